Background: an optimization exercise with open tools, aiming at small area and a short achievable clock period. Do not read the settings as production practice.
Where RTL was checked, it was by simulation tests only, not by an equivalence proof against the original.
Order is by start time. A run may have started before the one above it ended, and the first run may already hold edits.
Some runs may be left out. An edit can pass the tests and still lose a function that they never use.
The RTL of run 1 was laid out without a check of its function.
Power is estimated from default activity; no workload was simulated.

--- design/flow/config.mk ---
export PLATFORM = sky130hd
export DESIGN_NAME = TopLevel
export DESIGN_NICKNAME = TopLevel
export VERILOG_FILES = /design/flow/design.v
export SDC_FILE = /design/flow/constraint.sdc
export NUM_CORES = 4
export LEC_CHECK = 0
export CAP_MARGIN = 20
export CORE_MARGIN = 2
export CORE_UTILIZATION = 40
export SLEW_MARGIN = 20
--- design/flow/constraint.sdc ---
create_clock -name core_clock -period 15.0 [get_ports {clk}]
set_input_delay 3.0000 -clock core_clock [delete_from_list [all_inputs] [get_ports {clk}]]
set_output_delay 3.0000 -clock core_clock [all_outputs]
set_load 0.01 [all_outputs]
--- design/flow/design.v ---
module Instruction_Fetch (
    input logic [31:0] Inst,
    output logic [4:0] raddr1,raddr2,waddr
);
always_comb begin
        raddr1 = Inst[19:15];
        raddr2 = Inst[24:20];
        waddr  = Inst[11:7];  
end
endmodule
module program_counter (
	input  logic clk,rst,
	input  logic [31:0] PC,
	output logic [31:0] Addr
);
	always_ff @(posedge clk) begin
	 if (rst) 
	   		Addr <= 32'd0;
	 else 
			Addr <= PC;
	end	
endmodule
module PCPlus4 (
  input  logic [31:0] Addr,
  output logic [31:0] PCF
);
  assign PCF = Addr + 4;
endmodule
module Mux_PC (
    input logic         PCsrc,               
    input logic  [31:0] PCF,ALUResult,
    output logic [31:0] PC
);
 always_comb 
 begin 
    case (PCsrc)
        1'b0 :   PC = PCF;
        1'b1 :   PC = {ALUResult[31:1], 1'b0};
        default: PC = PCF;
    endcase
 end 
endmodule
module Register_file (
     input logic         clk,rst,reg_wr,
     input logic  [4:0]  raddr1,raddr2,waddr,
     input logic  [31:0] wdata,
     output logic [31:0] rdata1,rdata2
);
    logic [31:0] register_file[31:1];
    always_comb begin
        rdata1 = (|raddr1) ? register_file[raddr1] : '0 ;
        rdata2 = (|raddr2) ? register_file[raddr2] : '0 ;
    end
  integer i;
  always_ff @(posedge clk) begin
    if (rst) begin
      for(i = 1; i <= 31; i = i + 1)
        register_file[i] <= 32'd0;
    end
    else if (reg_wr && (|waddr)) begin
        register_file[waddr] <= wdata;
    end
  end
endmodule
module ALU (
    input logic  [4:0]  alu_op,
    input logic  [31:0] SrcA,SrcB,
    output logic [31:0] ALUResult
);
 always_comb begin
    case(alu_op)
    5'b00000: ALUResult = SrcA + SrcB ;                              
    5'b00001: ALUResult = SrcA - SrcB ;                              
    5'b00010: ALUResult = SrcA << SrcB[4:0];                         
    5'b00011: ALUResult = ($signed(SrcA) < $signed(SrcB)) ? 1 : 0;   
    5'b00100: ALUResult = (SrcA < SrcB) ? 1 : 0;                     
    5'b00101: ALUResult = SrcA ^ SrcB;                               
    5'b00110: ALUResult = SrcA >> SrcB[4:0];                              
    5'b00111: ALUResult = $signed(SrcA) >>> SrcB[4:0];                        
    5'b01000: ALUResult = SrcA | SrcB;                               
    5'b01001: ALUResult = SrcA & SrcB;                               
    5'b01010: ALUResult = SrcB;                                       
    default:  ALUResult = SrcA + SrcB;
    endcase
  end
endmodule
module controller (
    input  logic        br_taken,
    input  logic [31:0] Inst,
    output logic        PCsrc,reg_wr,sel_A,sel_B,
    output logic [1:0]  wb_sel,
    output logic [2:0]  ImmSrcD,funct3,
    output logic [4:0]  alu_op,
    output logic [6:0]  instr_opcode
);
logic       Btype;
logic [6:0] funct7;
parameter [4:0] ADD  = 5'b00000;
parameter [4:0] SUB  = 5'b00001;
parameter [4:0] SLL  = 5'b00010;
parameter [4:0] SLT  = 5'b00011;
parameter [4:0] SLTU = 5'b00100;
parameter [4:0] XOR  = 5'b00101;
parameter [4:0] SRL  = 5'b00110;
parameter [4:0] SRA  = 5'b00111;
parameter [4:0] OR   = 5'b01000;
parameter [4:0] AND  = 5'b01001;
parameter [4:0] LUI  = 5'b01010;
assign instr_opcode = Inst[6:0];
assign funct7       = Inst[31:25];
assign funct3       = Inst[14:12];
always_comb
begin
    reg_wr   = 1'b0;
    sel_A    = 1'b1;
    sel_B    = 1'b0;
    wb_sel   = 2'b01;
    Btype    = 1'b0;
    ImmSrcD  = 3'b000;
    alu_op   = ADD;
    case(instr_opcode)
        7'b0110011:  
        begin 
            reg_wr   = 1'b1;
            sel_A    = 1'b1;
            sel_B    = 1'b0;
            wb_sel   = 2'b01;
            Btype    = 1'b0;
            ImmSrcD  = 3'b000;
            case (funct3)
                3'b000: begin
                    case (funct7) 
                        7'b0000000 : alu_op = ADD; 
                        7'b0100000 : alu_op = SUB; 
                    endcase
                    end
                3'b001: alu_op = SLL;
                3'b010: alu_op = SLT;
                3'b011: alu_op = SLTU;
                3'b100: alu_op = XOR;
                3'b101: begin
                    case (funct7)
                        7'b0000000 : alu_op = SRL;
                        7'b0100000 : alu_op = SRA; 
                    endcase          
                    end
                3'b110: alu_op = OR;
                3'b111: alu_op = AND;   
            endcase
            end
        7'b0010011: begin  
        reg_wr   = 1'b1;
        sel_A    = 1'b1;
        sel_B    = 1'b1;
        wb_sel   = 2'b01;
        Btype    = 1'b0;
        ImmSrcD  = 3'b000;
        case (funct3)
            3'b000: alu_op = ADD;
            3'b001: alu_op = SLL;
            3'b010: alu_op = SLT;
            3'b011: alu_op = SLTU;
            3'b100: alu_op = XOR;
            3'b101: begin
                    case (funct7)
                        7'b0000000: alu_op = SRL;
                        7'b0100000: alu_op = SRA; 
                    endcase
                    end
            3'b110: alu_op = OR;
            3'b111: alu_op = AND; 
        endcase
        end
        7'b0000011: begin  
            reg_wr  = 1'b1;
            sel_A   = 1'b1;
            sel_B   = 1'b1;
            wb_sel  = 2'b10;
            Btype    = 1'b0;
            ImmSrcD = 3'b000;
            alu_op  = ADD;
            end
        7'b0100011: begin  
            reg_wr  = 1'b0;
            sel_A   = 1'b1;
            sel_B   = 1'b1;
            wb_sel  = 2'b01;
            Btype   = 1'b0;
            ImmSrcD = 3'b001;
            alu_op  = ADD;
        end
        7'b0110111: begin  
            reg_wr  = 1'b1;
            sel_B   = 1'b1;
            sel_A   = 1'b1;
            wb_sel  = 2'b01;
            Btype    = 1'b0;
            ImmSrcD = 3'b100;
            alu_op  = LUI;
        end
        7'b0010111: begin  
            reg_wr  = 1'b1;
            sel_B   = 1'b1;
            sel_A   = 1'b0; 
            wb_sel  = 2'b01;
            Btype   = 1'b0;
            ImmSrcD = 3'b100;
            alu_op  = ADD;
        end
        7'b1100011: begin  
            Btype   = 1'b1;
            reg_wr  = 1'b0;
            sel_A   = 1'b0; 
            sel_B   = 1'b1; 
            wb_sel  = 2'b01;
            ImmSrcD = 3'b010;
            alu_op  = ADD;
        end
        7'b1101111: begin  
            Btype   = 1'b1;
            reg_wr  = 1'b1;
            sel_A   = 1'b0; 
            sel_B   = 1'b1; 
            wb_sel  = 2'b00;
            ImmSrcD = 3'b011;
            alu_op  = ADD;
            end
        7'b1100111: begin  
            Btype   = 1'b1;
            reg_wr  = 1'b1;
            sel_A   = 1'b1; 
            sel_B   = 1'b1; 
            wb_sel  = 2'b00;
            ImmSrcD = 3'b000;
            alu_op  = ADD;
        end
        default: begin
        end
    endcase
    PCsrc = Btype && br_taken;
end
endmodule
module LoadStore_Unit (
    input  logic [2:0]  funct3,
    input  logic [6:0]  instr_opcode,          
    input  logic [31:0] data_rd,        
	input  logic [31:0] rdata2,        
    input  logic [31:0] ALUResult,    
    output logic        cs,wr, 
    output logic [3:0]  mask,
    output logic [31:0] addr,data_wr,   
	output logic [31:0] rdata           
);
parameter Byte              = 3'b000; 
parameter HalfWord          = 3'b001;
parameter Word              = 3'b010;
parameter Byte_Unsigned     = 3'b100;
parameter HalfWord_Unsigned = 3'b101;
assign addr                 = ALUResult;
always_comb begin
    wr = 1;
    cs = 1;
	case (instr_opcode)
	7'b0000011: begin 
		wr = 1;
	    cs = 0;   
	end
	7'b0100011: begin 
		wr = 0; 
	    cs = 0;   
	end
	endcase
end
logic [7:0]  rdata_byte;
logic [15:0] rdata_hword;
logic [31:0] rdata_word;
    always_comb begin
        rdata_byte  = '0;
        rdata_hword = '0;
        rdata_word  = '0;
        case(instr_opcode) 
            7'b0000011: begin  
                case (funct3)
                    Byte, Byte_Unsigned: case( addr[1:0] )
                            2'b00 : rdata_byte = data_rd [7:0];
                            2'b01 : rdata_byte = data_rd [15:8];     
                            2'b10 : rdata_byte = data_rd [23:16];
                            2'b11 : rdata_byte = data_rd [31:24]; 
                        endcase     
                    HalfWord, HalfWord_Unsigned: case( addr[1] )
                            1'b0 : rdata_hword = data_rd [15:0];       
                            1'b1 : rdata_hword = data_rd [31:16];
                        endcase
                    Word: rdata_word = data_rd; 
                endcase
            end
        endcase
    end
 always_comb
   begin 
        case (funct3)
            Byte              : rdata = {{24{rdata_byte[7]}},   rdata_byte}; 
            Byte_Unsigned     : rdata = {24'b0,                 rdata_byte};
            HalfWord          : rdata = {{16{rdata_hword[15]}}, rdata_hword}; 
            HalfWord_Unsigned : rdata = {16'b0,                 rdata_hword};
            Word              : rdata = {                       rdata_word};
            default           : rdata = '0;        
        endcase 
  end
always_comb begin
    data_wr = '0;
    mask    = '0;
    case (instr_opcode)
       7'b0100011 : begin  
            case (funct3)
            	Byte :  begin
            		case (addr[1:0])
                    2'b00 : begin
                        data_wr[7:0] = rdata2[7:0];begin
                        mask         = 4'b0001;
                        end
                    end 
                    2'b01: begin
                        data_wr [15:8] = rdata2[7:0];
                        mask           = 4'b0010;
                    end
                    2'b10: begin
                        data_wr[23:16] = rdata2 [7:0];
                        mask           = 4'b0100;
                    end
                    2'b11:begin
                        data_wr[31:24] = rdata2[7:0];
                        mask           = 4'b1000;
                    end
                    default: begin
                    end
                    endcase
            	end
                HalfWord: begin
                    case(addr[1]) 
                        1'b0 : begin data_wr [15:0]  = rdata2[15:0];
                        mask                         = 4'b0011;
						end
                        1'b1 : begin data_wr [31:16] = rdata2 [15:0];
                        mask                         = 4'b1100;
						end
                    endcase
                end
				Word: begin 
					data_wr = rdata2;
					mask 	= 4'b1111;
				end 		
            endcase
       end 
    endcase
end
endmodule
module immediate_gen (
  input  logic [31:0] Inst,
  input  logic [2:0]  ImmSrcD,
  output logic [31:0] ImmExtD
);
logic [24:0] Imm;
assign Imm =Inst [31:7];
  always_comb begin
    casex(ImmSrcD)
    3'b000:   ImmExtD = {{20{Imm[24]}}, Imm[24:13]};
    3'b001:   ImmExtD = {{20{Imm[24]}}, Imm[24:18], Imm[4:0]};
    3'b010:   ImmExtD = {{20{Imm[24]}}, Imm[0],  Imm[23:18], Imm[4:1], 1'b0};
    3'b011:   ImmExtD = {{12{Imm[24]}}, Imm[12:5],  Imm[13], Imm[23:14], 1'b0};
    3'b100:   ImmExtD = {Imm[24:5],12'b000000000000};
    default: 	ImmExtD = 32'd0;
    endcase
  end
endmodule
module mux_selA (
    input logic         sel_A,  
    input logic  [31:0] rdata1,Addr,
    output logic [31:0] SrcA
);
always_comb begin 
    case (sel_A)
       1'b0 : SrcA = Addr;
       1'b1 : SrcA = rdata1;
    endcase  
end
endmodule
module mux_selB (
    input logic         sel_B,  
    input logic  [31:0] ImmExtD,rdata2,
    output logic [31:0] SrcB
);
always_comb begin 
    case (sel_B)
       1'b0 : SrcB = rdata2;
       1'b1 : SrcB = ImmExtD;
    endcase
end
endmodule
module MuxResult (
    input logic  [1:0]  wb_sel,  
    input logic  [31:0] ALUResult,rdata,PCF,
    output logic [31:0] wdata
);
always_comb begin 
    case (wb_sel)
       2'b00 : wdata = PCF;
       2'b01 : wdata = ALUResult;
       2'b10 : wdata = rdata;
       default: wdata = ALUResult;
    endcase
    end
endmodule
module BranchCond (
    input logic [2:0]  funct3,
    input logic [6:0]  instr_opcode,
    input logic [31:0] rdata1,rdata2,
    output logic br_taken
);
parameter [2:0] BEQ  = 3'b000;
parameter [2:0] BNE  = 3'b001;
parameter [2:0] BLT  = 3'b100;
parameter [2:0] BGE  = 3'b101;
parameter [2:0] BLTU = 3'b110;
parameter [2:0] BGEU = 3'b111;
logic [32:0] cmp_output;
logic [31:0] cmp_operand_1,cmp_operand_2;
logic        cmp_not_zero,cmp_neg,cmp_overflow;
assign cmp_operand_1 = rdata1;
assign cmp_operand_2 = rdata2;
assign cmp_output    = {1'b0, cmp_operand_1} -{1'b0, cmp_operand_2};
assign cmp_not_zero  = |cmp_output [31:0];
assign cmp_neg       = cmp_output [31];
assign cmp_overflow  = (cmp_neg & ~cmp_operand_1[31] & cmp_operand_2 [31] ) | ( ~cmp_neg & cmp_operand_1[31] & ~cmp_operand_2[31] );
always_comb begin
    case (instr_opcode)
        7'b1100011 :begin   
            case(funct3) 
                BEQ    : br_taken = ~cmp_not_zero;
                BNE    : br_taken = cmp_not_zero; 
                BLT    : br_taken = (cmp_neg ^ cmp_overflow);
                BLTU   : br_taken = cmp_output[32];
                BGE    : br_taken = ~( cmp_neg ^ cmp_overflow); 
                BGEU   : br_taken = ~cmp_output[32];
                default: br_taken = 1'b0;
            endcase
        end
        7'b1101111, 7'b1100111: br_taken = 1'b1;  
        default   : br_taken = 1'b0;
    endcase
end
endmodule
module TopLevel (
    input  logic        clk,rst,
    output logic [31:0] imem_addr,
    input  logic [31:0] imem_rdata,
    output logic [31:0] dmem_addr,
    output logic [31:0] dmem_wdata,
    output logic [3:0]  dmem_wstrb,
    output logic        dmem_re,
    input  logic [31:0] dmem_rdata
);
    logic        PCsrc,reg_wr,sel_A,sel_B,cs,wr,br_taken;
    logic [1:0]  wb_sel;
    logic [2:0]  ImmSrcD,funct3;
    logic [3:0]  mask;
    logic [4:0]  raddr1,raddr2,waddr,alu_op;
    logic [6:0]  instr_opcode;
    logic [31:0] Addr,PC,Inst,PCF,wdata,rdata1,rdata2,ImmExtD,SrcA,SrcB,ALUResult,rdata,data_rd,addr,data_wr;
assign imem_addr  = Addr;
assign Inst       = imem_rdata;
assign data_rd    = dmem_rdata;
assign dmem_addr  = addr;
assign dmem_wdata = data_wr;
assign dmem_wstrb = ((~cs) & (~wr)) ? mask : 4'b0000;
assign dmem_re    = (~cs) & wr;
Mux_PC MuxPC(.PCF(PCF),.ALUResult(ALUResult),.PCsrc(PCsrc),.PC(PC));
program_counter ProgCouner (.clk(clk),.rst(rst),.PC(PC),.Addr(Addr));
Instruction_Fetch Fetch(.Inst(Inst),.raddr1(raddr1),.raddr2(raddr2),.waddr(waddr));
PCPlus4 PCplus4 (.Addr(Addr),.PCF(PCF));
Register_file RegsiterFile(.clk(clk),.rst(rst),.reg_wr(reg_wr),.raddr1(raddr1),.raddr2(raddr2),.waddr(waddr),.wdata(wdata),.rdata1(rdata1),.rdata2(rdata2));
ALU Alu(.alu_op(alu_op),.SrcA(SrcA),.SrcB(SrcB),.ALUResult(ALUResult));
controller Controller(.br_taken(br_taken),.Inst(Inst),.PCsrc(PCsrc),.reg_wr(reg_wr),.sel_A(sel_A),.sel_B(sel_B),.wb_sel(wb_sel),.ImmSrcD(ImmSrcD),
.funct3(funct3),.alu_op(alu_op),.instr_opcode(instr_opcode));
LoadStore_Unit loadstore(.funct3(funct3),.instr_opcode(instr_opcode),.data_rd(data_rd),.rdata2(rdata2),.ALUResult(ALUResult),.cs(cs),.wr(wr),.mask(mask),.addr(addr),.data_wr(data_wr),.rdata(rdata));
immediate_gen Immediate(.Inst(Inst),.ImmSrcD(ImmSrcD),.ImmExtD(ImmExtD));
mux_selA MuxselA(.sel_A(sel_A),.rdata1(rdata1),.Addr(Addr),.SrcA(SrcA));
mux_selB MuxselB(.sel_B(sel_B),.ImmExtD(ImmExtD),.rdata2(rdata2),.SrcB(SrcB));
MuxResult Muxresult(.wb_sel(wb_sel),.ALUResult(ALUResult),.rdata(rdata),.PCF(PCF),.wdata(wdata));
BranchCond Branchcond(.funct3(funct3),.instr_opcode(instr_opcode),.rdata1(rdata1),.rdata2(rdata2),.br_taken(br_taken));
endmodule
--- design/flow/run.sh ---
#!/bin/bash
# synth_recipe.tcl (not shown) runs the flow's synth.tcl, then flattens the netlist and writes it again
# the make line also repeats each setting of config.mk as NAME=value (left out here)
make -C /OpenROAD-flow-scripts/flow DESIGN_CONFIG=/design/flow/config.mk WORK_HOME=/design/flow/orfs CLKGATE_MAP_FILE= SYNTH_SCRIPT=/design/flow/synth_recipe.tcl finish
==> impl_metrics.yaml, run 1 <==
logic_synthesis:
  synthSimpleGateAreaFrac_pct: 12.5
  synth_warnings: 12
  synth_fa_ha_area_share_pct: 2.50
  synth_mux_area_share_pct: 21.8
  netlist_area_um2: 68300
  synth_edf_count: 1024
  synth-compound-area-share_pct: 11.5
  synth-seq-cells: 1055
  ys_types: 107
  synthArstFlopShare_pct: 0
  avgSynthCellArea_um2: 11.2
  yosysSeqAreaShare_pct: 45.9
  yosys.area_share.xor_xnor_pct: 0.782
  synthCells: 6093
  yosys_most_used_dff: "edfxtp_1"
  synth_top_family_by_area: "multiplexers"
critical_path:
  reg2reg_to: "ProgCouner.Addr[26]"
  crit_required_ns: 12.00
  critical_path_class: "input pin to output pin"
  startpoint_type: "input pin"
  cp_data_arrival_time_ns: 11.59
  r2r-start: "RegsiterFile.register_file[15][11]"
  critPathCaptureType: "output pin"
  r2r_cells: 36
  r2r_slack_ns: 4.28
  crit_path_max_fanout: 49
  crit_start: "imem_rdata[20]"
  endpoint: "dmem_wdata[19]"
routing:
  drtIter0Drc: 8036
  top_layer: "met5"
  drt-total-wl_mm: 313
  drtPass1Iterations: 8
  vias: 56320
  drc_errors: 0
  vias_per_cell: 6.67
  m1WireLength_mm: 110
  wl_per_cell_um: 37.0
  met3_length_mm: 35.6
  drtAntennaViolNets: 0
  wl_met2_mm: 141
pwr:
  ir_drop_mv: 0.0888
  leakage_nw: 29.3
  p_per_area_nw_per_um2: 126
  totalPowerFinal_w: 0.00964
placed_design:
  gp_congestion: 1.03
  place.port_buffers: 165
  dpl_cell_area_um2: 72700
  place_hpwl_mm: 215
sta:
  fin_worst_skew_ns: 0.0524
  slew_viol_final: 0
  fin_crit_sh_pct: 97.3
  setup_tns_ns: 0
  rsz0062_at_grt: "no"
  worst_slew_pin_slew_ns: 1.36
  max_freq_ghz: 0.0685
  period_needed_ns: 14.59
  setup_violations: 0
  timing.final.hold_violations: 0
  max_slew_margin_pct: 9.59
clock_tree:
  insertion_delay_ns: 0.75
  post_cts_resize_count: 0
  cts_hold_buf: 0
  cts_tree: "built"
  clockRootBuffer: "clkbuf_16"
  cts_buffers: 109
  cts_max_path_buffers: 3
  cts.sinks: 1055
  cts_htree_levels: 3
  post_cts.repair.setup_buffers: 0
  clk_pin_slew_ns: 0.06
min_path:
  hold_class: "flip-flop to flip-flop"
die:
  row_count: 151
  dieArea_um2: 174000
  initial_utilization_pct: 40.3
  fp.coreArea_um2: 169000
  die_x_um: 417
  die_h_um: 417
  top_level_ports: 167
cells_and_area:
  final_area_um2: 76200
  nFillCells: 15583
  area_delta_synth_final_pct: 11.6
  drive_gt1_share_pct: 17.8
  design.final.nets: 6326
global_routing:
  antenna_found_initial: 17
  grt_pass1_wl_mm: 431
  grt_pass1_vias: 54625
  globalRouteOverflowTotal: 0
  grt_usage_pct: 35.2
  grt_start_max_net_pins: 82
run_status:
  outcome: "timing/DRC/antenna clean"
job:
  maxCapViolCount: 0
## cells by family (layout without fill, tap and decap cells)
logic type / after synthesis / after routing
xor gates and xnor gates: 61 / 61
DFF: 1055 / 1055
and+or+nand+nor: 1956 / 1956
muxes: 1025 / 1025
other: 1 / 42
adders and majority gates: 134 / 134
buffers and inverters: 730 / 818
AOI/OAI and AO/OA: 1131 / 1131
## metrics by stage
stage / setup slack (ns) / util (%) / hold slack (ns) / std cells
finish: 0.409 / 45.0 / 0.768 / 8440
global route: 0.162 / 45.0 / 0.781 / 8431
CTS: 0.604 / 45.0 / 0.750 / 8430
detailed placement: 0.303 / 42.9 / 0.742 / 8232
global placement: 0.372 / 42.9 / 0.738 / 8229
floorplan: 1.51 / - / 0.562 / 6125
## sequential cells by signal, summed over array words and instances (netlist names)
name	count
ProgCouner.Addr	31
RegsiterFile.register_file	1024
## cell usage in the layout (no fill, tap or decap), types with 23 or more instances in the layout
cell type        Yosys  final
nor2_1            1215   1205
edfxtp_1          1024   1024
mux2i_1            627    627
mux4_2             365    365
a21oi_1            281    278
buf_4               46    275
nand2_1            257    225
a22oi_1            219    219
clkdlybuf4s50_1      0    156
o21ai_0            153    152
inv_1              150    149
ha_1               130    130
clkbuf_16            0    112
nor2_2              61     69
nor2b_1             65     59
a211oi_1            57     56
nand3_1             53     53
nor3_1              49     46
xnor2_1             39     39
a21o_1              38     38
or2_2               35     35
conb_1               1     33
nand2b_2             0     32
o211ai_1            32     32
dfxtp_1             31     31
nand2_2              0     30
a31oi_1             30     30
o22ai_1             33     30
mux2_2              29     29
and3_1              29     28
nand2b_1            58     25
clkinv_1             3     25
nor4_1              23     23
## final cells by class
type / count / area, um2 / area share (%)
multi-input combinational: 4340 / 34000 / 44.7
tap: 2218 / 2780 / 3.64
inverter: 174 / 661 / 0.867
timing repair buffer: 446 / 3890 / 5.10
clock inverter: 64 / 588 / 0.771
clock buffer: 134 / 2890 / 3.78
sequential: 1055 / 31400 / 41.1
antenna: 9 / 22.5 / 0.0295
## per-layer routing
layer | track usage, % | vias up
li1 | - | 22861
met1 | 43.3 | 28402
met2 | 54.7 | 4056
met3 | 8.34 | 979
met4 | 24.6 | 22
met5 | 0 | -
## synth_stat cells, types with 18 or more instances
| library cell | instances | area share, % |
|---|---|---|
| and3_1 | 29 | 0.27 |
| buf_1 | 45 | 0.25 |
| nor4_1 | 23 | 0.21 |
| mux2_2 | 29 | 0.48 |
| or4_1 | 22 | 0.24 |
| inv_1 | 150 | 0.82 |
| o22ai_1 | 33 | 0.30 |
| clkbuf_1 | 273 | 1.5 |
| nor2_2 | 61 | 0.56 |
| xnor2_1 | 39 | 0.50 |
| nand3_1 | 53 | 0.39 |
| dfxtp_1 | 31 | 0.91 |
| buf_4 | 46 | 0.51 |
| o21bai_1 | 22 | 0.24 |
| buf_2 | 148 | 1.1 |
| o211ai_1 | 32 | 0.35 |
| or2_2 | 35 | 0.32 |
| inv_2 | 19 | 0.10 |
| a221oi_1 | 22 | 0.28 |
| nand2b_1 | 58 | 0.53 |
| mux2i_1 | 627 | 9.2 |
| o21ai_0 | 153 | 1.1 |
| a21o_1 | 38 | 0.42 |
| a21oi_1 | 281 | 2.1 |
| nor3_1 | 49 | 0.36 |
| o221ai_1 | 18 | 0.23 |
| nor2b_1 | 65 | 0.60 |
| edfxtp_1 | 1024 | 45 |
| xor2_1 | 22 | 0.28 |
| a31oi_1 | 30 | 0.27 |
| nor2_1 | 1215 | 6.7 |
| mux4_2 | 365 | 12 |
| buf_6 | 41 | 0.68 |
| nand2_1 | 257 | 1.4 |
| ha_1 | 130 | 2.4 |
| o21a_1 | 21 | 0.23 |
| a22oi_1 | 219 | 2.4 |
| a211oi_1 | 57 | 0.63 |
## worst max-delay path, cell delays in order
cell and delay (ns):
buf_8 0.46, buf_12 0.46, mux4_2 0.58, mux4_2 0.46
mux2i_1 0.65, buf_4 0.22, nor2_1 0.11, inv_1 0.23
a21oi_2 0.27, ha_1 0.54, or3_1 0.43, or4_1 0.44
o211ai_1 0.34, a41oi_1 0.53, o221ai_1 0.39, o311ai_1 0.26
a41oi_4 0.28, nor2_2 0.15, nor4_1 0.79, a22oi_1 0.15
nor2_1 0.15, clkdlybuf4s50_1 0.57
## power breakdown
group | switching, W | internal, W
sequential | 0.0000725 | 0.00337
clock | 0.00120 | 0.00152
combinational | 0.00243 | 0.00105
total | 0.00371 | 0.00593
## worst min-delay path by stage
stage                         end  cells after the start  slack [ns]                from
6_report       ProgCouner.Addr[1]                      2        0.77  ProgCouner.Addr[1]
5_1_grt        ProgCouner.Addr[1]                      2        0.78  ProgCouner.Addr[1]
4_1_cts        ProgCouner.Addr[1]                      2        0.75  ProgCouner.Addr[1]
3_5_place_dp   ProgCouner.Addr[1]                      2        0.74  ProgCouner.Addr[1]
3_3_place_gp   ProgCouner.Addr[1]                      2        0.74  ProgCouner.Addr[1]
2_1_floorplan  ProgCouner.Addr[1]                      2        0.56  ProgCouner.Addr[1]
==> inputs of run 2 (changes only) <==
==> design/flow/design.v (replaced) <==
module TopLevel (
    input  logic        clk, rst,
    output logic [31:0] imem_addr,
    input  logic [31:0] imem_rdata,
    output logic [31:0] dmem_addr,
    output logic [31:0] dmem_wdata,
    output logic [3:0]  dmem_wstrb,
    output logic        dmem_re,
    input  logic [31:0] dmem_rdata
);
  logic [31:0] ins;
  logic [4:0]  op, rs1a, rs2a, rda;
  logic [2:0]  f3;
  assign ins  = imem_rdata;
  assign op   = ins[6:2];
  assign f3   = ins[14:12];
  assign rs1a = ins[19:15];
  assign rs2a = ins[24:20];
  assign rda  = ins[11:7];
  logic is_load, is_store, is_branch, is_jal, is_jalr, is_lui, is_auipc;
  assign is_load   = ~op[4] & ~op[3] & ~op[2];    
  assign is_store  = ~op[4] &  op[3] & ~op[2];    
  assign is_branch =  op[4] & ~op[0];             
  assign is_jal    =  op[4] &  op[1];             
  assign is_jalr   =  op[4] &  op[0] & ~op[1];    
  assign is_lui    =  op[3] &  op[2] &  op[0];    
  assign is_auipc  = ~op[3] &  op[2] &  op[0];    
  logic reg_wr;
  assign reg_wr = ~is_store & ~is_branch;
  logic [31:0] immI, immU, immC;
  assign immI = {{20{ins[31]}}, ins[31:20]};
  assign immU = {ins[31:12], 12'b0};
  always_comb begin
    if (is_branch)   immC = {{20{ins[31]}}, ins[7], ins[30:25], ins[11:8], 1'b0};
    else if (is_jal) immC = {{12{ins[31]}}, ins[19:12], ins[20], ins[30:21], 1'b0};
    else             immC = immU;
  end
  logic [31:0] wd, wdg;
  logic [31:0] rfq [0:31];
  assign wdg    = rst ? 32'd0 : wd;
  assign rfq[0] = 32'd0;
  genvar gi;
  generate
    for (gi = 1; gi < 32; gi = gi + 1) begin : g_rf
      logic [31:0] q;
      always_ff @(posedge clk)
        if (rst | (reg_wr & (rda == gi))) q <= wdg;
      assign rfq[gi] = q;
    end
  endgenerate
  logic [31:0] rs1, rs2;
  always_comb begin
    rs1 = 32'd0;
    rs2 = 32'd0;
    for (int k = 1; k < 32; k++) begin
      rs1 = rs1 | (rfq[k] & {32{rs1a == k[4:0]}});
      rs2 = rs2 | (rfq[k] & {32{rs2a == k[4:0]}});
    end
  end
  logic [31:1] pc;
  logic [31:0] pc4, pcadd, npc;
  assign imem_addr = {pc, 1'b0};
  assign pc4       = {pc[31:2] + 30'd1, pc[1], 1'b0};
  assign pcadd     = {pc, 1'b0} + immC;
  logic [31:0] addr;
  assign addr = rs1 + {immI[31:5], is_store ? ins[11:7] : ins[24:20]};
  logic [31:0] opb, sum, shin, shr, shres, alu;
  logic        sub_en, carry, lt, ltu, eq, cond;
  assign opb    = op[3] ? rs2 : immI;                  
  assign sub_en = op[4] | f3[1] | (op[3] & ins[30]);
  assign {carry, sum} = {1'b0, rs1} + {1'b0, opb ^ {32{sub_en}}} + {32'd0, sub_en};
  assign ltu    = ~carry;
  assign lt     = (rs1[31] ^ opb[31]) ? rs1[31] : sum[31];
  assign eq     = (rs1 == rs2);
  always_comb
    if (f3[2]) cond = (f3[1] ? ltu : lt) ^ f3[0];
    else       cond = eq ^ f3[0];
  always_comb begin
    for (int k = 0; k < 32; k++) shin[k] = f3[2] ? rs1[k] : rs1[31-k];
  end
  assign shr = 32'($signed({f3[2] & ins[30] & rs1[31], shin}) >>> opb[4:0]);
  always_comb begin
    for (int k = 0; k < 32; k++) shres[k] = f3[2] ? shr[k] : shr[31-k];
  end
  always_comb
    case (f3)
      3'b000:  alu = sum;
      3'b001:  alu = shres;
      3'b010:  alu = {31'd0, lt};
      3'b011:  alu = {31'd0, ltu};
      3'b100:  alu = rs1 ^ opb;
      3'b101:  alu = shres;
      3'b110:  alu = rs1 | opb;
      default: alu = rs1 & opb;
    endcase
  logic [7:0]  lbyte;
  logic [15:0] lhalf;
  logic [31:0] ld;
  always_comb begin
    case (addr[1:0])
      2'b00:   lbyte = dmem_rdata[7:0];
      2'b01:   lbyte = dmem_rdata[15:8];
      2'b10:   lbyte = dmem_rdata[23:16];
      default: lbyte = dmem_rdata[31:24];
    endcase
    lhalf = addr[1] ? dmem_rdata[31:16] : dmem_rdata[15:0];
    if (f3[1])      ld = dmem_rdata;
    else if (f3[0]) ld = {{16{~f3[2] & lhalf[15]}}, lhalf};
    else            ld = {{24{~f3[2] & lbyte[7]}}, lbyte};
  end
  assign dmem_addr  = addr;
  assign dmem_re    = is_load;
  assign dmem_wdata = f3[1] ? rs2 : f3[0] ? {2{rs2[15:0]}} : {4{rs2[7:0]}};
  always_comb begin
    if (!is_store)  dmem_wstrb = 4'b0000;
    else if (f3[1]) dmem_wstrb = 4'b1111;
    else if (f3[0]) dmem_wstrb = addr[1] ? 4'b1100 : 4'b0011;
    else            dmem_wstrb = 4'b0001 << addr[1:0];
  end
  always_comb begin
    if (op[4])                wd = pc4;                   
    else if (~op[2])          wd = ld;                    
    else if (op[0])           wd = op[3] ? immU : pcadd;  
    else                      wd = alu;                   
  end
  always_comb begin
    if (is_jalr)                         npc = {addr[31:1], 1'b0};
    else if (is_jal | (is_branch & cond)) npc = pcadd;
    else                                 npc = pc4;
  end
  always_ff @(posedge clk)
    if (rst) pc <= 31'd0;
    else     pc <= npc[31:1];
endmodule
==> run 2 against run 1 <==
- largest cell class is now sequential cells
- highest routed layer unchanged
- critical path type unchanged
- area after synthesis is 16% lower
- worst setup slack better by 0.36 ns
- register-to-register slack improved by 2.5 ns
- cell count decreased by 15%
- wire length grew 3.2%
- first-iteration DRC count grew 53%
- synthesized cell count down 17%
- combinational power down about 30%
- global-route usage rose by 7.2 points
- total power fell by 7.0%
==> impl_metrics.yaml, run 2 <==
run_status:
  outcome: "timing/DRC/antenna clean"
critical_path:
  startpoint_type: "input pin"
  r2r_slack_ns: 6.79
  cp_data_arrival_time_ns: 11.23
  critical_path_class: "input pin to output pin"
  r2r_cells: 24
  reg2reg_to: "g_rf[25].q[22]"
  crit_required_ns: 12.00
  r2r-start: "g_rf[29].q[0]"
  critPathCaptureType: "output pin"
  crit_path_max_fanout: 14
logic_synthesis:
  yosys.area.top_type: "edfxtp_1"
  yosys.area.top_type_share_pct: 51.8
  synth.area.top_cells: "edfxtp_1 52%, a22oi_1 7.1%, ha_1 3.4%"
  synthCells: 5072
  synth_most_common_cell: "edfxtp_1"
  yosys_most_used_dff: "edfxtp_1"
  synth_fa_ha_area_share_pct: 3.52
  synth_edf_count: 992
  synth_top_family_by_area: "compound AO/OA/AOI/OAI gates"
  synth-compound-area-share_pct: 20.5
  ys_types: 112
  avgSynthCellArea_um2: 11.3
  yosys.area_share.xor_xnor_pct: 2.72
  synth_mux_area_share_pct: 3.12
  netlist_area_um2: 57600
  yosys-top-cells-count: "992 x edfxtp_1, 541 x a22oi_1, 297 x clkbuf_1"
  synthArstFlopShare_pct: 0
  synthSimpleGateAreaFrac_pct: 13.3
  yosysSeqAreaShare_pct: 52.8
  synth_warnings: 2
  synth-seq-cells: 1023
sta:
  slew_viol_final: 0
  fin_worst_skew_ns: 0.0369
  max_freq_ghz: 0.0703
  period_needed_ns: 14.23
  max_slew_margin_pct: 8.50
  fin_crit_sh_pct: 94.9
  worst_slack_ns: 0.766
  timing.final.hold_violations: 0
  setup_tns_ns: 0
  setup_violations: 0
  rsz0062_at_grt: "no"
  worst_slew_pin_slew_ns: 1.37
cells_and_area:
  largest_register: "g_rf.q"
  largest_reg_flops: 992
  seq_area_um2: 30400
  final_cell_mix: "992 x edfxtp_1, 540 x a22oi_1, 260 x buf_4"
  final_common_cell: "edfxtp_1"
  nFillCells: 13145
  drive_gt1_share_pct: 13.0
  design.final.nets: 5420
  area_delta_synth_final_pct: 15.2
  multi_input_area_um2: 25700
  reg_top3: "g_rf.q: 992 flops, pc: 31 flops"
  fin_util_pct: 46.3
pwr:
  netSwitchingPower_w: 0.00309
  pwr-share-seq_pct: 41.3
  ir_drop_mv: 0.123
  clkPwrFrac_pct: 31.4
  totalPowerFinal_w: 0.00897
  leakage_nw: 24.8
  intPower_w: 0.00588
  comb_power_share_pct: 27.3
  swShare_pct: 34.4
  p_per_area_nw_per_um2: 135
min_path:
  min_path_cells: 2
  hp-start: "pc[1]"
  min_to: "pc[1]"
  hold_class: "flip-flop to flip-flop"
die:
  row_count: 139
  dieArea_um2: 147000
  fp.coreArea_um2: 143000
  top_level_ports: 167
  die_h_um: 383
  die_x_um: 383
  initial_utilization_pct: 40.2
job:
  maxCapViolCount: 0
placed_design:
  place_hpwl_mm: 200
  pre_cts_slack_ns: 1.23
  gp_congestion: 1.03
  place.port_buffers: 163
routing:
  drtAntennaViolNets: 0
  drc_errors: 0
  m1WireLength_mm: 105
  drtPass1Iterations: 10
  wl_per_cell_um: 44.8
  vias: 54925
  met3_length_mm: 56.2
  wl_met2_mm: 127
  vias_per_cell: 7.63
  drtIter0Drc: 12320
  top_layer: "met5"
  drt-total-wl_mm: 323
global_routing:
  grt_pass1_vias: 50673
  globalRouteOverflowTotal: 0
  antenna_found_initial: 26
  grt_pass1_wl_mm: 429
  grt_start_max_net_pins: 66
  grt_usage_pct: 42.4
clock_tree:
  cts.sinks: 1023
  cts_buffers: 108
  clockRootBuffer: "clkbuf_16"
  cts_hold_buf: 0
  insertion_delay_ns: 0.74
  post_cts.repair.setup_buffers: 0
  clk_pin_slew_ns: 0.07
  post_cts_resize_count: 0
  cts_htree_levels: 3
  cts_tree: "built"
  cts_max_path_buffers: 3
## run 2: cell count changes after synthesis, moves of 77 or more
cell     previous run  this run
a22oi_1           219       541
a32oi_1             5        82
and3_1             29       255
buf_2             148        66
mux2i_1           627        72
mux4_2            365        33
nand3_1            53       255
nand4_1            16       112
nor2_1           1215       266
xnor2_1            39       122
## run 2: how the worst max path moves through the flow
stage	from	endpoint	slack [ns]	cells after the start
floorplan	imem_rdata[19]	dmem_addr[22]	4.29	25
global placement	imem_rdata[17]	dmem_addr[31]	1.30	21
detailed placement	imem_rdata[17]	dmem_addr[31]	1.23	21
CTS	imem_rdata[17]	dmem_addr[31]	1.22	21
global route	imem_rdata[17]	dmem_addr[31]	0.89	21
finish	imem_rdata[17]	dmem_addr[31]	0.77	21
## run 2: cells by family after synthesis
group                    Yosys count
adder cells (fa/ha/maj)          160
buffers and inverters            536
AO/OA/AOI/OAI                   1596
other                              1
multiplexers                     132
AND/OR/NAND/NOR                 1445
XOR/XNOR                         179
flip-flops                      1023
## run 2: final cells by class
cell class,instances,area share (%)
repair buffers,433,5.66
clock buffers,122,4.25
inverters,115,0.656
well taps,1903,3.59
diodes,13,0.0490
multi-input cells,3513,38.7
flip-flops and latches,1023,45.8
clock inverters,78,1.25
## run 2: critical path, stage by stage
cell and delay [ns]:
clkdlybuf4s50_1 0.69, nor3b_2 1.04, buf_4 0.50, and2_1 1.06, buf_4 0.42, a22oi_1 0.13
nand4_1 0.14, or4_1 0.66, ha_1 0.29, nand3_1 0.09, a211oi_1 0.40, o221ai_1 0.30
a211oi_1 0.37, o2111ai_1 0.14, nand2_1 0.14, a311oi_1 0.15, o21ai_0 0.35, a21o_1 0.17
a21oi_1 0.07, xnor2_1 0.41, clkdlybuf4s50_1 0.63
## run 2: stage by stage
stage / hold slack [ns] / std cells / instance area, um2
detailed placement: 0.789 / 6985 / 62600
global placement: 0.812 / 6983 / 62500
finish: 0.828 / 7200 / 66300
global route: 0.855 / 7189 / 66300
CTS: 0.803 / 7185 / 66200
floorplan: 0.688 / 5072 / 57600
## run 2: power groups by stage
stage | clock (W) | combinational (W) | sequential, W
finish | 0.00281 | 0.00245 | 0.00370
CTS | 0.00279 | 0.00231 | 0.00369
floorplan | 0 | 0.00124 | 0.00368
detailed placement | 0 | 0.00231 | 0.00375
global route | 0.00290 | 0.00250 | 0.00372
global placement | 0 | 0.00230 | 0.00375
## run 2: layer usage
layer | GRT usage [%] | vias to the layer above
met4 | 32.7 | 14
met3 | 19.2 | 1986
met1 | 50.2 | 26229
met2 | 59.8 | 6033
li1 | - | 20663
met5 | 0 | -
==> inputs of run 3 (changes only) <==
--- a/design/flow/config.mk
+++ b/design/flow/config.mk
@@ -8,4 +8,5 @@
 export CAP_MARGIN = 20
 export CORE_MARGIN = 2
 export CORE_UTILIZATION = 40
+export SETUP_SLACK_MARGIN = 5
 export SLEW_MARGIN = 20
==> run 3 against run 2 <==
- sequential power barely moved
- clock-buffer cell count down 7
- utilization up 2.7 points
- still clean
- critical endpoint is now dmem_addr[30]
- non-clock buffer count increased by 205
==> impl_metrics.yaml, run 3 <==
run_status:
  outcome: "timing/DRC/antenna clean"
routing:
  wl_met2_mm: 129
  wl_per_cell_um: 44.5
  vias: 56977
  drtAntennaViolNets: 0
  m1WireLength_mm: 105
  vias_per_cell: 7.69
  drc_errors: 0
  drt-total-wl_mm: 330
  drtPass1Iterations: 12
  met3_length_mm: 59.4
  drtIter0Drc: 12761
  top_layer: "met5"
global_routing:
  grt_pass1_wl_mm: 437
  globalRouteOverflowTotal: 0
  grt_usage_pct: 43.3
  grt_pass1_vias: 52180
  antenna_found_initial: 28
  grt_start_max_net_pins: 54
die:
  initial_utilization_pct: 40.2
  top_level_ports: 167
  row_count: 139
  die_x_um: 383
  die_h_um: 383
  fp.coreArea_um2: 143000
  dieArea_um2: 147000
clock_tree:
  cts_buffers: 105
  cts.sinks: 1023
  cts_max_path_buffers: 3
  insertion_delay_ns: 0.79
  cts_htree_levels: 3
  cts_hold_buf: 0
  cts_tree: "built"
  clk_pin_slew_ns: 0.06
  clockRootBuffer: "clkbuf_16"
sta:
  worst_slack_ns: 4.02
  fin_worst_skew_ns: 0.101
  setup_violations: 0
  timing.final.hold_violations: 0
  rsz0062_at_grt: "yes"
  fin_crit_sh_pct: 73.2
  worst_slew_pin_slew_ns: 1.28
  period_needed_ns: 10.98
  max_freq_ghz: 0.0911
  slew_viol_final: 0
  setup_tns_ns: 0
  max_slew_margin_pct: 14.8
logic_synthesis:
  synth_warnings: 2
  netlist_area_um2: 57600
  synth.area.top_cells: "edfxtp_1 52%, a22oi_1 7.1%, ha_1 3.4%"
  yosysSeqAreaShare_pct: 52.8
  synth_most_common_cell: "edfxtp_1"
  avgSynthCellArea_um2: 11.3
  yosys-top-cells-count: "992 x edfxtp_1, 541 x a22oi_1, 297 x clkbuf_1"
  synth-seq-cells: 1023
  yosys.area.top_type_share_pct: 51.8
  synthCells: 5072
  ys_types: 112
  synth_edf_count: 992
  yosys_most_used_dff: "edfxtp_1"
  yosys.area.top_type: "edfxtp_1"
  synthArstFlopShare_pct: 0
pwr:
  p_per_area_nw_per_um2: 131
  ir_drop_mv: 0.109
  leakage_nw: 26.5
cells_and_area:
  final_common_cell: "edfxtp_1"
  reg_top3: "g_rf.q: 992 flops, pc: 31 flops"
  drive_gt1_share_pct: 19.5
  largest_register: "g_rf.q"
  design.final.nets: 5626
  nFillCells: 12704
  final_cell_mix: "992 x edfxtp_1, 536 x a22oi_1, 362 x buf_4"
  multi_input_area_um2: 27200
  area_delta_synth_final_pct: 22.0
  seq_area_um2: 30400
  largest_reg_flops: 992
critical_path:
  critPathCaptureType: "output pin"
  startpoint_type: "input pin"
  crit_path_max_fanout: 16
  critical_path_class: "input pin to output pin"
  crit_required_ns: 12.00
  cp_data_arrival_time_ns: 7.98
placed_design:
  place_hpwl_mm: 198
  pre_cts_slack_ns: 1.69
  place.port_buffers: 163
  gp_congestion: 1.08
job:
  maxCapViolCount: 0
min_path:
  hold_class: "flip-flop to flip-flop"
[run 3: cell types whose count changed in the layout (fill, tap and decap cells not counted), sizes merged, moves of 3 or more]
cell	before	now
bufbuf	0	5
clkinvlp	11	7
dlymetal6s2s	0	3
clkbuf	122	119
clkinv	54	57
diode	13	27
clkdlybuf4s50	151	119
buf	282	504
[run 3: stage by stage]
stage                     cell area (um2)  util (%)  cells  hold slack (ns)  total power, W
after floorplan                     57800         -   5072            0.688         0.00494
after global placement              62500      43.6   6964            0.811         0.00607
after detailed placement            62500      43.6   6964            0.825         0.00608
after CTS                           68900      48.0   7319            0.842         0.00892
after global routing                70200      49.0   7393            0.867         0.00935
final                               70200      49.0   7414            0.844         0.00921
[run 3: path summary, 6_finish.rpt]
path,slack (ns),cells past startpoint,to,from
hold / removal,0.84,3,pc[26],pc[26]
hold reg to reg,0.84,3,pc[26],pc[26]
setup reg to reg,7.65,26,g_rf[22].q[22],g_rf[29].q[0]
setup / recovery,4.02,25,dmem_addr[30],imem_rdata[17]
[run 3: area by class of cell]
class                   instances  share of cell area (%)
clock buffers                 115                    3.79
diodes                         27                  0.0962
repair buffers                638                    8.87
flip-flops and latches       1023                    43.3
inverters                     115                   0.625
well taps                    1903                    3.39
clock inverters                76                    1.23
multi-input cells            3517                    38.7
[run 3: metal layers]
| layer | vias up | GRT usage (%) |
|---|---|---|
| li1 | 21064 | - |
| met1 | 27043 | 50.8 |
| met2 | 6657 | 59.3 |
| met3 | 2176 | 21.1 |
| met4 | 37 | 34.9 |
| met5 | - | 2.96 |
[run 3: repair_timing]
item | in CTS | in global routing
setup endpoints to repair | 550 | 381
pin swaps | 88 | 63
setup buffers | 153 | 66
gates cloned | 11 | 2
gates resized for setup | 399 | 166
[run 3: kinds of logic after synthesis]
logic type	after synthesis	share of synthesized area [%]
multiplexers	132	3.12
flip-flops	1023	52.8
buffers and inverters	536	4.02
adder cells (fa/ha/maj)	160	3.52
other	1	0.00651
XOR/XNOR	179	2.72
AO/OA/AOI/OAI	1596	20.5
AND/OR/NAND/NOR	1445	13.3
[run 3: critical path, stage by stage]
cell and delay (ns):
buf_16 0.15, buf_12 0.18, nor3b_4 0.07, buf_12 0.16
and2_4 0.21, buf_12 0.14, buf_4 0.13, a22oi_1 0.12
nand4_1 0.10, or4_4 0.61, buf_12 0.18, fa_2 0.34
a21o_1 0.17, a21o_1 0.18, a21oi_2 0.19, o31ai_2 0.10
a21oi_2 0.18, a211oi_2 0.11, a21o_1 0.22, a21oi_2 0.16
a21oi_2 0.10, a41o_1 0.28, o41a_1 0.37, xor2_2 0.29
buf_2 0.19
[run 3: power by group]
group | total (W) | switching [W] | leakage, nW | internal (W)
logic | 0.00274 | 0.00181 | 14.4 | 0.000932
clock network | 0.00276 | 0.00123 | 1.70 | 0.00153
registers | 0.00371 | 0.000201 | 10.4 | 0.00351
total | 0.00921 | 0.00324 | 26.5 | 0.00597
==> inputs of run 4 (changes only) <==
--- a/design/flow/design.v
+++ b/design/flow/design.v
@@ -1,3 +1,13 @@
+module rf_read_port (
+    input  logic [31:1]   sel,
+    input  logic [1023:32] d,
+    output logic [31:0]   q
+);
+  always_comb begin
+    q = 32'd0;
+    for (int k = 1; k < 32; k++) q = q | (d[32*k +: 32] & {32{sel[k]}});
+  end
+endmodule
 module TopLevel (
     input  logic        clk, rst,
     output logic [31:0] imem_addr,
@@ -35,28 +45,27 @@
     else if (is_jal) immC = {{12{ins[31]}}, ins[19:12], ins[20], ins[30:21], 1'b0};
     else             immC = immU;
   end
-  logic [31:0] wd, wdg;
-  logic [31:0] rfq [0:31];
-  assign wdg    = rst ? 32'd0 : wd;
-  assign rfq[0] = 32'd0;
+  logic [31:0]    wd, wdg;
+  logic [1023:32] rff;
+  assign wdg = rst ? 32'd0 : wd;
   genvar gi;
   generate
     for (gi = 1; gi < 32; gi = gi + 1) begin : g_rf
       logic [31:0] q;
       always_ff @(posedge clk)
         if (rst | (reg_wr & (rda == gi))) q <= wdg;
-      assign rfq[gi] = q;
+      assign rff[32*gi +: 32] = q;
     end
   endgenerate
+  logic [31:1] sel1, sel2;
+  always_comb
+    for (int k = 1; k < 32; k++) begin
+      sel1[k] = (rs1a == k[4:0]);
+      sel2[k] = (rs2a == k[4:0]);
+    end
   logic [31:0] rs1, rs2;
-  always_comb begin
-    rs1 = 32'd0;
-    rs2 = 32'd0;
-    for (int k = 1; k < 32; k++) begin
-      rs1 = rs1 | (rfq[k] & {32{rs1a == k[4:0]}});
-      rs2 = rs2 | (rfq[k] & {32{rs2a == k[4:0]}});
-    end
-  end
+  rf_read_port rp1 (.sel(sel1), .d(rff), .q(rs1));
+  rf_read_port rp2 (.sel(sel2), .d(rff), .q(rs2));
   logic [31:1] pc;
   logic [31:0] pc4, pcadd, npc;
   assign imem_addr = {pc, 1'b0};
--- a/design/flow/config.mk
+++ b/design/flow/config.mk
@@ -10,3 +10,5 @@
 export CORE_UTILIZATION = 40
 export SETUP_SLACK_MARGIN = 5
 export SLEW_MARGIN = 20
+export SYNTH_HIERARCHICAL = 1
+export SYNTH_MINIMUM_KEEP_SIZE = 0
==> run 4 against run 3 <==
- total power down 4.0%
- register-to-register slack better by 0.67 ns
- sequential share of layout area up 2.0 points
- synthesized cell count down 6.5%
- wire length down 23%
- critical path depth down 5
- critical path type unchanged
- critical endpoint is now dmem_addr[31]
- highest routed layer unchanged
==> impl_metrics.yaml, run 4 <==
placed_design:
  place_hpwl_mm: 168
  place.port_buffers: 163
  gp_congestion: 1.08
logic_synthesis:
  netlist_area_um2: 55700
  synth.area.top_cells: "edfxtp_1 53%, a22oi_1 11%, ha_1 3.6%"
  yosys.area.top_type: "edfxtp_1"
  yosys-top-cells-count: "992 x edfxtp_1, 787 x a22oi_1, 268 x clkbuf_1"
  synthArstFlopShare_pct: 0
  synthCells: 4741
  synth_edf_count: 992
  yosys_most_used_dff: "edfxtp_1"
  synth_most_common_cell: "edfxtp_1"
  yosysSeqAreaShare_pct: 54.6
  yosys.area.top_type_share_pct: 53.5
  ys_types: 86
  synth-seq-cells: 1023
  avgSynthCellArea_um2: 11.8
  synth_warnings: 8
routing:
  drt-total-wl_mm: 255
  wl_per_cell_um: 36.8
  drc_errors: 0
  vias: 48609
  vias_per_cell: 7.01
  drtAntennaViolNets: 0
  drtIter0Drc: 8324
  drtPass1Iterations: 7
pwr:
  ir_drop_mv: 0.173
  leakage_nw: 24.3
  p_per_area_nw_per_um2: 132
min_path:
  hold_class: "flip-flop to flip-flop"
critical_path:
  cp_slowest_stage_delay_ns: 0.71
  cp_top_family: "compound AO/OA/AOI/OAI gates"
  critPathCaptureType: "output pin"
  r2r_slack_ns: 8.32
  startpoint_type: "input pin"
  cp_slowest_cell: "or4_4"
  critical_path_class: "input pin to output pin"
  crit_required_ns: 12.00
  crit_chain: "buf_6, buf_12, nand2b_4, nor2_2, buf_12, a222oi_1, nand3_1, or4_4, ha_4, and3_4, a221oi_4, a211oi_2, a2bb2oi_2, a31o_4, a31oi_4, a221oi_4, o22ai_2, buf_4, a311oi_2, buf_2"
  crit_path_max_fanout: 32
  path_buf_inv: 5
  cp_data_arrival_time_ns: 7.58
global_routing:
  globalRouteOverflowTotal: 0
  grt_pass1_vias: 44624
  grt_usage_pct: 34.5
  antenna_found_initial: 19
  grt_pass1_wl_mm: 347
  grt_start_max_net_pins: 66
die:
  initial_utilization_pct: 40.4
  top_level_ports: 167
  die_x_um: 377
  fp.coreArea_um2: 138000
  row_count: 136
  dieArea_um2: 142000
  die_h_um: 377
clock_tree:
  clk_pin_slew_ns: 0.06
  clockRootBuffer: "clkbuf_16"
  cts_max_path_buffers: 3
  insertion_delay_ns: 0.75
  cts_buffers: 105
  cts_htree_levels: 3
  cts.sinks: 1023
  cts_hold_buf: 0
  cts_tree: "built"
run_status:
  outcome: "timing/DRC/antenna clean"
cells_and_area:
  multi_input_area_um2: 25700
  drive_gt1_share_pct: 19.5
  design.final.nets: 5271
  seq_area_um2: 30400
  final_common_cell: "edfxtp_1"
  final_cell_mix: "992 x edfxtp_1, 777 x a22oi_1, 301 x buf_4"
  nFillCells: 12151
  largest_register: "g_rf.q"
  fin_util_pct: 48.7
  area_delta_synth_final_pct: 20.5
  reg_top3: "g_rf.q: 992 flops, pc: 31 flops"
  largest_reg_flops: 992
sta:
  worst_slew_pin_slew_ns: 1.15
  setup_violations: 0
  period_needed_ns: 10.58
  max_freq_ghz: 0.0945
  timing.final.hold_violations: 0
  fin_worst_skew_ns: 0.0645
  setup_tns_ns: 0
  rsz0062_at_grt: "yes"
  slew_viol_final: 0
  max_slew_margin_pct: 23.3
  fin_crit_sh_pct: 70.5
job:
  maxCapViolCount: 0
## run 4: changes by cell type in the layout (fill, tap and decap cells not counted), moves of 39 or more
cell	delta
nand3_1	-100
and3_1	-224
a2111oi_0	-39
nor2_1	-40
a22oi_1	+241
a221oi_2	+60
a221oi_1	-66
a32oi_1	-77
buf_4	-61
buf_6	-47
## run 4: worst paths after layout
path | from | to | cells after the start
min | pc[1] | pc[1] | 3
min reg2reg | pc[1] | pc[1] | 3
max reg2reg | g_rf[2].q[2] | pc[25] | 19
max | imem_rdata[17] | dmem_addr[31] | 20
## run 4: cell families (layout without fill, tap and decap cells)
group	after synthesis	after routing	synth area share (%)
AOI/OAI and AO/OA	1716	1717	22.8
and+or+nand+nor	1070	1074	9.47
DFF	1023	1023	54.6
buffers and inverters	437	822	3.24
xor gates and xnor gates	175	175	2.75
adders and majority gates	162	162	3.68
muxes	157	157	3.53
other	1	8	0.00673
## run 4: repair_timing
item                                   in CTS  in global routing
setup endpoints to repair                 562                311
endpoints found under the hold margin       0                  0
setup buffers                             119                 33
pin swaps                                 105                 57
cloned                                      9                  6
gates resized for setup                   352                129
## run 4: cell type report
class	instances	area share, %
antenna	7	0.0261
clock buffer	130	4.05
clock inverter	65	1.01
inverter	97	0.550
multi-input combinational	3286	38.3
sequential	1023	45.3
tap	1794	3.34
timing repair buffer	530	7.45
## run 4: per-layer routing
metal | GRT usage (%) | up-vias | share of wire, %
li1 | - | 19940 | -
met1 | 45.2 | 24008 | 37
met2 | 50.2 | 3843 | 42
met3 | 9.74 | 804 | 14
met4 | 22.1 | 14 | 7.9
met5 | 0 | - | 0.042
## run 4: per-module statistics from Yosys (local to each module, per instance)
module	times used	cells	cell area [um2]	flip-flops and latches
rf_read_port	2	733	5330	0
TopLevel	1	3275	45100	1023
## run 4: tightest hold or removal path: cells and delay by family (launching register included)
| family | cells | cell delay [ns] |
|---|---|---|
| flip-flops | 1 | 0.37 |
| AND/OR/NAND/NOR | 2 | 0.18 |
| AO/OA/AOI/OAI | 1 | 0.11 |
## run 4: power breakdown
part | switching [W] | leakage, nW | internal (W) | total [W]
Combinational | 0.00168 | 12.3 | 0.000888 | 0.00256
Sequential | 0.000168 | 10.4 | 0.00350 | 0.00367
Clock | 0.00114 | 1.64 | 0.00147 | 0.00261
Total | 0.00298 | 24.3 | 0.00585 | 0.00884
## run 4: stage by stage
step	total power, W	hold WS [ns]	std cells	area (um2)	setup slack (ns)
2_1_floorplan	0.00491	0.649	4741	55900	5.00
3_3_place_gp	0.00591	0.667	6562	60500	2.21
3_5_place_dp	0.00593	0.689	6562	60500	2.17
4_1_cts	0.00867	0.700	6885	66300	4.60
5_1_grt	0.00906	0.758	6926	67100	4.42
6_report	0.00884	0.706	6932	67200	4.42
==> inputs of run 5 (changes only) <==
--- a/design/flow/design.v
+++ b/design/flow/design.v
@@ -1,12 +1,341 @@
+module rf_dec (input logic [4:0] a, output logic [31:1] sel);
+  always_comb for (int k = 1; k < 32; k++) sel[k] = (a == k[4:0]);
+endmodule
+module rf_l1 (input logic [31:1] sel, input logic [1023:32] d, output logic [511:0] n);
+  assign n[31:0] = ~(d[63:32] & {32{sel[1]}});
+  always_comb
+    for (int j = 1; j < 16; j++)
+      n[32*j +: 32] = ~((d[64*j +: 32] & {32{sel[2*j]}}) | (d[64*j+32 +: 32] & {32{sel[2*j+1]}}));
+endmodule
+module rf_l2 (input logic [511:0] n, output logic [127:0] o);
+  always_comb
+    for (int j = 0; j < 4; j++)
+      o[32*j +: 32] = ~(n[128*j +: 32] & n[128*j+32 +: 32] & n[128*j+64 +: 32] & n[128*j+96 +: 32]);
+endmodule
+module rf_l3 (input logic [127:0] o, output logic [63:0] n);
+  assign n[31:0]  = ~(o[31:0]  | o[63:32]);
+  assign n[63:32] = ~(o[95:64] | o[127:96]);
+endmodule
+module rf_l4 (input logic [63:0] n, output logic [31:0] q);
+  assign q = ~(n[31:0] & n[63:32]);
+endmodule
 module rf_read_port (
-    input  logic [31:1]   sel,
+    input  logic [4:0]     a,
     input  logic [1023:32] d,
-    output logic [31:0]   q
+    output logic [31:0]    q
 );
-  always_comb begin
-    q = 32'd0;
-    for (int k = 1; k < 32; k++) q = q | (d[32*k +: 32] & {32{sel[k]}});
-  end
+  logic [31:1]  sel;
+  logic [511:0] n1;
+  logic [127:0] o2;
+  logic [63:0]  n3;
+  rf_dec u_dec (.a(a), .sel(sel));
+  rf_l1  u_l1  (.sel(sel), .d(d), .n(n1));
+  rf_l2  u_l2  (.n(n1), .o(o2));
+  rf_l3  u_l3  (.o(o2), .n(n3));
+  rf_l4  u_l4  (.n(n3), .q(q));
+endmodule
+module ks_p (input logic [31:0] a, b, output logic [31:0] p);
+  assign p = a ^ b;
+endmodule
+module ks_g (input logic [31:0] a, b, output logic [31:0] g);
+  assign g = a & b;
+endmodule
+module ks_l1 (input logic [31:0] gi, pi, output logic [31:1] go, output logic [31:2] po);
+  assign go[1] = ~(gi[1] | (pi[1] & gi[0]));
+  assign go[2] = ~(gi[2] | (pi[2] & gi[1]));
+  assign po[2] = ~(pi[2] & pi[1]);
+  assign go[3] = ~(gi[3] | (pi[3] & gi[2]));
+  assign po[3] = ~(pi[3] & pi[2]);
+  assign go[4] = ~(gi[4] | (pi[4] & gi[3]));
+  assign po[4] = ~(pi[4] & pi[3]);
+  assign go[5] = ~(gi[5] | (pi[5] & gi[4]));
+  assign po[5] = ~(pi[5] & pi[4]);
+  assign go[6] = ~(gi[6] | (pi[6] & gi[5]));
+  assign po[6] = ~(pi[6] & pi[5]);
+  assign go[7] = ~(gi[7] | (pi[7] & gi[6]));
+  assign po[7] = ~(pi[7] & pi[6]);
+  assign go[8] = ~(gi[8] | (pi[8] & gi[7]));
+  assign po[8] = ~(pi[8] & pi[7]);
+  assign go[9] = ~(gi[9] | (pi[9] & gi[8]));
+  assign po[9] = ~(pi[9] & pi[8]);
+  assign go[10] = ~(gi[10] | (pi[10] & gi[9]));
+  assign po[10] = ~(pi[10] & pi[9]);
+  assign go[11] = ~(gi[11] | (pi[11] & gi[10]));
+  assign po[11] = ~(pi[11] & pi[10]);
+  assign go[12] = ~(gi[12] | (pi[12] & gi[11]));
+  assign po[12] = ~(pi[12] & pi[11]);
+  assign go[13] = ~(gi[13] | (pi[13] & gi[12]));
+  assign po[13] = ~(pi[13] & pi[12]);
+  assign go[14] = ~(gi[14] | (pi[14] & gi[13]));
+  assign po[14] = ~(pi[14] & pi[13]);
+  assign go[15] = ~(gi[15] | (pi[15] & gi[14]));
+  assign po[15] = ~(pi[15] & pi[14]);
+  assign go[16] = ~(gi[16] | (pi[16] & gi[15]));
+  assign po[16] = ~(pi[16] & pi[15]);
+  assign go[17] = ~(gi[17] | (pi[17] & gi[16]));
+  assign po[17] = ~(pi[17] & pi[16]);
+  assign go[18] = ~(gi[18] | (pi[18] & gi[17]));
+  assign po[18] = ~(pi[18] & pi[17]);
+  assign go[19] = ~(gi[19] | (pi[19] & gi[18]));
+  assign po[19] = ~(pi[19] & pi[18]);
+  assign go[20] = ~(gi[20] | (pi[20] & gi[19]));
+  assign po[20] = ~(pi[20] & pi[19]);
+  assign go[21] = ~(gi[21] | (pi[21] & gi[20]));
+  assign po[21] = ~(pi[21] & pi[20]);
+  assign go[22] = ~(gi[22] | (pi[22] & gi[21]));
+  assign po[22] = ~(pi[22] & pi[21]);
+  assign go[23] = ~(gi[23] | (pi[23] & gi[22]));
+  assign po[23] = ~(pi[23] & pi[22]);
+  assign go[24] = ~(gi[24] | (pi[24] & gi[23]));
+  assign po[24] = ~(pi[24] & pi[23]);
+  assign go[25] = ~(gi[25] | (pi[25] & gi[24]));
+  assign po[25] = ~(pi[25] & pi[24]);
+  assign go[26] = ~(gi[26] | (pi[26] & gi[25]));
+  assign po[26] = ~(pi[26] & pi[25]);
+  assign go[27] = ~(gi[27] | (pi[27] & gi[26]));
+  assign po[27] = ~(pi[27] & pi[26]);
+  assign go[28] = ~(gi[28] | (pi[28] & gi[27]));
+  assign po[28] = ~(pi[28] & pi[27]);
+  assign go[29] = ~(gi[29] | (pi[29] & gi[28]));
+  assign po[29] = ~(pi[29] & pi[28]);
+  assign go[30] = ~(gi[30] | (pi[30] & gi[29]));
+  assign po[30] = ~(pi[30] & pi[29]);
+  assign go[31] = ~(gi[31] | (pi[31] & gi[30]));
+  assign po[31] = ~(pi[31] & pi[30]);
+endmodule
+module ks_l2 (input logic [31:0] gi, pi, output logic [31:2] go, output logic [31:4] po);
+  assign go[2] = (~gi[2] | (~pi[2] & gi[0]));
+  assign go[3] = (~gi[3] | (~pi[3] & ~gi[1]));
+  assign go[4] = (~gi[4] | (~pi[4] & ~gi[2]));
+  assign po[4] = (~pi[4] & ~pi[2]);
+  assign go[5] = (~gi[5] | (~pi[5] & ~gi[3]));
+  assign po[5] = (~pi[5] & ~pi[3]);
+  assign go[6] = (~gi[6] | (~pi[6] & ~gi[4]));
+  assign po[6] = (~pi[6] & ~pi[4]);
+  assign go[7] = (~gi[7] | (~pi[7] & ~gi[5]));
+  assign po[7] = (~pi[7] & ~pi[5]);
+  assign go[8] = (~gi[8] | (~pi[8] & ~gi[6]));
+  assign po[8] = (~pi[8] & ~pi[6]);
+  assign go[9] = (~gi[9] | (~pi[9] & ~gi[7]));
+  assign po[9] = (~pi[9] & ~pi[7]);
+  assign go[10] = (~gi[10] | (~pi[10] & ~gi[8]));
+  assign po[10] = (~pi[10] & ~pi[8]);
+  assign go[11] = (~gi[11] | (~pi[11] & ~gi[9]));
+  assign po[11] = (~pi[11] & ~pi[9]);
+  assign go[12] = (~gi[12] | (~pi[12] & ~gi[10]));
+  assign po[12] = (~pi[12] & ~pi[10]);
+  assign go[13] = (~gi[13] | (~pi[13] & ~gi[11]));
+  assign po[13] = (~pi[13] & ~pi[11]);
+  assign go[14] = (~gi[14] | (~pi[14] & ~gi[12]));
+  assign po[14] = (~pi[14] & ~pi[12]);
+  assign go[15] = (~gi[15] | (~pi[15] & ~gi[13]));
+  assign po[15] = (~pi[15] & ~pi[13]);
+  assign go[16] = (~gi[16] | (~pi[16] & ~gi[14]));
+  assign po[16] = (~pi[16] & ~pi[14]);
+  assign go[17] = (~gi[17] | (~pi[17] & ~gi[15]));
+  assign po[17] = (~pi[17] & ~pi[15]);
+  assign go[18] = (~gi[18] | (~pi[18] & ~gi[16]));
+  assign po[18] = (~pi[18] & ~pi[16]);
+  assign go[19] = (~gi[19] | (~pi[19] & ~gi[17]));
+  assign po[19] = (~pi[19] & ~pi[17]);
+  assign go[20] = (~gi[20] | (~pi[20] & ~gi[18]));
+  assign po[20] = (~pi[20] & ~pi[18]);
+  assign go[21] = (~gi[21] | (~pi[21] & ~gi[19]));
+  assign po[21] = (~pi[21] & ~pi[19]);
+  assign go[22] = (~gi[22] | (~pi[22] & ~gi[20]));
+  assign po[22] = (~pi[22] & ~pi[20]);
+  assign go[23] = (~gi[23] | (~pi[23] & ~gi[21]));
+  assign po[23] = (~pi[23] & ~pi[21]);
+  assign go[24] = (~gi[24] | (~pi[24] & ~gi[22]));
+  assign po[24] = (~pi[24] & ~pi[22]);
+  assign go[25] = (~gi[25] | (~pi[25] & ~gi[23]));
+  assign po[25] = (~pi[25] & ~pi[23]);
+  assign go[26] = (~gi[26] | (~pi[26] & ~gi[24]));
+  assign po[26] = (~pi[26] & ~pi[24]);
+  assign go[27] = (~gi[27] | (~pi[27] & ~gi[25]));
+  assign po[27] = (~pi[27] & ~pi[25]);
+  assign go[28] = (~gi[28] | (~pi[28] & ~gi[26]));
+  assign po[28] = (~pi[28] & ~pi[26]);
+  assign go[29] = (~gi[29] | (~pi[29] & ~gi[27]));
+  assign po[29] = (~pi[29] & ~pi[27]);
+  assign go[30] = (~gi[30] | (~pi[30] & ~gi[28]));
+  assign po[30] = (~pi[30] & ~pi[28]);
+  assign go[31] = (~gi[31] | (~pi[31] & ~gi[29]));
+  assign po[31] = (~pi[31] & ~pi[29]);
+endmodule
+module ks_l3 (input logic [31:0] gi, pi, output logic [31:4] go, output logic [31:8] po);
+  assign go[4] = ~(gi[4] | (pi[4] & gi[0]));
+  assign go[5] = ~(gi[5] | (pi[5] & ~gi[1]));
+  assign go[6] = ~(gi[6] | (pi[6] & gi[2]));
+  assign go[7] = ~(gi[7] | (pi[7] & gi[3]));
+  assign go[8] = ~(gi[8] | (pi[8] & gi[4]));
+  assign po[8] = ~(pi[8] & pi[4]);
+  assign go[9] = ~(gi[9] | (pi[9] & gi[5]));
+  assign po[9] = ~(pi[9] & pi[5]);
+  assign go[10] = ~(gi[10] | (pi[10] & gi[6]));
+  assign po[10] = ~(pi[10] & pi[6]);
+  assign go[11] = ~(gi[11] | (pi[11] & gi[7]));
+  assign po[11] = ~(pi[11] & pi[7]);
+  assign go[12] = ~(gi[12] | (pi[12] & gi[8]));
+  assign po[12] = ~(pi[12] & pi[8]);
+  assign go[13] = ~(gi[13] | (pi[13] & gi[9]));
+  assign po[13] = ~(pi[13] & pi[9]);
+  assign go[14] = ~(gi[14] | (pi[14] & gi[10]));
+  assign po[14] = ~(pi[14] & pi[10]);
+  assign go[15] = ~(gi[15] | (pi[15] & gi[11]));
+  assign po[15] = ~(pi[15] & pi[11]);
+  assign go[16] = ~(gi[16] | (pi[16] & gi[12]));
+  assign po[16] = ~(pi[16] & pi[12]);
+  assign go[17] = ~(gi[17] | (pi[17] & gi[13]));
+  assign po[17] = ~(pi[17] & pi[13]);
+  assign go[18] = ~(gi[18] | (pi[18] & gi[14]));
+  assign po[18] = ~(pi[18] & pi[14]);
+  assign go[19] = ~(gi[19] | (pi[19] & gi[15]));
+  assign po[19] = ~(pi[19] & pi[15]);
+  assign go[20] = ~(gi[20] | (pi[20] & gi[16]));
+  assign po[20] = ~(pi[20] & pi[16]);
+  assign go[21] = ~(gi[21] | (pi[21] & gi[17]));
+  assign po[21] = ~(pi[21] & pi[17]);
+  assign go[22] = ~(gi[22] | (pi[22] & gi[18]));
+  assign po[22] = ~(pi[22] & pi[18]);
+  assign go[23] = ~(gi[23] | (pi[23] & gi[19]));
+  assign po[23] = ~(pi[23] & pi[19]);
+  assign go[24] = ~(gi[24] | (pi[24] & gi[20]));
+  assign po[24] = ~(pi[24] & pi[20]);
+  assign go[25] = ~(gi[25] | (pi[25] & gi[21]));
+  assign po[25] = ~(pi[25] & pi[21]);
+  assign go[26] = ~(gi[26] | (pi[26] & gi[22]));
+  assign po[26] = ~(pi[26] & pi[22]);
+  assign go[27] = ~(gi[27] | (pi[27] & gi[23]));
+  assign po[27] = ~(pi[27] & pi[23]);
+  assign go[28] = ~(gi[28] | (pi[28] & gi[24]));
+  assign po[28] = ~(pi[28] & pi[24]);
+  assign go[29] = ~(gi[29] | (pi[29] & gi[25]));
+  assign po[29] = ~(pi[29] & pi[25]);
+  assign go[30] = ~(gi[30] | (pi[30] & gi[26]));
+  assign po[30] = ~(pi[30] & pi[26]);
+  assign go[31] = ~(gi[31] | (pi[31] & gi[27]));
+  assign po[31] = ~(pi[31] & pi[27]);
+endmodule
+module ks_l4 (input logic [31:0] gi, pi, output logic [31:8] go, output logic [31:16] po);
+  assign go[8] = (~gi[8] | (~pi[8] & gi[0]));
+  assign go[9] = (~gi[9] | (~pi[9] & ~gi[1]));
+  assign go[10] = (~gi[10] | (~pi[10] & gi[2]));
+  assign go[11] = (~gi[11] | (~pi[11] & gi[3]));
+  assign go[12] = (~gi[12] | (~pi[12] & ~gi[4]));
+  assign go[13] = (~gi[13] | (~pi[13] & ~gi[5]));
+  assign go[14] = (~gi[14] | (~pi[14] & ~gi[6]));
+  assign go[15] = (~gi[15] | (~pi[15] & ~gi[7]));
+  assign go[16] = (~gi[16] | (~pi[16] & ~gi[8]));
+  assign po[16] = (~pi[16] & ~pi[8]);
+  assign go[17] = (~gi[17] | (~pi[17] & ~gi[9]));
+  assign po[17] = (~pi[17] & ~pi[9]);
+  assign go[18] = (~gi[18] | (~pi[18] & ~gi[10]));
+  assign po[18] = (~pi[18] & ~pi[10]);
+  assign go[19] = (~gi[19] | (~pi[19] & ~gi[11]));
+  assign po[19] = (~pi[19] & ~pi[11]);
+  assign go[20] = (~gi[20] | (~pi[20] & ~gi[12]));
+  assign po[20] = (~pi[20] & ~pi[12]);
+  assign go[21] = (~gi[21] | (~pi[21] & ~gi[13]));
+  assign po[21] = (~pi[21] & ~pi[13]);
+  assign go[22] = (~gi[22] | (~pi[22] & ~gi[14]));
+  assign po[22] = (~pi[22] & ~pi[14]);
+  assign go[23] = (~gi[23] | (~pi[23] & ~gi[15]));
+  assign po[23] = (~pi[23] & ~pi[15]);
+  assign go[24] = (~gi[24] | (~pi[24] & ~gi[16]));
+  assign po[24] = (~pi[24] & ~pi[16]);
+  assign go[25] = (~gi[25] | (~pi[25] & ~gi[17]));
+  assign po[25] = (~pi[25] & ~pi[17]);
+  assign go[26] = (~gi[26] | (~pi[26] & ~gi[18]));
+  assign po[26] = (~pi[26] & ~pi[18]);
+  assign go[27] = (~gi[27] | (~pi[27] & ~gi[19]));
+  assign po[27] = (~pi[27] & ~pi[19]);
+  assign go[28] = (~gi[28] | (~pi[28] & ~gi[20]));
+  assign po[28] = (~pi[28] & ~pi[20]);
+  assign go[29] = (~gi[29] | (~pi[29] & ~gi[21]));
+  assign po[29] = (~pi[29] & ~pi[21]);
+  assign go[30] = (~gi[30] | (~pi[30] & ~gi[22]));
+  assign po[30] = (~pi[30] & ~pi[22]);
+  assign go[31] = (~gi[31] | (~pi[31] & ~gi[23]));
+  assign po[31] = (~pi[31] & ~pi[23]);
+endmodule
+module ks_l5 (input logic [31:0] gi, pi, output logic [31:16] go);
+  assign go[16] = ~(gi[16] | (pi[16] & gi[0]));
+  assign go[17] = ~(gi[17] | (pi[17] & ~gi[1]));
+  assign go[18] = ~(gi[18] | (pi[18] & gi[2]));
+  assign go[19] = ~(gi[19] | (pi[19] & gi[3]));
+  assign go[20] = ~(gi[20] | (pi[20] & ~gi[4]));
+  assign go[21] = ~(gi[21] | (pi[21] & ~gi[5]));
+  assign go[22] = ~(gi[22] | (pi[22] & ~gi[6]));
+  assign go[23] = ~(gi[23] | (pi[23] & ~gi[7]));
+  assign go[24] = ~(gi[24] | (pi[24] & gi[8]));
+  assign go[25] = ~(gi[25] | (pi[25] & gi[9]));
+  assign go[26] = ~(gi[26] | (pi[26] & gi[10]));
+  assign go[27] = ~(gi[27] | (pi[27] & gi[11]));
+  assign go[28] = ~(gi[28] | (pi[28] & gi[12]));
+  assign go[29] = ~(gi[29] | (pi[29] & gi[13]));
+  assign go[30] = ~(gi[30] | (pi[30] & gi[14]));
+  assign go[31] = ~(gi[31] | (pi[31] & gi[15]));
+endmodule
+module ks_sum (input logic [31:0] p, g, output logic [31:1] s);
+  assign s[1] = p[1] ^ g[0];
+  assign s[2] = p[2] ^ ~g[1];
+  assign s[3] = p[3] ^ g[2];
+  assign s[4] = p[4] ^ g[3];
+  assign s[5] = p[5] ^ ~g[4];
+  assign s[6] = p[6] ^ ~g[5];
+  assign s[7] = p[7] ^ ~g[6];
+  assign s[8] = p[8] ^ ~g[7];
+  assign s[9] = p[9] ^ g[8];
+  assign s[10] = p[10] ^ g[9];
+  assign s[11] = p[11] ^ g[10];
+  assign s[12] = p[12] ^ g[11];
+  assign s[13] = p[13] ^ g[12];
+  assign s[14] = p[14] ^ g[13];
+  assign s[15] = p[15] ^ g[14];
+  assign s[16] = p[16] ^ g[15];
+  assign s[17] = p[17] ^ ~g[16];
+  assign s[18] = p[18] ^ ~g[17];
+  assign s[19] = p[19] ^ ~g[18];
+  assign s[20] = p[20] ^ ~g[19];
+  assign s[21] = p[21] ^ ~g[20];
+  assign s[22] = p[22] ^ ~g[21];
+  assign s[23] = p[23] ^ ~g[22];
+  assign s[24] = p[24] ^ ~g[23];
+  assign s[25] = p[25] ^ ~g[24];
+  assign s[26] = p[26] ^ ~g[25];
+  assign s[27] = p[27] ^ ~g[26];
+  assign s[28] = p[28] ^ ~g[27];
+  assign s[29] = p[29] ^ ~g[28];
+  assign s[30] = p[30] ^ ~g[29];
+  assign s[31] = p[31] ^ ~g[30];
+endmodule
+module ks_add32 (input logic [31:0] a, b, output logic [31:0] s);
+  logic [31:0] p, g;
+  logic [31:0] g1, p1;
+  logic [31:0] g2, p2;
+  logic [31:0] g3, p3;
+  logic [31:0] g4, p4;
+  logic [31:0] g5, p5;
+  ks_p u_p (.a(a), .b(b), .p(p));
+  ks_g u_g (.a(a), .b(b), .g(g));
+  assign p1[1:0] = '0;
+  assign g1[0:0] = g[0:0];
+  ks_l1 u_l1 (.gi(g), .pi(p), .go(g1[31:1]), .po(p1[31:2]));
+  assign p2[3:0] = '0;
+  assign g2[1:0] = g1[1:0];
+  ks_l2 u_l2 (.gi(g1), .pi(p1), .go(g2[31:2]), .po(p2[31:4]));
+  assign p3[7:0] = '0;
+  assign g3[3:0] = g2[3:0];
+  ks_l3 u_l3 (.gi(g2), .pi(p2), .go(g3[31:4]), .po(p3[31:8]));
+  assign p4[15:0] = '0;
+  assign g4[7:0] = g3[7:0];
+  ks_l4 u_l4 (.gi(g3), .pi(p3), .go(g4[31:8]), .po(p4[31:16]));
+  assign p5 = '0;
+  assign g5[15:0] = g4[15:0];
+  ks_l5 u_l5 (.gi(g4), .pi(p4), .go(g5[31:16]));
+  assign s[0] = p[0];
+  ks_sum u_s (.p(p), .g(g5), .s(s[31:1]));
 endmodule
 module TopLevel (
     input  logic        clk, rst,
@@ -57,22 +386,16 @@
       assign rff[32*gi +: 32] = q;
     end
   endgenerate
-  logic [31:1] sel1, sel2;
-  always_comb
-    for (int k = 1; k < 32; k++) begin
-      sel1[k] = (rs1a == k[4:0]);
-      sel2[k] = (rs2a == k[4:0]);
-    end
   logic [31:0] rs1, rs2;
-  rf_read_port rp1 (.sel(sel1), .d(rff), .q(rs1));
-  rf_read_port rp2 (.sel(sel2), .d(rff), .q(rs2));
+  rf_read_port rp1 (.a(rs1a), .d(rff), .q(rs1));
+  rf_read_port rp2 (.a(rs2a), .d(rff), .q(rs2));
   logic [31:1] pc;
   logic [31:0] pc4, pcadd, npc;
   assign imem_addr = {pc, 1'b0};
   assign pc4       = {pc[31:2] + 30'd1, pc[1], 1'b0};
   assign pcadd     = {pc, 1'b0} + immC;
   logic [31:0] addr;
-  assign addr = rs1 + {immI[31:5], is_store ? ins[11:7] : ins[24:20]};
+  ks_add32 u_aadd (.a(rs1), .b({immI[31:5], is_store ? ins[11:7] : ins[24:20]}), .s(addr));
   logic [31:0] opb, sum, shin, shr, shres, alu;
   logic        sub_en, carry, lt, ltu, eq, cond;
   assign opb    = op[3] ? rs2 : immI;                  
==> run 5 against run 4 <==
- register-to-register slack lost 0.05 ns
- worst setup slack better by 0.40 ns
- clock-buffer cell count did not move
==> impl_metrics.yaml, run 5 <==
clock_tree:
  clk_pin_slew_ns: 0.06
  clockRootBuffer: "clkbuf_16"
  cts.sinks: 1023
  cts_hold_buf: 0
  insertion_delay_ns: 0.80
  cts_buffers: 107
  cts_htree_levels: 3
  cts_max_path_buffers: 3
  cts_tree: "built"
cells_and_area:
  final_cell_mix: "992 x edfxtp_1, 961 x a22oi_1, 428 x nand2_1"
  largest_register: "g_rf.q"
  area_delta_synth_final_pct: 18.7
  drive_gt1_share_pct: 15.8
  reg_top3: "g_rf.q: 992 flops, pc: 31 flops"
  nFillCells: 12748
  final_common_cell: "edfxtp_1"
  largest_reg_flops: 992
  design.final.nets: 5561
routing:
  drc_errors: 0
  drt-total-wl_mm: 260
  wl_per_cell_um: 35.4
  vias_per_cell: 6.93
  drtAntennaViolNets: 0
  drtPass1Iterations: 10
  vias: 50906
  drtIter0Drc: 8452
critical_path:
  critPathCaptureType: "flip-flop"
  r2r_cells: 19
  crit_required_ns: 15.41
  startpoint_type: "input pin"
  critical_path_class: "input pin to flip-flop"
  r2r_slack_ns: 8.27
  cp_data_arrival_time_ns: 10.59
  r2r-start: "g_rf[30].q[2]"
  reg2reg_to: "g_rf[26].q[19]"
  crit_path_max_fanout: 25
die:
  die_x_um: 382
  initial_utilization_pct: 40.3
  dieArea_um2: 146000
  die_h_um: 382
  top_level_ports: 167
  fp.coreArea_um2: 142000
  row_count: 138
min_path:
  hp-start: "pc[1]"
  min_path_cells: 2
  hold_class: "flip-flop to flip-flop"
  min_to: "pc[1]"
logic_synthesis:
  synthCells: 5106
  avgSynthCellArea_um2: 11.2
  netlist_area_um2: 57000
  synth_warnings: 10
global_routing:
  grt_start_max_net_pins: 57
  antenna_found_initial: 7
  grt_usage_pct: 34.1
  globalRouteOverflowTotal: 0
  grt_pass1_vias: 46646
  grt_pass1_wl_mm: 353
sta:
  setup_tns_ns: 0
  fin_worst_skew_ns: 0.0785
  setup_violations: 0
  max_slew_margin_pct: 20.6
  period_needed_ns: 10.18
  fin_crit_sh_pct: 67.9
  worst_slew_pin_slew_ns: 1.19
  rsz0062_at_grt: "yes"
  timing.final.hold_violations: 0
  slew_viol_final: 0
  max_freq_ghz: 0.0982
  worst_slack_ns: 4.82
pwr:
  p_per_area_nw_per_um2: 133
  ir_drop_mv: 0.109
  totalPowerFinal_w: 0.00899
  leakage_nw: 23.8
run_status:
  outcome: "timing/DRC/antenna clean"
job:
  maxCapViolCount: 0
placed_design:
  gp_congestion: 1.06
  pre_cts_slack_ns: 2.74
  place.port_buffers: 163
  place_hpwl_mm: 166
[run 5: metrics by stage]
step | std cells | cell area [um2] | utilization, % | hold slack, ns
after floorplan | 5106 | 57100 | - | 0.589
after CTS | 7312 | 66900 | 47.2 | 0.641
final | 7351 | 67700 | 47.8 | 0.649
after global placement | 7008 | 61300 | 43.3 | 0.617
after detailed placement | 7008 | 61300 | 43.3 | 0.633
after global routing | 7343 | 67700 | 47.8 | 0.691
[run 5: timing repair]
action	CTS	global route
setup buffers	99	23
cloned	8	6
pin swaps	76	19
setup endpoints to repair	890	321
resized for setup	273	88
[run 5: worst max path at each step]
stage | to | from | cells after the start
after CTS | dmem_addr[14] | imem_rdata[18] | 19
after global placement | dmem_addr[29] | imem_rdata[16] | 16
after global routing | dmem_addr[14] | imem_rdata[16] | 17
final | g_rf[30].q[0] | imem_rdata[24] | 22
after floorplan | g_rf[10].q[10] | imem_rdata[24] | 23
after detailed placement | dmem_addr[29] | imem_rdata[16] | 16
[run 5: per-layer routing]
metal | part of all wire, % | up-vias | GRT usage (%)
met2 | 41 | 4067 | 47.6
met3 | 16 | 832 | 12.8
met4 | 7.5 | 12 | 21.0
li1 | - | 20784 | -
met5 | 0.15 | - | 1.79
met1 | 36 | 25211 | 44.3
[run 5: report_power, final]
group	total [W]	switching (W)	internal, W
sequential	0.00366	0.000162	0.00350
clock	0.00276	0.00118	0.00158
combinational	0.00257	0.00175	0.000818
total	0.00899	0.00310	0.00589
[run 5: worst max-delay path, cell delays in order]
cell             delay, ns
clkdlybuf4s50_1       0.45
buf_4                 0.27
nand2b_2              0.49
nor2_4                0.22
buf_4                 0.33
a22oi_1               0.24
nand4_1               0.11
nor2_1                0.70
nand2_1               0.28
a21oi_1               0.53
xor2_1                0.15
ha_1                  0.45
nand2_1               0.13
or3_4                 0.42
nor4_2                0.45
or4b_4                0.57
nand2_1               0.09
nor2_1                0.05
xor2_1                0.16
o21ai_0               0.26
a31oi_2               0.36
a21oi_4               0.81
[run 5: cell type report]
cell class / instances / area [um2] / share of cell area (%)
timing repair buffer: 478 / 4470 / 6.61
multi-input combinational: 3648 / 26400 / 39.0
clock buffer: 130 / 2760 / 4.08
antenna: 8 / 20.0 / 0.0296
inverter: 107 / 404 / 0.597
tap: 1890 / 2360 / 3.49
clock inverter: 67 / 847 / 1.25
sequential: 1023 / 30400 / 44.9
==> inputs of run 6 (changes only) <==
==> design/flow/flow/run.sh (new file) <==
#!/bin/bash
set -euo pipefail
cd "$(dirname "$0")/.."
bash standard.sh SETUP_SLACK_MARGIN=7 finish > standard_flow.log 2>&1
==> design/flow/standard.sh (new file) <==
#!/bin/bash
# synth_recipe.tcl (not shown) runs the flow's synth.tcl, then flattens the netlist and writes it again
# the make line also repeats each setting of config.mk as NAME=value (left out here)
make -C /OpenROAD-flow-scripts/flow DESIGN_CONFIG=/design/flow/config.mk WORK_HOME=/design/flow/orfs CLKGATE_MAP_FILE= SYNTH_SCRIPT=/design/flow/synth_recipe.tcl "${@:-finish}"
--- a/design/flow/config.mk
+++ b/design/flow/config.mk
@@ -8,7 +8,6 @@
 export CAP_MARGIN = 20
 export CORE_MARGIN = 2
 export CORE_UTILIZATION = 40
-export SETUP_SLACK_MARGIN = 5
 export SLEW_MARGIN = 20
 export SYNTH_HIERARCHICAL = 1
 export SYNTH_MINIMUM_KEEP_SIZE = 0
removed: design/flow/run.sh
==> run 6 against run 5 <==
- maximum frequency rose by 4.1%
- critical endpoint is now dmem_addr[30]
- via count grew 10%
- cell count rose by 7.8%
- critical path type is now input pin to output pin
- clock skew shrank 0.016 ns
- first-iteration DRC count grew 23%
- largest cell class is now multi-input gates
- critical path depth shrank 1
- wire length up 16%
- area after synthesis is the same
- die area did not move
- total power grew 12%
==> impl_metrics.yaml, run 6 <==
critical_path:
  critPathCaptureType: "output pin"
  crit_required_ns: 12.00
  r2r_cells: 28
  cp_slowest_cell: "nand4_1"
  critical_path_class: "input pin to output pin"
  crit_chain: "buf_12, buf_8, nand3b_1, buf_6, buf_12, nor2_4, buf_12, buf_4, a22oi_2, nand4_1, nor2_4, nand2_8, xor2_4, nand2_2, nor2_4, nand2_2, o21ai_4, buf_4, a21oi_4, xnor2_2, buf_2"
  r2r_slack_ns: 9.00
  cp_data_arrival_time_ns: 6.78
  startpoint_type: "input pin"
  crit_path_max_fanout: 7
  r2r-start: "g_rf[8].q[1]"
  reg2reg_to: "g_rf[12].q[23]"
  cp_slowest_stage_delay_ns: 0.42
sta:
  worst_slew_pin_slew_ns: 1.35
  worst_slack_ns: 5.22
  setup_violations: 0
  slew_viol_final: 0
  timing.final.hold_violations: 0
  fin_worst_skew_ns: 0.0625
  fin_crit_sh_pct: 65.2
  setup_tns_ns: 0
  max_slew_margin_pct: 9.68
  period_needed_ns: 9.78
  rsz0062_at_grt: "yes"
  max_freq_ghz: 0.102
clock_tree:
  cts.sinks: 1023
  insertion_delay_ns: 0.80
  cts_htree_levels: 3
  clk_pin_slew_ns: 0.07
  clockRootBuffer: "clkbuf_16"
  cts_buffers: 105
  cts_max_path_buffers: 3
  cts_tree: "built"
run_status:
  outcome: "timing/DRC/antenna clean"
routing:
  drtPass1Iterations: 11
  vias: 55978
  wl_per_cell_um: 38.2
  drt-total-wl_mm: 303
  drtAntennaViolNets: 0
  drtIter0Drc: 10393
  drc_errors: 0
  vias_per_cell: 7.07
cells_and_area:
  final_cell_mix: "992 x edfxtp_1, 889 x a22oi_1, 440 x buf_4"
  largest_reg_flops: 992
  nFillCells: 11270
  final_cells: 7923
  final_common_cell: "edfxtp_1"
  reg_top3: "g_rf.q: 992 flops, pc: 31 flops"
  area_delta_synth_final_pct: 41.1
  largest_register: "g_rf.q"
  design.final.nets: 6139
  drive_gt1_share_pct: 34.1
placed_design:
  gp_congestion: 1.06
  dp_cells: 6992
  place.port_buffers: 163
  place_hpwl_mm: 172
  pre_cts_slack_ns: 3.05
global_routing:
  antenna_found_initial: 20
  globalRouteOverflowTotal: 0
  grt_pass1_wl_mm: 394
  grt_pass1_vias: 50081
  grt_start_max_net_pins: 57
  grt_usage_pct: 38.5
die:
  die_x_um: 382
  die_h_um: 382
  dieArea_um2: 146000
  fp.coreArea_um2: 142000
  top_level_ports: 167
  initial_utilization_pct: 40.3
  row_count: 138
logic_synthesis:
  avgSynthCellArea_um2: 11.2
  synth_warnings: 10
  synthCells: 5106
  netlist_area_um2: 57000
min_path:
  hp-start: "pc[30]"
  min_path_cells: 2
  hold_class: "flip-flop to flip-flop"
  min_to: "pc[30]"
job:
  maxCapViolCount: 0
pwr:
  ir_drop_mv: 0.107
  leakage_nw: 29.0
  p_per_area_nw_per_um2: 125
[run 6: worst max-delay path: cells and delay by family]
family	cells	cell delay, ns
AO/OA/AOI/OAI	3	0.37
XOR/XNOR	2	0.53
buffers and inverters	8	1.19
AND/OR/NAND/NOR	8	1.63
[run 6: cell type report]
class                   count  area (um2)  area share [%]
diodes                      9        22.5          0.0280
clock buffers             136        2740            3.41
clock inverters            52         601           0.747
inverters                 107         419           0.521
multi-input cells        3653       30900            38.4
flip-flops and latches   1023       30400            37.8
well taps                1890        2360            2.94
repair buffers           1053       13000            16.2
[run 6: how the worst max path moves through the flow]
| stage | startpoint | end | cells past startpoint |
|---|---|---|---|
| after floorplan | imem_rdata[16] | dmem_addr[31] | 14 |
| final | imem_rdata[17] | dmem_addr[30] | 21 |
| after detailed placement | imem_rdata[15] | dmem_addr[19] | 16 |
| after global placement | imem_rdata[15] | dmem_addr[19] | 16 |
| after CTS | imem_rdata[16] | dmem_addr[25] | 19 |
| after global routing | imem_rdata[16] | dmem_addr[23] | 18 |
[run 6: metal layers]
layer,part of all wire (%),up-vias,GRT usage [%]
met5,0.18,-,0
met4,8.9,20,25.0
met3,17,1291,16.5
met2,40,5135,54.0
met1,34,27526,48.2
li1,-,22006,-
[run 6: power breakdown]
part	internal (W)	switching [W]
combinational	0.00149	0.00232
clock	0.00143	0.00116
sequential	0.00350	0.000169
total	0.00642	0.00365
[run 6: what timing repair did]
| action | CTS | global route |
|---|---|---|
| gates cloned | 62 | 43 |
| gates resized for setup | 1461 | 444 |
| buffers inserted | 461 | 166 |
| endpoints found under the setup margin | 1091 | 1060 |
| pin swaps | 364 | 260 |
| hold buffers | 0 | 0 |
[run 6: through the flow]
stage          power (W)  util (%)  hold WS [ns]  area [um2]
6_report          0.0101      56.8         0.767       80400
5_1_grt           0.0103      56.8         0.797       80400
4_1_cts          0.00941      53.6         0.667       75900
3_5_place_dp     0.00608      43.7         0.661       61900
3_3_place_gp     0.00606      43.7         0.651       61800
2_1_floorplan    0.00503         -         0.589       58400
==> inputs of run 7 (changes only) <==
==> design/flow/flow/run.sh (replaced) <==
#!/bin/bash
# The standard layout with two changes: the port buffers are buf_4 cells (buffer_ports'
# own pick is a slow delay cell), and timing repair aims SETUP_SLACK_MARGIN below the period.
# The full make output goes to standard_flow.log; ORFS's own logs are under orfs/logs.
set -euo pipefail
cd "$(dirname "$0")/.."
bash standard.sh "BUFFER_PORTS_ARGS=-buffer_cell sky130_fd_sc_hd__buf_4" SETUP_SLACK_MARGIN=5 finish > standard_flow.log 2>&1
--- a/design/flow/config.mk
+++ b/design/flow/config.mk
@@ -5,9 +5,10 @@
 export SDC_FILE = /design/flow/constraint.sdc
 export NUM_CORES = 4
 export LEC_CHECK = 0
-export CAP_MARGIN = 20
+export CAP_MARGIN = 10
 export CORE_MARGIN = 2
 export CORE_UTILIZATION = 40
-export SLEW_MARGIN = 20
+export CTS_BUF_LIST = sky130_fd_sc_hd__clkbuf_8
+export SLEW_MARGIN = 10
 export SYNTH_HIERARCHICAL = 1
 export SYNTH_MINIMUM_KEEP_SIZE = 0
==> run 7 against run 6 <==
- highest routed layer unchanged
- combinational power down 35%
- non-clock buffer count down 689
- worst setup slack worse by 0.36 ns
- clock power down 12%
- final area down 19%
- sequential power about the same
- first-iteration DRC count down 13%
==> impl_metrics.yaml, run 7 <==
global_routing:
  grt_start_max_net_pins: 54
  grt_usage_pct: 33.8
  globalRouteOverflowTotal: 0
  grt_pass1_vias: 46324
  antenna_found_initial: 21
  grt_pass1_wl_mm: 351
clock_tree:
  insertion_delay_ns: 0.94
  cts_tree: "built"
  cts_max_path_buffers: 3
  cts_htree_levels: 4
  cts_buffers: 169
  clk_pin_slew_ns: 0.05
  clockRootBuffer: "clkbuf_8"
  cts.sinks: 1023
die:
  initial_utilization_pct: 40.3
  die_h_um: 382
  dieArea_um2: 146000
  die_x_um: 382
  top_level_ports: 167
  row_count: 138
  fp.coreArea_um2: 142000
cells_and_area:
  final_cell_mix: "992 x edfxtp_1, 967 x a22oi_1, 437 x nand2_1"
  largest_reg_flops: 992
  fin_util_pct: 45.8
  design.final.nets: 5504
  final_common_cell: "edfxtp_1"
  area_delta_synth_final_pct: 13.7
  largest_register: "g_rf.q"
  reg_top3: "g_rf.q: 992 flops, pc: 31 flops"
  nFillCells: 13206
  drive_gt1_share_pct: 16.0
routing:
  wl_per_cell_um: 35.1
  vias: 50569
  drtIter0Drc: 9051
  drtPass1Iterations: 8
  vias_per_cell: 6.89
  drtAntennaViolNets: 0
  drt-total-wl_mm: 258
  drc_errors: 0
sta:
  max_slew_margin_pct: 13.8
  period_needed_ns: 10.15
  worst_slack_ns: 4.85
  fin_crit_sh_pct: 67.6
  setup_violations: 0
  rsz0062_at_grt: "yes"
  worst_slew_pin_slew_ns: 1.29
  setup_tns_ns: 0
  slew_viol_final: 0
  fin_worst_skew_ns: 0.0644
  max_freq_ghz: 0.0986
  timing.final.hold_violations: 0
critical_path:
  crit_path_max_fanout: 32
  r2r_slack_ns: 8.12
  startpoint_type: "input pin"
  cp_data_arrival_time_ns: 7.15
  r2r_cells: 18
  r2r-start: "g_rf[26].q[2]"
  critPathCaptureType: "output pin"
  critical_path_class: "input pin to output pin"
  reg2reg_to: "g_rf[22].q[23]"
  crit_required_ns: 12.00
placed_design:
  place.port_buffers: 163
  gp_congestion: 1.04
  pre_cts_slack_ns: 3.57
  place_hpwl_mm: 161
run_status:
  outcome: "timing/DRC/antenna clean"
logic_synthesis:
  avgSynthCellArea_um2: 11.2
  synth_warnings: 10
  synthCells: 5106
  netlist_area_um2: 57000
min_path:
  min_to: "pc[1]"
  hold_class: "flip-flop to flip-flop"
  min_path_cells: 2
  hp-start: "pc[1]"
pwr:
  leakage_nw: 23.1
  totalPowerFinal_w: 0.00842
  p_per_area_nw_per_um2: 130
  ir_drop_mv: 0.0819
job:
  maxCapViolCount: 0
run 7: what timing repair did:
action	CTS	global route
pin swaps	8	17
hold buffers	0	0
resized for setup	69	70
setup buffers	13	23
endpoints found under the setup margin	119	377
gates cloned	3	1
run 7: worst max-delay path by stage:
stage,cells past startpoint,slack (ns),to,startpoint
floorplan,23,5.21,g_rf[10].q[10],imem_rdata[24]
global placement,22,3.81,g_rf[22].q[25],imem_rdata[24]
detailed placement,22,3.57,g_rf[23].q[25],imem_rdata[24]
CTS,17,4.95,dmem_addr[28],imem_rdata[17]
global route,18,4.84,dmem_addr[28],imem_rdata[15]
finish,18,4.85,dmem_addr[28],imem_rdata[15]
run 7: cell type report:
class	instances	area, um2	area share, %
inverter	107	404	0.623
clock buffer	174	2390	3.69
clock inverter	125	629	0.971
antenna	9	22.5	0.0347
timing repair buffer	364	2870	4.43
sequential	1023	30400	46.9
tap	1890	2360	3.65
multi-input combinational	3643	25700	39.7
run 7: stage by stage:
step,area (um2),hold slack (ns),std cells
final,64800,0.706,7335
after global routing,64800,0.715,7328
after CTS,64300,0.707,7302
after detailed placement,60800,0.701,6987
after global placement,60800,0.653,6987
after floorplan,57100,0.589,5106
run 7: worst max-delay path: stages:
cell	delay, ns
buf_4	0.23
nand3b_1	0.18
buf_4	0.21
nor2_4	0.05
buf_4	0.30
a22oi_1	0.25
nand4_1	0.42
nor2_4	0.33
nand2_1	0.09
buf_4	0.25
xor2_2	0.28
nand2_1	0.16
nor2_1	0.16
nand2_1	0.10
o21ai_2	0.32
a21oi_1	0.16
xnor2_2	0.39
buf_4	0.21
run 7: layer usage:
metal / share of wire, % / up-vias / track usage, %
met4: 7.3 / 14 / 20.8
met3: 15 / 843 / 11.1
met5: 0.16 / - / 0.860
met1: 37 / 25032 / 44.7
met2: 41 / 4021 / 47.9
li1: - / 20659 / -
run 7: power by group:
group | internal [W] | switching (W) | total (W)
Clock | 0.00113 | 0.00115 | 0.00228
Sequential | 0.00350 | 0.000159 | 0.00366
Combinational | 0.000735 | 0.00174 | 0.00248
==> inputs of run 8 (changes only) <==
--- a/design/flow/config.mk
+++ b/design/flow/config.mk
@@ -7,8 +7,9 @@
 export LEC_CHECK = 0
 export CAP_MARGIN = 10
 export CORE_MARGIN = 2
-export CORE_UTILIZATION = 40
+export CORE_UTILIZATION = 55
 export CTS_BUF_LIST = sky130_fd_sc_hd__clkbuf_8
+export PLACE_DENSITY = 0.75
 export SLEW_MARGIN = 10
 export SYNTH_HIERARCHICAL = 1
 export SYNTH_MINIMUM_KEEP_SIZE = 0
==> run 8 against run 7 <==
- critical endpoint is now dmem_addr[10]
- register-to-register slack got worse by 0.24 ns
- synthesized cell count unchanged
- total power shrank 0.53%
==> impl_metrics.yaml, run 8 <==
critical_path:
  crit_path_max_fanout: 32
  cp_data_arrival_time_ns: 7.21
  critPathCaptureType: "output pin"
  critical_path_class: "input pin to output pin"
  reg2reg_to: "g_rf[12].q[0]"
  startpoint_type: "input pin"
  r2r_slack_ns: 7.88
  crit_required_ns: 12.00
  endpoint: "dmem_addr[10]"
  r2r_cells: 17
  crit_start: "imem_rdata[15]"
  r2r-start: "g_rf[20].q[23]"
global_routing:
  grt_start_max_net_pins: 58
  grt_usage_pct: 45.5
  grt_pass1_wl_mm: 343
  antenna_found_initial: 13
  grt_pass1_vias: 46127
  globalRouteOverflowTotal: 0
  busiest_layer: "met2"
  gr-usage-met2_pct: 64.4
  globalRouteMet1Util_pct: 58.0
  gr-usage-met3_pct: 16.5
cells_and_area:
  design.final.nets: 5454
  nFillCells: 8194
  area_delta_synth_final_pct: 11.7
  largest_reg_flops: 992
  final_common_cell: "edfxtp_1"
  final_area_um2: 63700
  final_cell_mix: "992 x edfxtp_1, 967 x a22oi_1, 419 x nand2_1"
  reg_top3: "g_rf.q: 992 flops, pc: 31 flops"
  fin_util_pct: 61.8
  seq_area_um2: 30400
  drive_gt1_share_pct: 16.0
  multi_input_area_um2: 25600
  largest_register: "g_rf.q"
clock_tree:
  cts_buffers: 158
  cts_tree: "built"
  cts.sinks: 1023
  clk_pin_slew_ns: 0.05
  cts_max_path_buffers: 3
  insertion_delay_ns: 0.89
  cts_htree_levels: 4
  cts_hold_buf: 0
  clockRootBuffer: "clkbuf_8"
sta:
  fin_crit_sh_pct: 68.1
  period_needed_ns: 10.21
  worst_slew_pin_slew_ns: 1.27
  max_freq_ghz: 0.0979
  worst_slack_ns: 4.79
  setup_violations: 0
  timing.final.hold_violations: 0
  rsz0062_at_grt: "yes"
  fin_hold_ws_ns: 0.635
  fin_worst_skew_ns: 0.0725
  slew_viol_final: 0
  max_slew_margin_pct: 13.7
  setup_tns_ns: 0
min_path:
  hold_class: "flip-flop to flip-flop"
die:
  dieArea_um2: 106000
  fp.coreArea_um2: 103000
  row_count: 118
  initial_utilization_pct: 55.3
  die_h_um: 326
  top_level_ports: 167
  die_x_um: 326
logic_synthesis:
  netlist_area_um2: 57000
  synth_warnings: 10
  avgSynthCellArea_um2: 11.2
  synthCells: 5106
placed_design:
  place_hpwl_mm: 162
  gp_congestion: 1.13
  dpl_cell_area_um2: 59800
  pre_cts_slack_ns: 3.97
  place.port_buffers: 163
routing:
  drtPass1Iterations: 9
  vias_per_cell: 7.50
  vias: 50774
  drtIter0Drc: 9251
  drt-total-wl_mm: 251
  wl_per_cell_um: 37.1
  drc_errors: 0
  drtAntennaViolNets: 0
run_status:
  outcome: "timing/DRC/antenna clean"
pwr:
  ir_drop_mv: 0.0933
  leakage_nw: 22.9
  p_per_area_nw_per_um2: 131
job:
  maxCapViolCount: 0
-- run 8: critical path, cell delays in order --
cell	delay [ns]
buf_4	0.23
nand3b_1	0.17
buf_4	0.17
nor2_2	0.05
buf_4	0.29
a22oi_1	0.24
nand4_1	0.25
nor2_1	0.44
nand2_2	0.35
xor2_1	0.41
nand2_1	0.18
nor2_1	0.22
nand2_1	0.10
o21ai_1	0.29
xor2_1	0.55
buf_4	0.23
-- run 8: metrics by stage --
stage               total power [W]  instances
floorplan                   0.00495       5106
global placement            0.00595       6464
global route                0.00857       6759
CTS                         0.00819       6747
detailed placement          0.00598       6464
finish                      0.00837       6771
-- run 8: how the worst min path moves through the flow --
stage | endpoint | slack (ns) | cells after the start | start
CTS | pc[1] | 0.62 | 2 | pc[1]
global placement | pc[1] | 0.59 | 2 | pc[1]
detailed placement | pc[1] | 0.61 | 2 | pc[1]
floorplan | pc[1] | 0.59 | 2 | pc[1]
global route | pc[1] | 0.64 | 2 | pc[1]
finish | pc[1] | 0.63 | 2 | pc[1]
-- run 8: metal layers --
| layer | routed length [um] | vias up |
|---|---|---|
| li1 | - | 20529 |
| met1 | 84400 | 24454 |
| met2 | 103000 | 4762 |
| met3 | 40200 | 1023 |
| met4 | 23000 | 6 |
| met5 | 74 | - |
-- run 8: cell type report --
type / count / share of cell area (%)
Multi-Input combinational cell: 3640 / 40.2
Antenna cell: 14 / 0.0550
Clock inverter: 117 / 1.14
Tap cell: 1380 / 2.71
Inverter: 107 / 0.630
Clock buffer: 162 / 3.50
Sequential cell: 1023 / 47.7
Timing Repair Buffer: 328 / 4.02
-- run 8: timing repair --
| item | CTS | global route |
|---|---|---|
| pin swaps | 4 | 13 |
| gates cloned | 1 | 0 |
| setup endpoints to repair | 92 | 438 |
| gates resized for setup | 101 | 72 |
| buffers inserted | 3 | 10 |
-- run 8: power breakdown --
part	internal, W	switching [W]
clock network	0.00110	0.00113
registers	0.00350	0.000167
logic	0.000721	0.00175
total	0.00533	0.00305
==> inputs of run 9 (changes only) <==
--- a/design/flow/design.v
+++ b/design/flow/design.v
@@ -22,7 +22,8 @@
 module rf_read_port (
     input  logic [4:0]     a,
     input  logic [1023:32] d,
-    output logic [31:0]    q
+    output logic [31:0]    q,
+    output logic [31:0]    qa
 );
   logic [31:1]  sel;
   logic [511:0] n1;
@@ -33,6 +34,7 @@
   rf_l2  u_l2  (.n(n1), .o(o2));
   rf_l3  u_l3  (.o(o2), .n(n3));
   rf_l4  u_l4  (.n(n3), .q(q));
+  rf_l4  u_l4a (.n(n3), .q(qa));
 endmodule
 module ks_p (input logic [31:0] a, b, output logic [31:0] p);
   assign p = a ^ b;
@@ -40,6 +42,10 @@
 module ks_g (input logic [31:0] a, b, output logic [31:0] g);
   assign g = a & b;
 endmodule
+module ks_gc (input logic [31:0] a, b, input logic cin, output logic [31:0] g);
+  assign g[31:1] = a[31:1] & b[31:1];
+  assign g[0] = (a[0] & b[0]) | ((a[0] | b[0]) & cin);
+endmodule
 module ks_l1 (input logic [31:0] gi, pi, output logic [31:1] go, output logic [31:2] po);
   assign go[1] = ~(gi[1] | (pi[1] & gi[0]));
   assign go[2] = ~(gi[2] | (pi[2] & gi[1]));
@@ -337,6 +343,34 @@
   assign s[0] = p[0];
   ks_sum u_s (.p(p), .g(g5), .s(s[31:1]));
 endmodule
+module ks_addc32 (input logic [31:0] a, b, input logic cin, output logic [31:0] s, output logic cout);
+  logic [31:0] p, g;
+  logic [31:0] g1, p1;
+  logic [31:0] g2, p2;
+  logic [31:0] g3, p3;
+  logic [31:0] g4, p4;
+  logic [31:0] g5, p5;
+  ks_p u_p (.a(a), .b(b), .p(p));
+  ks_gc u_g (.a(a), .b(b), .cin(cin), .g(g));
+  assign p1[1:0] = '0;
+  assign g1[0:0] = g[0:0];
+  ks_l1 u_l1 (.gi(g), .pi(p), .go(g1[31:1]), .po(p1[31:2]));
+  assign p2[3:0] = '0;
+  assign g2[1:0] = g1[1:0];
+  ks_l2 u_l2 (.gi(g1), .pi(p1), .go(g2[31:2]), .po(p2[31:4]));
+  assign p3[7:0] = '0;
+  assign g3[3:0] = g2[3:0];
+  ks_l3 u_l3 (.gi(g2), .pi(p2), .go(g3[31:4]), .po(p3[31:8]));
+  assign p4[15:0] = '0;
+  assign g4[7:0] = g3[7:0];
+  ks_l4 u_l4 (.gi(g3), .pi(p3), .go(g4[31:8]), .po(p4[31:16]));
+  assign p5 = '0;
+  assign g5[15:0] = g4[15:0];
+  ks_l5 u_l5 (.gi(g4), .pi(p4), .go(g5[31:16]));
+  assign s[0] = p[0] ^ cin;
+  assign cout = ~g5[31];
+  ks_sum u_s (.p(p), .g(g5), .s(s[31:1]));
+endmodule
 module TopLevel (
     input  logic        clk, rst,
     output logic [31:0] imem_addr,
@@ -386,21 +420,21 @@
       assign rff[32*gi +: 32] = q;
     end
   endgenerate
-  logic [31:0] rs1, rs2;
-  rf_read_port rp1 (.a(rs1a), .d(rff), .q(rs1));
-  rf_read_port rp2 (.a(rs2a), .d(rff), .q(rs2));
+  logic [31:0] rs1, rs2, rs1a_q, rs2a_q;
+  rf_read_port rp1 (.a(rs1a), .d(rff), .q(rs1), .qa(rs1a_q));
+  rf_read_port rp2 (.a(rs2a), .d(rff), .q(rs2), .qa(rs2a_q));
   logic [31:1] pc;
   logic [31:0] pc4, pcadd, npc;
   assign imem_addr = {pc, 1'b0};
   assign pc4       = {pc[31:2] + 30'd1, pc[1], 1'b0};
   assign pcadd     = {pc, 1'b0} + immC;
   logic [31:0] addr;
-  ks_add32 u_aadd (.a(rs1), .b({immI[31:5], is_store ? ins[11:7] : ins[24:20]}), .s(addr));
+  ks_add32 u_aadd (.a(rs1a_q), .b({immI[31:5], is_store ? ins[11:7] : ins[24:20]}), .s(addr));
   logic [31:0] opb, sum, shin, shr, shres, alu;
   logic        sub_en, carry, lt, ltu, eq, cond;
   assign opb    = op[3] ? rs2 : immI;                  
   assign sub_en = op[4] | f3[1] | (op[3] & ins[30]);
-  assign {carry, sum} = {1'b0, rs1} + {1'b0, opb ^ {32{sub_en}}} + {32'd0, sub_en};
+  ks_addc32 u_alu_add (.a(rs1), .b(opb ^ {32{sub_en}}), .cin(sub_en), .s(sum), .cout(carry));
   assign ltu    = ~carry;
   assign lt     = (rs1[31] ^ opb[31]) ? rs1[31] : sum[31];
   assign eq     = (rs1 == rs2);
@@ -425,24 +459,26 @@
       3'b110:  alu = rs1 | opb;
       default: alu = rs1 & opb;
     endcase
+  logic [1:0] la;
+  assign la = rs1[1:0] + ins[21:20];
   logic [7:0]  lbyte;
   logic [15:0] lhalf;
   logic [31:0] ld;
   always_comb begin
-    case (addr[1:0])
+    case (la)
       2'b00:   lbyte = dmem_rdata[7:0];
       2'b01:   lbyte = dmem_rdata[15:8];
       2'b10:   lbyte = dmem_rdata[23:16];
       default: lbyte = dmem_rdata[31:24];
     endcase
-    lhalf = addr[1] ? dmem_rdata[31:16] : dmem_rdata[15:0];
+    lhalf = la[1] ? dmem_rdata[31:16] : dmem_rdata[15:0];
     if (f3[1])      ld = dmem_rdata;
     else if (f3[0]) ld = {{16{~f3[2] & lhalf[15]}}, lhalf};
     else            ld = {{24{~f3[2] & lbyte[7]}}, lbyte};
   end
   assign dmem_addr  = addr;
   assign dmem_re    = is_load;
-  assign dmem_wdata = f3[1] ? rs2 : f3[0] ? {2{rs2[15:0]}} : {4{rs2[7:0]}};
+  assign dmem_wdata = f3[1] ? rs2a_q : f3[0] ? {2{rs2a_q[15:0]}} : {4{rs2a_q[7:0]}};
   always_comb begin
     if (!is_store)  dmem_wstrb = 4'b0000;
     else if (f3[1]) dmem_wstrb = 4'b1111;
--- a/design/flow/config.mk
+++ b/design/flow/config.mk
@@ -7,9 +7,8 @@
 export LEC_CHECK = 0
 export CAP_MARGIN = 10
 export CORE_MARGIN = 2
-export CORE_UTILIZATION = 55
+export CORE_UTILIZATION = 40
 export CTS_BUF_LIST = sky130_fd_sc_hd__clkbuf_8
-export PLACE_DENSITY = 0.75
 export SLEW_MARGIN = 10
 export SYNTH_HIERARCHICAL = 1
 export SYNTH_MINIMUM_KEEP_SIZE = 0
==> run 9 against run 8 <==
- register-to-register slack improved by 0.03 ns
- critical path type unchanged
- critical path depth decreased by 1
- first-iteration DRC count decreased by 14%
- largest power group unchanged
- largest cell class unchanged
==> impl_metrics.yaml, run 9 <==
run_status:
  outcome: "timing/DRC/antenna clean"
global_routing:
  globalRouteOverflowTotal: 0
  grt_usage_pct: 34.0
  grt_start_max_net_pins: 59
  grt_pass1_vias: 45622
  antenna_found_initial: 11
  grt_pass1_wl_mm: 351
job:
  maxCapViolCount: 0
clock_tree:
  clk_pin_slew_ns: 0.06
  insertion_delay_ns: 0.95
  cts_buffers: 170
  cts.sinks: 1023
  cts_max_path_buffers: 3
  cts_hold_buf: 0
  cts_tree: "built"
  clockRootBuffer: "clkbuf_8"
  cts_htree_levels: 4
sta:
  fin_worst_skew_ns: 0.0818
  rsz0062_at_grt: "yes"
  max_freq_ghz: 0.0983
  setup_violations: 0
  slew_viol_final: 0
  worst_slew_pin_slew_ns: 1.40
  max_slew_margin_pct: 6.95
  fin_crit_sh_pct: 67.8
  timing.final.hold_violations: 0
  setup_tns_ns: 0
  period_needed_ns: 10.17
cells_and_area:
  fin_util_pct: 45.7
  area_delta_synth_final_pct: 13.2
  design.final.nets: 5544
  reg_top3: "g_rf.q: 992 flops, pc: 31 flops"
  final_cell_mix: "992 x edfxtp_1, 974 x a22oi_1, 500 x nand2_1"
  final_common_cell: "edfxtp_1"
  largest_register: "g_rf.q"
  drive_gt1_share_pct: 15.8
  largest_reg_flops: 992
min_path:
  hold_class: "flip-flop to flip-flop"
  hp-start: "pc[1]"
  min_path_cells: 2
critical_path:
  crit_path_max_fanout: 32
  critical_path_class: "input pin to output pin"
  cp_data_arrival_time_ns: 7.17
  critPathCaptureType: "output pin"
  crit_required_ns: 12.00
  crit_start: "imem_rdata[18]"
  startpoint_type: "input pin"
  r2r-start: "g_rf[24].q[11]"
  r2r_cells: 20
  r2r_slack_ns: 7.91
die:
  die_h_um: 382
  initial_utilization_pct: 40.4
  die_x_um: 382
  fp.coreArea_um2: 142000
  top_level_ports: 167
  dieArea_um2: 146000
  row_count: 138
routing:
  drt-total-wl_mm: 257
  drtPass1Iterations: 9
  vias_per_cell: 6.74
  drc_errors: 0
  drtAntennaViolNets: 0
  drtIter0Drc: 7930
  vias: 49980
  wl_per_cell_um: 34.7
pwr:
  leakage_nw: 23.1
  comb_power_share_pct: 30.0
  intPower_w: 0.00535
  ir_drop_mv: 0.0611
  netSwitchingPower_w: 0.00315
  p_per_area_nw_per_um2: 131
  swShare_pct: 37.1
  clkPwrFrac_pct: 26.9
  pwr-share-seq_pct: 43.0
placed_design:
  place_hpwl_mm: 168
  place.port_buffers: 163
  gp_congestion: 1.01
logic_synthesis:
  synth_warnings: 10
  avgSynthCellArea_um2: 11.0
  netlist_area_um2: 57200
  synthCells: 5198
## run 9: power by group through the flow
stage               Combinational, W  Sequential (W)  Clock [W]
finish                       0.00255         0.00366    0.00229
global route                 0.00263         0.00369    0.00244
CTS                          0.00242         0.00365    0.00231
detailed placement           0.00239         0.00371          0
global placement             0.00238         0.00369          0
floorplan                    0.00133         0.00367          0
## run 9: timing repair
action	in CTS	in global routing
pin swaps	8	7
setup endpoints to repair	29	177
gates resized for setup	78	62
buffers inserted	22	4
## run 9: cell type report
class	count	area, um2
clock buffers	172	2370
multi-input cells	3751	25900
fillers	13249	77000
clock inverters	132	694
diodes	11	27.5
well taps	1890	2360
flip-flops and latches	1023	30400
inverters	102	390
repair buffers	332	2630
## run 9: worst paths after layout
kind | endpoint
hold / removal | pc[1]
setup reg to reg | g_rf[30].q[29]
hold reg to reg | pc[1]
setup / recovery | dmem_addr[15]
## run 9: stage by stage
stage	power, W	hold WS (ns)	area [um2]	setup slack (ns)	cells
detailed placement	0.00610	0.499	60800	3.94	7072
global placement	0.00607	0.503	60800	3.98	7072
finish	0.00850	0.516	64800	4.83	7413
global route	0.00875	0.539	64800	4.92	7404
CTS	0.00839	0.511	64400	5.00	7398
floorplan	0.00500	0.508	57200	5.13	5198
## run 9: critical path, stage by stage
cell and delay, ns:
buf_4 0.27, nand2b_4 0.35, nor2_4 0.04, buf_4 0.31
a22oi_1 0.25, nand4_1 0.38, nor2_2 0.36, nand2_1 0.19
xor2_2 0.30, nand2_1 0.16, nor2_1 0.29, nand2_1 0.14
o21ai_2 0.27, xor2_1 0.58, buf_4 0.24
## run 9: routing by layer
layer  global-route usage, %  routed length, um  vias to the layer above
li1                        -                  -                    20757
met1                    43.8              96100                    24789
met2                    50.2             110000                     3765
met3                    10.4              33700                      667
met4                    20.2              17400                        2
met5                       0                 17                        -
==> inputs of run 10 (changes only) <==
==> design/flow/flow/run.sh (replaced) <==
#!/bin/bash
# The standard layout with these changes:
#  - the port buffers are buf_4 cells (buffer_ports' own pick is a slow delay cell);
#  - timing repair aims SETUP_SLACK_MARGIN below the clock period;
#  - clock tree synthesis inserts no dummy loads.
# The full make output goes to standard_flow.log; ORFS's own logs are under orfs/logs.
set -euo pipefail
cd "$(dirname "$0")/.."
bash standard.sh \
  "BUFFER_PORTS_ARGS=-buffer_cell sky130_fd_sc_hd__buf_4" \
  SETUP_SLACK_MARGIN=6 \
  "CTS_ARGS=-sink_clustering_enable -repair_clock_nets -buf_list sky130_fd_sc_hd__clkbuf_8 -dont_use_dummy_load" \
  finish > standard_flow.log 2>&1
--- a/design/flow/config.mk
+++ b/design/flow/config.mk
@@ -7,8 +7,9 @@
 export LEC_CHECK = 0
 export CAP_MARGIN = 10
 export CORE_MARGIN = 2
-export CORE_UTILIZATION = 40
+export CORE_UTILIZATION = 55
 export CTS_BUF_LIST = sky130_fd_sc_hd__clkbuf_8
+export PLACE_DENSITY = 0.75
 export SLEW_MARGIN = 10
 export SYNTH_HIERARCHICAL = 1
 export SYNTH_MINIMUM_KEEP_SIZE = 0
==> run 10 against run 9 <==
- now fails the layout checks on max-capacitance violations, max-slew violations
- area after synthesis unchanged
- total power is 1.9% higher
- clock skew up 0.092 ns
- non-clock buffer count rose by 184
- worst setup slack improved by 0.41 ns
- register-to-register slack improved by 0.48 ns
- via count grew 6.9%
- synthesized cell count is the same
- worst hold slack improved by 0.055 ns
- cell count down 6.2%
- critical path type unchanged
==> impl_metrics.yaml, run 10 <==
routing:
  drtIter0Drc: 10487
  wl_met2_mm: 104
  m1WireLength_mm: 81.6
  wl_per_cell_um: 37.0
  vias: 53443
  met3_length_mm: 47.5
  drtAntennaViolNets: 0
  drt-total-wl_mm: 257
  top_layer: "met5"
  drc_errors: 0
  vias_per_cell: 7.69
  drtPass1Iterations: 12
clock_tree:
  cts.sinks: 1023
  cts_hold_buf: 0
  clk_pin_slew_ns: 0.06
  cts_tree: "built"
  insertion_delay_ns: 0.94
  clockRootBuffer: "clkbuf_8"
  cts_max_path_buffers: 3
  cts_buffers: 159
  cts_htree_levels: 4
cells_and_area:
  reg_top3: "g_rf.q: 992 flops, pc: 31 flops"
  drive_gt1_share_pct: 24.3
  design.final.nets: 5725
  multi_input_area_um2: 28600
  final_cell_mix: "992 x edfxtp_1, 921 x a22oi_1, 426 x nand2_1"
  largest_register: "g_rf.q"
  nFillCells: 7408
  seq_area_um2: 30400
  final_common_cell: "edfxtp_1"
  largest_reg_flops: 992
  area_delta_synth_final_pct: 19.8
die:
  die_h_um: 327
  dieArea_um2: 107000
  initial_utilization_pct: 55.4
  fp.coreArea_um2: 103000
  row_count: 118
  die_x_um: 327
  top_level_ports: 167
logic_synthesis:
  synthCells: 5198
  avgSynthCellArea_um2: 11.0
  netlist_area_um2: 57200
  synth_warnings: 10
global_routing:
  antenna_found_initial: 11
  grt_pass1_vias: 48172
  grt_start_max_net_pins: 64
  globalRouteOverflowTotal: 0
  grt_pass1_wl_mm: 343
  grt_usage_pct: 45.1
critical_path:
  cp_data_arrival_time_ns: 6.76
  startpoint_type: "input pin"
  crit_path_max_fanout: 16
  critical_path_class: "input pin to output pin"
  crit_required_ns: 12.00
  critPathCaptureType: "output pin"
sta:
  timing.final.hold_violations: 0
  slew_viol_final: 3
  setup_tns_ns: 0
  fin_crit_sh_pct: 65.1
  rsz0062_at_grt: "yes"
  fin_worst_skew_ns: 0.174
  fin_hold_ws_ns: 0.571
  max_slew_margin_pct: -8.42
  worst_slew_pin_slew_ns: 1.61
  max_freq_ghz: 0.102
  period_needed_ns: 9.76
  setup_violations: 0
pwr:
  totalPowerFinal_w: 0.00866
  ir_drop_mv: 0.0807
  p_per_area_nw_per_um2: 126
  leakage_nw: 24.4
min_path:
  hold_class: "flip-flop to flip-flop"
placed_design:
  gp_congestion: 1.10
  place_hpwl_mm: 153
  place.port_buffers: 163
job:
  maxCapViolCount: 1
run_status:
  violations: "max-capacitance violations, max-slew violations"
  outcome: "complete, but fails checks"
==> run 10: path summary, 6_finish.rpt <==
kind / cells after the start / from / to / slack, ns
worst max-delay path: 17 / imem_rdata[18] / dmem_addr[24] / 5.24
worst min-delay path: 2 / pc[1] / pc[1] / 0.57
worst max register to register: 22 / g_rf[26].q[9] / g_rf[19].q[0] / 8.39
worst min register to register: 2 / pc[1] / pc[1] / 0.57
==> run 10: cell type report <==
cell class              count  area share (%)
multi-input cells        3759            41.7
clock buffers             159            3.19
flip-flops and latches   1023            44.4
diodes                     12          0.0438
inverters                 102           0.569
repair buffers            516            7.63
well taps                1380            2.52
==> run 10: metrics by stage <==
step           worst slack [ns]  area (um2)  util [%]  instances
2_1_floorplan              6.06       57300         -       5198
3_3_place_gp               4.13       59900      58.0       6552
3_5_place_dp               4.09       59900      58.0       6552
4_1_cts                    5.82       66400      64.3       6853
5_1_grt                    5.39       68500      66.3       6942
6_report                   5.24       68600      66.3       6951
==> run 10: report_power, final <==
part	switching, W	leakage [nW]	internal, W	total [W]
Combinational	0.00204	12.8	0.00103	0.00307
Sequential	0.000172	10.4	0.00350	0.00367
Clock	0.000993	1.14	0.000930	0.00192
Total	0.00321	24.4	0.00545	0.00866
==> run 10: worst max-delay path: stages <==
cell	delay (ns)
buf_16	0.12
nand2b_4	0.27
buf_4	0.17
nor2_4	0.04
buf_12	0.15
a22oi_1	0.19
nand4_1	0.43
nor2_4	0.52
nand2_4	0.12
xor2_4	0.28
nand2_2	0.18
nor2_2	0.28
nand2_1	0.12
nor2_1	0.16
a21oi_2	0.09
xnor2_2	0.36
buf_4	0.20
==> run 10: layer usage <==
layer / global-route usage, % / vias up
li1: - / 21015
met1: 55.5 / 25491
met2: 63.4 / 5581
met3: 20.1 / 1340
met4: 30.8 / 16
met5: 1.15 / -
==> run 10: repair_timing <==
action                     4_1_cts  5_1_grt
hold endpoints to repair         0        0
pin swaps                      169      134
gates cloned                    14       10
buffers inserted               128       76
setup endpoints to repair      552      724
resized for setup              598      231
==> inputs of run 11 (changes only) <==
--- a/design/flow/design.v
+++ b/design/flow/design.v
@@ -1,16 +1,15 @@
 module rf_dec (input logic [4:0] a, output logic [31:1] sel);
   always_comb for (int k = 1; k < 32; k++) sel[k] = (a == k[4:0]);
 endmodule
-module rf_l1 (input logic [31:1] sel, input logic [1023:32] d, output logic [511:0] n);
-  assign n[31:0] = ~(d[63:32] & {32{sel[1]}});
+module rf_l12 (input logic [31:1] sel, input logic [31:1] d, output logic [3:0] o);
+  logic [15:0] n;
+  assign n[0] = ~(d[1] & sel[1]);
   always_comb
     for (int j = 1; j < 16; j++)
-      n[32*j +: 32] = ~((d[64*j +: 32] & {32{sel[2*j]}}) | (d[64*j+32 +: 32] & {32{sel[2*j+1]}}));
-endmodule
-module rf_l2 (input logic [511:0] n, output logic [127:0] o);
+      n[j] = ~((d[2*j] & sel[2*j]) | (d[2*j+1] & sel[2*j+1]));
   always_comb
     for (int j = 0; j < 4; j++)
-      o[32*j +: 32] = ~(n[128*j +: 32] & n[128*j+32 +: 32] & n[128*j+64 +: 32] & n[128*j+96 +: 32]);
+      o[j] = ~(n[4*j] & n[4*j+1] & n[4*j+2] & n[4*j+3]);
 endmodule
 module rf_l3 (input logic [127:0] o, output logic [63:0] n);
   assign n[31:0]  = ~(o[31:0]  | o[63:32]);
@@ -26,12 +25,20 @@
     output logic [31:0]    qa
 );
   logic [31:1]  sel;
-  logic [511:0] n1;
   logic [127:0] o2;
   logic [63:0]  n3;
   rf_dec u_dec (.a(a), .sel(sel));
-  rf_l1  u_l1  (.sel(sel), .d(d), .n(n1));
-  rf_l2  u_l2  (.n(n1), .o(o2));
+  for (genvar b = 0; b < 32; b++) begin : g_bit
+    logic [31:1] db;
+    logic [3:0]  ob;
+    for (genvar k = 1; k < 32; k++) begin : g_reg
+      assign db[k] = d[32*k + b];
+    end
+    rf_l12 u_l12 (.sel(sel), .d(db), .o(ob));
+    for (genvar j = 0; j < 4; j++) begin : g_out
+      assign o2[32*j + b] = ob[j];
+    end
+  end
   rf_l3  u_l3  (.o(o2), .n(n3));
   rf_l4  u_l4  (.n(n3), .q(q));
   rf_l4  u_l4a (.n(n3), .q(qa));
@@ -430,14 +437,15 @@
   assign pcadd     = {pc, 1'b0} + immC;
   logic [31:0] addr;
   ks_add32 u_aadd (.a(rs1a_q), .b({immI[31:5], is_store ? ins[11:7] : ins[24:20]}), .s(addr));
-  logic [31:0] opb, sum, shin, shr, shres, alu;
+  logic [31:0] opb, sum, shin, shr, shres, alu, xo;
   logic        sub_en, carry, lt, ltu, eq, cond;
   assign opb    = op[3] ? rs2 : immI;                  
   assign sub_en = op[4] | f3[1] | (op[3] & ins[30]);
   ks_addc32 u_alu_add (.a(rs1), .b(opb ^ {32{sub_en}}), .cin(sub_en), .s(sum), .cout(carry));
   assign ltu    = ~carry;
   assign lt     = (rs1[31] ^ opb[31]) ? rs1[31] : sum[31];
-  assign eq     = (rs1 == rs2);
+  assign xo     = rs1 ^ opb;                          
+  assign eq     = ~|xo;
   always_comb
     if (f3[2]) cond = (f3[1] ? ltu : lt) ^ f3[0];
     else       cond = eq ^ f3[0];
@@ -454,7 +462,7 @@
       3'b001:  alu = shres;
       3'b010:  alu = {31'd0, lt};
       3'b011:  alu = {31'd0, ltu};
-      3'b100:  alu = rs1 ^ opb;
+      3'b100:  alu = xo;
       3'b101:  alu = shres;
       3'b110:  alu = rs1 | opb;
       default: alu = rs1 & opb;
--- a/design/flow/flow/run.sh
+++ b/design/flow/flow/run.sh
@@ -8,6 +8,6 @@
 cd "$(dirname "$0")/.."
 bash standard.sh \
   "BUFFER_PORTS_ARGS=-buffer_cell sky130_fd_sc_hd__buf_4" \
-  SETUP_SLACK_MARGIN=6 \
+  SETUP_SLACK_MARGIN=5 \
   "CTS_ARGS=-sink_clustering_enable -repair_clock_nets -buf_list sky130_fd_sc_hd__clkbuf_8 -dont_use_dummy_load" \
   finish > standard_flow.log 2>&1
==> run 11 against run 10 <==
- still fails the layout checks on max-capacitance violations, max-slew violations
- critical path depth unchanged
- register-to-register slack got worse by 0.45 ns
- via count decreased by 6.3%
- critical endpoint is now dmem_addr[22]
- largest power group unchanged
==> impl_metrics.yaml, run 11 <==
run_status:
  outcome: "complete, but fails checks"
  violations: "max-capacitance violations, max-slew violations"
sta:
  rsz0062_at_grt: "yes"
  worst_slew_pin_slew_ns: 1.52
  worst_slack_ns: 4.80
  period_needed_ns: 10.20
  fin_crit_sh_pct: 68.0
  setup_tns_ns: 0
  fin_hold_ws_ns: 0.660
  max_freq_ghz: 0.0980
  timing.final.hold_violations: 0
  slew_viol_final: 32
  fin_worst_skew_ns: 0.109
  max_slew_margin_pct: -1.25
  setup_violations: 0
global_routing:
  grt_start_max_net_pins: 66
  globalRouteOverflowTotal: 0
  grt_usage_pct: 45.3
  grt_pass1_vias: 45808
  antenna_found_initial: 12
  grt_pass1_wl_mm: 329
die:
  top_level_ports: 167
  die_x_um: 321
  row_count: 116
  fp.coreArea_um2: 99900
  initial_utilization_pct: 55.4
  dieArea_um2: 103000
  die_h_um: 321
placed_design:
  dpl_cell_area_um2: 59500
  pre_cts_slack_ns: 3.41
  gp_congestion: 1.07
  place_hpwl_mm: 155
  place.port_buffers: 163
critical_path:
  crit_path_max_fanout: 32
  crit_required_ns: 12.00
  cp_slowest_stage_delay_ns: 0.52
  startpoint_type: "input pin"
  cp_slowest_cell: "xnor2_1"
  critPathCaptureType: "output pin"
  path_buf_inv: 4
  cp_top_family: "simple AND/OR/NAND/NOR gates"
  crit_top_cell: "buf_4"
  crit_chain: "buf_4, nand3b_1, buf_4, nor2_2, buf_4, a22oi_1, nand4_1, nor2_4, nand2_1, xor2_1, nand2_1, nor2_1, nand2_1, nor2_1, a21oi_2, xnor2_1, buf_4"
  critical_path_class: "input pin to output pin"
  cp_data_arrival_time_ns: 7.20
cells_and_area:
  design.final.nets: 5412
  reg_top3: "g_rf.q: 992 flops, pc: 31 flops"
  final_common_cell: "edfxtp_1"
  final_area_um2: 62300
  largest_register: "g_rf.q"
  area_delta_synth_final_pct: 12.5
  final_cell_mix: "992 x edfxtp_1, 910 x a22oi_1, 445 x nand2_1"
  largest_reg_flops: 992
  drive_gt1_share_pct: 14.8
job:
  maxCapViolCount: 1
routing:
  wl_per_cell_um: 36.5
  vias_per_cell: 7.64
  drt-total-wl_mm: 239
  m1WireLength_mm: 79.0
  met3_length_mm: 43.3
  drtPass1Iterations: 11
  drc_errors: 0
  wl_met2_mm: 97.0
  drtAntennaViolNets: 0
  drtIter0Drc: 9135
  top_layer: "met5"
  vias: 50088
logic_synthesis:
  netlist_area_um2: 55400
  synth_warnings: 9
  avgSynthCellArea_um2: 11.3
  synthCells: 4907
clock_tree:
  insertion_delay_ns: 0.88
  cts_htree_levels: 4
  cts_tree: "built"
  cts_buffers: 158
  cts.sinks: 1023
  clk_pin_slew_ns: 0.06
  cts_max_path_buffers: 3
  clockRootBuffer: "clkbuf_8"
min_path:
  hold_class: "flip-flop to flip-flop"
pwr:
  ir_drop_mv: 0.0913
  p_per_area_nw_per_um2: 128
  leakage_nw: 22.3
## run 11: per-stage QoR
stage               instances  utilization [%]  power [W]
floorplan                4907                -    0.00492
global placement         6373             59.6    0.00587
detailed placement       6373             59.6    0.00591
CTS                      6533             62.0    0.00778
global route             6547             62.3    0.00814
finish                   6557             62.4    0.00796
## run 11: tightest hold or removal path, stage by stage, from the launching register on
cell and delay [ns]:
dfxtp_1 0.36, a22oi_1 0.17, a21oi_1 0.08
## run 11: path summary, 6_finish.rpt
path	start	endpoint	slack [ns]	cells past startpoint
worst max-delay path	imem_rdata[15]	dmem_addr[22]	4.80	17
worst min-delay path	pc[1]	pc[1]	0.66	2
worst max register to register	g_rf[24].q[6]	g_rf[31].q[30]	7.94	23
worst min register to register	pc[1]	pc[1]	0.66	2
## run 11: repair_timing
| item | CTS | global route |
|---|---|---|
| hold buffers | 0 | 0 |
| gates resized for setup | 39 | 64 |
| setup endpoints to repair | 65 | 144 |
| pin swaps | 0 | 8 |
| buffers inserted | 2 | 9 |
## run 11: power by group
group / leakage [nW] / switching, W / internal, W / total, W
combinational: 10.7 / 0.00171 / 0.000703 / 0.00241
sequential: 10.4 / 0.000159 / 0.00349 / 0.00365
clock: 1.14 / 0.000973 / 0.000925 / 0.00190
total: 22.3 / 0.00284 / 0.00511 / 0.00796
## run 11: cell type report
type	count	area (um2)
antenna	13	32.5
inverter	108	413
clock buffer	158	2170
multi-input combinational	3643	25200
tap	1298	1620
timing repair buffer	314	2390
sequential	1023	30400
fill	8023	37600
## run 11: metal layers
layer,vias to the layer above,GRT usage (%)
met5,-,0.662
met3,938,20.7
met1,23984,56.3
li1,20356,-
met2,4798,63.1
met4,12,29.9
==> inputs of run 12 (changes only) <==
--- a/design/flow/design.v
+++ b/design/flow/design.v
@@ -378,6 +378,14 @@
   assign cout = ~g5[31];
   ks_sum u_s (.p(p), .g(g5), .s(s[31:1]));
 endmodule
+module late_mux32 (
+    input  logic        s,
+    input  logic [31:0] a,    
+    input  logic [31:0] b,
+    output logic [31:0] y
+);
+  assign y = s ? a : b;
+endmodule
 module TopLevel (
     input  logic        clk, rst,
     output logic [31:0] imem_addr,
@@ -415,9 +423,8 @@
     else if (is_jal) immC = {{12{ins[31]}}, ins[19:12], ins[20], ins[30:21], 1'b0};
     else             immC = immU;
   end
-  logic [31:0]    wd, wdg;
+  logic [31:0]    wdg;
   logic [1023:32] rff;
-  assign wdg = rst ? 32'd0 : wd;
   genvar gi;
   generate
     for (gi = 1; gi < 32; gi = gi + 1) begin : g_rf
@@ -431,7 +438,7 @@
   rf_read_port rp1 (.a(rs1a), .d(rff), .q(rs1), .qa(rs1a_q));
   rf_read_port rp2 (.a(rs2a), .d(rff), .q(rs2), .qa(rs2a_q));
   logic [31:1] pc;
-  logic [31:0] pc4, pcadd, npc;
+  logic [31:0] pc4, pcadd;
   assign imem_addr = {pc, 1'b0};
   assign pc4       = {pc[31:2] + 30'd1, pc[1], 1'b0};
   assign pcadd     = {pc, 1'b0} + immC;
@@ -458,7 +465,7 @@
   end
   always_comb
     case (f3)
-      3'b000:  alu = sum;
+      3'b000:  alu = 32'd0;          
       3'b001:  alu = shres;
       3'b010:  alu = {31'd0, lt};
       3'b011:  alu = {31'd0, ltu};
@@ -493,18 +500,21 @@
     else if (f3[0]) dmem_wstrb = addr[1] ? 4'b1100 : 4'b0011;
     else            dmem_wstrb = 4'b0001 << addr[1:0];
   end
-  always_comb begin
-    if (op[4])                wd = pc4;                   
-    else if (~op[2])          wd = ld;                    
-    else if (op[0])           wd = op[3] ? immU : pcadd;  
-    else                      wd = alu;                   
-  end
-  always_comb begin
-    if (is_jalr)                         npc = {addr[31:1], 1'b0};
-    else if (is_jal | (is_branch & cond)) npc = pcadd;
-    else                                 npc = pc4;
-  end
+  logic [31:0] wd_other;
+  logic        sel_sum;
+  assign sel_sum = op[2] & ~op[0] & ~op[4] & (f3 == 3'b000);    
+  always_comb begin
+    if (op[4])                wd_other = pc4;                   
+    else if (~op[2])          wd_other = ld;                    
+    else if (op[0])           wd_other = op[3] ? immU : pcadd;  
+    else                      wd_other = alu;                   
+  end
+  late_mux32 u_wb (.s(sel_sum & ~rst), .a(sum), .b(wd_other & {32{~rst}}), .y(wdg));
+  logic        take;
+  logic [31:0] npc_other, pc_d;
+  assign take      = is_jal | (is_branch & cond);
+  assign npc_other = is_jalr ? {addr[31:1], 1'b0} : pc4;
+  late_mux32 u_npc (.s(take & ~rst), .a(pcadd), .b(npc_other & {32{~rst}}), .y(pc_d));
   always_ff @(posedge clk)
-    if (rst) pc <= 31'd0;
-    else     pc <= npc[31:1];
+    pc <= pc_d[31:1];
 endmodule
--- a/design/flow/flow/run.sh
+++ b/design/flow/flow/run.sh
@@ -8,6 +8,6 @@
 cd "$(dirname "$0")/.."
 bash standard.sh \
   "BUFFER_PORTS_ARGS=-buffer_cell sky130_fd_sc_hd__buf_4" \
-  SETUP_SLACK_MARGIN=5 \
+  SETUP_SLACK_MARGIN=5.5 \
   "CTS_ARGS=-sink_clustering_enable -repair_clock_nets -buf_list sky130_fd_sc_hd__clkbuf_8 -dont_use_dummy_load" \
   finish > standard_flow.log 2>&1
--- a/design/flow/config.mk
+++ b/design/flow/config.mk
@@ -5,11 +5,11 @@
 export SDC_FILE = /design/flow/constraint.sdc
 export NUM_CORES = 4
 export LEC_CHECK = 0
-export CAP_MARGIN = 10
+export CAP_MARGIN = 20
 export CORE_MARGIN = 2
 export CORE_UTILIZATION = 55
 export CTS_BUF_LIST = sky130_fd_sc_hd__clkbuf_8
 export PLACE_DENSITY = 0.75
-export SLEW_MARGIN = 10
+export SLEW_MARGIN = 20
 export SYNTH_HIERARCHICAL = 1
 export SYNTH_MINIMUM_KEEP_SIZE = 0
==> run 12 against run 11 <==
- now clean on timing, DRC and antenna
- worst setup slack gained 0.55 ns
- critical path depth down 1
- die area is 1.1% higher
- total power up 5.9%
- utilization grew 1.2 points
- sequential cell count unchanged
- critical endpoint is now dmem_addr[2]
==> impl_metrics.yaml, run 12 <==
global_routing:
  grt_start_max_net_pins: 71
  globalRouteOverflowTotal: 0
  grt_usage_pct: 46.6
  antenna_found_initial: 15
  grt_pass1_vias: 46607
  grt_pass1_wl_mm: 341
die:
  fp.coreArea_um2: 101000
  top_level_ports: 167
  die_x_um: 323
  dieArea_um2: 104000
  die_h_um: 323
  row_count: 117
  initial_utilization_pct: 55.3
pwr:
  netSwitchingPower_w: 0.00308
  intPower_w: 0.00534
  leakage_nw: 23.0
  pwr-share-seq_pct: 44.4
  comb_power_share_pct: 32.4
  clkPwrFrac_pct: 23.1
  p_per_area_nw_per_um2: 131
  ir_drop_mv: 0.0907
  swShare_pct: 36.6
logic_synthesis:
  netlist_area_um2: 56000
  synthCells: 4891
  synth_warnings: 9
  avgSynthCellArea_um2: 11.4
critical_path:
  crit_required_ns: 12.00
  critical_path_class: "input pin to output pin"
  cp_slowest_cell: "xnor2_1"
  critPathCaptureType: "output pin"
  crit_path_max_fanout: 16
  cp_slowest_stage_delay_ns: 0.85
  crit_top_cell: "buf_4"
  crit_chain: "buf_6, or3b_4, nor2_4, buf_4, bufbuf_16, a22oi_1, nand4_1, nor2_4, buf_12, nand2_2, and2_4, a21oi_4, buf_4, buf_4, xnor2_1, buf_4"
  cp_data_arrival_time_ns: 6.66
  startpoint_type: "input pin"
clock_tree:
  clockRootBuffer: "clkbuf_8"
  clk_pin_slew_ns: 0.05
  cts_htree_levels: 4
  insertion_delay_ns: 0.89
  cts_hold_buf: 0
  cts.sinks: 1023
  cts_max_path_buffers: 3
  cts_tree: "built"
  cts_buffers: 162
sta:
  max_slew_margin_pct: 16.7
  fin_hold_ws_ns: 0.820
  worst_slew_pin_slew_ns: 1.25
  timing.final.hold_violations: 0
  max_freq_ghz: 0.104
  rsz0062_at_grt: "yes"
  period_needed_ns: 9.66
  fin_worst_skew_ns: 0.0884
  slew_viol_final: 0
  setup_tns_ns: 0
  fin_crit_sh_pct: 64.4
  setup_violations: 0
min_path:
  hold_class: "flip-flop to flip-flop"
cells_and_area:
  largest_reg_flops: 992
  largest_register: "g_rf.q"
  drive_gt1_share_pct: 18.9
  reg_top3: "g_rf.q: 992 flops, pc: 31 flops"
  area_delta_synth_final_pct: 15.0
  final_common_cell: "edfxtp_1"
  design.final.nets: 5421
  final_cell_mix: "992 x edfxtp_1, 904 x a22oi_1, 372 x nand2_1"
routing:
  drtIter0Drc: 8970
  drt-total-wl_mm: 248
  vias: 50204
  drtPass1Iterations: 12
  drtAntennaViolNets: 0
  vias_per_cell: 7.57
  drc_errors: 0
  wl_per_cell_um: 37.5
run_status:
  outcome: "timing/DRC/antenna clean"
placed_design:
  place_hpwl_mm: 161
  place.port_buffers: 163
  gp_congestion: 1.07
job:
  maxCapViolCount: 0
==> run 12: cell types whose count changed in the layout (fill, tap and decap cells not counted), sizes merged, moves of 14 or more <==
cell | previous run | this run
nor2 | 412 | 427
mux2 | 29 | 91
mux2i | 97 | 59
nand2 | 445 | 410
xor2 | 135 | 121
a21oi | 344 | 301
xnor2 | 76 | 93
buf | 314 | 331
==> run 12: timing repair <==
action | in CTS | in global routing
cloned | 2 | 1
setup endpoints to repair | 42 | 91
buffers inserted | 23 | 35
pin swaps | 31 | 71
resized for setup | 248 | 164
endpoints found under the hold margin | 0 | 0
==> run 12: path summary, 6_finish.rpt <==
kind,from,end,slack [ns],cells after the start
worst max-delay path,imem_rdata[16],dmem_addr[2],5.34,16
worst min-delay path,pc[1],pc[1],0.82,3
worst max register to register,g_rf[24].q[0],g_rf[2].q[0],8.33,23
worst min register to register,pc[1],pc[1],0.82,3
==> run 12: power groups by stage <==
stage	clock network [W]	logic (W)	registers, W
global placement	0	0.00234	0.00376
global route	0.00205	0.00280	0.00377
finish	0.00195	0.00273	0.00374
floorplan	0	0.00134	0.00374
CTS	0.00194	0.00247	0.00373
detailed placement	0	0.00235	0.00379
==> run 12: worst max-delay path: cells and delay by family <==
family	cells	cell delay [ns]
xor gates and xnor gates	1	0.85
buffers and inverters	7	1.34
AOI/OAI and AO/OA	2	0.22
and+or+nand+nor	6	1.22
==> run 12: stage by stage <==
step	setup WS (ns)	utilization [%]	cell area [um2]	total power, W	instances
final	5.34	63.6	64400	0.00843	6630
after global routing	5.42	63.6	64400	0.00862	6625
after CTS	5.46	62.4	63200	0.00814	6588
after detailed placement	4.23	58.7	59500	0.00614	6401
after global placement	4.24	58.7	59500	0.00610	6401
after floorplan	5.77	-	56000	0.00508	4891
==> run 12: layer usage <==
metal,global-route usage (%),share of wire (%),vias to the layer above
met5,0.0926,0.027,-
met4,31.2,8.5,10
met3,20.5,17,945
met2,66.5,42,4635
met1,57.0,33,24236
li1,-,-,20378
==> run 12: area by class of cell <==
type                            instances  area [um2]
Timing Repair Buffer                  335        2960
Multi-Input combinational cell       3624       26700
Tap cell                             1368        1710
Antenna cell                            6        15.0
Clock buffer                          162        2230
Sequential cell                      1023       30400
Inverter                              112         429
Fill cell                            8012       36900
==> inputs of run 13 (changes only) <==
==> design/flow/design.v: back to that of run 11 <==
--- a/design/flow/flow/run.sh
+++ b/design/flow/flow/run.sh
@@ -8,6 +8,6 @@
 cd "$(dirname "$0")/.."
 bash standard.sh \
   "BUFFER_PORTS_ARGS=-buffer_cell sky130_fd_sc_hd__buf_4" \
-  SETUP_SLACK_MARGIN=5.5 \
+  SETUP_SLACK_MARGIN=5 \
   "CTS_ARGS=-sink_clustering_enable -repair_clock_nets -buf_list sky130_fd_sc_hd__clkbuf_8 -dont_use_dummy_load" \
   finish > standard_flow.log 2>&1
==> run 13 against run 12 <==
- register-to-register slack worse by 0.38 ns
- worst setup slack got worse by 0.55 ns
- synthesized cell count increased by 0.33%
- highest routed layer unchanged
==> impl_metrics.yaml, run 13 <==
pwr:
  ir_drop_mv: 0.0967
  leakage_nw: 22.3
  p_per_area_nw_per_um2: 128
critical_path:
  cp_data_arrival_time_ns: 7.20
  r2r_cells: 23
  crit_top_cell: "buf_4"
  crit_path_max_fanout: 32
  r2r-start: "g_rf[24].q[6]"
  crit_chain: "buf_4, nand2b_1, nor2_2, buf_4, a22oi_1, nand4_1, nor2_1, nand2_1, mux2i_1, o21ai_0, buf_4"
  crit_required_ns: 12.00
  critPathCaptureType: "output pin"
  critical_path_class: "input pin to output pin"
  cp_slowest_cell: "nor2_1"
  cp_slowest_stage_delay_ns: 1.05
  r2r_slack_ns: 7.95
  startpoint_type: "input pin"
  reg2reg_to: "g_rf[20].q[30]"
routing:
  drtPass1Iterations: 10
  wl_met2_mm: 96.1
  drc_errors: 0
  vias: 50054
  wl_per_cell_um: 36.4
  vias_per_cell: 7.63
  drtIter0Drc: 9354
  m1WireLength_mm: 79.5
  top_layer: "met5"
  drt-total-wl_mm: 239
  drtAntennaViolNets: 0
  met3_length_mm: 42.8
clock_tree:
  clk_pin_slew_ns: 0.06
  cts_htree_levels: 4
  cts_buffers: 160
  clockRootBuffer: "clkbuf_8"
  insertion_delay_ns: 0.89
  cts_tree: "built"
  cts.sinks: 1023
  cts_max_path_buffers: 3
sta:
  setup_violations: 0
  fin_crit_sh_pct: 68.0
  slew_viol_final: 0
  fin_hold_ws_ns: 0.660
  worst_slack_ns: 4.80
  setup_tns_ns: 0
  worst_slew_pin_slew_ns: 1.33
  max_freq_ghz: 0.0980
  period_needed_ns: 10.20
  max_slew_margin_pct: 11.2
  fin_worst_skew_ns: 0.107
  rsz0062_at_grt: "yes"
  timing.final.hold_violations: 0
global_routing:
  grt_start_max_net_pins: 66
  antenna_found_initial: 9
  grt_pass1_vias: 45695
  globalRouteOverflowTotal: 0
  grt_usage_pct: 45.1
  grt_pass1_wl_mm: 328
run_status:
  outcome: "timing/DRC/antenna clean"
cells_and_area:
  fin_util_pct: 62.4
  reg_top3: "g_rf.q: 992 flops, pc: 31 flops"
  final_area_um2: 62400
  area_delta_synth_final_pct: 12.7
  final_common_cell: "edfxtp_1"
  largest_reg_flops: 992
  largest_register: "g_rf.q"
  design.final.nets: 5416
  final_cell_mix: "992 x edfxtp_1, 910 x a22oi_1, 445 x nand2_1"
  drive_gt1_share_pct: 15.1
die:
  initial_utilization_pct: 55.4
  row_count: 116
  die_x_um: 321
  fp.coreArea_um2: 99900
  top_level_ports: 167
  dieArea_um2: 103000
  die_h_um: 321
min_path:
  hold_class: "flip-flop to flip-flop"
  min_path_cells: 2
  min_to: "pc[1]"
  hp-start: "pc[1]"
logic_synthesis:
  synthCells: 4907
  synth_warnings: 9
  avgSynthCellArea_um2: 11.3
  netlist_area_um2: 55400
placed_design:
  gp_congestion: 1.07
  place_hpwl_mm: 155
  dpl_cell_area_um2: 59600
  place.port_buffers: 163
  pre_cts_slack_ns: 3.43
job:
  maxCapViolCount: 0
## run 13: how the worst max path moves through the flow
| stage | start | end | slack [ns] |
|---|---|---|---|
| after detailed placement | imem_rdata[21] | g_rf[20].q[30] | 3.43 |
| after CTS | imem_rdata[19] | dmem_addr[24] | 4.92 |
| final | imem_rdata[23] | dmem_wdata[27] | 4.80 |
| after global placement | imem_rdata[21] | g_rf[17].q[30] | 3.51 |
| after global routing | imem_rdata[15] | dmem_addr[19] | 4.91 |
| after floorplan | imem_rdata[24] | g_rf[10].q[31] | 5.33 |
## run 13: final cells by class
| class | instances | area [um2] |
|---|---|---|
| Multi-Input combinational cell | 3643 | 25300 |
| Fill cell | 7969 | 37500 |
| Antenna cell | 9 | 22.5 |
| Inverter | 108 | 410 |
| Sequential cell | 1023 | 30400 |
| Tap cell | 1298 | 1620 |
| Clock buffer | 160 | 2200 |
| Timing Repair Buffer | 316 | 2430 |
## run 13: timing repair
action	CTS	global route
resized for setup	39	70
hold buffers	0	0
pin swaps	0	8
setup buffers	2	10
endpoints found under the setup margin	64	79
## run 13: routing by layer
layer | track usage [%] | vias to the layer above
met1 | 56.2 | 24030
met3 | 20.5 | 966
met5 | 0 | -
met4 | 29.9 | 10
li1 | - | 20359
met2 | 62.7 | 4689
## run 13: critical path, delay by kind of cell
family                 cells  cell delay (ns)
AND/OR/NAND/NOR            5             2.23
buffers and inverters      3             0.85
AO/OA/AOI/OAI              2             0.64
multiplexers               1             0.42
## run 13: power breakdown
part	switching [W]	internal, W	total [W]
clock network	0.000981	0.000936	0.00192
registers	0.000159	0.00349	0.00365
logic	0.00171	0.000708	0.00242
## run 13: through the flow
step	cells	power, W
after CTS	6537	0.00779
after global routing	6550	0.00817
after global placement	6373	0.00587
after detailed placement	6375	0.00591
final	6557	0.00798
after floorplan	4907	0.00492
==> inputs of run 14 (changes only) <==
==> design/flow/design.v: back to that of run 12 <==
==> design/flow/flow/run.sh (replaced) <==
#!/bin/bash
# The standard layout with these changes:
#  - the port buffers are buf_2 cells (buffer_ports' own pick is a slow delay cell);
#  - timing repair aims SETUP_SLACK_MARGIN below the clock period;
#  - clock tree synthesis inserts no dummy loads and clusters up to 14 sinks per leaf buffer.
# The full make output goes to standard_flow.log; ORFS's own logs are under orfs/logs.
set -euo pipefail
cd "$(dirname "$0")/.."
bash standard.sh \
  "BUFFER_PORTS_ARGS=-buffer_cell sky130_fd_sc_hd__buf_2" \
  SETUP_SLACK_MARGIN=5.5 \
  "CTS_ARGS=-sink_clustering_enable -repair_clock_nets -buf_list sky130_fd_sc_hd__clkbuf_8 -sink_clustering_size 14 -sink_clustering_max_diameter 80 -dont_use_dummy_load" \
  finish > standard_flow.log 2>&1
==> run 14 against run 13 <==
- still clean on timing, DRC and antenna
- register-to-register slack improved by 0.24 ns
- global-route usage decreased by 0.39 points
- wire length increased by 0.39%
- total power decreased by 3.0%
- area after synthesis increased by 1.2%
- clock skew decreased by 0.028 ns
- clock-buffer cell count decreased by 74
- via count decreased by 0.46%
- non-clock buffer count increased by 24
- combinational power increased by 8.3%
- worst hold slack improved by 0.15 ns
==> impl_metrics.yaml, run 14 <==
routing:
  drtPass1Iterations: 10
  drc_errors: 0
  vias: 49824
  drtAntennaViolNets: 0
  drt-total-wl_mm: 240
  wl_per_cell_um: 36.6
  vias_per_cell: 7.60
  drtIter0Drc: 9443
sta:
  rsz0062_at_grt: "yes"
  timing.final.hold_violations: 0
  slew_viol_final: 0
  max_slew_margin_pct: 16.5
  max_freq_ghz: 0.103
  worst_slew_pin_slew_ns: 1.25
  period_needed_ns: 9.70
  setup_violations: 0
  setup_tns_ns: 0
  fin_worst_skew_ns: 0.0788
  fin_crit_sh_pct: 64.7
  fin_hold_ws_ns: 0.811
placed_design:
  place.port_buffers: 163
  dp_cells: 6410
  gp_congestion: 1.08
  place_hpwl_mm: 157
clock_tree:
  cts_htree_levels: 3
  cts_max_path_buffers: 3
  cts.sinks: 1023
  cts_tree: "built"
  insertion_delay_ns: 0.77
  cts_hold_buf: 0
  cts_buffers: 86
  clk_pin_slew_ns: 0.08
  clockRootBuffer: "clkbuf_8"
die:
  dieArea_um2: 104000
  initial_utilization_pct: 55.3
  top_level_ports: 167
  fp.coreArea_um2: 101000
  die_h_um: 323
  die_x_um: 323
  row_count: 117
run_status:
  outcome: "timing/DRC/antenna clean"
global_routing:
  grt_start_max_net_pins: 63
  grt_pass1_wl_mm: 329
  grt_pass1_vias: 44916
  globalRouteOverflowTotal: 0
  grt_usage_pct: 44.7
  antenna_found_initial: 15
cells_and_area:
  design.final.nets: 5351
  nFillCells: 8184
  area_delta_synth_final_pct: 11.9
  multi_input_area_um2: 26400
  final_cells: 6559
  final_cell_mix: "992 x edfxtp_1, 904 x a22oi_1, 386 x nand2_1"
  final_common_cell: "edfxtp_1"
  largest_reg_flops: 992
  reg_top3: "g_rf.q: 992 flops, pc: 31 flops"
  largest_register: "g_rf.q"
  seq_area_um2: 30400
  drive_gt1_share_pct: 17.8
critical_path:
  crit_required_ns: 15.41
  critical_path_class: "input pin to flip-flop"
  crit_path_max_fanout: 32
  cp_data_arrival_time_ns: 10.11
  critPathCaptureType: "flip-flop"
  r2r_slack_ns: 8.19
  startpoint_type: "input pin"
logic_synthesis:
  netlist_area_um2: 56000
  synthCells: 4891
  avgSynthCellArea_um2: 11.4
  synth_warnings: 9
job:
  maxCapViolCount: 0
pwr:
  leakage_nw: 22.3
  totalPowerFinal_w: 0.00775
  ir_drop_mv: 0.0973
  p_per_area_nw_per_um2: 124
min_path:
  hold_class: "flip-flop to flip-flop"
run 14: changes by cell type in the layout (fill, tap and decap cells not counted), sizes merged, moves of 14 or more:
cell,change
nor2,+15
nand2,-35
mux2,+63
a21oi,-43
mux2i,-38
buf,+18
clkbuf,-68
xor2,-14
xnor2,+17
run 14: per-stage QoR:
| stage | utilization, % | setup slack (ns) | cell area (um2) |
|---|---|---|---|
| 2_1_floorplan | - | 5.77 | 56000 |
| 3_3_place_gp | 58.4 | 4.21 | 59200 |
| 3_5_place_dp | 58.4 | 4.22 | 59200 |
| 4_1_cts | 60.5 | 5.45 | 61300 |
| 5_1_grt | 61.8 | 5.41 | 62600 |
| 6_report | 61.8 | 5.30 | 62600 |
run 14: cell type report:
| cell class | instances | area share, % |
|---|---|---|
| repair buffers | 340 | 3.94 |
| multi-input cells | 3625 | 42.2 |
| diodes | 5 | 0.0200 |
| flip-flops and latches | 1023 | 48.6 |
| well taps | 1368 | 2.73 |
| clock buffers | 86 | 1.89 |
| inverters | 112 | 0.679 |
run 14: repair_timing:
action,4_1_cts,5_1_grt
setup endpoints to repair,97,123
cloned,0,2
resized for setup,187,214
pin swaps,23,74
endpoints found under the hold margin,0,0
setup buffers,12,44
run 14: layer usage:
metal | GRT usage (%) | routed length (um) | vias up
li1 | - | - | 20248
met1 | 58.1 | 82100 | 24189
met2 | 63.3 | 98000 | 4524
met3 | 17.5 | 41100 | 853
met4 | 26.2 | 18500 | 10
met5 | 0 | 62 | -
run 14: path summary, 6_finish.rpt:
path | startpoint | to | depth (start not counted)
hold / removal | pc[1] | pc[1] | 3
setup reg to reg | g_rf[26].q[0] | g_rf[10].q[31] | 16
setup / recovery | imem_rdata[21] | g_rf[10].q[31] | 20
hold reg to reg | pc[1] | pc[1] | 3
run 14: worst max-delay path: stages:
cell and delay, ns:
clkbuf_4 0.26, or3b_4 0.38, nor2_2 0.05, buf_4 0.29, a22oi_1 0.26, nand4_1 0.56
nor2_4 0.44, nand2_1 0.27, mux2i_2 0.24, buf_6 0.29, inv_1 0.07, buf_4 0.27
nand2_1 0.31, o22ai_1 0.15, a21oi_1 0.37, mux2i_1 0.27, a211oi_1 0.54, a22oi_1 0.27
o32ai_1 0.80, mux2_2 0.91
run 14: power breakdown:
part           internal, W  leakage, nW  switching (W)
registers          0.00355         10.4       0.000186
clock network     0.000511        0.618       0.000886
logic             0.000775         11.2        0.00184
total              0.00483         22.3        0.00291
==> inputs of run 15 (changes only) <==
--- a/design/flow/config.mk
+++ b/design/flow/config.mk
@@ -7,9 +7,9 @@
 export LEC_CHECK = 0
 export CAP_MARGIN = 20
 export CORE_MARGIN = 2
-export CORE_UTILIZATION = 55
+export CORE_UTILIZATION = 62
 export CTS_BUF_LIST = sky130_fd_sc_hd__clkbuf_8
-export PLACE_DENSITY = 0.75
+export PLACE_DENSITY = 0.85
 export SLEW_MARGIN = 20
 export SYNTH_HIERARCHICAL = 1
 export SYNTH_MINIMUM_KEEP_SIZE = 0
==> run 15 against run 14 <==
- worst hold slack worse by 0.049 ns
- sequential share of layout area is 0.084 points higher
- worst setup slack worse by 0.024 ns
- combinational power about the same
- critical path depth is 4 lower
- sequential cell count stayed put
- wire length grew 0.63%
- final area down 0.17%
- synthesized cell count did not move
- clock-buffer cell count did not move
- highest routed layer unchanged
- sequential power barely moved
- still clean on timing, DRC and antenna
==> impl_metrics.yaml, run 15 <==
min_path:
  hold_class: "flip-flop to flip-flop"
  min_path_cells: 3
  hp-start: "pc[1]"
  min_to: "pc[1]"
sta:
  slew_viol_final: 0
  worst_slack_ns: 5.28
  fin_crit_sh_pct: 64.8
  period_needed_ns: 9.72
  fin_hold_ws_ns: 0.762
  timing.final.hold_violations: 0
  worst_slew_pin_slew_ns: 1.25
  setup_violations: 0
  max_freq_ghz: 0.103
  rsz0062_at_grt: "yes"
  fin_worst_skew_ns: 0.0748
  max_slew_margin_pct: 16.3
  setup_tns_ns: 0
placed_design:
  gp_congestion: 1.09
  place.port_buffers: 163
  dp_cells: 6205
  pre_cts_slack_ns: 4.39
  place_hpwl_mm: 157
cells_and_area:
  design.final.nets: 5340
  largest_register: "g_rf.q"
  reg_top3: "g_rf.q: 992 flops, pc: 31 flops"
  final_cell_mix: "992 x edfxtp_1, 905 x a22oi_1, 390 x nand2_1"
  final_cells: 6359
  area_delta_synth_final_pct: 11.7
  final_common_cell: "edfxtp_1"
  drive_gt1_share_pct: 17.9
  largest_reg_flops: 992
run_status:
  outcome: "timing/DRC/antenna clean"
die:
  die_x_um: 305
  fp.coreArea_um2: 89700
  die_h_um: 305
  top_level_ports: 167
  initial_utilization_pct: 62.4
  dieArea_um2: 92700
  row_count: 110
clock_tree:
  cts.sinks: 1023
  clk_pin_slew_ns: 0.07
  cts_tree: "built"
  cts_htree_levels: 3
  cts_hold_buf: 0
  insertion_delay_ns: 0.76
  cts_buffers: 86
  cts_max_path_buffers: 3
  clockRootBuffer: "clkbuf_8"
logic_synthesis:
  synth_warnings: 9
  synthCells: 4891
  netlist_area_um2: 56000
  avgSynthCellArea_um2: 11.4
critical_path:
  crit_top_cell: "nand2_1"
  cp_data_arrival_time_ns: 6.72
  critPathCaptureType: "output pin"
  r2r_cells: 22
  crit_required_ns: 12.00
  reg2reg_to: "g_rf[28].q[0]"
  cp_slowest_cell: "or3b_4"
  critical_path_class: "input pin to output pin"
  r2r-start: "g_rf[26].q[2]"
  crit_path_max_fanout: 32
  cp_slowest_stage_delay_ns: 0.51
  r2r_slack_ns: 8.24
  startpoint_type: "input pin"
  crit_start: "imem_rdata[16]"
  crit_chain: "buf_6, or3b_4, nor2_2, buf_12, a22oi_1, nand4_1, nor2_4, nand2_1, xor2_2, nand2_1, nor2_2, nand2_1, o21ai_2, a21oi_2, xnor2_2, buf_2"
global_routing:
  grt_start_max_net_pins: 69
  globalRouteOverflowTotal: 0
  grt_usage_pct: 49.8
  grt_pass1_vias: 46170
  grt_pass1_wl_mm: 329
  antenna_found_initial: 8
routing:
  wl_per_cell_um: 38.0
  drc_errors: 0
  drtIter0Drc: 10570
  m1WireLength_mm: 75.4
  wl_met2_mm: 96.3
  drt-total-wl_mm: 241
  vias_per_cell: 8.01
  met3_length_mm: 45.3
  top_layer: "met5"
  drtPass1Iterations: 14
  drtAntennaViolNets: 0
  vias: 50906
pwr:
  leakage_nw: 22.2
  ir_drop_mv: 0.104
  p_per_area_nw_per_um2: 124
job:
  maxCapViolCount: 0
run 15: worst max path at each step:
stage,to,slack [ns],cells after the start
final,dmem_addr[27],5.28,16
after global placement,dmem_addr[16],4.44,14
after detailed placement,dmem_addr[19],4.39,15
after floorplan,dmem_addr[31],5.77,14
after CTS,dmem_addr[19],5.48,18
after global routing,dmem_addr[28],5.37,18
run 15: final cells by class:
class                           count  area, um2
Sequential cell                  1023      30400
Multi-Input combinational cell   3626      26600
Clock buffer                       86       1180
Inverter                          112        429
Tap cell                         1176       1470
Timing Repair Buffer              328       2410
Antenna cell                        8       20.0
Fill cell                        6348      27200
run 15: per-stage QoR:
step                      power, W  area, um2  util [%]
after floorplan            0.00508      56000         -
after global routing       0.00791      62500      69.7
final                      0.00777      62500      69.7
after global placement     0.00600      58900      65.6
after detailed placement   0.00605      58900      65.6
after CTS                  0.00744      61100      68.1
run 15: where the power goes:
part | leakage, nW | internal (W) | switching [W]
combinational | 11.2 | 0.000764 | 0.00188
clock | 0.618 | 0.000511 | 0.000879
sequential | 10.4 | 0.00355 | 0.000196
total | 22.2 | 0.00482 | 0.00295
run 15: what timing repair did:
item                       CTS  global route
pin swaps                   24            77
buffers inserted            18            38
setup endpoints to repair   70           136
cloned                       2             2
hold endpoints to repair     0             0
resized for setup          176           245
run 15: routing by layer:
layer	vias to the layer above	track usage [%]
met5	-	0.0517
met4	6	36.5
met3	1153	21.4
met2	5416	69.3
met1	24087	62.0
li1	20244	-
run 15: critical path, delay by kind of cell:
kind	cells	cell delay, ns
XOR/XNOR	2	0.71
AND/OR/NAND/NOR	8	1.93
AO/OA/AOI/OAI	3	0.38
buffers and inverters	3	0.65
==> inputs of run 16 (changes only) <==
--- a/design/flow/design.v
+++ b/design/flow/design.v
@@ -446,8 +446,8 @@
   ks_add32 u_aadd (.a(rs1a_q), .b({immI[31:5], is_store ? ins[11:7] : ins[24:20]}), .s(addr));
   logic [31:0] opb, sum, shin, shr, shres, alu, xo;
   logic        sub_en, carry, lt, ltu, eq, cond;
-  assign opb    = op[3] ? rs2 : immI;                  
-  assign sub_en = op[4] | f3[1] | (op[3] & ins[30]);
+  assign opb    = (op[3] & ~op[0]) ? rs2 : immI;
+  assign sub_en = (op[4] & ~op[0]) | (~op[4] & (f3[1] | (op[3] & ins[30])));
   ks_addc32 u_alu_add (.a(rs1), .b(opb ^ {32{sub_en}}), .cin(sub_en), .s(sum), .cout(carry));
   assign ltu    = ~carry;
   assign lt     = (rs1[31] ^ opb[31]) ? rs1[31] : sum[31];
@@ -513,7 +513,7 @@
   logic        take;
   logic [31:0] npc_other, pc_d;
   assign take      = is_jal | (is_branch & cond);
-  assign npc_other = is_jalr ? {addr[31:1], 1'b0} : pc4;
+  assign npc_other = is_jalr ? {sum[31:1], 1'b0} : pc4;
   late_mux32 u_npc (.s(take & ~rst), .a(pcadd), .b(npc_other & {32{~rst}}), .y(pc_d));
   always_ff @(posedge clk)
     pc <= pc_d[31:1];
--- a/design/flow/config.mk
+++ b/design/flow/config.mk
@@ -7,9 +7,9 @@
 export LEC_CHECK = 0
 export CAP_MARGIN = 20
 export CORE_MARGIN = 2
-export CORE_UTILIZATION = 62
+export CORE_UTILIZATION = 55
 export CTS_BUF_LIST = sky130_fd_sc_hd__clkbuf_8
-export PLACE_DENSITY = 0.85
+export PLACE_DENSITY = 0.75
 export SLEW_MARGIN = 20
 export SYNTH_HIERARCHICAL = 1
 export SYNTH_MINIMUM_KEEP_SIZE = 0
==> run 16 against run 15 <==
- still clean
- maximum frequency increased by 0.48%
- critical path depth increased by 2
- sequential cell count unchanged
- register-to-register slack improved by 0.21 ns
- worst setup slack improved by 0.047 ns
- largest cell class unchanged
==> impl_metrics.yaml, run 16 <==
critical_path:
  cp_slowest_cell: "a211oi_1"
  startpoint_type: "input pin"
  cp_slowest_stage_delay_ns: 0.88
  reg2reg_to: "g_rf[31].q[24]"
  cp_top_family: "simple AND/OR/NAND/NOR gates"
  crit_top_cell: "nor2_1"
  r2r-start: "g_rf[18].q[4]"
  endpoint: "g_rf[31].q[24]"
  crit_chain: "clkbuf_4, nand3b_1, nor2_4, buf_4, a22oi_1, nand4_1, nor2_1, nand2_1, mux2i_2, buf_4, inv_1, nor2_1, nor2_1, a211oi_1, a211oi_1, or4_1, o2111a_1, mux2_4"
  r2r_slack_ns: 8.45
  cp_data_arrival_time_ns: 10.11
  crit_required_ns: 15.44
  path_buf_inv: 4
  crit_start: "imem_rdata[20]"
  crit_path_max_fanout: 31
  r2r_cells: 14
  cp_num_cells: 18
  critical_path_class: "input pin to flip-flop"
  critPathCaptureType: "flip-flop"
clock_tree:
  cts_htree_levels: 3
  cts_tree: "built"
  clockRootBuffer: "clkbuf_8"
  cts_buffers: 85
  clk_pin_slew_ns: 0.08
  cts_max_path_buffers: 3
  cts.sinks: 1023
  cts_hold_buf: 0
  insertion_delay_ns: 0.80
sta:
  setup_tns_ns: 0
  fin_crit_sh_pct: 64.5
  period_needed_ns: 9.68
  worst_slew_pin_slew_ns: 1.18
  slew_viol_final: 0
  rsz0062_at_grt: "yes"
  setup_violations: 0
  timing.final.hold_violations: 0
  max_slew_margin_pct: 21.5
  fin_worst_skew_ns: 0.0571
  max_freq_ghz: 0.103
die:
  top_level_ports: 167
  dieArea_um2: 105000
  initial_utilization_pct: 55.4
  die_h_um: 324
  fp.coreArea_um2: 102000
  row_count: 117
  die_x_um: 324
cells_and_area:
  final_cell_mix: "992 x edfxtp_1, 909 x a22oi_1, 394 x nand2_1"
  design.final.nets: 5406
  largest_register: "g_rf.q"
  nFillCells: 8158
  final_common_cell: "edfxtp_1"
  area_delta_synth_final_pct: 11.1
  drive_gt1_share_pct: 16.2
  largest_reg_flops: 992
  reg_top3: "g_rf.q: 992 flops, pc: 31 flops"
  final_area_um2: 62700
routing:
  wl_per_cell_um: 36.5
  vias: 49968
  vias_per_cell: 7.55
  drtPass1Iterations: 10
  drc_errors: 0
  drt-total-wl_mm: 242
  drtAntennaViolNets: 0
  drtIter0Drc: 9577
global_routing:
  grt_pass1_vias: 45575
  grt_usage_pct: 44.7
  grt_start_max_net_pins: 61
  globalRouteOverflowTotal: 0
  antenna_found_initial: 12
  grt_pass1_wl_mm: 330
run_status:
  outcome: "timing/DRC/antenna clean"
placed_design:
  gp_congestion: 1.07
  dpl_cell_area_um2: 59600
  place.port_buffers: 163
  place_hpwl_mm: 154
pwr:
  leakage_nw: 22.3
  p_per_area_nw_per_um2: 121
  ir_drop_mv: 0.0891
logic_synthesis:
  netlist_area_um2: 56400
  synthCells: 4949
  avgSynthCellArea_um2: 11.4
  synth_warnings: 9
job:
  maxCapViolCount: 0
min_path:
  hold_class: "flip-flop to flip-flop"
run 16: how the worst min path moves through the flow:
stage,end,slack [ns],from,cells after the start
floorplan,pc[1],0.72,pc[1],2
global placement,pc[1],0.75,pc[1],3
detailed placement,pc[1],0.78,pc[1],3
CTS,pc[1],0.79,pc[1],3
global route,pc[1],0.85,pc[1],2
finish,pc[1],0.78,pc[1],3
run 16: layer usage:
metal	GRT usage [%]	vias to the layer above	wire, um
met3	17.7	893	40200
met2	62.8	4469	99000
met1	57.2	24148	82000
met5	0	-	73
li1	-	20450	-
met4	29.4	8	20300
run 16: report_power, final:
group          internal, W  leakage [nW]  switching, W
clock             0.000505         0.611      0.000889
sequential         0.00354          10.4      0.000185
combinational     0.000712          11.2       0.00174
total              0.00476          22.3       0.00281
run 16: worst register-to-register path, stage by stage (launching register included):
cell,delay (ns)
edfxtp_1,0.40
a22oi_1,0.21
nand4_1,0.24
nor2_1,0.81
nand2_1,0.14
mux2i_2,0.18
buf_4,0.34
inv_1,0.46
nor2_1,0.71
nor2_1,0.32
a211oi_1,0.88
a211oi_1,0.12
or4_1,0.64
o2111a_1,0.22
mux2_4,0.49
run 16: timing repair:
item,4_1_cts,5_1_grt
pin swaps,23,37
gates resized for setup,129,139
endpoints found under the setup margin,95,150
buffers inserted,30,26
gates cloned,5,1
run 16: per-stage QoR:
stage | total power [W] | utilization (%) | setup slack [ns] | cells | hold slack [ns]
global placement | 0.00594 | 58.6 | 4.57 | 6461 | 0.752
finish | 0.00757 | 61.6 | 5.32 | 6615 | 0.779
detailed placement | 0.00598 | 58.6 | 4.53 | 6461 | 0.775
global route | 0.00775 | 61.6 | 5.42 | 6610 | 0.855
floorplan | 0.00505 | - | 5.81 | 4949 | 0.715
CTS | 0.00734 | 60.6 | 5.49 | 6581 | 0.791
run 16: area by class of cell:
type	count	area [um2]	share of cell area, %
antenna	6	15.0	0.0240
timing repair buffer	349	2570	4.11
sequential	1023	30400	48.5
multi-input combinational	3672	26300	42.1
tap	1368	1710	2.73
clock buffer	85	1170	1.87
inverter	112	425	0.679
==> inputs of run 17 (changes only) <==
--- a/design/flow/design.v
+++ b/design/flow/design.v
@@ -446,8 +446,8 @@
   ks_add32 u_aadd (.a(rs1a_q), .b({immI[31:5], is_store ? ins[11:7] : ins[24:20]}), .s(addr));
   logic [31:0] opb, sum, shin, shr, shres, alu, xo;
   logic        sub_en, carry, lt, ltu, eq, cond;
-  assign opb    = (op[3] & ~op[0]) ? rs2 : immI;
-  assign sub_en = (op[4] & ~op[0]) | (~op[4] & (f3[1] | (op[3] & ins[30])));
+  assign opb    = op[3] ? rs2 : immI;                  
+  assign sub_en = op[4] | f3[1] | (op[3] & ins[30]);
   ks_addc32 u_alu_add (.a(rs1), .b(opb ^ {32{sub_en}}), .cin(sub_en), .s(sum), .cout(carry));
   assign ltu    = ~carry;
   assign lt     = (rs1[31] ^ opb[31]) ? rs1[31] : sum[31];
@@ -513,7 +513,7 @@
   logic        take;
   logic [31:0] npc_other, pc_d;
   assign take      = is_jal | (is_branch & cond);
-  assign npc_other = is_jalr ? {sum[31:1], 1'b0} : pc4;
+  assign npc_other = is_jalr ? {addr[31:1], 1'b0} : pc4;
   late_mux32 u_npc (.s(take & ~rst), .a(pcadd), .b(npc_other & {32{~rst}}), .y(pc_d));
   always_ff @(posedge clk)
     pc <= pc_d[31:1];
--- a/design/flow/config.mk
+++ b/design/flow/config.mk
@@ -13,3 +13,4 @@
 export SLEW_MARGIN = 20
 export SYNTH_HIERARCHICAL = 1
 export SYNTH_MINIMUM_KEEP_SIZE = 0
+export TNS_END_PERCENT = 10
==> run 17 against run 16 <==
- synthesized cell count decreased by 1.2%
- cell count decreased by 0.79%
- die area decreased by 0.67%
- maximum frequency about the same
- via count decreased by 0.33%
- critical path type unchanged
==> impl_metrics.yaml, run 17 <==
critical_path:
  cp_data_arrival_time_ns: 10.09
  critPathCaptureType: "flip-flop"
  cp_slowest_cell: "mux2_2"
  cp_slowest_stage_delay_ns: 0.90
  crit_path_max_fanout: 32
  startpoint_type: "input pin"
  crit_required_ns: 15.42
  crit_chain: "clkbuf_4, or3b_4, nor2_2, buf_4, a22oi_1, nand4_1, nor2_4, nand2_1, mux2i_2, buf_6, inv_1, buf_4, nand2_1, o22ai_1, a21oi_1, mux2i_1, a211oi_1, a22oi_1, o32ai_1, mux2_2"
  critical_path_class: "input pin to flip-flop"
clock_tree:
  cts_buffers: 86
  cts_htree_levels: 3
  clk_pin_slew_ns: 0.08
  cts.sinks: 1023
  clockRootBuffer: "clkbuf_8"
  cts_max_path_buffers: 3
  cts_hold_buf: 0
  insertion_delay_ns: 0.80
  cts_tree: "built"
sta:
  rsz0062_at_grt: "yes"
  fin_worst_skew_ns: 0.0915
  slew_viol_final: 0
  worst_slew_pin_slew_ns: 1.25
  max_slew_margin_pct: 16.1
  period_needed_ns: 9.67
  max_freq_ghz: 0.103
  fin_crit_sh_pct: 64.5
  fin_hold_ws_ns: 0.792
  timing.final.hold_violations: 0
  worst_slack_ns: 5.33
  setup_tns_ns: 0
  setup_violations: 0
routing:
  vias_per_cell: 7.59
  drtPass1Iterations: 8
  vias: 49802
  drtIter0Drc: 9180
  wl_per_cell_um: 36.6
  drtAntennaViolNets: 0
  drt-total-wl_mm: 241
  drc_errors: 0
cells_and_area:
  largest_reg_flops: 992
  largest_register: "g_rf.q"
  drive_gt1_share_pct: 17.8
  final_area_um2: 62700
  final_cells: 6563
  area_delta_synth_final_pct: 12.0
  reg_top3: "g_rf.q: 992 flops, pc: 31 flops"
  final_cell_mix: "992 x edfxtp_1, 902 x a22oi_1, 386 x nand2_1"
  design.final.nets: 5353
  final_common_cell: "edfxtp_1"
  nFillCells: 8187
logic_synthesis:
  synth_warnings: 9
  avgSynthCellArea_um2: 11.4
  synthCells: 4891
  netlist_area_um2: 56000
global_routing:
  grt_usage_pct: 44.6
  antenna_found_initial: 15
  grt_pass1_vias: 44936
  grt_pass1_wl_mm: 328
  globalRouteOverflowTotal: 0
  grt_start_max_net_pins: 63
pwr:
  ir_drop_mv: 0.0969
  p_per_area_nw_per_um2: 124
  leakage_nw: 22.3
placed_design:
  pre_cts_slack_ns: 4.22
  gp_congestion: 1.08
  place_hpwl_mm: 157
  dp_cells: 6410
  place.port_buffers: 163
  dpl_cell_area_um2: 59200
die:
  die_x_um: 323
  row_count: 117
  top_level_ports: 167
  fp.coreArea_um2: 101000
  initial_utilization_pct: 55.3
  die_h_um: 323
  dieArea_um2: 104000
min_path:
  hold_class: "flip-flop to flip-flop"
job:
  maxCapViolCount: 0
run_status:
  outcome: "timing/DRC/antenna clean"
==> run 17: final timing paths <==
check / start / endpoint / slack [ns] / cells past startpoint
min: pc[1] / pc[1] / 0.79 / 3
max: imem_rdata[20] / g_rf[10].q[31] / 5.33 / 20
min reg2reg: pc[1] / pc[1] / 0.79 / 3
max reg2reg: g_rf[26].q[0] / g_rf[10].q[31] / 8.19 / 16
==> run 17: layout make-up <==
type	instances	area (um2)	share of cell area, %
diodes	7	17.5	0.0279
multi-input cells	3625	26500	42.2
clock buffers	86	1180	1.89
inverters	112	425	0.678
well taps	1368	1710	2.73
repair buffers	342	2480	3.96
flip-flops and latches	1023	30400	48.5
==> run 17: power breakdown <==
part	internal [W]	switching, W
sequential	0.00355	0.000186
combinational	0.000776	0.00185
clock	0.000511	0.000890
==> run 17: layer usage <==
| metal | routed length, um | global-route usage, % | vias up |
|---|---|---|---|
| met5 | 69 | 0 | - |
| met2 | 97800 | 62.9 | 4461 |
| met3 | 41500 | 18.0 | 850 |
| met4 | 19100 | 26.9 | 10 |
| li1 | - | - | 20276 |
| met1 | 82000 | 57.6 | 24205 |
==> run 17: critical path: cells and delay by family <==
| kind | cells | cell delay, ns |
|---|---|---|
| compound gates | 6 | 2.33 |
| buf+inv | 5 | 1.17 |
| mux | 3 | 1.41 |
| simple gates | 6 | 2.04 |
==> run 17: what timing repair did <==
action | CTS | global route
pin swaps | 21 | 74
cloned | 0 | 3
hold endpoints to repair | 0 | 0
setup buffers | 11 | 46
endpoints found under the setup margin | 97 | 135
resized for setup | 186 | 219
==> run 17: per-stage QoR <==
| step | total power, W | util [%] |
|---|---|---|
| after floorplan | 0.00508 | - |
| after global placement | 0.00602 | 58.4 |
| after detailed placement | 0.00606 | 58.4 |
| after CTS | 0.00746 | 60.5 |
| after global routing | 0.00794 | 61.9 |
| final | 0.00775 | 61.9 |
==> inputs of run 18 (changes only) <==
==> design/flow/config.mk (replaced) <==
export PLATFORM = sky130hd
export DESIGN_NAME = TopLevel
export DESIGN_NICKNAME = TopLevel
export VERILOG_FILES = /design/flow/design.v
export SDC_FILE = /design/flow/constraint.sdc
export NUM_CORES = 4
export LEC_CHECK = 0
export CAP_MARGIN = 15
export CORE_MARGIN = 2
export CORE_UTILIZATION = 55
export CTS_BUF_LIST = sky130_fd_sc_hd__clkbuf_8
export PLACE_DENSITY = 0.75
export SLEW_MARGIN = 15
export SYNTH_HIERARCHICAL = 1
export SYNTH_MINIMUM_KEEP_SIZE = 0
==> run 18 against run 17 <==
- sequential power is essentially flat
- cell count about the same
- largest cell class unchanged
- clock-buffer cell count did not move
- synthesized cell count unchanged
- die area stayed put
- clock power hardly changed
==> impl_metrics.yaml, run 18 <==
clock_tree:
  cts_htree_levels: 3
  clk_pin_slew_ns: 0.08
  cts_max_path_buffers: 3
  clockRootBuffer: "clkbuf_8"
  cts.sinks: 1023
  cts_buffers: 86
  cts_hold_buf: 0
  cts_tree: "built"
  insertion_delay_ns: 0.77
critical_path:
  crit_required_ns: 15.41
  cp_data_arrival_time_ns: 10.11
  crit_start: "imem_rdata[21]"
  cp_slowest_stage_delay_ns: 0.91
  critPathCaptureType: "flip-flop"
  startpoint_type: "input pin"
  crit_chain: "clkbuf_4, or3b_4, nor2_2, buf_4, a22oi_1, nand4_1, nor2_4, nand2_1, mux2i_2, buf_6, inv_1, buf_4, nand2_1, o22ai_1, a21oi_1, mux2i_1, a211oi_1, a22oi_1, o32ai_1, mux2_2"
  r2r_slack_ns: 8.19
  reg2reg_to: "g_rf[10].q[31]"
  cp_top_family: "compound AO/OA/AOI/OAI gates"
  critical_path_class: "input pin to flip-flop"
  cp_slowest_cell: "mux2_2"
  cp_num_cells: 20
  crit_path_max_fanout: 32
  r2r-start: "g_rf[26].q[0]"
  r2r_cells: 16
  endpoint: "g_rf[10].q[31]"
  path_buf_inv: 5
sta:
  setup_violations: 0
  slew_viol_final: 0
  fin_hold_ws_ns: 0.811
  max_slew_margin_pct: 16.5
  fin_worst_skew_ns: 0.0788
  max_freq_ghz: 0.103
  worst_slew_pin_slew_ns: 1.25
  fin_crit_sh_pct: 64.7
  setup_tns_ns: 0
  period_needed_ns: 9.70
  rsz0062_at_grt: "yes"
  timing.final.hold_violations: 0
global_routing:
  antenna_found_initial: 15
  globalRouteOverflowTotal: 0
  grt_pass1_wl_mm: 329
  grt_pass1_vias: 44916
  grt_usage_pct: 44.7
  grt_start_max_net_pins: 63
placed_design:
  gp_congestion: 1.08
  place.port_buffers: 163
  place_hpwl_mm: 157
min_path:
  min_path_cells: 3
  hold_class: "flip-flop to flip-flop"
cells_and_area:
  final_common_cell: "edfxtp_1"
  final_cell_mix: "992 x edfxtp_1, 904 x a22oi_1, 386 x nand2_1"
  reg_top3: "g_rf.q: 992 flops, pc: 31 flops"
  drive_gt1_share_pct: 17.8
  largest_register: "g_rf.q"
  largest_reg_flops: 992
  area_delta_synth_final_pct: 11.9
  design.final.nets: 5351
job:
  maxCapViolCount: 0
logic_synthesis:
  avgSynthCellArea_um2: 11.4
  synth_warnings: 9
  synthCells: 4891
  netlist_area_um2: 56000
pwr:
  p_per_area_nw_per_um2: 124
  comb_power_share_pct: 33.8
  intPower_w: 0.00483
  swShare_pct: 37.6
  netSwitchingPower_w: 0.00291
  leakage_nw: 22.3
  clkPwrFrac_pct: 18.0
  pwr-share-seq_pct: 48.2
  ir_drop_mv: 0.0973
die:
  row_count: 117
  initial_utilization_pct: 55.3
  fp.coreArea_um2: 101000
  die_h_um: 323
  top_level_ports: 167
  die_x_um: 323
  dieArea_um2: 104000
routing:
  wl_per_cell_um: 36.6
  drtPass1Iterations: 10
  drt-total-wl_mm: 240
  drtAntennaViolNets: 0
  vias: 49824
  vias_per_cell: 7.60
  drc_errors: 0
  drtIter0Drc: 9443
run_status:
  outcome: "timing/DRC/antenna clean"
==> run 18: cell type report <==
type                       instances  area, um2
fill                            8184      38700
antenna                            5       12.5
sequential                      1023      30400
inverter                         112        425
multi-input combinational       3625      26400
timing repair buffer             340       2470
tap                             1368       1710
clock buffer                      86       1180
==> run 18: per-layer routing <==
metal	track usage (%)	wire length [um]
met5	0	62
met4	26.2	18500
met3	17.5	41100
met2	63.3	98000
met1	58.1	82100
==> run 18: timing repair <==
| item | 4_1_cts | 5_1_grt |
|---|---|---|
| gates resized for setup | 187 | 214 |
| cloned | 0 | 2 |
| buffers inserted | 12 | 44 |
| endpoints found under the setup margin | 97 | 123 |
| pin swaps | 23 | 74 |
==> run 18: metrics by stage <==
stage               util (%)  instances  instance area, um2  setup WS, ns  total power, W
finish                  61.8       6559               62600          5.30         0.00775
global route            61.8       6557               62600          5.41         0.00793
CTS                     60.5       6508               61300          5.45         0.00746
detailed placement      58.4       6410               59200          4.22         0.00606
global placement        58.4       6410               59200          4.21         0.00602
floorplan                  -       4891               56000          5.77         0.00508
==> run 18: worst min path at each step <==
stage,from,slack (ns),to
final,pc[1],0.81,pc[1]
after floorplan,pc[1],0.72,pc[1]
after detailed placement,pc[1],0.76,pc[1]
after CTS,pc[1],0.77,pc[1]
after global placement,pc[1],0.74,pc[1]
after global routing,pc[1],0.80,pc[1]
==> run 18: tightest hold or removal path: stages, from the launching register on <==
cell and delay [ns]:
dfxtp_1 0.42, mux2i_1 0.10, nor2_1 0.10, mux2_4 0.16
==> run 18: power by group through the flow <==
| stage | Clock [W] | Sequential (W) | Combinational [W] |
|---|---|---|---|
| after floorplan | 0 | 0.00374 | 0.00134 |
| after global routing | 0.00149 | 0.00376 | 0.00268 |
| after CTS | 0.00139 | 0.00372 | 0.00235 |
| after detailed placement | 0 | 0.00379 | 0.00228 |
| after global placement | 0 | 0.00376 | 0.00226 |
| final | 0.00140 | 0.00373 | 0.00262 |
==> inputs of run 19 (changes only) <==
==> design/flow/flow/run.sh (replaced) <==
#!/bin/bash
# The standard layout with these changes:
#  - the port buffers are buf_2 cells (buffer_ports' own pick is a slow delay cell);
#  - timing repair aims SETUP_SLACK_MARGIN below the clock period;
#  - clock tree synthesis inserts no dummy loads and clusters up to 16 sinks per leaf buffer.
# The full make output goes to standard_flow.log; ORFS's own logs are under orfs/logs.
set -euo pipefail
cd "$(dirname "$0")/.."
bash standard.sh \
  "BUFFER_PORTS_ARGS=-buffer_cell sky130_fd_sc_hd__buf_2" \
  SETUP_SLACK_MARGIN=5.5 \
  "CTS_ARGS=-sink_clustering_enable -repair_clock_nets -buf_list sky130_fd_sc_hd__clkbuf_8 -sink_clustering_size 16 -sink_clustering_max_diameter 90 -dont_use_dummy_load" \
  finish > standard_flow.log 2>&1
==> run 19 against run 18 <==
- clock skew rose by 0.025 ns
- maximum frequency is 0.98% higher
- first-iteration DRC count down 5.2%
- final area is 0.30% lower
- wire length is 0.20% lower
- largest cell class unchanged
- largest power group unchanged
==> impl_metrics.yaml, run 19 <==
run_status:
  outcome: "timing/DRC/antenna clean"
logic_synthesis:
  synthCells: 4891
  netlist_area_um2: 56000
  synth_warnings: 9
  avgSynthCellArea_um2: 11.4
cells_and_area:
  nFillCells: 8192
  final_cells: 6550
  largest_register: "g_rf.q"
  area_delta_synth_final_pct: 11.5
  fin_util_pct: 61.6
  reg_top3: "g_rf.q: 992 flops, pc: 31 flops"
  drive_gt1_share_pct: 17.5
  design.final.nets: 5342
  final_cell_mix: "992 x edfxtp_1, 905 x a22oi_1, 387 x nand2_1"
  multi_input_area_um2: 26300
  largest_reg_flops: 992
  seq_area_um2: 30400
  final_common_cell: "edfxtp_1"
global_routing:
  grt_pass1_wl_mm: 328
  grt_start_max_net_pins: 63
  globalRouteOverflowTotal: 0
  grt_pass1_vias: 44972
  antenna_found_initial: 10
  grt_usage_pct: 44.6
critical_path:
  critPathCaptureType: "output pin"
  cp_slowest_stage_delay_ns: 0.38
  r2r_cells: 16
  cp_data_arrival_time_ns: 6.60
  critical_path_class: "input pin to output pin"
  r2r-start: "g_rf[26].q[0]"
  crit_path_max_fanout: 32
  reg2reg_to: "g_rf[10].q[31]"
  r2r_slack_ns: 8.38
  startpoint_type: "input pin"
  crit_required_ns: 12.00
  crit_chain: "buf_6, nand3b_1, buf_4, buf_4, nor2_2, clkbuf_8, a22oi_1, nand4_1, nor2_4, nand2_1, xor2_4, nand2_2, o21ai_1, a21oi_1, o21ai_1, a21oi_2, xnor2_2, buf_2"
  cp_slowest_cell: "xnor2_2"
placed_design:
  place_hpwl_mm: 157
  place.port_buffers: 163
  dp_cells: 6410
  gp_congestion: 1.08
die:
  initial_utilization_pct: 55.3
  die_h_um: 323
  die_x_um: 323
  top_level_ports: 167
  dieArea_um2: 104000
  row_count: 117
  fp.coreArea_um2: 101000
routing:
  vias: 49599
  drtIter0Drc: 8949
  drt-total-wl_mm: 239
  drc_errors: 0
  drtPass1Iterations: 8
  drtAntennaViolNets: 0
  vias_per_cell: 7.57
  wl_per_cell_um: 36.5
pwr:
  p_per_area_nw_per_um2: 123
  clkPwrFrac_pct: 17.3
  netSwitchingPower_w: 0.00289
  swShare_pct: 37.7
  comb_power_share_pct: 34.1
  intPower_w: 0.00477
  pwr-share-seq_pct: 48.6
  ir_drop_mv: 0.0789
  leakage_nw: 22.2
sta:
  setup_tns_ns: 0
  fin_crit_sh_pct: 64.0
  period_needed_ns: 9.60
  max_slew_margin_pct: 13.2
  timing.final.hold_violations: 0
  rsz0062_at_grt: "yes"
  fin_worst_skew_ns: 0.104
  worst_slew_pin_slew_ns: 1.30
  setup_violations: 0
  slew_viol_final: 0
  max_freq_ghz: 0.104
min_path:
  min_path_cells: 3
  hold_class: "flip-flop to flip-flop"
  hp-start: "pc[1]"
  min_to: "pc[1]"
clock_tree:
  cts_hold_buf: 0
  clockRootBuffer: "clkbuf_8"
  cts_max_path_buffers: 3
  cts_buffers: 76
  cts_htree_levels: 3
  clk_pin_slew_ns: 0.11
  insertion_delay_ns: 0.77
  cts_tree: "built"
  cts.sinks: 1023
job:
  maxCapViolCount: 0
run 19: how the worst max path moves through the flow:
| stage | startpoint | to | slack, ns | cells past startpoint |
|---|---|---|---|---|
| 5_1_grt | imem_rdata[21] | g_rf[27].q[0] | 5.37 | 27 |
| 3_3_place_gp | imem_rdata[16] | dmem_addr[16] | 4.21 | 15 |
| 4_1_cts | imem_rdata[16] | dmem_addr[9] | 5.46 | 15 |
| 2_1_floorplan | imem_rdata[19] | dmem_addr[31] | 5.77 | 14 |
| 6_report | imem_rdata[15] | dmem_addr[21] | 5.40 | 18 |
| 3_5_place_dp | imem_rdata[16] | dmem_addr[16] | 4.22 | 15 |
run 19: what timing repair did:
action	in CTS	in global routing
endpoints found under the setup margin	97	124
cloned	0	1
endpoints found under the hold margin	0	0
setup buffers	12	46
gates resized for setup	186	198
pin swaps	24	66
run 19: metrics by stage:
stage / power, W / hold slack [ns] / worst slack, ns / area (um2)
floorplan: 0.00508 / 0.718 / 5.77 / 56000
global placement: 0.00602 / 0.743 / 4.21 / 59200
detailed placement: 0.00606 / 0.762 / 4.22 / 59200
CTS: 0.00739 / 0.787 / 5.46 / 61100
global route: 0.00785 / 0.812 / 5.37 / 62400
finish: 0.00767 / 0.820 / 5.40 / 62400
run 19: critical path: cells and delay by family:
kind | cells | cell delay (ns)
AO/OA/AOI/OAI | 5 | 0.96
XOR/XNOR | 2 | 0.65
AND/OR/NAND/NOR | 6 | 0.99
buffers and inverters | 5 | 0.89
run 19: final cells by class:
class                           count  area share (%)
Sequential cell                  1023            48.7
Multi-Input combinational cell   3624            42.2
Timing Repair Buffer              342            3.99
Tap cell                         1368            2.74
Clock buffer                       76            1.68
Inverter                          112           0.681
Antenna cell                        5          0.0200
run 19: power by group through the flow:
stage	registers, W	logic (W)	clock network (W)
final	0.00373	0.00261	0.00133
after detailed placement	0.00379	0.00228	0
after global placement	0.00376	0.00226	0
after global routing	0.00376	0.00268	0.00141
after CTS	0.00372	0.00235	0.00132
after floorplan	0.00374	0.00134	0
run 19: per-layer routing:
layer	track usage [%]	vias up	wire length [um]
met1	57.4	24189	82600
met2	62.9	4338	97600
li1	-	20234	-
met5	0.926	-	322
met3	18.1	830	40100
met4	27.1	8	18700
==> inputs of run 20 (changes only) <==
--- a/design/flow/flow/run.sh
+++ b/design/flow/flow/run.sh
@@ -8,6 +8,6 @@
 cd "$(dirname "$0")/.."
 bash standard.sh \
   "BUFFER_PORTS_ARGS=-buffer_cell sky130_fd_sc_hd__buf_2" \
-  SETUP_SLACK_MARGIN=5.5 \
+  SETUP_SLACK_MARGIN=5.7 \
   "CTS_ARGS=-sink_clustering_enable -repair_clock_nets -buf_list sky130_fd_sc_hd__clkbuf_8 -sink_clustering_size 16 -sink_clustering_max_diameter 90 -dont_use_dummy_load" \
   finish > standard_flow.log 2>&1
==> run 20 against run 19 <==
- still clean
- global-route usage up 0.32 points
- non-clock buffer count grew 34
- die area stayed put
- critical path type unchanged
- critical endpoint is now dmem_wdata[8]
- highest routed layer unchanged
==> impl_metrics.yaml, run 20 <==
global_routing:
  grt_start_max_net_pins: 63
  antenna_found_initial: 13
  grt_usage_pct: 44.9
  gr-usage-met2_pct: 63.3
  grt_pass1_wl_mm: 331
  globalRouteMet1Util_pct: 58.4
  gr-usage-met3_pct: 17.5
  globalRouteOverflowTotal: 0
  busiest_layer: "met2"
  grt_pass1_vias: 45341
critical_path:
  crit_chain: "clkbuf_4, or3_1, nor2_2, buf_4, a22oi_1, nand4_1, nor2_1, nand2_1, mux2_2, buf_2"
  reg2reg_to: "g_rf[31].q[0]"
  cp_top_family: "simple AND/OR/NAND/NOR gates"
  cp_num_cells: 10
  crit_required_ns: 12.00
  cp_slowest_stage_delay_ns: 0.81
  crit_path_max_fanout: 32
  r2r_slack_ns: 8.54
  cp_slowest_cell: "nor2_1"
  critical_path_class: "input pin to output pin"
  startpoint_type: "input pin"
  r2r-start: "g_rf[27].q[20]"
  critPathCaptureType: "output pin"
  cp_data_arrival_time_ns: 6.49
  path_buf_inv: 3
  r2r_cells: 21
die:
  initial_utilization_pct: 55.3
  fp.coreArea_um2: 101000
  die_x_um: 323
  top_level_ports: 167
  die_h_um: 323
  dieArea_um2: 104000
  row_count: 117
routing:
  drt-total-wl_mm: 244
  drc_errors: 0
  vias_per_cell: 7.64
  drtIter0Drc: 9360
  drtPass1Iterations: 10
  wl_per_cell_um: 37.1
  drtAntennaViolNets: 0
  vias: 50263
cells_and_area:
  final_common_cell: "edfxtp_1"
  drive_gt1_share_pct: 19.4
  nFillCells: 7971
  fin_util_pct: 63.0
  largest_reg_flops: 992
  final_area_um2: 63800
  area_delta_synth_final_pct: 14.0
  seq_area_um2: 30400
  design.final.nets: 5376
  multi_input_area_um2: 27100
  final_cell_mix: "992 x edfxtp_1, 892 x a22oi_1, 369 x nand2_1"
  reg_top3: "g_rf.q: 992 flops, pc: 31 flops"
  largest_register: "g_rf.q"
logic_synthesis:
  netlist_area_um2: 56000
  synth_warnings: 9
  synthCells: 4891
  avgSynthCellArea_um2: 11.4
sta:
  fin_crit_sh_pct: 63.3
  worst_slew_pin_slew_ns: 1.25
  fin_worst_skew_ns: 0.0954
  setup_violations: 0
  max_slew_margin_pct: 16.1
  period_needed_ns: 9.49
  setup_tns_ns: 0
  worst_slack_ns: 5.51
  max_freq_ghz: 0.105
  timing.final.hold_violations: 0
  rsz0062_at_grt: "yes"
  slew_viol_final: 0
clock_tree:
  clockRootBuffer: "clkbuf_8"
  clk_pin_slew_ns: 0.11
  cts_max_path_buffers: 3
  cts_buffers: 76
  cts_htree_levels: 3
  cts.sinks: 1023
  cts_tree: "built"
  insertion_delay_ns: 0.77
pwr:
  ir_drop_mv: 0.0789
  leakage_nw: 22.6
  p_per_area_nw_per_um2: 122
  totalPowerFinal_w: 0.00779
placed_design:
  pre_cts_slack_ns: 4.22
  dpl_cell_area_um2: 59200
  place.port_buffers: 163
  place_hpwl_mm: 157
  gp_congestion: 1.08
min_path:
  hp-start: "pc[1]"
  min_path_cells: 3
  hold_class: "flip-flop to flip-flop"
  min_to: "pc[1]"
run_status:
  outcome: "timing/DRC/antenna clean"
job:
  maxCapViolCount: 0
-- run 20: cell type report --
cell class	instances	share of cell area, %
tap	1368	2.68
multi-input combinational	3624	42.4
clock buffer	76	1.64
sequential	1023	47.7
inverter	112	0.667
timing repair buffer	376	4.91
antenna	4	0.0157
-- run 20: worst max-delay path by stage --
stage	to	start	slack, ns
2_1_floorplan	dmem_addr[31]	imem_rdata[19]	5.77
3_3_place_gp	dmem_addr[16]	imem_rdata[16]	4.21
3_5_place_dp	dmem_addr[16]	imem_rdata[16]	4.22
4_1_cts	dmem_addr[31]	imem_rdata[17]	5.68
5_1_grt	dmem_addr[27]	imem_rdata[16]	5.49
6_report	dmem_wdata[8]	imem_rdata[20]	5.51
-- run 20: report_power, final --
group          switching (W)  internal [W]
Combinational        0.00190      0.000831
Sequential          0.000188       0.00355
Clock               0.000873      0.000455
-- run 20: per-stage QoR --
| step | hold WS, ns | cells |
|---|---|---|
| 2_1_floorplan | 0.718 | 4891 |
| 6_report | 0.810 | 6583 |
| 4_1_cts | 0.787 | 6518 |
| 5_1_grt | 0.812 | 6580 |
| 3_3_place_gp | 0.743 | 6410 |
| 3_5_place_dp | 0.762 | 6410 |
-- run 20: metal layers --
layer,part of all wire [%],up-vias
li1,-,20317
met1,34,24325
met4,8.2,8
met2,41,4677
met3,18,936
met5,0.054,-
-- run 20: what timing repair did --
item | 4_1_cts | 5_1_grt
resized for setup | 312 | 260
hold buffers | 0 | 0
cloned | 1 | 10
buffers inserted | 31 | 51
setup endpoints to repair | 129 | 166
pin swaps | 53 | 106
-- run 20: worst reg2reg max path: stages, from the launching register on --
cell and delay, ns:
edfxtp_1 0.41, a22oi_1 0.24, nand4_1 0.46, nor2_1 0.62, nand2_1 0.36, a21oi_1 0.67
xnor2_1 0.22, xor2_1 0.46, nand2_1 0.21, nor2_1 0.25, nand2_1 0.13, nor2_1 0.13
a21oi_1 0.09, xnor2_1 0.21, mux2_2 0.33, o21ai_0 0.20, a21oi_2 0.13, a221oi_2 0.29
o32ai_4 0.15, buf_12 0.18, mux2_4 0.31, buf_12 0.16

[port drivers added, routing unchanged]
Ports are ideal in the flow. The routed layouts listed here were re-timed in OpenROAD. Step 1: set_driving_cell puts a clkbuf_16 on clk and a buf_2 on each other input, an assumption about the parent block. Step 2 moves the port delays by t, midway between the first and last clock arrival at a register: inputs arrive t later, outputs are due t later. That takes back most of the time a late clock gives input paths. a / b / c = ideal ports / drivers / drivers and shift; a / b = the first two.
| run | t (ns) | setup slack, ns | clock arrival spread, ns |
|---|---|---|---|
| run 1 | 0.806 | 0.409 / 0.358 / 0.210 | 0.052 / 0.053 |
| run 2 | 0.792 | 0.766 / 0.720 / 0.720 | 0.037 / 0.037 |
| run 3 | 0.821 | 4.022 / 3.901 / 3.901 | 0.102 / 0.101 |
| run 4 | 0.785 | 4.421 / 4.381 / 4.270 | 0.065 / 0.065 |
| run 5 | 0.832 | 4.820 / 4.838 / 4.028 | 0.078 / 0.078 |
| run 6 | 0.845 | 5.219 / 5.152 / 5.056 | 0.062 / 0.063 |
| run 7 | 0.975 | 4.854 / 4.824 / 4.159 | 0.064 / 0.064 |
| run 8 | 0.929 | 4.788 / 4.761 / 3.995 | 0.073 / 0.073 |
| run 9 | 0.980 | 4.831 / 4.796 / 4.064 | 0.082 / 0.082 |
| run 10 | 0.926 | 5.238 / 5.085 / 4.713 | 0.175 / 0.174 |
| run 11 | 0.897 | 4.796 / 4.764 / 4.098 | 0.109 / 0.109 |
| run 12 | 0.923 | 5.343 / 5.295 / 4.689 | 0.088 / 0.089 |
| run 13 | 0.905 | 4.798 / 4.767 / 4.132 | 0.107 / 0.107 |
| run 14 | 0.807 | 5.301 / 5.346 / 4.539 | 0.079 / 0.079 |
| run 15 | 0.795 | 5.277 / 5.234 / 4.588 | 0.075 / 0.075 |
| run 16 | 0.845 | 5.324 / 5.371 / 4.526 | 0.057 / 0.057 |
| run 17 | 0.831 | 5.329 / 5.380 / 4.554 | 0.092 / 0.092 |
| run 18 | 0.807 | 5.301 / 5.346 / 4.539 | 0.079 / 0.079 |
| run 19 | 0.796 | 5.395 / 5.350 / 4.717 | 0.104 / 0.104 |
| run 20 | 0.806 | 5.506 / 5.397 / 4.895 | 0.096 / 0.096 |
The setup slack of run 16, which loses most, moves by +0.047 ns with the drivers and by -0.798 ns with both steps.
